From an optimization exercise on the open Yosys and OpenROAD flow, aimed at small area, a short achievable clock period and few clock cycles per item; shortcuts taken in it are not production practice. At most, simulation tests tie the RTL to the original design; equivalence was not proved. The runs stand in the order in which they began. Some may have run side by side, so a run need not build on the results above it, and the first need not be the original design. Some runs may be left out. An edit can pass the tests and still lose a function that they never use. For runs 2, 3, 5 to 11, 15, 20, 23, 24 and 28, only the layout was checked, not whether the RTL still works.

$ cat run.sh
#!/bin/bash
# synth_recipe.tcl (not shown) runs the flow's synth.tcl, then flattens the netlist and writes it again
# the make line also repeats each setting of config.mk as NAME=value (left out here)
make -C /OpenROAD-flow-scripts/flow DESIGN_CONFIG=/design/flow/config.mk WORK_HOME=/design/flow/orfs CLKGATE_MAP_FILE= SYNTH_SCRIPT=/design/flow/synth_recipe.tcl finish
$ cat config.mk
export PLATFORM = sky130hd
export DESIGN_NAME = GCD_full
export DESIGN_NICKNAME = GCD_full
export VERILOG_FILES = /design/flow/design.v
export SDC_FILE = /design/flow/constraint.sdc
export NUM_CORES = 4
export LEC_CHECK = 0
export CAP_MARGIN = 20
export CORE_MARGIN = 2
export CORE_UTILIZATION = 40
export SLEW_MARGIN = 20
$ cat constraint.sdc
create_clock -name core_clock -period 3.6 [get_ports {clk}]
set_input_delay 0.7200 -clock core_clock [delete_from_list [all_inputs] [get_ports {clk}]]
set_output_delay 0.7200 -clock core_clock [all_outputs]
set_load 0.01 [all_outputs]
$ cat design.v
module GCD_FSM(
   input x_eq_y, x_gt_y, x_lt_y, calculate_new,
   input clk,rstn, 
   output reg x_sel, y_sel, x_ld, y_ld, data_en
   );
   reg [2:0]   state;    
   reg [2:0]   nextstate;
   parameter [2:0] X_Y_LOAD=3'b000;  
   parameter [2:0] COMPARE=3'b001;  
   parameter [2:0] Y_MINUS_X=3'b010;  
   parameter [2:0] X_MINUS_Y=3'b011;  
   parameter [2:0] DATA_READY=3'b100;  
   always @(posedge clk or negedge rstn)
     begin
       if (!rstn)  
         state=X_Y_LOAD;
       else
         state=nextstate;
     end
   always @(state,x_eq_y, x_gt_y, x_lt_y, calculate_new)
     begin
    case (state)        
            X_Y_LOAD:   begin
                            if (calculate_new==1'b1)			                                                nextstate = COMPARE;                                                                       
                            else							                                                    nextstate = X_Y_LOAD;
            end
			COMPARE: 	begin
                            if (x_gt_y==1'b1&&calculate_new==1'b0)                                              nextstate = X_MINUS_Y;
                            else if (x_lt_y==1'b1&&calculate_new==1'b0)                                         nextstate = Y_MINUS_X;
                            else if (x_eq_y==1'b1&&calculate_new==1'b0)                                         nextstate = DATA_READY;
					        else							                                                    nextstate = COMPARE;
            end
			Y_MINUS_X:	begin
                            nextstate = COMPARE;
            end
			X_MINUS_Y:    begin
                            nextstate = COMPARE;
            end
            DATA_READY:    begin
                            nextstate = X_Y_LOAD;
            end
			default:								                                                            nextstate = X_Y_LOAD;
    endcase  
     end  
   always @(state)
 begin
   case (state)
      X_Y_LOAD: 
      begin 
        x_sel <= 1'b1;
        y_sel <= 1'b1;
        x_ld <= 1'b1;
        y_ld <= 1'b1;
        data_en <= 1'b0;
      end
      COMPARE: 
      begin 
        x_sel <= 1'b0;
        y_sel <= 1'b0;
        x_ld <= 1'b0;
        y_ld <= 1'b0;
        data_en <= 1'b0;
      end
      X_MINUS_Y   : 
      begin 
        x_sel <= 1'b0;
        y_sel <= 1'b0;
        x_ld <= 1'b1;
        y_ld <= 1'b0;
        data_en <= 1'b0;
      end
      Y_MINUS_X   : 
      begin 
        x_sel <= 1'b0;
        y_sel <= 1'b0;
        x_ld <= 1'b0;
        y_ld <= 1'b1;
        data_en <= 1'b0;
      end
      DATA_READY   : 
      begin 
        x_sel <= 1'b0;
        y_sel <= 1'b0;
        x_ld <= 1'b0;
        y_ld <= 1'b0;
        data_en <= 1'b1;
      end
    default: begin 
        x_sel <= 1'b1;
        y_sel <= 1'b1;
        x_ld <= 1'b1;
        y_ld <= 1'b1;
        data_en <= 1'b0;
      end
   endcase  
 end
endmodule
module Comparator(
    input [31:0] x_i,
    input [31:0] y_i,
    output x_eq_y, x_gt_y, x_lt_y,
    output [31:0] x_o
);
    assign x_eq_y = (x_i==y_i) ? 1 : 0;
    assign x_gt_y = (x_i>y_i) ? 1 : 0;
    assign x_lt_y = (x_i<y_i) ? 1 : 0;
    assign x_o = x_i;
endmodule
module GCD_Datapath(
input [31:0] x_i,
input [31:0] y_i,
input x_sel, y_sel, x_ld, y_ld, data_en,
input clk,rstn,
output x_eq_y, x_gt_y, x_lt_y,
output [31:0] data_o
);
reg [31:0] output_reg;
wire [31:0] x_o;
wire [31:0] mux_for_x;
wire [31:0] mux_for_y;
wire [31:0] x_sub;
wire [31:0] y_sub;
reg [31:0] x_reg;
reg [31:0] y_reg;
wire [31:0] x_mid;
wire [31:0] y_mid;
assign x_sub = x_reg - y_reg;
assign y_sub = y_reg - x_reg;
assign mux_for_x = (x_sel) ? x_i : x_sub;
assign mux_for_y = (y_sel) ? y_i : y_sub;
always @ (posedge clk or negedge rstn) begin
    if (!rstn) x_reg <= 32'h0000;
    else if (x_ld) x_reg <= mux_for_x;
end
always @ (posedge clk or negedge rstn) begin
    if (!rstn) y_reg <= 32'h0000;
    else if (y_ld) y_reg <= mux_for_y;
end
assign x_mid = x_reg;
assign y_mid = y_reg;
Comparator c1(x_mid, y_mid, x_eq_y, x_gt_y, x_lt_y, x_o);
always @ (posedge clk or negedge rstn) begin
    if (!rstn) output_reg <= 32'h0000;
    else if(data_en) output_reg <= x_o;
end
assign data_o = output_reg;
endmodule
module GCD_full
(
input [31:0] x_i,
input [31:0] y_i,
input calculate_new,     
input clk,         
input rstn,     
output [31:0] data_o,
output data_ready_reg
);
wire x_sel_w, y_sel_w, x_ld_w, y_ld_w, data_en_w, x_eq_y_w, x_gt_y_w, x_lt_y_w;
GCD_FSM fsm(x_eq_y_w, x_gt_y_w, x_lt_y_w, calculate_new, clk, rstn, x_sel_w, y_sel_w, x_ld_w, y_ld_w, data_en_w);
GCD_Datapath dp(x_i, y_i, x_sel_w, y_sel_w, x_ld_w, y_ld_w, data_en_w, clk, rstn, x_eq_y_w, x_gt_y_w, x_lt_y_w, data_o);
assign data_ready_reg = data_en_w;
endmodule
==> results of run 1 <==
## metrics by stage
step	instances	area [um2]
after floorplan	999	8229
after global placement	1323	9432
after detailed placement	1323	9432
after CTS	1339	9723
after global routing	1339	9723
final	1339	9723
## worst paths after layout
path | slack [ps] | cells after the start | end | from
min in group core_clock | 510 | 1 | dp.output_reg[22] | dp.output_reg[22]
setup reg to reg | 480 | 10 | dp.x_reg[18] | dp.y_reg[0]
hold reg to reg | 510 | 1 | dp.output_reg[22] | dp.output_reg[22]
hold / removal | 370 | 1 | dp.output_reg[4] | rstn
setup / recovery | 480 | 10 | dp.x_reg[18] | dp.y_reg[0]
max in group asynchronous | 2480 | 2 | dp.x_reg[17] | rstn
## routing by layer
metal | vias to the layer above | routed length (um)
met1 | 3625 | 12240
met4 | 0 | 464
met3 | 24 | 1222
li1 | 3709 | -
met5 | - | 0
met2 | 205 | 11500
## cells by family after synthesis
family,Yosys count,synth area share
buf+inv,140,0.06933
mux,44,0.05839
flops,99,0.3010
simple gates,259,0.1510
fa+ha+maj,65,0.1007
xor+xnor,44,0.04683
compound gates,348,0.2728
## layout make-up
type | instances | area, um2 | share of cell area
multi-input cells | 760 | 5195 | 0.5343
flip-flops and latches | 99 | 2477 | 0.2548
well taps | 270 | 337.8 | 0.03474
inverters | 78 | 292.8 | 0.03011
clock inverters | 3 | 21.27 | 0.002188
repair buffers | 116 | 1129 | 0.1161
clock buffers | 13 | 270.3 | 0.02780
## cell usage in the layout (no fill, tap or decap), drive strengths merged, types with 10 or more instances in the layout
cell           synthesis  layout
dfrtp                 99      99
clkdlybuf4s50          0      98
a21oi                 96      96
nand2                 85      85
o21ai                 80      80
inv                   78      78
ha                    63      63
nor2                  60      60
a21o                  33      33
mux2                  32      32
xnor2                 29      29
nor3                  24      24
nand3                 19      19
buf                   25      18
a211oi                17      17
a22oi                 16      16
xor2                  15      15
a31oi                 13      13
clkbuf                37      13
mux2i                 12      12
o21a                  12      12
o22ai                 12      12
a221oi                11      11
and3                  11      11
nor2b                 10      10
==> summary.txt, run 1 <==
* Area Growth Syn to Fin at 18.15%
* Worst slew margin at 0.5093
* DRT Pass-1 Iters at 5
* Final setup viols at 0
* CTS root buffer: clkbuf_16
* Met1 global-route usage at 0.3381
* # hold bufs at CTS at 0
* CP max stage cell: dfrtp_1
* Initial drt markers at 665
* Core footprint at 20230 um2
* Cts repair resizes at 0
* Clock latency (worst-skew pair) at 360 ps
* IO Pins at 100
* Top Usage Layer GRT: met2
* Critical-path cell list: ha_1 -> fa_1 -> and2b_1 -> o31a_1 -> o21ai_0 -> nand2_1 -> a21oi_1 -> o21bai_1 -> xnor2_1 -> a41oi_1
* Clock buffer depth at 2
* Final Hold Vio Count at 0
* DIE HEIGHT at 147.4 um
* Starting Density at 0.4067
* Initial antenna violation count at 0
* Setup crit end kind: flip-flop
* Setup Skew at 11.09 ps
* Syn Area/Cell at 8.237 um2
* Yosys reg bits at 99
* FP Rows at 52
* TritonCTS buffer count at 9
* CP required at 3790 ps
* Status: no timing/DRC/antenna violations
* Final worst setup slack at 480.6 ps
* Synth Instances at 999
* Final min period at 3119 ps
* Nets at 1196
* Yosys cell types at 72
* First-pass GRT wire length at 40280 um
* Die area at 21740 um2
* Die Wd at 147.4 um
* GRT overflow at 0
* CTS tree: yes
* CTS H-Tree Depth at 3
* Number of diodes at 0
* Synthesized net count at 1131
* Vias in the first global route at 7288
* Met3 usage at 0.03272
* RSZ-0062 raised after global routing: false
* Met2 GRT Util at 0.3731
* Largest cells by area after synthesis: dfrtp_1 (30%), ha_1 (9.6%), a21oi_1 (5.8%)
* I/O Buffers at 99
* DR WL/cell at 18.99 um
* Fillers at 1983
* Worst Setup Start Kind: flip-flop
* Setup TNS at 0 ps
* Area leader, netlist: dfrtp_1
* Post-synth top cells: dfrtp_1 (99), a21oi_1 (95), nand2_1 (85), inv_1 (78), o21ai_0 (73)
* Async SR Flop Fraction at 1.000
* Crit-path max FO at 4
* Most frequent cell after synthesis: dfrtp_1
* Tcrit/Tclk final at 0.8665
* CP delay by family, top: compound AO/OA/AOI/OAI gates
* Via count at 7563
* Setup bufs post-CTS at 0
* EDFF count, synth at 0
* Post-Syn Area at 8229 um2
* Share of layout cells above drive strength 1 at 0.07858
* DRC at 0
* Total wire length at 25420 um
* Dpl ws at 560.9 ps
* Number of vias per cell at 5.648
* Clock sinks at 99
* Top achievable clock speed at 320.6 MHz
* Final Max Tran Viols at 0
* Min-Delay Path Class: primary input to asynchronous set/reset pin
* Final Util at 0.4805
* Number of max-cap violations at 0
* Dominant synthesized flop cell: dfrtp_1
* RePlAce Congestion at 0.9078
* Max stage delay on crit path at 470 ps
* Worst slew pin tran at 736.1 ps
* Register area share after synthesis at 0.3010
* Worst hold slack at 366.1 ps
* Pin count of the biggest net entering global routing at 55
* Worst endpoint data arrival time at 3310 ps
* Crit path buffers/inverters at 0
* Global Route Usage Sum at 0.2359
* Worst Setup Path Type: flip-flop to flip-flop
* CTS clk-pin slew, worst paths at 70 ps
* Dpl hpwl at 19100 um
* Top-area cell type share of the netlist area at 0.3010
* Routed Antenna Nets at 0
* Yosys warning count at 2
Testbench counts, summed over its fixed seeds: cycles 284,128, items 960.
Power of run 1 is not shown: the default activity estimate is doubtful for this run.
==> inputs of run 2 (changes only) <==
==> design.v (replaced) <==
module GCD_full
(
input [31:0] x_i,
input [31:0] y_i,
input calculate_new,
input clk,
input rstn,
output [31:0] data_o,
output data_ready_reg
);
localparam N = 31;
reg        busy;      
reg        shl;       
reg [4:0]  k;         
reg [31:0] a, b;
reg [31:0] res;
wire ao = a[0];
wire bo = b[0];
wire m_sub  = ao & bo;
wire m_both = ~ao & ~bo;
wire use_a  = ~ao | bo;
wire use_b  = ao;
wire [N-1:0] A = a[31:1] & {N{use_a}};
wire [N-1:0] B = b[31:1] & {N{use_b}};
wire [N-1:0] p = ~(A ^ B);
wire [N-1:0] g = A & ~B;
wire [N-1:0] Gs [0:5];
wire [N-1:0] Ps [0:5];
assign Gs[0] = g;
assign Ps[0] = p;
genvar i, l;
generate
  for (l = 0; l < 5; l = l + 1) begin : lvl
    for (i = 0; i < N; i = i + 1) begin : bt
      if (i >= (1 << l)) begin : node
        assign Gs[l+1][i] = Gs[l][i] | (Ps[l][i] & Gs[l][i-(1<<l)]);
        assign Ps[l+1][i] = Ps[l][i] & Ps[l][i-(1<<l)];
      end else begin : pass
        assign Gs[l+1][i] = Gs[l][i];
        assign Ps[l+1][i] = Ps[l][i];
      end
    end
  end
endgenerate
wire [N-1:0] G = Gs[5];
wire [N-1:0] P = Ps[5];
wire ge = G[N-1] | P[N-1];           
wire eqv = P[N-1];                    
wire [N-1:0] c0 = {G[N-2:0], 1'b0};
wire [N-1:0] c1 = {G[N-2:0] | P[N-2:0], 1'b1};
wire [N-1:0] R = ge ? (p ^ c1) : ~(p ^ c0);
wire [2:0] dl = A[2:0] - B[2:0];
wire [1:0] t = m_both ? 2'd0 : dl[0] ? 2'd0 : dl[1] ? 2'd1 : dl[2] ? 2'd2 : 2'd3;
wire [N-1:0] Rs = R >> t;
wire kz  = (k == 5'd0);
wire k31 = (k == 5'd31);
wire eq  = (m_sub & eqv) | (m_both & k31);
wire done  = busy & kz & (shl | eq);
wire step  = busy & ~shl & ~eq;
wire a_upd = step & (m_both | (~ao & bo) | (m_sub & ge));
wire b_upd = step & ((ao & ~bo) | (m_sub & ~ge));
wire start = ~busy & calculate_new;
assign data_ready_reg = done;
assign data_o = res;
always @(posedge clk or negedge rstn) begin
    if (!rstn) begin
        busy <= 1'b0;
        shl  <= 1'b0;
    end else begin
        if (start) busy <= 1'b1;
        else if (done) busy <= 1'b0;
        if (done) shl <= 1'b0;
        else if (busy & eq & ~kz) shl <= 1'b1;
    end
end
always @(posedge clk) begin
    if (start) begin
        a <= x_i;
        k <= 5'd0;
    end else if (busy & (shl | eq) & ~kz) begin
        a <= {a[30:0], 1'b0};
        k <= k - 5'd1;
    end else begin
        if (a_upd) a <= {1'b0, Rs};
        if (step & m_both) k <= k + 5'd1;
    end
    if (start) b <= y_i;
    else if (step & m_both) b <= {1'b0, b[31:1]};
    else if (b_upd) b <= {1'b0, Rs};
    if (done) res <= a;
end
endmodule
==> summary.txt, run 2 <==
* Status: finished with violations
* Violated Checks: setup timing
* CP max stage cell: edfxtp_1
* Max stage delay on crit path at 410 ps (-60 ps)
* Final Max Tran Viols at 0 (unchanged)
* Yosys warning count at 1 (-1)
* Number of max-cap violations at 0 (unchanged)
* Setup Skew at 8.188 ps (-2.906 ps)
* Area Growth Syn to Fin at 71.30%
* Most frequent cell after synthesis: nand2_1
* Yosys cell types at 90 (+25%)
* Worst endpoint data arrival time at 4130 ps (+820 ps)
* Initial drt markers at 983 (+48%)
* Largest cells by area after synthesis: edfxtp_1 (33%), a21oi_1 (5.4%), ha_1 (5.0%)
* Via count at 10560 (+40%)
* Final min period at 4014 ps (+894.3 ps)
* I/O Buffers at 99 (unchanged)
* DRC at 0 (unchanged)
* Top-area cell type share of the netlist area at 0.3276 (+0.02650)
* Worst slew pin tran at 658.1 ps (-78.01 ps)
* Synthesized net count at 1120 (-0.97%)
* Post-synth top cells: nand2_1 (105), edfxtp_1 (96), a21oi_1 (95), nor2_1 (82), o21ai_0 (69)
* Yosys reg bits at 103 (+4.0%)
* Pin count of the biggest net entering global routing at 34 (-38%)
* Total wire length at 40190 um (+58%)
* Most frequent cells in the layout: buf_4 (312), clkdlybuf4s50_1 (98), nand2_1 (97)
* Register area share after synthesis at 0.3446 (+0.04356)
* Final Util at 0.6951 (+0.2146)
* TritonCTS buffer count at 9 (unchanged)
* Fillers at 1577 (-20%)
* Syn Area/Cell at 8.645 um2 (+5.0%)
* Global Route Usage Sum at 0.3192 (+0.08329)
* CTS H-Tree Depth at 3 (unchanged)
* Initial antenna violation count at 0 (unchanged)
* Clock sinks at 103 (+4.0%)
* Core footprint at 21690 um2 (+7.2%)
* Final setup viols at 98 (+98)
* EDFF count, synth at 96 (+96)
* CP required at 3710 ps (-80 ps)
* DR WL/cell at 23.40 um (+23%)
* Vias in the first global route at 10488 (+44%)
* Post-Syn Area at 8801 um2 (+6.9%)
* Reg area at 3033 um2 (+22%)
* GRT overflow at 0 (unchanged)
* Number of vias per cell at 6.147 (+8.8%)
* Area leader, netlist: edfxtp_1
* CTS root buffer: clkbuf_16
* Multi-input gate area at 7162 um2 (+38%)
* Die area at 23200 um2 (+6.8%)
* Clock buffer depth at 2 (unchanged)
* Most common cell after layout, fill and taps aside: buf_4
* FP Rows at 54 (+3.8%)
* Dominant synthesized flop cell: edfxtp_1
* Critical-path cell list: buf_6 -> nand2b_4 -> and2_4 -> ha_4 -> nand4_1 -> nor3_4 -> buf_6 -> a41o_4 -> o31ai_4 -> buf_6 -> buf_6 -> a221o_1 -> o21ai_2 -> xor2_2 -> mux2i_1 -> mux2i_1 -> buf_4 -> a21oi_1
* Nets at 1535 (+28%)
* IO Pins at 100 (unchanged)
* First-pass GRT wire length at 58390 um (+45%)
* Number of diodes at 0 (unchanged)
* CTS tree: yes
* Async SR Flop Fraction at 0.01942 (-0.9806)
* Tcrit/Tclk final at 1.115 (+0.2484)
* RePlAce Congestion at 0.9749 (+7.4%)
* Final Hold Vio Count at 0 (unchanged)
* Setup crit end kind: flip-flop
* Top achievable clock speed at 249.1 MHz (-22%)
* Routed Antenna Nets at 0 (unchanged)
* Synth Instances at 1018 (+1.9%)
* Final worst setup slack at -413.8 ps (-894.3 ps)
* Most Frequent Cell on Critical Path: buf_6
* Worst Setup Path Type: flip-flop to flip-flop
* Die Wd at 152.3 um (+3.3%)
* Dpl hpwl at 28230 um (+48%)
* Share of layout cells above drive strength 1 at 0.4618 (+0.3832)
* DRT Pass-1 Iters at 5 (unchanged)
* Worst Setup Start Kind: flip-flop
* Clock latency (worst-skew pair) at 360 ps (about the same)
* Worst slew margin at 0.5597 (+0.05038)
* Starting Density at 0.4058 (-0.0008985)
* Crit-path max FO at 7 (+3)
* Min-Delay Path Class: primary input to asynchronous set/reset pin
* DIE HEIGHT at 152.3 um (+3.3%)
* RSZ-0062 raised after global routing: true
* CTS clk-pin slew, worst paths at 80 ps (about the same)
-- run 2: cell types whose count changed after synthesis, sizes merged, moves of 23 or more --
cell    delta
ha        -28
and2      +30
inv       -62
mux2      -29
o22ai     +23
edfxtp    +96
nor2      +24
dfrtp     -97
-- run 2: layer usage --
layer  routed length [um]  global-route usage  vias to the layer above
li1                     -                   -                     4758
met1                15490              0.3999                     5079
met2                19470              0.5491                      578
met3                 2944             0.04778                      145
met4                 2282              0.1366                        0
met5                    0                   0                        -
-- run 2: cells by family after synthesis --
kind of cell,Yosys count,synth area share
adders and majority gates,35,0.04976
buffers and inverters,93,0.05033
AOI/OAI and AO/OA,386,0.2954
muxes,26,0.03042
DFF,103,0.3446
and+or+nand+nor,340,0.1946
xor gates and xnor gates,35,0.03483
-- run 2: worst max-delay path: cells and delay by family, from the launching register on --
kind	cells	cell delay (ps)
buffers and inverters	5	710
adder cells (fa/ha/maj)	1	280
AO/OA/AOI/OAI	5	780
AND/OR/NAND/NOR	4	980
flip-flops	1	410
multiplexers	2	350
XOR/XNOR	1	260
-- run 2: final timing paths --
| check | start | endpoint | slack (ps) | cells past startpoint |
|---|---|---|---|---|
| max in group asynchronous | rstn | busy | 2970 | 1 |
| min in group core_clock | a[31] | res[31] | 510 | 0 |
| setup reg to reg | b[0] | b[7] | -410 | 18 |
| hold / removal | rstn | shl | 510 | 1 |
| setup / recovery | b[0] | b[7] | -410 | 18 |
| hold reg to reg | a[31] | res[31] | 510 | 0 |
-- run 2: timing repair --
item                                    4_1_cts  5_1_grt
resized for setup                           235      132
pin swaps                                    86       88
hold buffers                                  0        0
buffers inserted                             48       35
endpoints found under the setup margin      130      130
gates cloned                                  6        2
-- run 2: through the flow --
| step | hold slack (ps) | std cells | TNS, ps | setup WS [ps] | cell area (um2) |
|---|---|---|---|---|---|
| 3_5_place_dp | 492.0 | 1619 | -38260 | -578.1 | 12340 |
| 6_report | 511.1 | 1718 | -27160 | -413.8 | 15080 |
| 5_1_grt | 516.2 | 1718 | -43730 | -537.1 | 15080 |
| 4_1_cts | 508.2 | 1684 | -11130 | -237.4 | 14160 |
| 2_1_floorplan | 417.4 | 1018 | -13390 | -409.1 | 9193 |
| 3_3_place_gp | 492.9 | 1619 | -35300 | -576.1 | 12340 |
-- run 2: final cells by class --
| type | count | area share |
|---|---|---|
| Clock buffer | 9 | 0.01494 |
| Clock inverter | 7 | 0.004233 |
| Inverter | 16 | 0.004316 |
| Multi-Input combinational cell | 828 | 0.4751 |
| Sequential cell | 103 | 0.2012 |
| Tap cell | 280 | 0.02324 |
| Timing Repair Buffer | 475 | 0.2770 |
Power of run 2 is left out: the tool's default activity adds up to more than one toggle a clock period on the data nets, which glitch-free logic cannot reach.
==> inputs of run 3 (changes only) <==
--- a/design.v
+++ b/design.v
@@ -32,9 +32,9 @@
 generate
   for (l = 0; l < 5; l = l + 1) begin : lvl
     for (i = 0; i < N; i = i + 1) begin : bt
-      if (i >= (1 << l)) begin : node
-        assign Gs[l+1][i] = Gs[l][i] | (Ps[l][i] & Gs[l][i-(1<<l)]);
-        assign Ps[l+1][i] = Ps[l][i] & Ps[l][i-(1<<l)];
+      if ((i >> l) & 1) begin : node
+        assign Gs[l+1][i] = Gs[l][i] | (Ps[l][i] & Gs[l][((i >> l) << l) - 1]);
+        assign Ps[l+1][i] = Ps[l][i] & Ps[l][((i >> l) << l) - 1];
       end else begin : pass
         assign Gs[l+1][i] = Gs[l][i];
         assign Ps[l+1][i] = Ps[l][i];
==> summary.txt, run 3 <==
* Largest cells by area after synthesis: edfxtp_1 (36%), ha_1 (5.4%), nand2_1 (4.4%)
* Synth Instances at 880 (-14%)
* FP Rows at 51 (-5.6%)
* R2R setup slack at -360 ps (+60 ps)
* DR WL/cell at 21.72 um (-7.2%)
* DIE HEIGHT at 145.9 um (-4.2%)
* Yosys cell types at 74 (-18%)
* Dominant synthesized flop cell: edfxtp_1
* CP delay by family, top: simple AND/OR/NAND/NOR gates
* Dpl ws at -533.0 ps (+45.02 ps)
* CTS root buffer: clkbuf_16
* Final setup viols at 66 (-33%)
* # hold bufs at CTS at 0 (unchanged)
* Syn Area/Cell at 9.154 um2 (+5.9%)
* CTS clk-pin slew, worst paths at 70 ps (about the same)
* Top-area cell type share of the netlist area at 0.3579 (+0.03032)
* Pin count of the biggest net entering global routing at 34 (unchanged)
* CTS tree: yes
* Async SR Flop Fraction at 0.01942 (unchanged)
* Max stage delay on crit path at 400 ps (about the same)
* Post-Syn Area at 8055 um2 (-8.5%)
* Crit path buffers/inverters at 3 (-2)
* Register area share after synthesis at 0.3765 (+0.03190)
* Setup Skew at 10.89 ps (+2.697 ps)
* Final Hold Vio Count at 0 (unchanged)
* Final Max Tran Viols at 0 (unchanged)
* Initial antenna violation count at 0 (unchanged)
* Vias in the first global route at 8846 (-16%)
* RSZ-0062 raised after global routing: true
* Top Usage Layer GRT: met2
* Hold path start: a[31]
* TritonCTS buffer count at 9 (unchanged)
* Final worst setup slack at -355.1 ps (+58.67 ps)
* Top achievable clock speed at 252.8 MHz (+1.5%)
* Fillers at 1579 (+0.13%)
* Starting Density at 0.4112 (+0.005398)
* Final instance area at 12940 um2 (-14%)
* Clock sinks at 103 (unchanged)
* Number of diodes at 0 (unchanged)
* Global Route Usage Sum at 0.2942 (-0.02499)
* IO Pins at 100 (unchanged)
* Number of vias per cell at 5.973 (-2.8%)
* Dpl cell area at 11200 um2 (-9.2%)
* Final min period at 3955 ps (-58.67 ps)
* Worst slew margin at 0.4112 (-0.1485)
* Setup crit end kind: primary output
* Most frequent cell after synthesis: edfxtp_1
* DRT Pass-1 Iters at 5 (unchanged)
* Via count at 8834 (-16%)
* I/O Buffers at 99 (unchanged)
* First-pass GRT wire length at 49010 um (-16%)
* Most common cell after layout, fill and taps aside: buf_4
* Critical-path cell list: nand2b_4 -> buf_4 -> and2_1 -> ha_4 -> nand4_1 -> buf_4 -> or3_4 -> nor2_4 -> nand4_1 -> a21boi_2 -> and2_4 -> clkdlybuf4s15_2
* Post-synth top cells: edfxtp_1 (96), nand2_1 (94), a21oi_1 (69), nor2_1 (54), o21ai_0 (48)
* Cell depth of the worst hold path at 0
* Violated Checks: setup timing
* Area Growth Syn to Fin at 60.62%
* Worst r2r src: b[0]
* Area leader, netlist: edfxtp_1
* Die area at 21290 um2 (-8.3%)
* Number of max-cap violations at 0 (unchanged)
* Initial drt markers at 833 (-15%)
* Share of layout cells above drive strength 1 at 0.3954 (-0.06637)
* Met3 usage at 0.03950 (-0.008283)
* Crit-path max FO at 6 (-1)
* Yosys warning count at 1 (unchanged)
* CP required at 2880 ps (-830 ps)
* Worst Setup Path Type: flip-flop to primary output
* Core footprint at 19590 um2 (-9.7%)
* Nets at 1318 (-14%)
* Most frequent cells in the layout: buf_4 (237), clkdlybuf4s50_1 (98), edfxtp_1 (96)
* Final Util at 0.6605 (-0.03464)
* CP max stage cell: edfxtp_1
* Status: finished with violations
* Met1 global-route usage at 0.4034 (+0.003551)
* Routed Antenna Nets at 0 (unchanged)
* FF-to-FF path depth at 16 (-2)
* RePlAce Congestion at 0.9305 (-4.6%)
* Synthesized net count at 989 (-12%)
* Clock latency (worst-skew pair) at 360 ps (about the same)
* Worst endpoint data arrival time at 3240 ps (-890 ps)
* Total wire length at 32120 um (-20%)
* Tcrit/Tclk final at 1.099 (-0.01630)
* R2R Path End: b[2]
* EDFF count, synth at 96 (unchanged)
* DRC at 0 (unchanged)
* Die Wd at 145.9 um (-4.2%)
* GRT overflow at 0 (unchanged)
* Worst Setup Start Kind: flip-flop
* Worst slew pin tran at 882.3 ps (+224.2 ps)
* Yosys reg bits at 103 (unchanged)
* Dpl hpwl at 23530 um (-17%)
* Min-Delay Path Class: flip-flop to flip-flop
* Met2 GRT Util at 0.4821 (-0.06705)
* Clock buffer depth at 2 (unchanged)
* CTS H-Tree Depth at 3 (unchanged)
* Hold Path End: res[31]
==> run 3: worst max path at each step <==
stage,from,endpoint,slack [ps],cells after the start
after floorplan,b[0],k[4],-170,20
after CTS,b[0],a[6],-340,14
final,b[0],data_ready_reg,-360,12
after detailed placement,a[0],a[6],-530,14
after global routing,b[0],data_ready_reg,-490,12
after global placement,b[0],b[4],-500,17
==> run 3: through the flow <==
step,hold WS (ps),instances,TNS (ps)
after floorplan,417.4,880,-630.0
after global placement,438.2,1429,-22460
after detailed placement,443.5,1429,-25920
after CTS,461.6,1466,-14290
after global routing,474.0,1479,-28210
final,460.3,1479,-16300
==> run 3: what timing repair did <==
action,in CTS,in global routing
endpoints found under the setup margin,109,132
pin swaps,63,58
resized for setup,140,103
setup buffers,22,13
gates cloned,1,1
==> run 3: cells by family after synthesis <==
kind of cell,synth area share
AO/OA/AOI/OAI,0.2799
XOR/XNOR,0.03573
adder cells (fa/ha/maj),0.07176
buffers and inverters,0.04768
flip-flops,0.3765
multiplexers,0.01879
AND/OR/NAND/NOR,0.1696
==> run 3: area by class of cell <==
class / count / area, um2 / area share
clock buffers: 13 / 282.8 / 0.02185
clock inverters: 3 / 22.52 / 0.001741
inverters: 28 / 105.1 / 0.008123
multi-input cells: 688 / 5767 / 0.4457
flip-flops and latches: 103 / 3033 / 0.2344
well taps: 265 / 331.6 / 0.02563
repair buffers: 379 / 3397 / 0.2625
==> run 3: layer usage <==
layer  wire [um]  share of wire
met1       13720           0.43
met2       15540           0.48
met3        2137          0.067
met4         719          0.022
met5           0              0
Power of run 3 is left out for the same reason.
==> inputs of run 4 (changes only) <==
==> design.v (replaced) <==
module GCD_full
(
input [31:0] x_i,
input [31:0] y_i,
input calculate_new,
input clk,
input rstn,
output [31:0] data_o,
output data_ready_reg
);
reg        busy;      
reg        shl;       
reg [4:0]  k;         
reg [31:0] a, b;
reg [31:0] res;
wire eq     = (a == b);
wire sub_en = a[0] & b[0];
wire [32:0] da = {1'b0, a} - {1'b0, b & {32{sub_en}}};
wire [31:0] db = b - (a & {32{sub_en}});
wire a_lt_b = da[32];
wire kz     = (k == 5'd0);
wire done   = busy & kz & (shl | eq);
wire step   = busy & ~shl & ~eq;
wire a_upd  = step & (~a[0] | (sub_en & ~a_lt_b));
wire b_upd  = step & (~b[0] | (sub_en &  a_lt_b));
wire start  = ~busy & calculate_new;
assign data_ready_reg = done;
assign data_o = res;
always @(posedge clk or negedge rstn) begin
    if (!rstn) begin
        busy <= 1'b0;
        shl  <= 1'b0;
    end else begin
        if (start) busy <= 1'b1;
        else if (done) busy <= 1'b0;
        if (done) shl <= 1'b0;
        else if (busy & eq & ~kz) shl <= 1'b1;
    end
end
always @(posedge clk) begin
    if (start) begin
        a <= x_i;
        k <= 5'd0;
    end else if (busy & (shl | eq) & ~kz) begin
        a <= {a[30:0], 1'b0};
        k <= k - 5'd1;
    end else if (a_upd) begin
        a <= da[32:1];
    end
    if (step & ~a[0] & ~b[0]) k <= k + 5'd1;
    if (start) b <= y_i;
    else if (b_upd) b <= db[31:1];
    if (done) res <= a;
end
endmodule
==> summary.txt, run 4 <==
* Status: no timing/DRC/antenna violations
* DRT Pass-1 Iters at 7 (+2)
* TritonCTS buffer count at 9 (unchanged)
* Max stage delay on crit path at 410 ps (about the same)
* Synth Instances at 939 (+6.7%)
* Area leader, netlist: edfxtp_1
* Worst Setup Start Kind: flip-flop
* Cell depth of the worst hold path at 2 (+2)
* Largest cells by area after synthesis: edfxtp_1 (36%), ha_1 (9.5%), nand2_1 (7.5%)
* Area Growth Syn to Fin at 25.57%
* Final min period at 3521 ps (-433.7 ps)
* Die area at 22200 um2 (+4.3%)
* I/O Buffers at 99 (unchanged)
* Core footprint at 20820 um2 (+6.3%)
* Worst slew pin tran at 707.3 ps (-174.9 ps)
* Final Hold Vio Count at 0 (unchanged)
* EDFF count, synth at 101 (+5.2%)
* Post-route insts no fill at 1339 (-9.5%)
* IO Pins at 100 (unchanged)
* First-pass GRT wire length at 38830 um (-21%)
* Setup crit end kind: flip-flop
* Crit-path max FO at 11 (+5)
* Vias in the first global route at 7120 (-20%)
* Yosys cell types at 78 (+5.4%)
* Clock sinks at 103 (unchanged)
* Placed Cells at 1308 (-8.5%)
* Async SR Flop Fraction at 0.01942 (unchanged)
* Most frequent cells in the layout: nand2_1 (166), edfxtp_1 (101), clkdlybuf4s50_1 (99)
* Critical-path cell list: ha_4 -> buf_12 -> nand2_8 -> fa_2 -> a211oi_2 -> o21bai_2 -> o2111ai_2 -> a311oi_2 -> a41o_1 -> a21o_1 -> or2_4 -> a41oi_4 -> buf_12 -> clkbuf_16
* Top-area cell type share of the netlist area at 0.3606 (+0.002732)
* Worst r2r src: a[0]
* Number of vias per cell at 5.645 (-5.5%)
* Most frequent cell after synthesis: nand2_1
* Yosys warning count at 1 (unchanged)
* Worst Setup Path Type: flip-flop to flip-flop
* CTS clk-pin slew, worst paths at 80 ps (about the same)
* Total wire length at 25380 um (-21%)
* Hold Path End: shl
* Via count at 7559 (-14%)
* FP Rows at 53 (+3.9%)
* RSZ-0062 raised after global routing: true
* GRT overflow at 0 (unchanged)
* Die Wd at 149.0 um (+2.1%)
* Clock buffer depth at 2 (unchanged)
* CTS root buffer: clkbuf_16
* Min-Delay Path Class: flip-flop to flip-flop
* Initial antenna violation count at 0 (unchanged)
* R2R Path End: b[31]
* Tcrit/Tclk final at 0.9782 (-0.1205)
* Most Frequent Cell on Critical Path: buf_12
* Dpl hpwl at 19110 um (-19%)
* CTS tree: yes
* DIE HEIGHT at 149.0 um (+2.1%)
* Initial drt markers at 593 (-29%)
* Final worst setup slack at 78.59 ps (+433.7 ps)
* Pin count of the biggest net entering global routing at 59 (+74%)
* Final Util at 0.5072 (-0.1533)
* Nets at 1192 (-9.6%)
* Register area share after synthesis at 0.3666 (-0.009957)
* Routed Antenna Nets at 0 (unchanged)
* Most common cell after layout, fill and taps aside: nand2_1
* Worst endpoint data arrival time at 3600 ps (+360 ps)
* DRC at 0 (unchanged)
* # hold bufs at CTS at 0 (unchanged)
* FF-to-FF path depth at 14 (-2)
* Post-Syn Area at 8411 um2 (+4.4%)
* Dpl cell area at 9980 um2 (-11%)
* Syn Area/Cell at 8.957 um2 (-2.1%)
* Final Max Tran Viols at 0 (unchanged)
* Dominant synthesized flop cell: edfxtp_1
* Share of layout cells above drive strength 1 at 0.1081 (-0.2873)
* Fillers at 2010 (+27%)
* Global Route Usage Sum at 0.2255 (-0.06870)
* Reg area at 3083 um2 (+1.7%)
* Clock latency (worst-skew pair) at 360 ps (about the same)
* Worst slew margin at 0.5284 (+0.1173)
* Number of diodes at 0 (unchanged)
* Hold path start: shl
* RePlAce Congestion at 0.9420 (+1.2%)
* Post-synth top cells: nand2_1 (167), edfxtp_1 (101), a21oi_1 (77), nor2_1 (72), ha_1 (64)
* Multi-input gate area at 5243 um2 (-9.1%)
* CP max stage cell: edfxtp_1
* Dpl ws at 81.62 ps (+614.6 ps)
* CP required at 3680 ps (+800 ps)
* Final instance area at 10560 um2 (-18%)
* Yosys reg bits at 103 (unchanged)
* DR WL/cell at 18.95 um (-13%)
* Synthesized net count at 1072 (+8.4%)
* CTS H-Tree Depth at 3 (unchanged)
* R2R setup slack at 80 ps (+430 ps)
* Starting Density at 0.4039 (-0.007272)
* Top achievable clock speed at 284.0 MHz (+12%)
* Number of max-cap violations at 0 (unchanged)
* Final setup viols at 0 (-100%)
* Setup Skew at 9.598 ps (-1.287 ps)
## run 4: changes by cell type after synthesis, sizes merged, moves of 12 or more
| cell | change |
|---|---|
| nand2 | +71 |
| and2 | -38 |
| xnor2 | +34 |
| ha | +29 |
| o21ai | -26 |
| a21o | +20 |
| a22oi | -19 |
| nor2 | +18 |
| o22ai | -15 |
| xor2 | +15 |
| buf | -12 |
## run 4: worst max path at each step
stage          startpoint              to  slack [ps]  cells after the start
2_1_floorplan        b[0]            b[0]        -180                     13
3_3_place_gp         b[0]            a[0]         180                     13
3_5_place_dp         a[0]            a[2]          80                     13
4_1_cts              a[6]  data_ready_reg          50                      6
5_1_grt              a[0]           b[31]         -40                     14
6_report             a[0]           b[31]          80                     14
## run 4: what timing repair did
item / in CTS / in global routing
buffers inserted: 0 / 10
pin swaps: 0 / 10
gates resized for setup: 3 / 7
gates cloned: 0 / 6
endpoints found under the setup margin: 1 / 70
## run 4: area by class of cell
type / count / area share
multi-input cells: 775 / 0.4964
flip-flops and latches: 103 / 0.2919
repair buffers: 152 / 0.1441
well taps: 275 / 0.03258
clock buffers: 9 / 0.02132
clock inverters: 7 / 0.007345
inverters: 18 / 0.006397
## run 4: cell families after synthesis
| family | synth area share |
|---|---|
| compound gates | 0.2242 |
| mux | 0.007290 |
| fa+ha+maj | 0.09997 |
| buf+inv | 0.02871 |
| simple gates | 0.1889 |
| flops | 0.3666 |
| xor+xnor | 0.08435 |
## run 4: metrics by stage
| step | hold slack (ps) | setup TNS (ps) |
|---|---|---|
| floorplan | 424.4 | -5828 |
| global placement | 519.1 | 0 |
| detailed placement | 521.6 | 0 |
| CTS | 546.9 | 0 |
| global route | 574.9 | -668.8 |
| finish | 550.3 | 0 |
## run 4: routing by layer
layer | global-route usage | share of wire
met3 | 0.03333 | 0.073
met5 | 0 | 0
met4 | 0.06429 | 0.016
met2 | 0.3304 | 0.43
met1 | 0.3437 | 0.48
## run 4: worst max-delay path, delay by kind of cell, from the launching register on
kind / cells / cell delay (ps)
compound gates: 7 / 1500
fa+ha+maj: 2 / 540
buf+inv: 3 / 460
flops: 1 / 410
simple gates: 2 / 310
Testbench counts for the RTL of run 4, summed over its fixed seeds: cycles 39,516, items 960.
Power of run 4 is not shown: the default activity estimate is doubtful for this run.
==> inputs of run 5 (changes only) <==
==> design.v (replaced) <==
module GCD_full
(
input [31:0] x_i,
input [31:0] y_i,
input calculate_new,
input clk,
input rstn,
output [31:0] data_o,
output data_ready_reg
);
localparam N = 31;
reg        busy;      
reg        shl;       
reg [4:0]  k;         
reg [31:0] a, b;
reg [31:0] res;
wire ao = a[0];
wire bo = b[0];
wire m_sub  = ao & bo;
wire m_both = ~ao & ~bo;
wire [N-1:0] A = a[31:1];
wire [N-1:0] B = b[31:1] & {N{ao}};
wire [N-1:0] p = ~(A ^ B);
wire [N-1:0] g = A & ~B;
wire [N-1:0] Gs [0:5];
wire [N-1:0] Ps [0:5];
assign Gs[0] = g;
assign Ps[0] = p;
genvar i, l;
generate
  for (l = 0; l < 5; l = l + 1) begin : lvl
    for (i = 0; i < N; i = i + 1) begin : bt
      if (i >= (1 << l)) begin : node
        assign Gs[l+1][i] = Gs[l][i] | (Ps[l][i] & Gs[l][i-(1<<l)]);
        assign Ps[l+1][i] = Ps[l][i] & Ps[l][i-(1<<l)];
      end else begin : pass
        assign Gs[l+1][i] = Gs[l][i];
        assign Ps[l+1][i] = Ps[l][i];
      end
    end
  end
endgenerate
wire [N-1:0] G = Gs[5];
wire [N-1:0] P = Ps[5];
wire ge = G[N-1] | P[N-1];           
wire eqv = P[N-1];                    
wire [N-1:0] c0 = {G[N-2:0], 1'b0};
wire [N-1:0] c1 = {G[N-2:0] | P[N-2:0], 1'b1};
wire [N-1:0] R = ge ? (p ^ c1) : ~(p ^ c0);
wire [2:0] dl = A[2:0] - B[2:0];
wire [1:0] t = m_both ? 2'd0 : dl[0] ? 2'd0 : dl[1] ? 2'd1 : dl[2] ? 2'd2 : 2'd3;
wire [N-1:0] Rs = R >> t;
wire kz  = (k == 5'd0);
wire k31 = (k == 5'd31);
wire eq  = (m_sub & eqv) | (m_both & k31);
wire done  = busy & kz & (shl | eq);
wire step  = busy & ~shl & ~eq;
wire a_upd = step & ~(ao & ~bo);
wire b_sh  = step & ~bo;
wire b_min = step & m_sub & ~ge;
wire start = ~busy & calculate_new;
assign data_ready_reg = done;
assign data_o = res;
always @(posedge clk or negedge rstn) begin
    if (!rstn) begin
        busy <= 1'b0;
        shl  <= 1'b0;
    end else begin
        if (start) busy <= 1'b1;
        else if (done) busy <= 1'b0;
        if (done) shl <= 1'b0;
        else if (busy & eq & ~kz) shl <= 1'b1;
    end
end
always @(posedge clk) begin
    if (start) begin
        a <= x_i;
        k <= 5'd0;
    end else if (busy & (shl | eq) & ~kz) begin
        a <= {a[30:0], 1'b0};
        k <= k - 5'd1;
    end else begin
        if (a_upd) a <= {1'b0, Rs};
        if (step & m_both) k <= k + 5'd1;
    end
    if (start) b <= y_i;
    else if (b_sh) b <= {1'b0, b[31:1]};
    else if (b_min) b <= a;
    if (done) res <= a;
end
endmodule
==> summary.txt, run 5 <==
* Worst hold slack at 490.5 ps (-59.81 ps)
* Nets at 1334 (+12%)
* RSZ-0062 raised after global routing: true
* Tcrit/Tclk final at 1.012 (+0.03398)
* Multi-input gate area at 5605 um2 (+6.9%)
* Dpl hpwl at 24280 um (+27%)
* # hold bufs at CTS at 0 (unchanged)
* Violated Checks: setup timing
* Async SR Flop Fraction at 0.01942 (unchanged)
* Initial antenna violation count at 0 (unchanged)
* Area leader, netlist: edfxtp_1
* Most common cell after layout, fill and taps aside: buf_4
* Routed Antenna Nets at 0 (unchanged)
* Number of vias per cell at 5.796 (+2.7%)
* Largest cells by area after synthesis: edfxtp_1 (35%), mux2i_1 (7.2%), ha_1 (6.6%)
* Setup Skew at 5.526 ps (-4.072 ps)
* Top-area cell type share of the netlist area at 0.3528 (-0.007828)
* Clock latency (worst-skew pair) at 360 ps (about the same)
* Global Route Usage Sum at 0.2768 (+0.05128)
* Most frequent cells in the layout: buf_4 (226), nand2_1 (123), clkdlybuf4s50_1 (98)
* GRT overflow at 0 (unchanged)
* Setup TNS at -147.2 ps (-147.2 ps)
* Worst Setup Start Kind: flip-flop
* CP delay by family, top: simple AND/OR/NAND/NOR gates
* Crit-path max FO at 8 (-3)
* EDFF count, synth at 96 (-5.0%)
* Number of max-cap violations at 0 (unchanged)
* Post-Syn Area at 8172 um2 (-2.8%)
* Initial drt markers at 966 (+63%)
* Final Hold Vio Count at 0 (unchanged)
* Final setup viols at 7 (+7)
* Critical-path cell list: buf_12 -> buf_12 -> nand2_2 -> ha_4 -> nand4_1 -> nor4_2 -> buf_4 -> buf_4 -> a21boi_4 -> nand2b_4 -> mux2i_1 -> xor2_1 -> nand2_1 -> a222oi_1 -> o21ai_1
* Register area share after synthesis at 0.3712 (+0.004595)
* FP Rows at 52 (-1.9%)
* Final min period at 3644 ps (+122.3 ps)
* CTS clk-pin slew, worst paths at 70 ps (about the same)
* DIE HEIGHT at 146.9 um (-1.4%)
* Final Util at 0.6128 (+0.1056)
* Worst slew margin at 0.4698 (-0.05868)
* Synthesized net count at 1025 (-4.4%)
* IO Pins at 100 (unchanged)
* I/O Buffers at 99 (unchanged)
* Final worst setup slack at -43.74 ps (-122.3 ps)
* Most frequent cell after synthesis: nand2_1
* CP max stage cell: edfxtp_1
* Max stage delay on crit path at 410 ps (about the same)
* Via count at 8676 (+15%)
* Pin count of the biggest net entering global routing at 56 (-5.1%)
* CP required at 3700 ps (+20 ps)
* R2R setup slack at -40 ps (-120 ps)
* Syn Area/Cell at 8.950 um2 (about the same)
* Placed Cells at 1461 (+12%)
* Die Wd at 146.9 um (-1.4%)
* TritonCTS buffer count at 9 (unchanged)
* Clock sinks at 103 (unchanged)
* Worst slew pin tran at 787.0 ps (+79.70 ps)
* Dominant synthesized flop cell: edfxtp_1
* Min-Delay Path Class: flip-flop to flip-flop
* Crit path buffers/inverters at 4 (+1)
* Clock buffer depth at 2 (unchanged)
* Yosys cell types at 76 (-2.6%)
* First-pass GRT wire length at 46170 um (+19%)
* Post-route insts no fill at 1497 (+12%)
* Setup crit end kind: flip-flop
* Yosys warning count at 1 (unchanged)
* Vias in the first global route at 8131 (+14%)
* Area Growth Syn to Fin at 51.26%
* Synth Instances at 913 (-2.8%)
* Number of diodes at 0 (unchanged)
* Die area at 21590 um2 (-2.8%)
* Worst Setup Path Type: flip-flop to flip-flop
* RePlAce Congestion at 0.9662 (+2.6%)
* Status: finished with violations
* Worst endpoint data arrival time at 3740 ps (+140 ps)
* CTS H-Tree Depth at 3 (unchanged)
* CTS tree: yes
* Top achievable clock speed at 274.4 MHz (-3.4%)
* Share of layout cells above drive strength 1 at 0.3366 (+0.2285)
* Total wire length at 31500 um (+24%)
* DRT Pass-1 Iters at 6 (-1)
* Post-synth top cells: nand2_1 (140), edfxtp_1 (96), a21oi_1 (81), nor2_1 (73), o21ai_0 (71)
* CTS root buffer: clkbuf_16
* DRC at 0 (unchanged)
* Core footprint at 20170 um2 (-3.1%)
* Yosys reg bits at 103 (unchanged)
* DR WL/cell at 21.04 um (+11%)
* Starting Density at 0.4051 (+0.001231)
* Final Max Tran Viols at 0 (unchanged)
* Fillers at 1797 (-11%)
* Reg area at 3033 um2 (-1.6%)
run 5: area by class of cell:
cell class	count	area share
Clock inverter	6	0.004454
Multi-Input combinational cell	748	0.4535
Timing Repair Buffer	349	0.2475
Sequential cell	103	0.2454
Inverter	11	0.003340
Clock buffer	10	0.01852
Tap cell	270	0.02733
run 5: per-stage QoR:
stage / setup slack (ps) / instance area (um2)
floorplan: 23.04 / 8240
finish: -43.74 / 12360
CTS: -33.77 / 11490
detailed placement: -138.1 / 11130
global placement: -80.82 / 11130
global route: -183.0 / 12360
run 5: logic make-up (layout without fill, tap and decap cells):
logic type | count (synthesis) | in the layout | synth area share
adders and majority gates | 45 | 45 | 0.07074
AOI/OAI and AO/OA | 296 | 296 | 0.2297
buffers and inverters | 63 | 376 | 0.03721
DFF | 103 | 103 | 0.3712
xor gates and xnor gates | 42 | 42 | 0.04502
muxes | 63 | 63 | 0.07778
and+or+nand+nor | 301 | 302 | 0.1684
run 5: final timing paths:
path                            from  endpoint  cells past startpoint
worst max register to register  a[0]      a[1]                     15
max in group asynchronous       rstn      busy                      1
worst max-delay path            a[0]      a[1]                     15
min in group asynchronous       rstn       shl                      1
worst min-delay path             shl       shl                      1
worst min register to register   shl       shl                      1
run 5: routing by layer:
layer / part of all wire / routed length, um / vias up / global-route usage
li1: - / - / 4056 / -
met1: 0.47 / 14800 / 4184 / 0.4372
met2: 0.43 / 13430 / 408 / 0.3946
met3: 0.090 / 2825 / 28 / 0.04348
met4: 0.014 / 437 / 0 / 0.06346
met5: 0 / 0 / - / 0
run 5: timing repair:
item / CTS / global route
endpoints found under the setup margin: 20 / 33
cloned: 1 / 0
setup buffers: 2 / 20
pin swaps: 4 / 37
resized for setup: 15 / 155
Power of run 5 is not shown: default switching activity piles up to over one toggle a cycle in this logic, so the estimate is an artifact.
==> inputs of run 6 (changes only) <==
--- a/config.mk
+++ b/config.mk
@@ -7,5 +7,5 @@
 export LEC_CHECK = 0
 export CAP_MARGIN = 20
 export CORE_MARGIN = 2
-export CORE_UTILIZATION = 40
+export CORE_UTILIZATION = 65
 export SLEW_MARGIN = 20
==> summary.txt, run 6 <==
* Global Route Usage Sum at 0.7476
* Status: stopped before the end
* Starting Density at 0.6719 (+0.2668)
* GRT overflow at 82
* Worst_ep kind: register data pin
* EDFF count, synth at 96 (unchanged)
* Area leader, netlist: edfxtp_1
* Post-synth top cells: nand2_1 (140), edfxtp_1 (96), a21oi_1 (81), nor2_1 (73), o21ai_0 (71)
* IO Pins at 100 (unchanged)
* DIE HEIGHT at 116.1 um (-21%)
* Yosys warning count at 1 (unchanged)
* Post-Syn Area at 8172 um2 (unchanged)
* Yosys reg bits at 103 (unchanged)
* FP Rows at 40 (-23%)
* Clock buffer depth at 2 (unchanged)
* Err: [ERROR GRT-0232] Routing congestion too high. Check the congestion heatmap in the GUI.
* Worst endpoint after global-route timing repair: a[1]$_DFFE_PP_/D
* Synthesized net count at 1025 (unchanged)
* TritonCTS buffer count at 9 (unchanged)
* Dpl hpwl at 21360 um (-12%)
* Stopped at: global routing
* Clock sinks at 103 (unchanged)
* Pin count of the biggest net entering global routing at 47
* Dpl ws at -90.99 ps (+47.14 ps)
* Async SR Flop Fraction at 0.01942 (unchanged)
* RePlAce Congestion at 1.142 (+18%)
* Yosys cell types at 76 (unchanged)
* Synth Instances at 913 (unchanged)
* Top-area cell type share of the netlist area at 0.3528 (unchanged)
* Dominant synthesized flop cell: edfxtp_1
* Most frequent cell after synthesis: nand2_1
* Die Wd at 116.1 um (-21%)
* CTS root buffer: clkbuf_16
* Register area share after synthesis at 0.3712 (unchanged)
* Syn Area/Cell at 8.950 um2 (unchanged)
* CTS H-Tree Depth at 3 (unchanged)
* I/O Buffers at 99 (unchanged)
* Largest cells by area after synthesis: edfxtp_1 (35%), mux2i_1 (7.2%), ha_1 (6.6%)
[run 6: cell counts after synthesis]
Identical to the previous run, type by type.
[run 6: cell families after synthesis]
family | share of synthesized area
and+or+nand+nor | 0.1684
muxes | 0.07778
xor gates and xnor gates | 0.04502
buffers and inverters | 0.03721
AOI/OAI and AO/OA | 0.2297
adders and majority gates | 0.07074
DFF | 0.3712
[run 6: worst max path at each step]
stage | from | endpoint | slack [ps]
CTS | a[0] | data_ready_reg | -2
floorplan | a[0] | k[4] | 20
detailed placement | a[0] | data_ready_reg | -90
global placement | a[0] | data_ready_reg | 6
[run 6: per-layer routing]
layer  overflow  GRT usage
met5          0    0.07778
met4         33     0.7556
met3          1     0.5812
met2         47     0.9279
met1          1     0.7572
[run 6: through the flow]
stage | setup TNS, ps | utilization | cell area (um2) | instances | hold WS [ps]
after floorplan | 0 | - | 8240 | 913 | 424.4
after global placement | 0 | 0.8377 | 10190 | 1250 | 471.7
after detailed placement | -323.4 | 0.8377 | 10190 | 1250 | 479.0
after CTS | -3.894 | 0.8777 | 10670 | 1276 | 494.0
[run 6: repair_timing]
action / 4_1_cts
hold buffers: 0
endpoints found under the setup margin: 14
cloned: 2
gates resized for setup: 26
pin swaps: 7
buffers inserted: 8
==> inputs of run 7 (changes only) <==
--- a/config.mk
+++ b/config.mk
@@ -8,4 +8,5 @@
 export CAP_MARGIN = 20
 export CORE_MARGIN = 2
 export CORE_UTILIZATION = 65
+export SETUP_SLACK_MARGIN = 0.15
 export SLEW_MARGIN = 20
==> summary.txt, run 7 <==
* Syn Area/Cell at 8.950 um2 (unchanged)
* I/O Buffers at 99 (unchanged)
* Pin count of the biggest net entering global routing at 43
* Clock sinks at 103 (unchanged)
* Yosys warning count at 1 (unchanged)
* DIE HEIGHT at 116.1 um (unchanged)
* Die Wd at 116.1 um (unchanged)
* Dominant synthesized flop cell: edfxtp_1
* EDFF count, synth at 96 (unchanged)
* Register area share after synthesis at 0.3712 (unchanged)
* Area leader, netlist: edfxtp_1
* CTS H-Tree Depth at 3 (unchanged)
* # hold bufs at CTS at 0 (unchanged)
* Synthesized net count at 1025 (unchanged)
* Global Route Usage Sum at 0.6789
* Most frequent cell after synthesis: nand2_1
* Starting Density at 0.6719 (unchanged)
* Synth Instances at 913 (unchanged)
* Post-synth top cells: nand2_1 (140), edfxtp_1 (96), a21oi_1 (81), nor2_1 (73), o21ai_0 (71)
* Top-area cell type share of the netlist area at 0.3528 (unchanged)
* FP Rows at 40 (unchanged)
* Largest cells by area after synthesis: edfxtp_1 (35%), mux2i_1 (7.2%), ha_1 (6.6%)
* First-pass GRT wire length at 67850 um
* Clock buffer depth at 2 (unchanged)
* Status: stopped before the end
* CTS root buffer: clkbuf_16
* Dpl hpwl at 21870 um (+2.4%)
* Yosys cell types at 76 (unchanged)
* Stopped at: global routing
* Err: [ERROR GRT-0116] Global routing finished with congestion. Check the congestion regions in the DRC Viewer.
* GRT overflow at 3
* Vias in the first global route at 11502
* IO Pins at 100 (unchanged)
* Async SR Flop Fraction at 0.01942 (unchanged)
* TritonCTS buffer count at 9 (unchanged)
* RePlAce Congestion at 1.162 (+1.8%)
* Yosys reg bits at 103 (unchanged)
* Post-Syn Area at 8172 um2 (unchanged)
-- run 7: cell counts after synthesis --
Identical to the previous run, type by type.
-- run 7: what timing repair did --
action | 4_1_cts
pin swaps | 57
gates resized for setup | 158
cloned | 3
endpoints found under the setup margin | 37
setup buffers | 40
-- run 7: cells by family after synthesis --
family	Yosys count	synth area share
AOI/OAI and AO/OA	296	0.2297
xor gates and xnor gates	42	0.04502
adders and majority gates	45	0.07074
buffers and inverters	63	0.03721
DFF	103	0.3712
muxes	63	0.07778
and+or+nand+nor	301	0.1684
-- run 7: how the worst max path moves through the flow --
stage,from,endpoint,slack (ps),cells after the start
after floorplan,a[0],a[1],140,16
after global placement,a[0],a[20],20,16
after detailed placement,a[0],k[4],-200,20
after CTS,a[0],a[1],10,16
-- run 7: per-stage QoR --
step	util	cell area (um2)	worst slack, ps	cells
after floorplan	-	8328	137.7	913
after global placement	0.8376	10190	19.61	1246
after detailed placement	0.8376	10190	-200.5	1246
after CTS	0.9474	11520	13.55	1305
-- run 7: metal layers --
metal  GRT usage  GRT overflow
met5      0.2333             0
met1      0.7011             0
met3      0.5117             0
met4      0.5976             1
met2      0.8655             2
==> inputs of run 8 (changes only) <==
==> design.v (replaced) <==
module GCD_full
(
input [31:0] x_i,
input [31:0] y_i,
input calculate_new,
input clk,
input rstn,
output [31:0] data_o,
output data_ready_reg
);
localparam W = 33;
reg        busy;      
reg        fin;       
reg        shl;       
reg [4:0]  k;         
reg [W-1:0] a, b;
reg [31:0] res;
wire ao  = a[0];
wire bo  = b[0];
wire sa  = a[W-1];
wire sb  = b[W-1];
wire run = ~fin & ~shl;
wire m_sub  = run & ao & bo;
wire m_both = run & ~ao & ~bo;
wire use_b = ao | fin;
wire inv   = fin ? sb : ~(sa ^ sb);
wire [W-1:0] bx = (b & {W{use_b}}) ^ {W{inv}};
wire [W:0]   rc = {a, 1'b1} + {bx, inv};
wire [W-1:0] r  = rc[W:1];
wire [1:0] t = m_both ? 2'd0 : r[1] ? 2'd0 : r[2] ? 2'd1 : r[3] ? 2'd2 : 2'd3;
wire [W-1:0] r1 = {r[W-1], r[W-1:1]};
wire [W-1:0] rs = $signed(r1) >>> t;
wire kz   = (k == 5'd0);
wire k31  = (k == 5'd31);
wire rz   = (r == {W{1'b0}});
wire done = busy & ~run & kz;
wire step = busy & run;
wire start = ~busy & calculate_new;
assign data_ready_reg = done;
assign data_o = res;
always @(posedge clk or negedge rstn) begin
    if (!rstn) begin
        busy <= 1'b0;
        fin  <= 1'b0;
        shl  <= 1'b0;
    end else begin
        if (start) busy <= 1'b1;
        else if (done) busy <= 1'b0;
        if (done) begin
            fin <= 1'b0;
            shl <= 1'b0;
        end else if (busy) begin
            if (fin) begin
                fin <= 1'b0;
                shl <= 1'b1;
            end else if ((m_sub & rz) | (m_both & k31)) begin
                fin <= 1'b1;
            end
        end
    end
end
always @(posedge clk) begin
    if (start) begin
        a <= {1'b0, x_i};
        k <= 5'd0;
    end else if (busy & ~run & ~kz) begin
        a <= {r[W-2:0], 1'b0};
        k <= k - 5'd1;
    end else if (step & ~(ao & ~bo)) begin
        a <= rs;
        if (m_both & ~k31) k <= k + 5'd1;
    end
    if (start) b <= {1'b0, y_i};
    else if (step & ~bo) b <= {b[W-1], b[W-1:1]};
    else if ((m_sub & (r[W-1] ^ sa)) | (busy & fin)) b <= a;
    if (done) res <= r[31:0];
end
endmodule
--- a/config.mk
+++ b/config.mk
@@ -7,6 +7,5 @@
 export LEC_CHECK = 0
 export CAP_MARGIN = 20
 export CORE_MARGIN = 2
-export CORE_UTILIZATION = 65
-export SETUP_SLACK_MARGIN = 0.15
+export CORE_UTILIZATION = 40
 export SLEW_MARGIN = 20
==> summary.txt, run 8 <==
* Number of diodes at 0
* Top-area cell type share of the netlist area at 0.3603 (+0.007502)
* Yosys warning count at 1 (unchanged)
* Synth Instances at 904 (-0.99%)
* Post-synth top cells: nand2_1 (128), edfxtp_1 (96), a21oi_1 (87), o21ai_0 (80), nor2_1 (70)
* Yosys reg bits at 106 (+2.9%)
* Async SR Flop Fraction at 0.02830 (+0.008884)
* CP required at 3880 ps
* Worst endpoint data arrival time at 4730 ps
* Starting Density at 0.4098 (-0.2621)
* Clock latency (worst-skew pair) at 370 ps
* Yosys cell types at 66 (-13%)
* Routed Antenna Nets at 0
* Most frequent cells in the layout: buf_4 (232), nand2_1 (118), clkdlybuf4s50_1 (99)
* Area leader, netlist: edfxtp_1
* Clock buffer depth at 2 (unchanged)
* Final setup viols at 67
* Largest cells by area after synthesis: edfxtp_1 (36%), nand2_1 (6.0%), ha_1 (5.8%)
* Pin count of the biggest net entering global routing at 89
* Core footprint at 19530 um2
* Vias in the first global route at 8254
* I/O Buffers at 99 (unchanged)
* Post-route insts no fill at 1513
* Setup TNS at -36520 ps
* Number of vias per cell at 5.533
* Critical-path cell list: buf_6 -> o21ai_4 -> nand2_8 -> buf_12 -> xnor2_1 -> ha_2 -> buf_6 -> buf_6 -> nand2_1 -> o21ai_1 -> o311a_1 -> a211oi_2 -> or4_1 -> or4_1 -> or4b_1 -> o31ai_2
* Die area at 21150 um2
* CTS clk-pin slew, worst paths at 80 ps
* Dpl hpwl at 21510 um (-1.6%)
* Min-Delay Path Class: flip-flop to flip-flop
* Worst slew pin tran at 740.1 ps
* Most common cell after layout, fill and taps aside: buf_4
* Initial antenna violation count at 0
* DRT Pass-1 Iters at 7
* Dominant synthesized flop cell: edfxtp_1
* Max stage delay on crit path at 530 ps
* DIE HEIGHT at 145.4 um (+25%)
* CTS tree: yes
* Register area share after synthesis at 0.3872 (+0.01602)
* Area Growth Syn to Fin at 63.30%
* CTS root buffer: clkbuf_16
* Crit path buffers/inverters at 4
* Final min period at 4445 ps
* Share of layout cells above drive strength 1 at 0.3998
* TritonCTS buffer count at 9 (unchanged)
* Global Route Usage Sum at 0.2759
* Worst Setup Start Kind: flip-flop
* Final Max Tran Viols at 0
* Worst Setup Path Type: flip-flop to flip-flop
* Status: finished with violations
* Syn Area/Cell at 8.851 um2 (-1.1%)
* CP max stage cell: or4_1
* Tcrit/Tclk final at 1.235
* RSZ-0062 raised after global routing: true
* Violated Checks: setup timing
* GRT overflow at 0
* DRC at 0
* FP Rows at 51 (+28%)
* CP startpoint: fin
* CP delay by family, top: simple AND/OR/NAND/NOR gates
* Setup Skew at 10.18 ps
* Total wire length at 30130 um
* RePlAce Congestion at 0.9542 (-18%)
* Nets at 1348
* Placed Cells at 1452 (+17%)
* Final Hold Vio Count at 0
* Dpl ws at -935.5 ps (-735.1 ps)
* Worst r2r src: fin
* Most frequent cell after synthesis: nand2_1
* EDFF count, synth at 96 (unchanged)
* DR WL/cell at 19.92 um
* Hold path start: k[4]
* Top achievable clock speed at 225.0 MHz
* CTS H-Tree Depth at 3 (unchanged)
* Clock sinks at 106 (+2.9%)
* Final worst setup slack at -845.2 ps
* Setup crit end kind: flip-flop
* First-pass GRT wire length at 45590 um
* Synthesized net count at 1009 (-1.6%)
* Initial drt markers at 700
* Most Frequent Cell on Critical Path: buf_6
* Post-Syn Area at 8001 um2 (-2.1%)
* Worst slew margin at 0.5048
* IO Pins at 100 (unchanged)
* Die Wd at 145.4 um (+25%)
* Number of max-cap violations at 0
* Via count at 8371
* Crit-path max FO at 9
-- run 8: final cells by class --
cell class                      instances  area [um2]
Clock inverter                          7       83.83
Timing Repair Buffer                  375        3343
Tap cell                              265       331.6
Multi-Input combinational cell        733        5916
Sequential cell                       106        3099
Fill cell                            1588        6460
Clock buffer                            9       225.2
Inverter                               18       67.56
-- run 8: path summary, 6_finish.rpt --
path	end	slack, ps	depth (start not counted)
setup / recovery	fin	-850	16
max in group asynchronous	busy	2830	1
min in group asynchronous	shl	570	1
hold / removal	k[4]	520	2
hold reg to reg	k[4]	520	2
setup reg to reg	fin	-850	16
-- run 8: through the flow --
stage               hold WS, ps  instance area [um2]  utilization
finish                    518.4                13070       0.6692
global route              541.6                13070       0.6692
CTS                       517.3                12360       0.6328
detailed placement        505.8                11110       0.5690
global placement          496.7                11110       0.5690
floorplan                 424.4                 8155            -
-- run 8: per-layer routing --
metal | vias up | track usage | wire length [um]
met4 | 0 | 0.1088 | 1108
met1 | 3983 | 0.3523 | 12430
li1 | 4025 | - | -
met3 | 61 | 0.03887 | 1582
met2 | 302 | 0.4735 | 15010
met5 | - | 0 | 0
-- run 8: kinds of logic (layout without fill, tap and decap cells) --
family          after synthesis  count (layout)  share of synthesized area
simple gates                298             299                     0.1703
mux                          54              54                    0.06880
fa+ha+maj                    38              38                    0.06036
xor+xnor                     64              64                    0.07006
flops                       106             106                     0.3872
buf+inv                      66             409                    0.03143
compound gates              278             278                     0.2119
-- run 8: what timing repair did --
item	CTS	global route
pin swaps	55	50
endpoints found under the setup margin	76	77
resized for setup	156	126
hold endpoints to repair	0	0
gates cloned	3	0
hold buffers	0	0
buffers inserted	29	20
-- run 8: worst reg2reg max path, stage by stage, from the launching register on --
cell and delay (ps):
dfrtp_1 410, buf_6 130, o21ai_4 290, nand2_8 150, buf_12 180, xnor2_1 130
ha_2 400, buf_6 120, buf_6 100, nand2_1 60, o21ai_1 330, o311a_1 240
a211oi_2 50, or4_1 530, or4_1 510, or4b_1 530, o31ai_2 190
Power of run 8 is left out for the same reason.
==> inputs of run 9 (changes only) <==
==> design.v (replaced) <==
module GCD_full
(
input [31:0] x_i,
input [31:0] y_i,
input calculate_new,
input clk,
input rstn,
output [31:0] data_o,
output data_ready_reg
);
localparam N = 31;
reg        busy;      
reg        shl;       
reg [4:0]  k;         
reg [31:0] a, b;
reg [31:0] res;
wire ao = a[0];
wire bo = b[0];
wire m_sub  = ao & bo;
wire m_both = ~ao & ~bo;
wire [N-1:0] A = a[31:1];
wire [N-1:0] B = b[31:1] & {N{ao}};
wire [N-1:0] p = ~(A ^ B);
wire [N-1:0] g = A & ~B;
wire [N-1:0] Gs [0:5];
wire [N-1:0] Ps [0:5];
assign Gs[0] = g;
assign Ps[0] = p;
genvar i, l;
generate
  for (l = 0; l < 5; l = l + 1) begin : lvl
    for (i = 0; i < N; i = i + 1) begin : bt
      if (i >= (1 << l)) begin : node
        assign Gs[l+1][i] = Gs[l][i] | (Ps[l][i] & Gs[l][i-(1<<l)]);
        assign Ps[l+1][i] = Ps[l][i] & Ps[l][i-(1<<l)];
      end else begin : pass
        assign Gs[l+1][i] = Gs[l][i];
        assign Ps[l+1][i] = Ps[l][i];
      end
    end
  end
endgenerate
wire [N-1:0] G = Gs[5];
wire [N-1:0] P = Ps[5];
wire ge = G[N-1] | P[N-1];           
wire eqv = P[N-1];                    
wire [N-1:0] c0 = {G[N-2:0], 1'b0};
wire [N-1:0] c1 = {G[N-2:0] | P[N-2:0], 1'b1};
wire [N-1:0] R = ge ? (p ^ c1) : ~(p ^ c0);
wire [2:0] dl = A[2:0] - B[2:0];
wire [1:0] t = m_both ? 2'd0 : dl[0] ? 2'd0 : dl[1] ? 2'd1 : dl[2] ? 2'd2 : 2'd3;
wire [N-1:0] Rs = R >> t;
wire kz  = (k == 5'd0);
wire k31 = (k == 5'd31);
wire eq  = (m_sub & eqv) | (m_both & k31);
wire done  = busy & kz & (shl | eq);
wire step  = busy & ~shl & ~eq;
wire a_upd = step & ~(ao & ~bo);
wire b_sh  = step & ~bo;
wire b_min = step & m_sub & ~ge;
wire start = ~busy & calculate_new;
assign data_ready_reg = done;
assign data_o = res;
always @(posedge clk or negedge rstn) begin
    if (!rstn) begin
        busy <= 1'b0;
        shl  <= 1'b0;
    end else begin
        if (start) busy <= 1'b1;
        else if (done) busy <= 1'b0;
        if (done) shl <= 1'b0;
        else if (busy & eq & ~kz) shl <= 1'b1;
    end
end
always @(posedge clk) begin
    if (start) begin
        a <= x_i;
        k <= 5'd0;
    end else if (busy & (shl | eq) & ~kz) begin
        a <= {a[30:0], 1'b0};
        k <= k - 5'd1;
    end else begin
        if (a_upd) a <= {1'b0, Rs};
        if (step & m_both) k <= k + 5'd1;
    end
    if (start) b <= y_i;
    else if (b_sh) b <= {1'b0, b[31:1]};
    else if (b_min) b <= a;
    if (done) res <= a;
end
endmodule
--- a/config.mk
+++ b/config.mk
@@ -8,4 +8,5 @@
 export CAP_MARGIN = 20
 export CORE_MARGIN = 2
 export CORE_UTILIZATION = 40
+export SETUP_SLACK_MARGIN = 0.2
 export SLEW_MARGIN = 20
==> summary.txt, run 9 <==
* Violated Checks: setup timing
* Worst hold slack at 510.0 ps (-8.325 ps)
* Core footprint at 20170 um2 (+3.3%)
* Number of max-cap violations at 0 (unchanged)
* Post-synth top cells: nand2_1 (140), edfxtp_1 (96), a21oi_1 (81), nor2_1 (73), o21ai_0 (71)
* DIE HEIGHT at 146.9 um (+1.0%)
* Worst Setup Start Kind: flip-flop
* Crit-path max FO at 5 (-4)
* CP startpoint: a[0]
* First-pass GRT wire length at 49660 um (+8.9%)
* Via count at 8871 (+6.0%)
* Final worst setup slack at -147.8 ps (+697.4 ps)
* Routed Antenna Nets at 0 (unchanged)
* Die area at 21590 um2 (+2.1%)
* GRT overflow at 0 (unchanged)
* Yosys warning count at 1 (unchanged)
* Final Hold Vio Count at 0 (unchanged)
* Pin count of the biggest net entering global routing at 56 (-37%)
* Tcrit/Tclk final at 1.041 (-0.1937)
* Dominant synthesized flop cell: edfxtp_1
* Top-area cell type share of the netlist area at 0.3528 (-0.007502)
* CTS clk-pin slew, worst paths at 80 ps (about the same)
* Yosys cell types at 76 (+15%)
* Initial drt markers at 959 (+37%)
* RSZ-0062 raised after global routing: true
* Area leader, netlist: edfxtp_1
* Most common cell after layout, fill and taps aside: buf_4
* Placed Cells at 1449 (-0.21%)
* Final setup viols at 16 (-76%)
* Syn Area/Cell at 8.950 um2 (+1.1%)
* CTS root buffer: clkbuf_16
* Setup TNS at -847.6 ps (+35670 ps)
* TritonCTS buffer count at 9 (unchanged)
* Number of diodes at 0 (unchanged)
* Starting Density at 0.4051 (-0.004629)
* FF-to-FF path depth at 21 (+5)
* Register area share after synthesis at 0.3712 (-0.01602)
* # hold bufs at CTS at 0 (unchanged)
* Post-route insts no fill at 1524 (+0.73%)
* Synth Instances at 913 (+1.0%)
* IO Pins at 100 (unchanged)
* Worst Setup Path Type: flip-flop to flip-flop
* Worst slew margin at 0.4230 (-0.08184)
* Min-Delay Path Class: primary input to asynchronous set/reset pin
* CP required at 3710 ps (-170 ps)
* Share of layout cells above drive strength 1 at 0.4011 (+0.001277)
* Global Route Usage Sum at 0.2959 (+0.01996)
* Crit path to: a[23]
* RePlAce Congestion at 0.9704 (+1.7%)
* Vias in the first global route at 8653 (+4.8%)
* Most frequent cell after synthesis: nand2_1
* Worst r2r src: a[0]
* Status: finished with violations
* Worst slew pin tran at 856.5 ps (+116.4 ps)
* Clock latency (worst-skew pair) at 360 ps (about the same)
* Multi-input gate area at 6105 um2 (+3.2%)
* Number of vias per cell at 5.821 (+5.2%)
* Setup crit end kind: flip-flop
* Top achievable clock speed at 266.8 MHz (+19%)
* Dpl hpwl at 24380 um (+13%)
* Setup Skew at 12.53 ps (+2.352 ps)
* Area Growth Syn to Fin at 62.52%
* Worst endpoint data arrival time at 3850 ps (-880 ps)
* Initial antenna violation count at 0 (unchanged)
* Die Wd at 146.9 um (+1.0%)
* CTS tree: yes
* Nets at 1361 (+0.96%)
* DRC at 0 (unchanged)
* Clock buffer depth at 2 (unchanged)
* Final Max Tran Viols at 0 (unchanged)
* Most frequent cells in the layout: buf_4 (235), nand2_1 (108), clkdlybuf4s50_1 (98)
* Yosys reg bits at 103 (-2.8%)
* Final Util at 0.6584 (-0.01073)
* DRT Pass-1 Iters at 5 (-2)
* R2R setup slack at -150 ps (+700 ps)
* R2R Path End: a[23]
* Largest cells by area after synthesis: edfxtp_1 (35%), mux2i_1 (7.2%), ha_1 (6.6%)
* Final min period at 3748 ps (-697.4 ps)
* Clock sinks at 103 (-2.8%)
* I/O Buffers at 99 (unchanged)
* EDFF count, synth at 96 (unchanged)
* Async SR Flop Fraction at 0.01942 (-0.008884)
* Post-Syn Area at 8172 um2 (+2.1%)
* Total wire length at 33280 um (+10%)
* FP Rows at 52 (+2.0%)
* DR WL/cell at 21.84 um (+9.6%)
* Fillers at 1638 (+3.1%)
* Reg area at 3033 um2 (-2.1%)
* Synthesized net count at 1025 (+1.6%)
* CTS H-Tree Depth at 3 (unchanged)
-- run 9: cells by family after synthesis --
logic type | share of synthesized area
buf+inv | 0.03721
mux | 0.07778
compound gates | 0.2297
simple gates | 0.1684
xor+xnor | 0.04502
fa+ha+maj | 0.07074
flops | 0.3712
-- run 9: worst min-delay path by stage --
stage / to / slack [ps] / cells past startpoint
2_1_floorplan: busy / 420 / 0
3_3_place_gp: shl / 480 / 1
3_5_place_dp: shl / 490 / 1
4_1_cts: shl / 500 / 1
5_1_grt: shl / 520 / 1
6_report: shl / 510 / 1
-- run 9: timing repair --
action                                  4_1_cts  5_1_grt
pin swaps                                    62       54
endpoints found under the setup margin       72      144
gates resized for setup                     167       88
setup buffers                                33       17
cloned                                        2        7
-- run 9: metrics by stage --
stage          setup WS [ps]  instance area (um2)
6_report              -147.8                13280
5_1_grt               -235.5                13280
4_1_cts                22.00                12580
3_5_place_dp          -275.1                11190
3_3_place_gp          -322.8                11190
2_1_floorplan          157.7                 8424
-- run 9: critical path: stages, from the launching register on --
cell	delay, ps
edfxtp_1	390
buf_6	140
buf_6	100
buf_16	120
nand2_2	80
ha_4	290
nand4_1	250
buf_4	240
buf_4	120
buf_4	120
buf_4	120
buf_4	120
buf_4	120
buf_4	130
nor2_4	90
a21oi_2	70
xor2_1	170
mux2i_1	150
buf_4	180
buf_4	140
a221oi_2	250
a21oi_1	100
-- run 9: area by class of cell --
class | instances | share of cell area
Inverter | 11 | 0.003486
Timing Repair Buffer | 377 | 0.2607
Sequential cell | 103 | 0.2284
Clock buffer | 10 | 0.01724
Clock inverter | 6 | 0.005088
Tap cell | 270 | 0.02544
Multi-Input combinational cell | 747 | 0.4597
-- run 9: metal layers --
metal	global-route usage	vias up	part of all wire
met4	0.07163	0	0.019
met3	0.04814	53	0.076
li1	-	4089	-
met2	0.4455	396	0.45
met5	0	-	0
met1	0.4452	4333	0.46
Power of run 9 is left out for the same reason.
==> inputs of run 10 (changes only) <==
--- a/config.mk
+++ b/config.mk
@@ -7,6 +7,6 @@
 export LEC_CHECK = 0
 export CAP_MARGIN = 20
 export CORE_MARGIN = 2
-export CORE_UTILIZATION = 40
+export CORE_UTILIZATION = 50
 export SETUP_SLACK_MARGIN = 0.2
 export SLEW_MARGIN = 20
==> summary.txt, run 10 <==
* Status: finished with violations
* Violated Checks: setup timing
* Via count at 9483 (+6.9%)
* CTS root buffer: clkbuf_16
* Number of max-cap violations at 0 (unchanged)
* Pin count of the biggest net entering global routing at 48 (-14%)
* Synthesized net count at 1025 (unchanged)
* Core footprint at 15940 um2 (-21%)
* Share of layout cells above drive strength 1 at 0.3940 (-0.007103)
* Most frequent cell after synthesis: nand2_1
* FP Rows at 46 (-12%)
* GRT overflow at 0 (unchanged)
* Nets at 1343 (-1.3%)
* Yosys cell types at 76 (unchanged)
* RSZ-0062 raised after global routing: true
* Critical-path cell list: buf_6 -> buf_12 -> buf_16 -> nand2_4 -> ha_4 -> nand4_1 -> buf_4 -> nor4_4 -> buf_4 -> buf_12 -> nand4_1 -> buf_4 -> buf_6 -> buf_6 -> buf_6 -> nand3_2 -> or2_4 -> clkbuf_16 -> mux2i_1 -> o21ai_1
* CP required at 3710 ps (about the same)
* Min-Delay Path Class: primary input to asynchronous set/reset pin
* Register area share after synthesis at 0.3712 (unchanged)
* Syn Area/Cell at 8.950 um2 (unchanged)
* CTS H-Tree Depth at 3 (unchanged)
* CTS tree: yes
* Clock buffer depth at 2 (unchanged)
* Largest cells by area after synthesis: edfxtp_1 (35%), mux2i_1 (7.2%), ha_1 (6.6%)
* Placed Cells at 1376 (-5.0%)
* Post-route insts no fill at 1452 (-4.7%)
* DRT Pass-1 Iters at 5 (unchanged)
* Tcrit/Tclk final at 1.068 (+0.02651)
* Worst Setup Start Kind: flip-flop
* Die Wd at 131.8 um (-10%)
* Starting Density at 0.5126 (+0.1074)
* TritonCTS buffer count at 9 (unchanged)
* Worst slew margin at 0.5971 (+0.1741)
* Final Hold Vio Count at 0 (unchanged)
* Die area at 17380 um2 (-19%)
* Final setup viols at 63 (+47)
* Synth Instances at 913 (unchanged)
* Global Route Usage Sum at 0.3867 (+0.09080)
* Worst endpoint data arrival time at 3950 ps (+100 ps)
* Initial antenna violation count at 0 (unchanged)
* Number of diodes at 0 (unchanged)
* R2R setup slack at -240 ps (-100 ps)
* Worst Setup Path Type: flip-flop to flip-flop
* Routed Antenna Nets at 0 (unchanged)
* IO Pins at 100 (unchanged)
* Total wire length at 36790 um (+11%)
* Worst slew pin tran at 602.9 ps (-253.6 ps)
* Most common cell after layout, fill and taps aside: buf_4
* Final Util at 0.8278 (+0.1694)
* Setup crit end kind: flip-flop
* Clock sinks at 103 (unchanged)
* Crit-path max FO at 7 (+2)
* Dpl cell area at 10980 um2 (-1.9%)
* Post-synth top cells: nand2_1 (140), edfxtp_1 (96), a21oi_1 (81), nor2_1 (73), o21ai_0 (71)
* Area Growth Syn to Fin at 61.51%
* CP max stage cell: edfxtp_1
* Dpl hpwl at 25200 um (+3.4%)
* RePlAce Congestion at 0.9962 (+2.7%)
* DR WL/cell at 25.34 um (+16%)
* DRC at 0 (unchanged)
* Final instance area at 13200 um2 (-0.62%)
* CTS clk-pin slew, worst paths at 80 ps (about the same)
* Final min period at 3843 ps (+95.43 ps)
* Post-Syn Area at 8172 um2 (unchanged)
* EDFF count, synth at 96 (unchanged)
* Final Max Tran Viols at 0 (unchanged)
* First-pass GRT wire length at 51820 um (+4.3%)
* R2R Path End: b[1]
* Vias in the first global route at 9013 (+4.2%)
* Async SR Flop Fraction at 0.01942 (unchanged)
* Worst r2r src: a[0]
* Setup Skew at 8.449 ps (-4.082 ps)
* Dominant synthesized flop cell: edfxtp_1
* CP delay by family, top: buffers and inverters
* Crit path buffers/inverters at 11 (-1)
* Yosys reg bits at 103 (unchanged)
* Top-area cell type share of the netlist area at 0.3528 (unchanged)
* Top achievable clock speed at 260.2 MHz (-2.5%)
* Area leader, netlist: edfxtp_1
* Initial drt markers at 1230 (+28%)
* # hold bufs at CTS at 0 (unchanged)
* Final worst setup slack at -243.3 ps (-95.43 ps)
* Clock latency (worst-skew pair) at 360 ps (about the same)
* Most frequent cells in the layout: buf_4 (214), nand2_1 (113), clkdlybuf4s50_1 (98)
* I/O Buffers at 99 (unchanged)
* Most Frequent Cell on Critical Path: buf_6
* DIE HEIGHT at 131.8 um (-10%)
* Yosys warning count at 1 (unchanged)
* Max stage delay on crit path at 370 ps (-20 ps)
* FF-to-FF path depth at 20 (-4.8%)
* Number of vias per cell at 6.531 (+12%)
## run 10: worst max path at each step
stage / start / slack, ps / to / depth (start not counted)
2_1_floorplan: a[0] / 160 / a[1] / 16
3_3_place_gp: a[0] / -550 / a[21] / 15
3_5_place_dp: a[0] / -570 / a[21] / 15
4_1_cts: a[0] / -50 / k[4] / 21
5_1_grt: a[0] / -290 / b[1] / 20
6_report: a[0] / -240 / b[1] / 20
## run 10: cell type report
| cell class | count | area (um2) |
|---|---|---|
| multi-input cells | 747 | 6155 |
| inverters | 11 | 43.79 |
| repair buffers | 359 | 3415 |
| fillers | 915 | 2745 |
| clock buffers | 10 | 239.0 |
| well taps | 216 | 270.3 |
| flip-flops and latches | 103 | 3033 |
| clock inverters | 6 | 42.54 |
## run 10: through the flow
step	setup slack [ps]	setup TNS, ps	hold WS (ps)
after floorplan	157.7	0	424.4
after global placement	-550.5	-4083	475.6
after detailed placement	-566.6	-4830	486.4
after CTS	-54.10	-192.3	501.5
after global routing	-294.1	-14480	526.6
final	-243.3	-7504	518.3
## run 10: cell families (layout without fill, tap and decap cells)
group | Yosys count | count (layout) | share of synthesized area
multiplexers | 63 | 63 | 0.07778
buffers and inverters | 63 | 386 | 0.03721
AND/OR/NAND/NOR | 301 | 301 | 0.1684
flip-flops | 103 | 103 | 0.3712
AO/OA/AOI/OAI | 296 | 296 | 0.2297
XOR/XNOR | 42 | 42 | 0.04502
adder cells (fa/ha/maj) | 45 | 45 | 0.07074
## run 10: repair_timing
action	4_1_cts	5_1_grt
gates resized for setup	127	167
pin swaps	50	68
setup endpoints to repair	98	165
gates cloned	4	9
setup buffers	29	18
## run 10: routing by layer
metal / track usage / up-vias / routed length [um]
li1: - / 4064 / -
met2: 0.6399 / 771 / 17130
met5: 0 / - / 0
met3: 0.06690 / 181 / 3934
met1: 0.5033 / 4467 / 13790
met4: 0.1606 / 0 / 1937
Power of run 10 is left out for the same reason.
==> inputs of run 11 (changes only) <==
==> design.v (replaced) <==
module GCD_full
(
input [31:0] x_i,
input [31:0] y_i,
input calculate_new,
input clk,
input rstn,
output [31:0] data_o,
output data_ready_reg
);
localparam W = 33;
reg         busy;     
reg         fin;      
reg         shl;      
reg  [4:0]  k;        
reg  [W-1:0] a, b;
reg  [31:0] res;
reg         use_b;    
reg         inv;      
wire ao  = a[0];
wire bo  = b[0];
wire run = ~fin & ~shl;
wire m_sub  = run & ao & bo;
wire m_both = run & ~ao & ~bo;
wire [W-1:0] bx = (b & {W{use_b}}) ^ {W{inv}};
wire [W:0]   rc = {a, 1'b1} + {bx, inv};
wire [W-1:0] r  = rc[W:1];
wire rz = &(a[W-1:1] ^ bx[W-1:1]);
wire [1:0] t = m_both ? 2'd0 : r[1] ? 2'd0 : r[2] ? 2'd1 : r[3] ? 2'd2 : 2'd3;
wire [W-1:0] r1 = {r[W-1], r[W-1:1]};
wire [W-1:0] rs = $signed(r1) >>> t;
wire kz    = (k == 5'd0);
wire k31   = (k == 5'd31);
wire done  = busy & ~run & kz;
wire step  = busy & run;
wire start = ~busy & calculate_new;
wire fin_n = step & ((m_sub & rz) | (m_both & k31));
wire shl_n = busy & ~kz & (fin | shl);
reg [W-1:0] a_n, b_n;
always @(*) begin
    if (start)                  a_n = {1'b0, x_i};
    else if (busy & ~run & ~kz) a_n = {r[W-2:0], 1'b0};
    else if (step & ~(ao & ~bo)) a_n = rs;
    else                        a_n = a;
    if (start)                  b_n = {1'b0, y_i};
    else if (step & ~bo)        b_n = {b[W-1], b[W-1:1]};
    else if ((m_sub & (r[W-1] ^ a[W-1])) | (busy & fin)) b_n = a;
    else                        b_n = b;
end
assign data_ready_reg = done;
assign data_o = res;
always @(posedge clk or negedge rstn) begin
    if (!rstn) begin
        busy <= 1'b0;
        fin  <= 1'b0;
        shl  <= 1'b0;
    end else begin
        if (start) busy <= 1'b1;
        else if (done) busy <= 1'b0;
        fin <= fin_n;
        shl <= shl_n;
    end
end
always @(posedge clk) begin
    a <= a_n;
    b <= b_n;
    use_b <= a_n[0] | fin_n;
    inv   <= fin_n ? b_n[W-1] : ~(a_n[W-1] ^ b_n[W-1]);
    if (start) k <= 5'd0;
    else if (busy & ~run & ~kz) k <= k - 5'd1;
    else if (m_both & ~k31 & busy) k <= k + 5'd1;
    if (done) res <= r[31:0];
end
endmodule
--- a/config.mk
+++ b/config.mk
@@ -7,6 +7,5 @@
 export LEC_CHECK = 0
 export CAP_MARGIN = 20
 export CORE_MARGIN = 2
-export CORE_UTILIZATION = 50
-export SETUP_SLACK_MARGIN = 0.2
+export CORE_UTILIZATION = 40
 export SLEW_MARGIN = 20
==> summary.txt, run 11 <==
* Yosys cell types at 76 (unchanged)
* GRT overflow at 0 (unchanged)
* Worst r2r src: use_b
* CP required at 3680 ps (-30 ps)
* Yosys warning count at 1 (unchanged)
* Die area at 21000 um2 (+21%)
* RePlAce Congestion at 0.9628 (-3.4%)
* CTS root buffer: clkbuf_16
* Reg area at 3133 um2 (+3.3%)
* Global Route Usage Sum at 0.2459 (-0.1408)
* Worst Setup Path Type: flip-flop to flip-flop
* Core footprint at 19460 um2 (+22%)
* Most common cell after layout, fill and taps aside: nand2_1
* # hold bufs at CTS at 0 (unchanged)
* Pin count of the biggest net entering global routing at 38 (-21%)
* Crit path to: b[5]
* Syn Area/Cell at 8.896 um2 (-0.61%)
* Critical-path cell list: buf_12 -> nand2_1 -> xnor2_1 -> ha_2 -> nand3_4 -> a211oi_4 -> o211ai_2 -> a2111oi_4 -> o41ai_2 -> xnor3_1 -> o211ai_4 -> or2_4 -> clkbuf_16
* Yosys reg bits at 108 (+4.9%)
* Starting Density at 0.4082 (-0.1044)
* TritonCTS buffer count at 9 (unchanged)
* Post-Syn Area at 7944 um2 (-2.8%)
* Top-area cell type share of the netlist area at 0.3591 (+0.006333)
* Clock sinks at 108 (+4.9%)
* Die Wd at 144.9 um (+9.9%)
* Setup Skew at 8.108 ps (-0.3413 ps)
* Multi-input gate area at 4697 um2 (-24%)
* Top achievable clock speed at 287.4 MHz (+10%)
* Worst Setup Start Kind: flip-flop
* Tcrit/Tclk final at 0.9664 (-0.1011)
* Total wire length at 26470 um (-28%)
* Dpl hpwl at 19200 um (-24%)
* R2R setup slack at 120 ps (+360 ps)
* Synthesized net count at 996 (-2.8%)
* Initial drt markers at 865 (-30%)
* Largest cells by area after synthesis: edfxtp_1 (36%), xnor2_1 (6.4%), a21oi_1 (6.0%)
* Clock latency (worst-skew pair) at 360 ps (about the same)
* RSZ-0062 raised after global routing: true
* Area Growth Syn to Fin at 30.35%
* Clock buffer depth at 2 (unchanged)
* Number of diodes at 0 (unchanged)
* DRT Pass-1 Iters at 5 (unchanged)
* Routed Antenna Nets at 0 (unchanged)
* Max stage delay on crit path at 430 ps (+60 ps)
* Worst hold slack at 543.4 ps (+25.11 ps)
* CP delay by family, top: compound AO/OA/AOI/OAI gates
* Most frequent cells in the layout: nand2_1 (107), clkdlybuf4s50_1 (99), nor2_1 (96)
* Most frequent cell after synthesis: nand2_1
* CP max stage cell: ha_2
* FP Rows at 51 (+11%)
* Dominant synthesized flop cell: edfxtp_1
* CP startpoint: use_b
* Share of layout cells above drive strength 1 at 0.1546 (-0.2394)
* Post-synth top cells: nand2_1 (109), nor2_1 (98), a21oi_1 (96), edfxtp_1 (95), o21ai_0 (72)
* EDFF count, synth at 95 (-1.0%)
* WP depth at 13 (-35%)
* R2R Path End: b[5]
* Nets at 1133 (-16%)
* Worst slew margin at 0.4504 (-0.1467)
* First-pass GRT wire length at 40770 um (-21%)
* Vias in the first global route at 7204 (-20%)
* Register area share after synthesis at 0.3938 (+0.02261)
* CTS clk-pin slew, worst paths at 70 ps (about the same)
* Initial antenna violation count at 0 (unchanged)
* Async SR Flop Fraction at 0.02778 (+0.008360)
* CTS H-Tree Depth at 3 (unchanged)
* Worst endpoint data arrival time at 3550 ps (-400 ps)
* Crit-path max FO at 11 (+4)
* CTS tree: yes
* Worst slew pin tran at 823.5 ps (+220.6 ps)
* FF-to-FF path depth at 13 (-35%)
* Min-Delay Path Class: primary input to asynchronous set/reset pin
* Synth Instances at 893 (-2.2%)
* DIE HEIGHT at 144.9 um (+9.9%)
* Number of max-cap violations at 0 (unchanged)
* I/O Buffers at 99 (unchanged)
* Number of vias per cell at 5.741 (-12%)
* IO Pins at 100 (unchanged)
* Status: no timing/DRC/antenna violations
* Crit path buffers/inverters at 2 (-9)
* Via count at 7463 (-21%)
* Fillers at 1818 (+99%)
* Area leader, netlist: edfxtp_1
* Final Max Tran Viols at 0 (unchanged)
* Setup crit end kind: flip-flop
* DR WL/cell at 20.36 um (-20%)
* Final Hold Vio Count at 0 (unchanged)
* Final setup viols at 0 (-100%)
* Final min period at 3479 ps (-364.0 ps)
* DRC at 0 (unchanged)
## run 11: cell types whose count changed in the layout (fill, tap and decap cells not counted), moves of 10 or more
cell | before | now
mux2i_1 | 41 | 17
inv_1 | 10 | 20
nor2_1 | 61 | 96
xnor2_1 | 18 | 53
buf_4 | 214 | 72
nand2_2 | 19 | 3
o21ai_1 | 43 | 6
ha_1 | 17 | 29
ha_4 | 22 | 1
o21ai_2 | 18 | 3
mux2i_2 | 11 | 1
o21ai_0 | 26 | 67
buf_6 | 19 | 3
a21oi_1 | 58 | 86
## run 11: what timing repair did
item	in CTS	in global routing
cloned	0	4
setup buffers	1	4
setup endpoints to repair	8	89
resized for setup	1	52
pin swaps	1	19
## run 11: final cells by class
cell class	count	share of cell area
Clock buffer	12	0.02380
Clock inverter	4	0.007129
Inverter	21	0.007975
Multi-Input combinational cell	705	0.4536
Sequential cell	108	0.3026
Tap cell	265	0.03202
Timing Repair Buffer	185	0.1729
## run 11: worst min path at each step
stage | endpoint | cells after the start | slack (ps)
after floorplan | busy | 0 | 420
after global placement | k[4] | 2 | 520
after detailed placement | k[4] | 2 | 530
after CTS | busy | 1 | 540
after global routing | busy | 1 | 540
final | busy | 1 | 540
## run 11: layer usage
| layer | routed length [um] | vias to the layer above | track usage |
|---|---|---|---|
| met5 | 0 | - | 0 |
| met4 | 568 | 0 | 0.07673 |
| met2 | 11900 | 329 | 0.3862 |
| li1 | - | 3564 | - |
| met1 | 12210 | 3525 | 0.3462 |
| met3 | 1792 | 45 | 0.04277 |
## run 11: logic make-up (layout without fill, tap and decap cells)
logic type / count (synthesis) / in the layout / synth area share
muxes: 22 / 22 / 0.02835
adders and majority gates: 36 / 36 / 0.05765
and+or+nand+nor: 276 / 276 / 0.1507
xor gates and xnor gates: 71 / 71 / 0.08332
AOI/OAI and AO/OA: 300 / 300 / 0.2440
buffers and inverters: 80 / 222 / 0.04221
DFF: 108 / 108 / 0.3938
## run 11: stage by stage
| step | instance area (um2) | cells | setup TNS, ps | utilization | setup slack [ps] |
|---|---|---|---|---|---|
| finish | 10350 | 1300 | 0 | 0.5320 | 120.8 |
| global route | 10350 | 1300 | -824.3 | 0.5320 | -36.33 |
| CTS | 10010 | 1292 | 0 | 0.5141 | 18.70 |
| detailed placement | 9674 | 1275 | -12.89 | 0.4971 | -12.89 |
| global placement | 9674 | 1275 | 0 | 0.4971 | 108.4 |
| floorplan | 7954 | 893 | 0 | - | 83.87 |
Power of run 11 is left out for the same reason.
==> inputs of run 12 (changes only) <==
--- a/design.v
+++ b/design.v
@@ -28,7 +28,8 @@
 wire rz = &(a[W-1:1] ^ bx[W-1:1]);
 wire [1:0] t = m_both ? 2'd0 : r[1] ? 2'd0 : r[2] ? 2'd1 : r[3] ? 2'd2 : 2'd3;
 wire [W-1:0] r1 = {r[W-1], r[W-1:1]};
-wire [W-1:0] rs = $signed(r1) >>> t;
+wire [W+2:0] rx = {{3{r[W-1]}}, r1} >> t;
+wire [W-1:0] rs = rx[W-1:0];
 wire kz    = (k == 5'd0);
 wire k31   = (k == 5'd31);
 wire done  = busy & ~run & kz;
==> summary.txt, run 12 <==
* CP startpoint: use_b
* Met1 global-route usage at 0.3462 (unchanged)
* Crit-path max FO at 11 (unchanged)
* Core footprint at 19460 um2 (unchanged)
* FF-to-FF path depth at 13 (unchanged)
* CTS clk-pin slew, worst paths at 70 ps (about the same)
* Initial drt markers at 865 (unchanged)
* Most frequent cells in the layout: nand2_1 (107), clkdlybuf4s50_1 (99), nor2_1 (96)
* Clock sinks at 108 (unchanged)
* Min-Delay Path Class: primary input to asynchronous set/reset pin
* Worst slew margin at 0.4504 (unchanged)
* Worst slew pin tran at 823.5 ps (unchanged)
* Dpl cell area at 9674 um2 (unchanged)
* Setup Skew at 8.108 ps (unchanged)
* Placed Cells at 1275 (unchanged)
* Met3 usage at 0.04277 (unchanged)
* Tcrit/Tclk final at 0.9664 (unchanged)
* CTS root buffer: clkbuf_16
* Yosys warning count at 1 (unchanged)
* Starting Density at 0.4082 (unchanged)
* Final Hold Vio Count at 0 (unchanged)
* # hold bufs at CTS at 0 (unchanged)
* Largest cells by area after synthesis: edfxtp_1 (36%), xnor2_1 (6.4%), a21oi_1 (6.0%)
* Top-area cell type share of the netlist area at 0.3591 (unchanged)
* Area leader, netlist: edfxtp_1
* DIE HEIGHT at 144.9 um (unchanged)
* Most common cell after layout, fill and taps aside: nand2_1
* Top achievable clock speed at 287.4 MHz (unchanged)
* Met2 GRT Util at 0.3862 (unchanged)
* Final instance area at 10350 um2 (unchanged)
* Area Growth Syn to Fin at 30.35% (unchanged)
* First-pass GRT wire length at 40770 um (unchanged)
* Vias in the first global route at 7204 (unchanged)
* IO Pins at 100 (unchanged)
* Number of max-cap violations at 0 (unchanged)
* Worst Setup Start Kind: flip-flop
* DR WL/cell at 20.36 um (unchanged)
* Die Wd at 144.9 um (unchanged)
* I/O Buffers at 99 (unchanged)
* Number of vias per cell at 5.741 (unchanged)
* Fillers at 1818 (unchanged)
* EDFF count, synth at 95 (unchanged)
* Synth Instances at 893 (unchanged)
* Most frequent cell after synthesis: nand2_1
* Worst Setup Path Type: flip-flop to flip-flop
* Clock buffer depth at 2 (unchanged)
* Share of layout cells above drive strength 1 at 0.1546 (unchanged)
* GRT overflow at 0 (unchanged)
* Nets at 1133 (unchanged)
* Routed Antenna Nets at 0 (unchanged)
* Setup crit end kind: flip-flop
* FP Rows at 51 (unchanged)
* Status: no timing/DRC/antenna violations
* Via count at 7463 (unchanged)
* Number of diodes at 0 (unchanged)
* Multi-input gate area at 4697 um2 (unchanged)
* Dpl hpwl at 19200 um (unchanged)
* CTS tree: yes
* Clock latency (worst-skew pair) at 360 ps (about the same)
* Total wire length at 26470 um (unchanged)
* Worst endpoint data arrival time at 3550 ps (about the same)
* TritonCTS buffer count at 9 (unchanged)
* Pin count of the biggest net entering global routing at 38 (unchanged)
* CP required at 3680 ps (about the same)
* Final min period at 3479 ps (unchanged)
* Syn Area/Cell at 8.896 um2 (unchanged)
* RePlAce Congestion at 0.9628 (unchanged)
* Die area at 21000 um2 (unchanged)
* Global Route Usage Sum at 0.2459 (unchanged)
* Yosys cell types at 76 (unchanged)
* Yosys reg bits at 108 (unchanged)
* R2R Path End: b[5]
* Register area share after synthesis at 0.3938 (unchanged)
* DRT Pass-1 Iters at 5 (unchanged)
* Post-route insts no fill at 1300 (unchanged)
* Post-Syn Area at 7944 um2 (unchanged)
* Dominant synthesized flop cell: edfxtp_1
* Top Usage Layer GRT: met2
* Async SR Flop Fraction at 0.02778 (unchanged)
* Initial antenna violation count at 0 (unchanged)
* DRC at 0 (unchanged)
* Synthesized net count at 996 (unchanged)
* Crit path to: b[5]
* CTS H-Tree Depth at 3 (unchanged)
* Post-synth top cells: nand2_1 (109), nor2_1 (98), a21oi_1 (96), edfxtp_1 (95), o21ai_0 (72)
* Worst r2r src: use_b
* Final Max Tran Viols at 0 (unchanged)
* Final setup viols at 0 (unchanged)
* R2R setup slack at 120 ps (about the same)
* Reg area at 3133 um2 (unchanged)
* RSZ-0062 raised after global routing: true
==> run 12: cell counts in the layout (fill, tap and decap cells not counted) <==
Identical to the previous run, type by type.
==> run 12: layout make-up <==
class / instances / area share
Inverter: 21 / 0.007975
Clock buffer: 12 / 0.02380
Tap cell: 265 / 0.03202
Timing Repair Buffer: 185 / 0.1729
Clock inverter: 4 / 0.007129
Sequential cell: 108 / 0.3026
Multi-Input combinational cell: 705 / 0.4536
==> run 12: what timing repair did <==
| item | CTS | global route |
|---|---|---|
| hold endpoints to repair | 0 | 0 |
| setup endpoints to repair | 8 | 89 |
| setup buffers | 1 | 4 |
| pin swaps | 1 | 19 |
| gates resized for setup | 1 | 52 |
| gates cloned | 0 | 4 |
==> run 12: worst max-delay path: stages (launching register included) <==
cell       delay, ps
dfxtp_4          400
buf_12           140
nand2_1           60
xnor2_1          120
ha_2             430
nand3_4          110
a211oi_4         320
o211ai_2         170
a2111oi_4        370
o41ai_2          140
xnor3_1          230
o211ai_4         270
or2_4            230
clkbuf_16        190
==> run 12: worst min-delay path by stage <==
stage | from | to | slack (ps) | depth (start not counted)
floorplan | rstn | busy | 420 | 0
global placement | k[4] | k[4] | 520 | 2
detailed placement | k[4] | k[4] | 530 | 2
CTS | rstn | busy | 540 | 1
global route | rstn | busy | 540 | 1
finish | rstn | busy | 540 | 1
==> run 12: metal layers <==
layer / routed length, um / vias up
li1: - / 3564
met2: 11900 / 329
met1: 12210 / 3525
met4: 568 / 0
met3: 1792 / 45
met5: 0 / -
==> run 12: logic make-up (layout without fill, tap and decap cells) <==
family / after synthesis / after routing / share of synthesized area
compound gates: 300 / 300 / 0.2440
simple gates: 276 / 276 / 0.1507
flops: 108 / 108 / 0.3938
buf+inv: 80 / 222 / 0.04221
xor+xnor: 71 / 71 / 0.08332
fa+ha+maj: 36 / 36 / 0.05765
mux: 22 / 22 / 0.02835
==> run 12: through the flow <==
| step | setup slack [ps] | TNS, ps | hold slack (ps) | util |
|---|---|---|---|---|
| after floorplan | 83.87 | 0 | 424.4 | - |
| after global placement | 108.4 | 0 | 518.6 | 0.4971 |
| after detailed placement | -12.89 | -12.89 | 531.5 | 0.4971 |
| after CTS | 18.70 | 0 | 540.1 | 0.5141 |
| after global routing | -36.33 | -824.3 | 544.6 | 0.5320 |
| final | 120.8 | 0 | 543.4 | 0.5320 |
Testbench counts for the RTL of run 12, summed over its fixed seeds: cycles 24,109, items 960.
Power of run 12 is left out for the same reason.
==> inputs of run 13 (changes only) <==
--- a/config.mk
+++ b/config.mk
@@ -8,4 +8,5 @@
 export CAP_MARGIN = 20
 export CORE_MARGIN = 2
 export CORE_UTILIZATION = 40
+export SETUP_SLACK_MARGIN = 0.3
 export SLEW_MARGIN = 20
==> summary.txt, run 13 <==
* FP Rows at 51 (unchanged)
* Routed Antenna Nets at 0 (unchanged)
* Most common cell after layout, fill and taps aside: buf_4
* Most frequent cell after synthesis: nand2_1
* Clock buffer depth at 2 (unchanged)
* Post-synth top cells: nand2_1 (109), nor2_1 (98), a21oi_1 (96), edfxtp_1 (95), o21ai_0 (72)
* IO Pins at 100 (unchanged)
* RSZ-0062 raised after global routing: true
* DRT Pass-1 Iters at 7 (+2)
* Register area share after synthesis at 0.3938 (unchanged)
* Die Wd at 144.9 um (unchanged)
* Synthesized net count at 996 (unchanged)
* Largest cells by area after synthesis: edfxtp_1 (36%), xnor2_1 (6.4%), a21oi_1 (6.0%)
* Nets at 1187 (+4.8%)
* Worst slew pin tran at 833.4 ps (+9.919 ps)
* Final setup viols at 0 (unchanged)
* Top achievable clock speed at 282.5 MHz (-1.7%)
* DRC at 0 (unchanged)
* Number of diodes at 0 (unchanged)
* Initial antenna violation count at 0 (unchanged)
* Clock latency (worst-skew pair) at 370 ps (about the same)
* Yosys warning count at 1 (unchanged)
* DIE HEIGHT at 144.9 um (unchanged)
* Reg area at 3133 um2 (unchanged)
* Area Growth Syn to Fin at 45.17%
* CTS root buffer: clkbuf_16
* Core footprint at 19460 um2 (unchanged)
* Yosys cell types at 76 (unchanged)
* EDFF count, synth at 95 (unchanged)
* Number of vias per cell at 5.772 (+0.54%)
* CP delay by family, top: compound AO/OA/AOI/OAI gates
* Yosys reg bits at 108 (unchanged)
* Async SR Flop Fraction at 0.02778 (unchanged)
* TritonCTS buffer count at 9 (unchanged)
* CP required at 3720 ps (+40 ps)
* Pin count of the biggest net entering global routing at 34 (-11%)
* DR WL/cell at 21.25 um (+4.4%)
* Min-Delay Path Class: primary input to asynchronous set/reset pin
* Number of max-cap violations at 0 (unchanged)
* Global Route Usage Sum at 0.2614 (+0.01552)
* Setup Skew at 9.054 ps (+0.9458 ps)
* Area leader, netlist: edfxtp_1
* Initial drt markers at 696 (-20%)
* CTS tree: yes
* Vias in the first global route at 7485 (+3.9%)
* Final Max Tran Viols at 0 (unchanged)
* Synth Instances at 893 (unchanged)
* Final min period at 3540 ps (+60.45 ps)
* First-pass GRT wire length at 43100 um (+5.7%)
* Crit path buffers/inverters at 4 (+2)
* Setup crit end kind: flip-flop
* Total wire length at 28770 um (+8.7%)
* GRT overflow at 0 (unchanged)
* Starting Density at 0.4082 (unchanged)
* CTS clk-pin slew, worst paths at 80 ps (about the same)
* Share of layout cells above drive strength 1 at 0.2948 (+0.1402)
* Top-area cell type share of the netlist area at 0.3591 (unchanged)
* I/O Buffers at 99 (unchanged)
* Final Hold Vio Count at 0 (unchanged)
* Fillers at 1675 (-7.9%)
* Via count at 7815 (+4.7%)
* Max stage delay on crit path at 410 ps (-20 ps)
* # hold bufs at CTS at 0 (unchanged)
* Dominant synthesized flop cell: edfxtp_1
* Dpl hpwl at 20200 um (+5.2%)
* Status: no timing/DRC/antenna violations
* Post-Syn Area at 7944 um2 (unchanged)
* Worst Setup Path Type: flip-flop to flip-flop
* RePlAce Congestion at 0.9848 (+2.3%)
* Syn Area/Cell at 8.896 um2 (unchanged)
* Worst endpoint data arrival time at 3660 ps (+110 ps)
* Worst slew margin at 0.4438 (-0.006619)
* Most frequent cells in the layout: buf_4 (111), clkdlybuf4s50_1 (99), nand2_1 (96)
* Tcrit/Tclk final at 0.9832 (+0.01679)
* Setup TNS at 0 ps (unchanged)
* Clock sinks at 108 (unchanged)
* Crit-path max FO at 11 (unchanged)
* Multi-input gate area at 5403 um2 (+15%)
* CP max stage cell: a2111oi_4
* CTS H-Tree Depth at 3 (unchanged)
* Worst Setup Start Kind: flip-flop
* Die area at 21000 um2 (unchanged)
* Critical-path cell list: buf_8 -> nand2_1 -> xnor2_1 -> ha_1 -> nand2_2 -> a211oi_4 -> buf_6 -> o211ai_4 -> a2111oi_4 -> o41ai_2 -> xnor3_1 -> o211ai_2 -> buf_4 -> or2_4 -> buf_16
run 13: final cells by class:
type | count | area share
multi-input combinational | 705 | 0.4685
timing repair buffer | 239 | 0.1998
clock inverter | 4 | 0.002929
sequential | 108 | 0.2717
clock buffer | 12 | 0.02137
tap | 265 | 0.02875
inverter | 21 | 0.006944
run 13: worst paths after layout:
path                              to  slack (ps)  cells past startpoint   from
max in group asynchronous        fin        2920                      1   rstn
min in group core_clock         k[4]         540                      2   k[4]
worst max register to register  b[4]          60                     15  use_b
worst min-delay path            busy         540                      1   rstn
worst max-delay path            b[4]          60                     15  use_b
worst min register to register  k[4]         540                      2   k[4]
run 13: timing repair:
item | 4_1_cts | 5_1_grt
gates resized for setup | 64 | 163
buffers inserted | 20 | 28
pin swaps | 37 | 70
gates cloned | 2 | 3
endpoints found under the setup margin | 96 | 96
run 13: per-layer routing:
metal,share of wire,track usage,up-vias
met1,0.46,0.3690,3774
met3,0.060,0.04623,48
met5,0,0,-
li1,-,-,3668
met2,0.46,0.4186,325
met4,0.020,0.06188,0
run 13: logic make-up (layout without fill, tap and decap cells):
kind of cell / Yosys count / in the layout / share of synthesized area
adder cells (fa/ha/maj): 36 / 36 / 0.05765
flip-flops: 108 / 108 / 0.3938
AND/OR/NAND/NOR: 276 / 276 / 0.1507
AO/OA/AOI/OAI: 300 / 300 / 0.2440
XOR/XNOR: 71 / 71 / 0.08332
buffers and inverters: 80 / 276 / 0.04221
multiplexers: 22 / 22 / 0.02835
run 13: through the flow:
step	area [um2]	std cells	hold slack, ps	worst slack (ps)	util
finish	11530	1354	535.7	60.33	0.5925
global route	11530	1354	531.4	-73.53	0.5925
CTS	10530	1323	533.7	207.6	0.5411
detailed placement	9798	1285	532.4	-139.3	0.5034
global placement	9798	1285	518.0	-177.0	0.5034
floorplan	8083	893	424.4	174.9	-
run 13: worst register-to-register path, stage by stage (launching register included):
cell and delay [ps]:
dfxtp_4 390, buf_8 150, nand2_1 70, xnor2_1 120
ha_1 330, nand2_2 100, a211oi_4 310, buf_6 160
o211ai_4 90, a2111oi_4 410, o41ai_2 140, xnor3_1 240
o211ai_2 120, buf_4 170, or2_4 320, buf_16 180
Power of run 13 is left out for the same reason.
==> inputs of run 14 (changes only) <==
==> flow/run.sh (new file) <==
#!/bin/bash
# The standard layout, with the port buffers made from the smallest
# plain buffer instead of the delay buffer buffer_ports picks by default.
set -euo pipefail
bash standard.sh "BUFFER_PORTS_ARGS=-buffer_cell sky130_fd_sc_hd__buf_1" finish > standard_flow.log 2>&1
==> standard.sh (new file) <==
#!/bin/bash
# synth_recipe.tcl (not shown) runs the flow's synth.tcl, then flattens the netlist and writes it again
# the make line also repeats each setting of config.mk as NAME=value (left out here)
make -C /OpenROAD-flow-scripts/flow DESIGN_CONFIG=/design/flow/config.mk WORK_HOME=/design/flow/orfs CLKGATE_MAP_FILE= SYNTH_SCRIPT=/design/flow/synth_recipe.tcl "${@:-finish}"
--- a/config.mk
+++ b/config.mk
@@ -8,5 +8,4 @@
 export CAP_MARGIN = 20
 export CORE_MARGIN = 2
 export CORE_UTILIZATION = 40
-export SETUP_SLACK_MARGIN = 0.3
 export SLEW_MARGIN = 20
removed: run.sh
==> summary.txt, run 14 <==
* Status: finished with violations
* Routed Antenna Nets at 0 (unchanged)
* Share of layout cells above drive strength 1 at 0.1953 (-0.09951)
* Final setup viols at 28 (+28)
* Syn Area/Cell at 8.896 um2 (unchanged)
* Area leader, netlist: edfxtp_1
* Number of diodes at 0 (unchanged)
* Worst Setup Path Type: flip-flop to flip-flop
* Critical-path cell list: clkbuf_16 -> nand2_4 -> xnor2_2 -> ha_1 -> nand3_2 -> a211oi_4 -> o211ai_4 -> a2111oi_4 -> o41ai_2 -> xnor3_1 -> o211ai_4 -> buf_12 -> or2_4 -> buf_12
* Initial antenna violation count at 0 (unchanged)
* Final Max Tran Viols at 0 (unchanged)
* Multiplexer share of the synthesized area at 0.02835 (unchanged)
* Compound-gate portion of the synthesized area at 0.2440 (unchanged)
* Min-Delay Path Class: primary input to asynchronous set/reset pin
* Async SR Flop Fraction at 0.02778 (unchanged)
* EDFF count, synth at 95 (unchanged)
* Dpl hpwl at 18820 um (-6.8%)
* Post-route insts no fill at 1320 (-2.5%)
* Worst Setup Start Kind: flip-flop
* Simple-Gate Fraction of Synth Area at 0.1507 (unchanged)
* Total wire length at 27050 um (-6.0%)
* Tcrit/Tclk final at 1.012 (+0.02852)
* Clock buffer depth at 2 (unchanged)
* TritonCTS buffer count at 9 (unchanged)
* Die Wd at 144.9 um (unchanged)
* Pin count of the biggest net entering global routing at 35 (+2.9%)
* Yosys cell types at 76 (unchanged)
* Most common cell after layout, fill and taps aside: nand2_1
* Register area share after synthesis at 0.3938 (unchanged)
* Top-area cell type share of the netlist area at 0.3591 (unchanged)
* CP required at 3680 ps (-40 ps)
* Yosys warning count at 1 (unchanged)
* DR WL/cell at 20.49 um (-3.6%)
* I/O Buffers at 99 (unchanged)
* Final worst setup slack at -42.33 ps (-102.7 ps)
* Worst endpoint data arrival time at 3720 ps (+60 ps)
* Setup TNS at -917.5 ps (-917.5 ps)
* Setup crit end kind: flip-flop
* Core footprint at 19460 um2 (unchanged)
* CTS clk-pin slew, worst paths at 70 ps (about the same)
* Number of vias per cell at 5.736 (-0.63%)
* Final Hold Vio Count at 0 (unchanged)
* Die area at 21000 um2 (unchanged)
* Largest family of logic cells by synthesized area: compound AO/OA/AOI/OAI gates
* Post-synth top cells: nand2_1 (109), nor2_1 (98), a21oi_1 (96), edfxtp_1 (95), o21ai_0 (72)
* FP Rows at 51 (unchanged)
* Setup Skew at 7.694 ps (-1.360 ps)
* Starting Density at 0.4082 (unchanged)
* Synth Instances at 893 (unchanged)
* Synth Area in Adders at 0.05765 (unchanged)
* Post-Syn Area at 7944 um2 (unchanged)
* Worst slew margin at 0.4449 (+0.001104)
* Dominant synthesized flop cell: edfxtp_1
* Vias in the first global route at 7300 (-2.5%)
* Placed Cells at 1280 (-0.39%)
* Final min period at 3642 ps (+102.7 ps)
* Most frequent cell after synthesis: nand2_1
* DRT Pass-1 Iters at 5 (-2)
* Multi-input gate area at 4902 um2 (-9.3%)
* CP max stage cell: dfxtp_4
* CTS H-Tree Depth at 3 (unchanged)
* DIE HEIGHT at 144.9 um (unchanged)
* Crit-path max FO at 16 (+5)
* GRT overflow at 0 (unchanged)
* Initial drt markers at 733 (+5.3%)
* Global Route Usage Sum at 0.2443 (-0.01716)
* Clock latency (worst-skew pair) at 370 ps (about the same)
* IO Pins at 100 (unchanged)
* Synthesized net count at 996 (unchanged)
* Fillers at 1849 (+10%)
* Final Util at 0.5191 (-0.07342)
* Synth Area in XOR/XNOR at 0.08332 (unchanged)
* Via count at 7571 (-3.1%)
* Violated Checks: setup timing
* CTS tree: yes
* RSZ-0062 raised after global routing: true
* Crit path buffers/inverters at 3 (-1)
* Reg area at 3133 um2 (unchanged)
* Most frequent cells in the layout: nand2_1 (101), buf_1 (99), nor2_1 (96)
* Worst slew pin tran at 825.1 ps (-8.368 ps)
* Clock sinks at 108 (unchanged)
* Largest cells by area after synthesis: edfxtp_1 (36%), xnor2_1 (6.4%), a21oi_1 (6.0%)
* Max stage delay on crit path at 450 ps (+40 ps)
* Nets at 1153 (-2.9%)
* Area Growth Syn to Fin at 27.18%
* Top achievable clock speed at 274.6 MHz (-2.8%)
* DRC at 0 (unchanged)
* Number of max-cap violations at 0 (unchanged)
* Yosys reg bits at 108 (unchanged)
* CP delay by family, top: compound AO/OA/AOI/OAI gates
* RePlAce Congestion at 0.9065 (-8.0%)
* First-pass GRT wire length at 40340 um (-6.4%)
* CTS root buffer: clkbuf_16
## run 14: cell count changes in the layout (fill, tap and decap cells not counted), moves of 18 or more
cell	delta
buf_4	-22
a21oi_2	-18
o21ai_2	-19
buf_1	+99
a21oi_1	+18
o21ai_0	+33
clkdlybuf4s50_1	-99
## run 14: final cells by class
type / count / area share
sequential: 108 / 0.3101
tap: 265 / 0.03282
timing repair buffer: 205 / 0.1355
clock inverter: 3 / 0.003839
clock buffer: 13 / 0.02477
multi-input combinational: 705 / 0.4852
inverter: 21 / 0.007802
## run 14: metrics by stage
step / setup slack [ps] / hold slack (ps) / instance area [um2]
after detailed placement: -172.5 / 544.7 / 9105
final: -42.33 / 152.3 / 10100
after global routing: -129.1 / 162.7 / 10100
after CTS: -20.35 / 153.6 / 9464
after global placement: -47.84 / 519.9 / 9105
after floorplan: 83.87 / 424.4 / 7954
## run 14: final timing paths
path	start	to	slack [ps]	cells after the start
max in group asynchronous	rstn	shl	3280	1
setup reg to reg	use_b	b[5]	-40	14
hold reg to reg	k[1]	k[1]	550	2
min in group core_clock	k[1]	k[1]	550	2
hold / removal	rstn	busy	150	1
setup / recovery	use_b	b[5]	-40	14
## run 14: worst reg2reg max path, cell delays in order (launching register included)
cell	delay, ps
dfxtp_4	450
clkbuf_16	210
nand2_4	60
xnor2_2	130
ha_1	330
nand3_2	110
a211oi_4	370
o211ai_4	150
a2111oi_4	370
o41ai_2	140
xnor3_1	240
o211ai_4	280
buf_12	160
or2_4	170
buf_12	180
## run 14: kinds of logic after synthesis
kind of cell    Yosys count
fa+ha+maj                36
buf+inv                  80
mux                      22
simple gates            276
xor+xnor                 71
flops                   108
compound gates          300
## run 14: repair_timing
action,CTS,global route
setup endpoints to repair,61,90
hold endpoints to repair,0,0
gates cloned,0,7
gates resized for setup,12,82
pin swaps,5,17
hold buffers,0,0
buffers inserted,2,16
## run 14: metal layers
layer,global-route usage,wire (um)
met1,0.3457,11950
met2,0.3838,12410
met3,0.03082,1839
met4,0.09010,854
met5,0,0
Power of run 14 is left out for the same reason.
==> inputs of run 15 (changes only) <==
--- a/design.v
+++ b/design.v
@@ -23,8 +23,27 @@
 wire m_sub  = run & ao & bo;
 wire m_both = run & ~ao & ~bo;
 wire [W-1:0] bx = (b & {W{use_b}}) ^ {W{inv}};
-wire [W:0]   rc = {a, 1'b1} + {bx, inv};
-wire [W-1:0] r  = rc[W:1];
+wire [W-1:0] pg_p = a ^ bx;
+wire [W-1:0] pg_g = a & bx;
+wire [W-1:0] Gs [0:6];
+wire [W-1:0] Ps [0:6];
+assign Gs[0] = {pg_g[W-1:1], pg_g[0] | (pg_p[0] & inv)};
+assign Ps[0] = pg_p;
+genvar i, l;
+generate
+  for (l = 0; l < 6; l = l + 1) begin : lvl
+    for (i = 0; i < W; i = i + 1) begin : bt
+      if ((i >> l) & 1) begin : node
+        assign Gs[l+1][i] = Gs[l][i] | (Ps[l][i] & Gs[l][((i >> l) << l) - 1]);
+        assign Ps[l+1][i] = Ps[l][i] & Ps[l][((i >> l) << l) - 1];
+      end else begin : pass
+        assign Gs[l+1][i] = Gs[l][i];
+        assign Ps[l+1][i] = Ps[l][i];
+      end
+    end
+  end
+endgenerate
+wire [W-1:0] r = pg_p ^ {Gs[6][W-2:0], inv};
 wire rz = &(a[W-1:1] ^ bx[W-1:1]);
 wire [1:0] t = m_both ? 2'd0 : r[1] ? 2'd0 : r[2] ? 2'd1 : r[3] ? 2'd2 : 2'd3;
 wire [W-1:0] r1 = {r[W-1], r[W-1:1]};
==> run.sh (new file) <==
#!/bin/bash
# synth_recipe.tcl (not shown) runs the flow's synth.tcl, then flattens the netlist and writes it again
# the make line also repeats each setting of config.mk as NAME=value (left out here)
make -C /OpenROAD-flow-scripts/flow DESIGN_CONFIG=/design/flow/config.mk WORK_HOME=/design/flow/orfs CLKGATE_MAP_FILE= SYNTH_SCRIPT=/design/flow/synth_recipe.tcl finish
removed: flow/run.sh
removed: standard.sh
==> summary.txt, run 15 <==
* Vias in the first global route at 7133 (-2.3%)
* Worst endpoint data arrival time at 3790 ps (+70 ps)
* Initial drt markers at 757 (+3.3%)
* CP required at 3700 ps (+20 ps)
* IO Pins at 100 (unchanged)
* Nets at 1127 (-2.3%)
* RSZ-0062 raised after global routing: true
* Post-route insts no fill at 1259 (-4.6%)
* Worst Setup Start Kind: flip-flop
* Yosys cell types at 67 (-12%)
* Most frequent cell after synthesis: nand2_1
* Violated Checks: setup timing
* Post-Syn Area at 7676 um2 (-3.4%)
* CP max stage cell: dfxtp_4
* Yosys warning count at 1 (unchanged)
* Dpl ws at -91.42 ps (+81.05 ps)
* Placed Cells at 1217 (-4.9%)
* Routed Antenna Nets at 0 (unchanged)
* Top achievable clock speed at 270.6 MHz (-1.5%)
* I/O Buffers at 99 (unchanged)
* Syn Area/Cell at 9.384 um2 (+5.5%)
* TritonCTS buffer count at 9 (unchanged)
* Core footprint at 18770 um2 (-3.6%)
* EDFF count, synth at 95 (unchanged)
* Initial antenna violation count at 0 (unchanged)
* Dominant synthesized flop cell: edfxtp_1
* Global Route Usage Sum at 0.2529 (+0.008588)
* Async SR Flop Fraction at 0.02778 (unchanged)
* FP Rows at 50 (-2.0%)
* Setup crit end kind: flip-flop
* Synth Instances at 818 (-8.4%)
* Most Frequent Cell on Critical Path: clkbuf_16
* Final setup viols at 36 (+29%)
* Max stage delay on crit path at 420 ps (-30 ps)
* Post-synth top cells: nand2_1 (111), edfxtp_1 (95), nor2_1 (91), a21oi_1 (57), xnor2_1 (52)
* Number of diodes at 0 (unchanged)
* Starting Density at 0.4090 (+0.0008354)
* Area Growth Syn to Fin at 39.35%
* Yosys reg bits at 108 (unchanged)
* # hold bufs at CTS at 0 (unchanged)
* Register area share after synthesis at 0.4075 (+0.01374)
* First-pass GRT wire length at 38960 um (-3.4%)
* Min-Delay Path Class: primary input to asynchronous set/reset pin
* DRC at 0 (unchanged)
* Number of vias per cell at 5.836 (+1.8%)
* Pin count of the biggest net entering global routing at 34 (-2.9%)
* Dpl cell area at 9728 um2 (+6.8%)
* Die area at 20310 um2 (-3.3%)
* Dpl hpwl at 18480 um (-1.8%)
* CTS clk-pin slew, worst paths at 80 ps (about the same)
* Die Wd at 142.5 um (-1.7%)
* CTS H-Tree Depth at 3 (unchanged)
* DR WL/cell at 20.64 um (+0.72%)
* Setup Skew at 12.90 ps (+5.201 ps)
* FF-to-FF path depth at 15 (+1)
* Clock latency (worst-skew pair) at 380 ps (about the same)
* Crit-path max FO at 7 (-9)
* Tcrit/Tclk final at 1.027 (+0.01490)
* Final Hold Vio Count at 0 (unchanged)
* Top-area cell type share of the netlist area at 0.3716 (+0.01253)
* Number of max-cap violations at 0 (unchanged)
* CTS tree: yes
* Total wire length at 25990 um (-3.9%)
* WP depth at 15 (+1)
* Worst slew pin tran at 812.9 ps (-12.17 ps)
* Final min period at 3696 ps (+53.64 ps)
* Area leader, netlist: edfxtp_1
* Largest cells by area after synthesis: edfxtp_1 (37%), xnor2_1 (5.9%), ha_1 (5.5%)
* Critical-path cell list: clkbuf_16 -> nand2_1 -> xnor2_1 -> ha_1 -> a21oi_2 -> o21ai_2 -> a221o_1 -> a21o_1 -> or3b_4 -> a31oi_4 -> xnor3_1 -> o211a_4 -> o21ai_4 -> buf_6 -> clkbuf_16
* CP delay by family, top: compound AO/OA/AOI/OAI gates
* Clock sinks at 108 (unchanged)
* Final worst setup slack at -95.96 ps (-53.64 ps)
* Worst Setup Path Type: flip-flop to flip-flop
* Via count at 7348 (-2.9%)
* Crit path buffers/inverters at 3 (unchanged)
* Most frequent cells in the layout: buf_4 (122), nand2_1 (102), clkdlybuf4s50_1 (99)
* GRT overflow at 0 (unchanged)
* Most common cell after layout, fill and taps aside: buf_4
* CTS root buffer: clkbuf_16
* Synthesized net count at 925 (-7.1%)
* Share of layout cells above drive strength 1 at 0.2566 (+0.06132)
* Worst slew margin at 0.4569 (+0.01204)
* DIE HEIGHT at 142.5 um (-1.7%)
* Final instance area at 10700 um2 (+5.9%)
* Clock buffer depth at 2 (unchanged)
* RePlAce Congestion at 0.9462 (+4.4%)
* Status: finished with violations
* DRT Pass-1 Iters at 5 (unchanged)
* Final Max Tran Viols at 0 (unchanged)
-- run 15: cell count changes in the layout (fill, tap and decap cells not counted), moves of 19 or more --
| cell | before | now |
|---|---|---|
| o2bb2ai_1 | 1 | 30 |
| o21ai_0 | 64 | 22 |
| buf_4 | 89 | 122 |
| a21oi_2 | 9 | 28 |
| a21oi_1 | 84 | 48 |
| buf_1 | 99 | 0 |
| clkdlybuf4s50_1 | 0 | 99 |
-- run 15: timing repair --
action	4_1_cts	5_1_grt
gates cloned	4	2
pin swaps	0	23
buffers inserted	6	15
endpoints found under the setup margin	69	88
resized for setup	17	66
-- run 15: per-layer routing --
metal / part of all wire / routed length (um) / global-route usage / vias up
li1: - / - / - / 3457
met1: 0.43 / 11250 / 0.3313 / 3535
met2: 0.47 / 12280 / 0.4102 / 294
met3: 0.053 / 1365 / 0.03129 / 62
met4: 0.042 / 1092 / 0.1324 / 0
met5: 0 / 0 / 0 / -
-- run 15: cell families (layout without fill, tap and decap cells) --
logic type               Yosys count  count (layout)  synth area share
multiplexers                      20              20           0.02722
AND/OR/NAND/NOR                  276             276            0.1563
XOR/XNOR                          61              61           0.07139
adder cells (fa/ha/maj)           40              40           0.07107
AO/OA/AOI/OAI                    243             243            0.2284
buffers and inverters             70             277           0.03814
flip-flops                       108             108            0.4075
-- run 15: final timing paths --
path | start | end | slack, ps
worst max-delay path | use_b | b[20] | -100
worst min-delay path | rstn | busy | 530
worst max register to register | use_b | b[20] | -100
worst min register to register | k[4] | k[4] | 550
max in group asynchronous | rstn | fin | 2930
min in group core_clock | k[4] | k[4] | 550
-- run 15: cell type report --
cell class	instances	area (um2)
clock buffers	9	225.2
clock inverters	7	80.08
fillers	1692	8071
inverters	23	86.33
multi-input cells	640	4634
flip-flops and latches	108	3133
well taps	234	292.8
repair buffers	238	2245
-- run 15: metrics by stage --
stage          utilization  hold slack, ps  TNS (ps)
2_1_floorplan            -           424.4     -8032
3_3_place_gp        0.5183           519.6    -394.9
3_5_place_dp        0.5183           537.7     -2903
4_1_cts             0.5467           524.2     -1928
5_1_grt             0.5699           524.8     -7936
6_report            0.5699           526.5     -2412
Power of run 15 is left out for the same reason.
==> inputs of run 16 (changes only) <==
--- a/design.v
+++ b/design.v
@@ -23,27 +23,8 @@
 wire m_sub  = run & ao & bo;
 wire m_both = run & ~ao & ~bo;
 wire [W-1:0] bx = (b & {W{use_b}}) ^ {W{inv}};
-wire [W-1:0] pg_p = a ^ bx;
-wire [W-1:0] pg_g = a & bx;
-wire [W-1:0] Gs [0:6];
-wire [W-1:0] Ps [0:6];
-assign Gs[0] = {pg_g[W-1:1], pg_g[0] | (pg_p[0] & inv)};
-assign Ps[0] = pg_p;
-genvar i, l;
-generate
-  for (l = 0; l < 6; l = l + 1) begin : lvl
-    for (i = 0; i < W; i = i + 1) begin : bt
-      if ((i >> l) & 1) begin : node
-        assign Gs[l+1][i] = Gs[l][i] | (Ps[l][i] & Gs[l][((i >> l) << l) - 1]);
-        assign Ps[l+1][i] = Ps[l][i] & Ps[l][((i >> l) << l) - 1];
-      end else begin : pass
-        assign Gs[l+1][i] = Gs[l][i];
-        assign Ps[l+1][i] = Ps[l][i];
-      end
-    end
-  end
-endgenerate
-wire [W-1:0] r = pg_p ^ {Gs[6][W-2:0], inv};
+wire [W:0]   rc = {a, 1'b1} + {bx, inv};
+wire [W-1:0] r  = rc[W:1];
 wire rz = &(a[W-1:1] ^ bx[W-1:1]);
 wire [1:0] t = m_both ? 2'd0 : r[1] ? 2'd0 : r[2] ? 2'd1 : r[3] ? 2'd2 : 2'd3;
 wire [W-1:0] r1 = {r[W-1], r[W-1:1]};
--- a/config.mk
+++ b/config.mk
@@ -8,4 +8,5 @@
 export CAP_MARGIN = 20
 export CORE_MARGIN = 2
 export CORE_UTILIZATION = 40
+export GPL_TIMING_DRIVEN = 0
 export SLEW_MARGIN = 20
==> summary.txt, run 16 <==
* Status: finished with violations
* Violated Checks: setup timing
* R2R setup slack at -150 ps (-60 ps)
* Metal1 wirelength at 12510 um (+11%)
* Synthesized net count at 996 (+7.7%)
* Number of max-cap violations at 0 (unchanged)
* Core footprint at 19460 um2 (+3.7%)
* Top-area cell type share of the netlist area at 0.3591 (-0.01253)
* Die area at 21000 um2 (+3.4%)
* Yosys warning count at 1 (unchanged)
* Largest cells by area after synthesis: edfxtp_1 (36%), xnor2_1 (6.4%), a21oi_1 (6.0%)
* RSZ-0062 raised after global routing: true
* CTS root buffer: clkbuf_16
* Worst slew pin tran at 1116 ps (+302.9 ps)
* Crit path buffers/inverters at 5 (+2)
* WL met3 at 2532 um (+85%)
* Initial antenna violation count at 0 (unchanged)
* TritonCTS buffer count at 9 (unchanged)
* Final Max Tran Viols at 0 (unchanged)
* FF-to-FF path depth at 16 (+1)
* Final setup viols at 57 (+58%)
* Dpl ws at -1326 ps (-1234 ps)
* Vias in the first global route at 7376 (+3.4%)
* Dominant synthesized flop cell: edfxtp_1
* Top achievable clock speed at 266.5 MHz (-1.5%)
* Most frequent cell after synthesis: nand2_1
* Via count at 7832 (+6.6%)
* WP depth at 16 (+1)
* CP delay by family, top: compound AO/OA/AOI/OAI gates
* Yosys reg bits at 108 (unchanged)
* First-pass GRT wire length at 42610 um (+9.4%)
* Async SR Flop Fraction at 0.02778 (unchanged)
* CP startpoint: use_b
* Critical-path cell list: buf_12 -> clkbuf_16 -> nand2_4 -> xnor2_2 -> ha_1 -> buf_6 -> a21oi_4 -> o221ai_2 -> a21oi_2 -> a2111oi_4 -> o41ai_4 -> xnor3_1 -> o211ai_4 -> buf_6 -> or2_4 -> buf_12
* IO Pins at 100 (unchanged)
* Clock buffer depth at 2 (unchanged)
* CTS tree: yes
* Crit path to: b[15]
* Worst Setup Start Kind: flip-flop
* Pin count of the biggest net entering global routing at 21 (-38%)
* Most frequent cells in the layout: clkdlybuf4s50_1 (99), nand2_1 (98), edfxtp_1 (95)
* Post-Syn Area at 7944 um2 (+3.5%)
* R2R Path End: b[15]
* Worst r2r src: use_b
* Top Metal Used: met4
* # hold bufs at CTS at 0 (unchanged)
* Post-route insts no fill at 1339 (+6.4%)
* Crit-path max FO at 8 (+1)
* RePlAce Congestion at 0.9241 (-2.3%)
* DRT Pass-1 Iters at 6 (+1)
* Max stage delay on crit path at 380 ps (-40 ps)
* Met2 WL at 12500 um (+1.8%)
* Dpl hpwl at 19680 um (+6.5%)
* Total wire length at 28490 um (+9.6%)
* CP required at 3680 ps (-20 ps)
* Worst Setup Path Type: flip-flop to flip-flop
* FP Rows at 51 (+2.0%)
* Routed Antenna Nets at 0 (unchanged)
* DR WL/cell at 21.28 um (+3.1%)
* Yosys cell types at 76 (+13%)
* Tcrit/Tclk final at 1.042 (+0.01584)
* DRC at 0 (unchanged)
* Worst slew margin at 0.2534 (-0.2035)
* Syn Area/Cell at 8.896 um2 (-5.2%)
* Worst endpoint data arrival time at 3830 ps (+40 ps)
* CTS clk-pin slew, worst paths at 80 ps (about the same)
* Initial drt markers at 758 (+0.13%)
* Worst hold slack at 534.6 ps (+8.099 ps)
* EDFF count, synth at 95 (unchanged)
* Register area share after synthesis at 0.3938 (-0.01374)
* Starting Density at 0.4082 (-0.0008354)
* Number of diodes at 0 (unchanged)
* Placed Cells at 1259 (+3.5%)
* Number of vias per cell at 5.849 (+0.22%)
* Clock sinks at 108 (unchanged)
* Final Hold Vio Count at 0 (unchanged)
* Setup Skew at 9.351 ps (-3.544 ps)
* Clock latency (worst-skew pair) at 360 ps (-20 ps)
* GRT overflow at 0 (unchanged)
* Final worst setup slack at -153.0 ps (-57.02 ps)
* Most common cell after layout, fill and taps aside: clkdlybuf4s50_1
* Post-synth top cells: nand2_1 (109), nor2_1 (98), a21oi_1 (96), edfxtp_1 (95), o21ai_0 (72)
* Min-Delay Path Class: primary input to asynchronous set/reset pin
* Share of layout cells above drive strength 1 at 0.2421 (-0.01450)
* Synth Instances at 893 (+9.2%)
* Global Route Usage Sum at 0.2623 (+0.009427)
* CTS H-Tree Depth at 3 (unchanged)
* Area leader, netlist: edfxtp_1
* Area Growth Syn to Fin at 42.13%
* Setup TNS at -4695 ps (-2283 ps)
* Die Wd at 144.9 um (+1.7%)
* Nets at 1172 (+4.0%)
* Fillers at 1685 (-0.41%)
* Setup crit end kind: flip-flop
* CP max stage cell: o41ai_4
* Final min period at 3753 ps (+57.02 ps)
* DIE HEIGHT at 144.9 um (+1.7%)
* I/O Buffers at 99 (unchanged)
==> run 16: changes by cell type in the layout (fill, tap and decap cells not counted), moves of 14 or more <==
cell | previous run | this run
a21oi_1 | 48 | 74
buf_4 | 122 | 58
buf_6 | 4 | 18
clkbuf_1 | 0 | 25
o21ai_0 | 22 | 40
o2bb2ai_1 | 30 | 1
==> run 16: what timing repair did <==
item | 4_1_cts | 5_1_grt
gates resized for setup | 108 | 137
pin swaps | 51 | 57
setup buffers | 40 | 32
setup endpoints to repair | 111 | 128
gates cloned | 5 | 0
==> run 16: how the worst min path moves through the flow <==
stage / cells after the start / endpoint / start / slack (ps)
6_report: 1 / busy / rstn / 530
5_1_grt: 1 / busy / rstn / 540
4_1_cts: 1 / busy / rstn / 540
3_5_place_dp: 2 / k[1] / k[1] / 550
3_3_place_gp: 2 / k[1] / k[1] / 540
2_1_floorplan: 0 / busy / rstn / 420
==> run 16: per-layer routing <==
| metal | GRT usage | vias to the layer above |
|---|---|---|
| met4 | 0.09851 | 0 |
| met3 | 0.05849 | 68 |
| li1 | - | 3639 |
| met5 | 0 | - |
| met2 | 0.3898 | 385 |
| met1 | 0.3730 | 3740 |
==> run 16: worst register-to-register path, stage by stage, from the launching register on <==
cell and delay (ps):
dfxtp_2 340, buf_12 150, clkbuf_16 180, nand2_4 70, xnor2_2 120, ha_1 300, buf_6 140, a21oi_4 170
o221ai_2 110, a21oi_2 240, a2111oi_4 150, o41ai_4 380, xnor3_1 310, o211ai_4 250, buf_6 160, or2_4 210
buf_12 160
==> run 16: final cells by class <==
cell class | instances | area, um2 | share of cell area
tap | 265 | 331.6 | 0.02937
multi-input combinational | 706 | 5309 | 0.4702
clock buffer | 11 | 232.7 | 0.02061
sequential | 108 | 3129 | 0.2772
clock inverter | 5 | 125.1 | 0.01108
buffer | 48 | 346.6 | 0.03070
inverter | 21 | 87.58 | 0.007757
timing repair buffer | 175 | 1729 | 0.1531
==> run 16: logic make-up (layout without fill, tap and decap cells) <==
group / Yosys count / count (layout) / share of synthesized area
XOR/XNOR: 71 / 71 / 0.08332
AO/OA/AOI/OAI: 300 / 300 / 0.2440
flip-flops: 108 / 108 / 0.3938
adder cells (fa/ha/maj): 36 / 36 / 0.05765
AND/OR/NAND/NOR: 276 / 277 / 0.1507
buffers and inverters: 80 / 260 / 0.04221
multiplexers: 22 / 22 / 0.02835
==> run 16: through the flow <==
| stage | instance area [um2] | util |
|---|---|---|
| 3_3_place_gp | 9276 | 0.4766 |
| 6_report | 11290 | 0.5801 |
| 5_1_grt | 11290 | 0.5801 |
| 3_5_place_dp | 9344 | 0.4801 |
| 4_1_cts | 10470 | 0.5380 |
| 2_1_floorplan | 7954 | - |
Testbench counts for the RTL of run 16, summed over its fixed seeds: cycles 24,109, items 960.
Power of run 16 is left out for the same reason.
==> inputs of run 17 (changes only) <==
--- a/config.mk
+++ b/config.mk
@@ -7,6 +7,5 @@
 export LEC_CHECK = 0
 export CAP_MARGIN = 20
 export CORE_MARGIN = 2
-export CORE_UTILIZATION = 40
-export GPL_TIMING_DRIVEN = 0
+export CORE_UTILIZATION = 50
 export SLEW_MARGIN = 20
==> summary.txt, run 17 <==
* Die area at 16910 um2 (-19%)
* Post-Syn Area at 7944 um2 (unchanged)
* Nets at 1148 (-2.0%)
* Routed Antenna Nets at 0 (unchanged)
* CP delay by family, top: compound AO/OA/AOI/OAI gates
* Critical-path cell list: buf_12 -> nand2_1 -> xnor2_1 -> ha_2 -> nand3_1 -> o21ba_4 -> nor2_1 -> o41ai_4 -> buf_4 -> a31oi_2 -> mux2_4 -> mux2i_2 -> or2_1 -> a41oi_2
* CTS root buffer: clkbuf_16
* DRC at 0 (unchanged)
* I/O Buffers at 99 (unchanged)
* Setup crit end kind: flip-flop
* Worst endpoint data arrival time at 3510 ps (-320 ps)
* DIE HEIGHT at 130.0 um (-10%)
* RePlAce Congestion at 0.9300 (+0.64%)
* Crit path buffers/inverters at 2 (-3)
* Final Util at 0.6566 (+0.07642)
* CTS tree: yes
* Placed Cells at 1235 (-1.9%)
* DR WL/cell at 20.84 um (-2.0%)
* Clock latency (worst-skew pair) at 360 ps (about the same)
* Async SR Flop Fraction at 0.02778 (unchanged)
* DRT Pass-1 Iters at 5 (-1)
* Min-Delay Path Class: primary input to asynchronous set/reset pin
* IO Pins at 100 (unchanged)
* CTS H-Tree Depth at 3 (unchanged)
* Core footprint at 15710 um2 (-19%)
* Worst hold slack at 537.7 ps (+3.143 ps)
* R2R Path End: a[26]
* Clock buffer depth at 2 (unchanged)
* Register area share after synthesis at 0.3938 (unchanged)
* Final setup viols at 0 (-100%)
* Crit-path max FO at 18 (+10)
* Setup Skew at 7.056 ps (-2.295 ps)
* First-pass GRT wire length at 40340 um (-5.3%)
* Synthesized net count at 996 (unchanged)
* Area leader, netlist: edfxtp_1
* Most frequent cell after synthesis: nand2_1
* Final Max Tran Viols at 0 (unchanged)
* FP Rows at 46 (-9.8%)
* Dominant synthesized flop cell: edfxtp_1
* Yosys cell types at 76 (unchanged)
* Status: no timing/DRC/antenna violations
* Synth Instances at 893 (unchanged)
* Share of layout cells above drive strength 1 at 0.1686 (-0.07351)
* Yosys warning count at 1 (unchanged)
* Number of vias per cell at 6.036 (+3.2%)
* Post-route insts no fill at 1266 (-5.5%)
* Worst r2r src: use_b
* Worst slew margin at 0.3251 (+0.07174)
* Dpl ws at -229.1 ps (+1097 ps)
* Initial drt markers at 780 (+2.9%)
* RSZ-0062 raised after global routing: true
* Most frequent cells in the layout: nand2_1 (109), clkdlybuf4s50_1 (99), nor2_1 (96)
* CP max stage cell: ha_2
* GRT overflow at 0 (unchanged)
* Most common cell after layout, fill and taps aside: nand2_1
* CP required at 3680 ps (about the same)
* Via count at 7641 (-2.4%)
* CTS clk-pin slew, worst paths at 80 ps (about the same)
* Worst slew pin tran at 1011 ps (-104.6 ps)
* Pin count of the biggest net entering global routing at 34 (+62%)
* Number of diodes at 0 (unchanged)
* Max stage delay on crit path at 400 ps (+20 ps)
* Die Wd at 130.0 um (-10%)
* Number of max-cap violations at 0 (unchanged)
* Dpl hpwl at 19580 um (-0.50%)
* Worst Setup Start Kind: flip-flop
* Total wire length at 26390 um (-7.4%)
* Worst Setup Path Type: flip-flop to flip-flop
* Area Growth Syn to Fin at 29.86%
* TritonCTS buffer count at 9 (unchanged)
* EDFF count, synth at 95 (unchanged)
* Vias in the first global route at 7305 (-0.96%)
* Top achievable clock speed at 291.2 MHz (+9.3%)
* Top-area cell type share of the netlist area at 0.3591 (unchanged)
* Starting Density at 0.5056 (+0.09741)
* Syn Area/Cell at 8.896 um2 (unchanged)
* Yosys reg bits at 108 (unchanged)
* Tcrit/Tclk final at 0.9539 (-0.08858)
* Final Hold Vio Count at 0 (unchanged)
* Final worst setup slack at 165.9 ps (+318.9 ps)
* R2R setup slack at 170 ps (+320 ps)
* Post-synth top cells: nand2_1 (109), nor2_1 (98), a21oi_1 (96), edfxtp_1 (95), o21ai_0 (72)
* Largest cells by area after synthesis: edfxtp_1 (36%), xnor2_1 (6.4%), a21oi_1 (6.0%)
* FF-to-FF path depth at 14 (-2)
* Initial antenna violation count at 0 (unchanged)
* Final min period at 3434 ps (-318.9 ps)
* Clock sinks at 108 (unchanged)
* Global Route Usage Sum at 0.3132 (+0.05087)
## run 17: cell types whose count changed in the layout (fill, tap and decap cells not counted), moves of 12 or more
| cell | change |
|---|---|
| buf_4 | +33 |
| o21ai_0 | +25 |
| clkbuf_1 | -24 |
| a21oi_1 | +14 |
| buf_6 | -14 |
| xnor2_1 | +14 |
| o21ai_2 | -13 |
| xnor2_2 | -12 |
## run 17: metrics by stage
step                      TNS, ps  area (um2)
after floorplan                 0        7954
after global routing       -9.818       10320
after global placement     -680.6        9681
final                           0       10320
after CTS                       0       10050
after detailed placement    -5421        9681
## run 17: logic make-up (layout without fill, tap and decap cells)
family,after synthesis,in the layout,synth area share
flip-flops,108,108,0.3938
AO/OA/AOI/OAI,300,300,0.2440
multiplexers,22,22,0.02835
adder cells (fa/ha/maj),36,36,0.05765
buffers and inverters,80,237,0.04221
AND/OR/NAND/NOR,276,276,0.1507
XOR/XNOR,71,71,0.08332
## run 17: repair_timing
action                     4_1_cts  5_1_grt
resized for setup               14       44
pin swaps                        4       17
hold endpoints to repair         0        0
setup endpoints to repair       73       93
setup buffers                    1       14
hold buffers                     0        0
## run 17: worst register-to-register path, delay by kind of cell (launching register included)
family	cells	cell delay, ps
xor gates and xnor gates	1	130
muxes	2	580
DFF	1	360
buffers and inverters	2	340
AOI/OAI and AO/OA	4	900
and+or+nand+nor	4	450
adders and majority gates	1	400
## run 17: area by class of cell
cell class / instances / area (um2)
Inverter: 21 / 82.58
Clock buffer: 11 / 242.7
Clock inverter: 5 / 37.54
Sequential cell: 108 / 3131
Multi-Input combinational cell: 705 / 4718
Tap cell: 216 / 270.3
Timing Repair Buffer: 200 / 1834
Fill cell: 1314 / 5396
## run 17: routing by layer
layer  global-route usage  wire length, um
met2               0.5026            12190
met5                    0                0
met1               0.4393            11780
met4              0.09551              686
met3              0.04756             1737
## run 17: worst max-delay path by stage
stage,start,end,slack [ps],depth (start not counted)
after floorplan,use_b,b[0],80,15
after global placement,use_b,a[27],-210,13
after detailed placement,use_b,a[27],-230,13
after CTS,use_b,a[28],0.8,14
after global routing,use_b,b[12],-7,14
final,use_b,a[26],170,14
Power of run 17 is left out for the same reason.
==> inputs of run 18 (changes only) <==
==> flow/run.sh (new file) <==
#!/bin/bash
# The standard layout, with the port buffers made from the smallest
# plain buffer instead of the delay buffer buffer_ports picks by default.
set -euo pipefail
bash standard.sh "BUFFER_PORTS_ARGS=-buffer_cell sky130_fd_sc_hd__buf_1" finish > standard_flow.log 2>&1
==> standard.sh (new file) <==
#!/bin/bash
# synth_recipe.tcl (not shown) runs the flow's synth.tcl, then flattens the netlist and writes it again
# the make line also repeats each setting of config.mk as NAME=value (left out here)
make -C /OpenROAD-flow-scripts/flow DESIGN_CONFIG=/design/flow/config.mk WORK_HOME=/design/flow/orfs CLKGATE_MAP_FILE= SYNTH_SCRIPT=/design/flow/synth_recipe.tcl "${@:-finish}"
--- a/config.mk
+++ b/config.mk
@@ -7,5 +7,5 @@
 export LEC_CHECK = 0
 export CAP_MARGIN = 20
 export CORE_MARGIN = 2
-export CORE_UTILIZATION = 50
+export CORE_UTILIZATION = 45
 export SLEW_MARGIN = 20
removed: run.sh
==> summary.txt, run 18 <==
* Worst endpoint data arrival time at 3720 ps (+210 ps)
* Clock buffer depth at 2 (unchanged)
* Setup crit end kind: flip-flop
* Worst slew pin tran at 880.7 ps (-130.6 ps)
* Multi-input gate area at 4768 um2 (+1.1%)
* Final worst setup slack at -34.67 ps (-200.6 ps)
* Initial drt markers at 733 (-6.0%)
* Routed Antenna Nets at 0 (unchanged)
* Nets at 1149 (+0.087%)
* Worst r2r src: use_b
* Status: finished with violations
* Post-synth top cells: nand2_1 (109), nor2_1 (98), a21oi_1 (96), edfxtp_1 (95), o21ai_0 (72)
* Number of vias per cell at 5.867 (-2.8%)
* RSZ-0062 raised after global routing: true
* Compound-gate portion of the synthesized area at 0.2440 (unchanged)
* Most frequent cells in the layout: nand2_1 (105), buf_1 (99), nor2_1 (96)
* Final setup viols at 20 (+20)
* Most frequent cell after synthesis: nand2_1
* CTS H-Tree Depth at 3 (unchanged)
* DRT Pass-1 Iters at 5 (unchanged)
* Top achievable clock speed at 275.1 MHz (-5.5%)
* GRT overflow at 0 (unchanged)
* Die area at 18730 um2 (+11%)
* Fillers at 1609 (+22%)
* Multiplexer share of the synthesized area at 0.02835 (unchanged)
* Die Wd at 136.9 um (+5.2%)
* Post-Syn Area at 7944 um2 (unchanged)
* DIE HEIGHT at 136.9 um (+5.2%)
* IO Pins at 100 (unchanged)
* Setup Skew at 14.95 ps (+7.898 ps)
* Worst slew margin at 0.4075 (+0.08235)
* Top-area cell type share of the netlist area at 0.3591 (unchanged)
* CP required at 3680 ps (about the same)
* CTS tree: yes
* FF-to-FF path depth at 13 (-1)
* Simple-Gate Fraction of Synth Area at 0.1507 (unchanged)
* DR WL/cell at 20.97 um (+0.61%)
* Crit-path max FO at 6 (-12)
* Reg area at 3133 um2 (about the same)
* EDFF count, synth at 95 (unchanged)
* Vias in the first global route at 7114 (-2.6%)
* Register area share after synthesis at 0.3938 (unchanged)
* Min-Delay Path Class: primary input to asynchronous set/reset pin
* Area leader, netlist: edfxtp_1
* Async SR Flop Fraction at 0.02778 (unchanged)
* R2R setup slack at -30 ps (-200 ps)
* Starting Density at 0.4593 (-0.04630)
* TritonCTS buffer count at 9 (unchanged)
* Violated Checks: setup timing
* Pin count of the biggest net entering global routing at 37 (+8.8%)
* Tcrit/Tclk final at 1.010 (+0.05571)
* Share of layout cells above drive strength 1 at 0.1714 (+0.002857)
* Number of max-cap violations at 0 (unchanged)
* R2R Path End: b[11]
* Most common cell after layout, fill and taps aside: nand2_1
* Initial antenna violation count at 0 (unchanged)
* Area Growth Syn to Fin at 23.89%
* Crit path to: b[11]
* Core footprint at 17300 um2 (+10%)
* Final Hold Vio Count at 0 (unchanged)
* Final Util at 0.5690 (-0.08754)
* CTS clk-pin slew, worst paths at 80 ps (about the same)
* Synth Area in XOR/XNOR at 0.08332 (unchanged)
* Synth Area in Adders at 0.05765 (unchanged)
* I/O Buffers at 99 (unchanged)
* Number of diodes at 0 (unchanged)
* Largest family of logic cells by synthesized area: compound AO/OA/AOI/OAI gates
* RePlAce Congestion at 0.9372 (+0.77%)
* Largest cells by area after synthesis: edfxtp_1 (36%), xnor2_1 (6.4%), a21oi_1 (6.0%)
* Syn Area/Cell at 8.896 um2 (unchanged)
* Synthesized net count at 996 (unchanged)
* Dominant synthesized flop cell: edfxtp_1
* # hold bufs at CTS at 0 (unchanged)
* First-pass GRT wire length at 39720 um (-1.6%)
* Worst Setup Path Type: flip-flop to flip-flop
* Yosys reg bits at 108 (unchanged)
* Global Route Usage Sum at 0.2792 (-0.03398)
* Clock latency (worst-skew pair) at 360 ps (about the same)
* Synth Instances at 893 (unchanged)
* Yosys cell types at 76 (unchanged)
* Yosys warning count at 1 (unchanged)
* CTS root buffer: clkbuf_16
* Dpl hpwl at 18850 um (-3.7%)
* Clock sinks at 108 (unchanged)
* Final Max Tran Viols at 0 (unchanged)
* Final min period at 3635 ps (+200.6 ps)
* CP startpoint: use_b
* FP Rows at 48 (+4.3%)
* Worst Setup Start Kind: flip-flop
* Total wire length at 26740 um (+1.3%)
* DRC at 0 (unchanged)
* Via count at 7481 (-2.1%)
run 18: cell types whose count changed in the layout (fill, tap and decap cells not counted), moves of 3 or more:
cell	change
buf_1	+99
a21oi_1	-3
buf_4	-6
nand2_1	-4
o21ai_1	-3
ha_2	-3
nand2_2	+3
ha_4	+3
clkdlybuf4s50_1	-99
clkbuf_16	+4
run 18: through the flow:
| stage | worst slack, ps | TNS (ps) | std cells | cell area (um2) | hold WS (ps) |
|---|---|---|---|---|---|
| 3_5_place_dp | -43.74 | -109.6 | 1241 | 9062 | 533.4 |
| 3_3_place_gp | 73.65 | 0 | 1241 | 9062 | 518.9 |
| 2_1_floorplan | 83.87 | 0 | 893 | 7954 | 424.4 |
| 6_report | -34.67 | -401.5 | 1275 | 9842 | 167.6 |
| 5_1_grt | -210.9 | -8612 | 1275 | 9842 | 166.0 |
| 4_1_cts | -0.6408 | -0.6408 | 1256 | 9329 | 168.9 |
run 18: cells by family after synthesis:
group / Yosys count
compound gates: 300
simple gates: 276
flops: 108
buf+inv: 80
xor+xnor: 71
fa+ha+maj: 36
mux: 22
run 18: routing by layer:
metal  part of all wire  vias to the layer above  GRT usage
met5                  0                        -          0
met4              0.016                        0    0.06586
met3              0.066                       31    0.03926
met2               0.47                      318     0.4511
met1               0.45                     3547     0.3969
li1                   -                     3585          -
run 18: cell type report:
class                      instances  share of cell area
multi-input combinational        705              0.4845
timing repair buffer             201              0.1342
tap                              225             0.02860
inverter                          21            0.008009
clock inverter                     5            0.003051
sequential                       108              0.3183
clock buffer                      10             0.02326
run 18: worst min path at each step:
stage / startpoint / to / slack, ps
final: rstn / busy / 170
after global routing: rstn / busy / 170
after CTS: rstn / busy / 170
after detailed placement: k[4] / k[4] / 530
after global placement: k[4] / k[4] / 520
after floorplan: rstn / busy / 420
run 18: critical path: stages (launching register included):
cell and delay [ps]:
dfxtp_4 430, clkbuf_16 170, nand2_1 60, xnor2_1 120, ha_1 320, nand2_1 160, o21ai_4 250, o211ai_2 170
a2111oi_4 490, o41ai_4 140, xnor3_1 230, o211ai_4 300, or2_4 300, clkbuf_16 200
run 18: timing repair:
item                       in CTS  in global routing
gates cloned                    0                  5
setup endpoints to repair      32                 93
pin swaps                       0                 28
resized for setup               2                 66
buffers inserted                0                 14
Power of run 18 is left out for the same reason.
==> inputs of run 19 (changes only) <==
--- a/config.mk
+++ b/config.mk
@@ -7,5 +7,6 @@
 export LEC_CHECK = 0
 export CAP_MARGIN = 20
 export CORE_MARGIN = 2
-export CORE_UTILIZATION = 45
+export CORE_UTILIZATION = 50
+export SETUP_SLACK_MARGIN = 0.15
 export SLEW_MARGIN = 20
==> summary.txt, run 19 <==
* CTS H-Tree Depth at 3 (unchanged)
* Crit-path max FO at 8 (+2)
* Starting Density at 0.5056 (+0.04630)
* Min-Delay Path Class: primary input to asynchronous set/reset pin
* CTS root buffer: clkbuf_16
* CTS clk-pin slew, worst paths at 80 ps (about the same)
* DRC at 0 (unchanged)
* DIE HEIGHT at 130.0 um (-5.0%)
* GRT overflow at 0 (unchanged)
* Vias in the first global route at 7347 (+3.3%)
* Yosys warning count at 1 (unchanged)
* FP Rows at 46 (-4.2%)
* Top-area cell type share of the netlist area at 0.3591 (unchanged)
* Final setup viols at 32 (+60%)
* DR WL/cell at 22.17 um (+5.7%)
* Final min period at 3658 ps (+23.06 ps)
* Critical-path cell list: clkbuf_16 -> nand2_1 -> xnor2_2 -> ha_4 -> nand3_4 -> a211oi_4 -> o211ai_2 -> a2111oi_4 -> o41ai_4 -> xnor3_1 -> o211ai_4 -> or2_4 -> buf_12 -> clkbuf_16
* Pin count of the biggest net entering global routing at 34 (-8.1%)
* Post-Syn Area at 7944 um2 (unchanged)
* IO Pins at 100 (unchanged)
* Worst Setup Path Type: flip-flop to flip-flop
* CP required at 3680 ps (about the same)
* First-pass GRT wire length at 41140 um (+3.6%)
* Register area share after synthesis at 0.3938 (unchanged)
* CTS tree: yes
* Die area at 16910 um2 (-9.7%)
* TritonCTS buffer count at 9 (unchanged)
* Core footprint at 15710 um2 (-9.2%)
* Violated Checks: setup timing
* Most Frequent Cell on Critical Path: clkbuf_16
* Multiplexer share of the synthesized area at 0.02835 (unchanged)
* Clock buffer depth at 2 (unchanged)
* Worst slew margin at 0.3800 (-0.02743)
* Area Growth Syn to Fin at 32.05%
* Max stage delay on crit path at 520 ps (+30 ps)
* Largest family of logic cells by synthesized area: compound AO/OA/AOI/OAI gates
* RSZ-0062 raised after global routing: true
* # hold bufs at CTS at 0 (unchanged)
* Largest cells by area after synthesis: edfxtp_1 (36%), xnor2_1 (6.4%), a21oi_1 (6.0%)
* Clock latency (worst-skew pair) at 360 ps (about the same)
* Most frequent cell after synthesis: nand2_1
* Clock sinks at 108 (unchanged)
* Post-synth top cells: nand2_1 (109), nor2_1 (98), a21oi_1 (96), edfxtp_1 (95), o21ai_0 (72)
* Yosys cell types at 76 (unchanged)
* Synth Area in Adders at 0.05765 (unchanged)
* EDFF count, synth at 95 (unchanged)
* Compound-gate portion of the synthesized area at 0.2440 (unchanged)
* R2R Path End: b[9]
* Yosys reg bits at 108 (unchanged)
* Global Route Usage Sum at 0.3191 (+0.03995)
* Worst r2r src: use_b
* FF-to-FF path depth at 14 (+1)
* Dpl ws at -96.01 ps (-52.27 ps)
* Synthesized net count at 996 (unchanged)
* Syn Area/Cell at 8.896 um2 (unchanged)
* Status: finished with violations
* Initial antenna violation count at 0 (unchanged)
* Area leader, netlist: edfxtp_1
* Number of vias per cell at 6.194 (+5.6%)
* Total wire length at 28670 um (+7.2%)
* DRT Pass-1 Iters at 7 (+2)
* Number of max-cap violations at 0 (unchanged)
* Setup Skew at 11.66 ps (-3.290 ps)
* Final Max Tran Viols at 0 (unchanged)
* Nets at 1175 (+2.3%)
* RePlAce Congestion at 0.9768 (+4.2%)
* Setup crit end kind: flip-flop
* Final Hold Vio Count at 0 (unchanged)
* Die Wd at 130.0 um (-5.0%)
* Synth Area in XOR/XNOR at 0.08332 (unchanged)
* CP max stage cell: a2111oi_4
* Number of diodes at 0 (unchanged)
* Worst endpoint data arrival time at 3740 ps (+20 ps)
* R2R setup slack at -60 ps (-20 ps)
* Async SR Flop Fraction at 0.02778 (unchanged)
* Final worst setup slack at -57.73 ps (-23.06 ps)
* Tcrit/Tclk final at 1.016 (+0.006406)
* Initial drt markers at 837 (+14%)
* Dpl hpwl at 19430 um (+3.1%)
* Share of layout cells above drive strength 1 at 0.2386 (+0.06720)
* Synth Instances at 893 (unchanged)
* Routed Antenna Nets at 0 (unchanged)
* Final Util at 0.6676 (+0.09861)
* Worst Setup Start Kind: flip-flop
* Top achievable clock speed at 273.4 MHz (-0.63%)
* Worst slew pin tran at 928.9 ps (+48.27 ps)
* I/O Buffers at 99 (unchanged)
* Dominant synthesized flop cell: edfxtp_1
* Most frequent cells in the layout: nand2_1 (102), buf_4 (101), buf_1 (99)
* Via count at 8009 (+7.1%)
* Simple-Gate Fraction of Synth Area at 0.1507 (unchanged)
* Most common cell after layout, fill and taps aside: nand2_1
run 19: cell counts after synthesis:
No cell type changed its count.
run 19: area by class of cell:
type | instances | area [um2]
multi-input cells | 705 | 5114
well taps | 216 | 270.3
inverters | 21 | 80.08
clock inverters | 5 | 40.04
repair buffers | 227 | 1595
clock buffers | 11 | 257.7
fillers | 1323 | 5223
flip-flops and latches | 108 | 3133
run 19: routing by layer:
metal | global-route usage | routed length, um | share of wire | vias up
met2 | 0.5242 | 13420 | 0.47 | 472
met5 | 0 | 0 | 0 | -
met4 | 0.08349 | 888 | 0.031 | 0
li1 | - | - | - | 3633
met1 | 0.4470 | 12060 | 0.42 | 3813
met3 | 0.04264 | 2310 | 0.081 | 91
run 19: timing repair:
item / in CTS / in global routing
gates cloned: 2 / 5
setup endpoints to repair: 73 / 93
pin swaps: 16 / 47
buffers inserted: 14 / 27
gates resized for setup: 22 / 109
run 19: cell families (layout without fill, tap and decap cells):
family | count (synthesis) | count (layout)
flops | 108 | 108
fa+ha+maj | 36 | 36
xor+xnor | 71 | 71
buf+inv | 80 | 264
mux | 22 | 22
compound gates | 300 | 300
simple gates | 276 | 276
run 19: worst max-delay path by stage:
stage                 end  start
floorplan            b[0]  use_b
global placement    b[12]  use_b
detailed placement   b[5]  use_b
CTS                  b[7]  use_b
global route         b[7]  use_b
finish               b[9]  use_b
run 19: through the flow:
stage	setup TNS (ps)	instance area (um2)	hold WS, ps	cells
2_1_floorplan	0	8049	424.4	893
3_3_place_gp	-136.9	9082	517.4	1229
3_5_place_dp	-1324	9082	533.5	1229
4_1_cts	0	9635	144.1	1261
5_1_grt	-7602	10490	145.7	1293
6_report	-1038	10490	141.0	1293
run 19: worst max-delay path, delay by kind of cell (launching register included):
| kind | cells | cell delay (ps) |
|---|---|---|
| AO/OA/AOI/OAI | 5 | 1340 |
| buffers and inverters | 3 | 490 |
| flip-flops | 1 | 430 |
| adder cells (fa/ha/maj) | 1 | 310 |
| XOR/XNOR | 2 | 410 |
| AND/OR/NAND/NOR | 3 | 370 |
Power of run 19 is left out for the same reason.
==> inputs of run 20 (changes only) <==
--- a/design.v
+++ b/design.v
@@ -22,13 +22,14 @@
 wire run = ~fin & ~shl;
 wire m_sub  = run & ao & bo;
 wire m_both = run & ~ao & ~bo;
-wire [W-1:0] bx = (b & {W{use_b}}) ^ {W{inv}};
+wire [W-1:0] bx = b ^ {W{inv}};
 wire [W:0]   rc = {a, 1'b1} + {bx, inv};
 wire [W-1:0] r  = rc[W:1];
 wire rz = &(a[W-1:1] ^ bx[W-1:1]);
-wire [1:0] t = m_both ? 2'd0 : r[1] ? 2'd0 : r[2] ? 2'd1 : r[3] ? 2'd2 : 2'd3;
-wire [W-1:0] r1 = {r[W-1], r[W-1:1]};
-wire [W+2:0] rx = {{3{r[W-1]}}, r1} >> t;
+wire [W-1:0] q  = use_b ? r : a;
+wire [1:0] t = m_both ? 2'd0 : q[1] ? 2'd0 : q[2] ? 2'd1 : q[3] ? 2'd2 : 2'd3;
+wire [W-1:0] r1 = {q[W-1], q[W-1:1]};
+wire [W+2:0] rx = {{3{q[W-1]}}, r1} >> t;
 wire [W-1:0] rs = rx[W-1:0];
 wire kz    = (k == 5'd0);
 wire k31   = (k == 5'd31);
==> run.sh (new file) <==
#!/bin/bash
# synth_recipe.tcl (not shown) runs the flow's synth.tcl, then flattens the netlist and writes it again
# the make line also repeats each setting of config.mk as NAME=value (left out here)
make -C /OpenROAD-flow-scripts/flow DESIGN_CONFIG=/design/flow/config.mk WORK_HOME=/design/flow/orfs CLKGATE_MAP_FILE= SYNTH_SCRIPT=/design/flow/synth_recipe.tcl finish
--- a/config.mk
+++ b/config.mk
@@ -7,6 +7,5 @@
 export LEC_CHECK = 0
 export CAP_MARGIN = 20
 export CORE_MARGIN = 2
-export CORE_UTILIZATION = 50
-export SETUP_SLACK_MARGIN = 0.15
+export CORE_UTILIZATION = 40
 export SLEW_MARGIN = 20
removed: flow/run.sh
removed: standard.sh
==> summary.txt, run 20 <==
* Yosys reg bits at 108 (unchanged)
* Worst slew pin tran at 720.0 ps (-208.9 ps)
* Placed Cells at 1442 (+17%)
* Multi-input gate area at 5777 um2 (+13%)
* Post-Syn Area at 8388 um2 (+5.6%)
* Dominant synthesized flop cell: edfxtp_1
* Setup crit end kind: flip-flop
* Yosys cell types at 72 (-5.3%)
* Most common cell after layout, fill and taps aside: buf_4
* Violated Checks: setup timing
* Fillers at 1750 (+32%)
* DRC at 0 (unchanged)
* Post-synth top cells: nor2_1 (141), edfxtp_1 (95), nand2_1 (85), a21oi_1 (63), clkbuf_1 (56)
* Syn Area/Cell at 9.058 um2 (+1.8%)
* Number of diodes at 0 (unchanged)
* Register area share after synthesis at 0.3729 (-0.02085)
* Critical-path cell list: buf_12 -> xor2_1 -> ha_1 -> buf_6 -> a41o_1 -> o211ai_2 -> a2111oi_4 -> or4b_4 -> and3_4 -> or2_4 -> mux4_2 -> a211o_1
* DR WL/cell at 20.84 um (-6.0%)
* CTS clk-pin slew, worst paths at 80 ps (about the same)
* Worst slew margin at 0.5195 (+0.1394)
* CP delay by family, top: simple AND/OR/NAND/NOR gates
* IO Pins at 100 (unchanged)
* Worst r2r src: inv
* Final worst setup slack at -161.5 ps (-103.8 ps)
* WP depth at 12 (-2)
* Die Wd at 148.8 um (+14%)
* Clock latency (worst-skew pair) at 370 ps (about the same)
* Synth Instances at 926 (+3.7%)
* Tcrit/Tclk final at 1.045 (+0.02882)
* R2R Path End: a[28]
* Dpl ws at -251.7 ps (-155.7 ps)
* Crit path to: a[28]
* Final min period at 3761 ps (+103.8 ps)
* Total wire length at 31070 um (+8.4%)
* Status: finished with violations
* Crit-path max FO at 14 (+6)
* Synthesized net count at 1029 (+3.3%)
* DIE HEIGHT at 148.8 um (+14%)
* CP required at 3720 ps (+40 ps)
* FP Rows at 52 (+13%)
* RSZ-0062 raised after global routing: true
* Async SR Flop Fraction at 0.02778 (unchanged)
* GRT overflow at 0 (unchanged)
* Setup TNS at -4416 ps (-3377 ps)
* Number of vias per cell at 5.846 (-5.6%)
* Worst hold slack at 521.0 ps (+380.0 ps)
* Largest cells by area after synthesis: edfxtp_1 (34%), nor2_1 (6.3%), ha_1 (5.2%)
* Yosys warning count at 1 (unchanged)
* Nets at 1319 (+12%)
* Worst Setup Path Type: flip-flop to flip-flop
* Vias in the first global route at 8480 (+15%)
* Most frequent cell after synthesis: nor2_1
* CTS root buffer: clkbuf_16
* I/O Buffers at 99 (unchanged)
* CTS H-Tree Depth at 3 (unchanged)
* Top achievable clock speed at 265.9 MHz (-2.8%)
* Pin count of the biggest net entering global routing at 36 (+5.9%)
* Most frequent cells in the layout: buf_4 (218), nor2_1 (136), clkdlybuf4s50_1 (99)
* FF-to-FF path depth at 12 (-2)
* Crit path buffers/inverters at 2 (-1)
* Post-route insts no fill at 1491 (+15%)
* Final setup viols at 70 (+120%)
* Initial antenna violation count at 0 (unchanged)
* First-pass GRT wire length at 47000 um (+14%)
* Setup Skew at 7.239 ps (-4.425 ps)
* CP max stage cell: or4b_4
* Worst Setup Start Kind: flip-flop
* TritonCTS buffer count at 9 (unchanged)
* Clock buffer depth at 2 (unchanged)
* CTS tree: yes
* Final Max Tran Viols at 0 (unchanged)
* Area leader, netlist: edfxtp_1
* Die area at 22140 um2 (+31%)
* Starting Density at 0.4106 (-0.09499)
* Area Growth Syn to Fin at 51.48%
* Routed Antenna Nets at 0 (unchanged)
* Via count at 8716 (+8.8%)
* EDFF count, synth at 95 (unchanged)
* DRT Pass-1 Iters at 5 (-2)
* Final Hold Vio Count at 0 (unchanged)
* Min-Delay Path Class: primary input to asynchronous set/reset pin
* Worst endpoint data arrival time at 3880 ps (+140 ps)
* Share of layout cells above drive strength 1 at 0.3342 (+0.09553)
* Number of max-cap violations at 0 (unchanged)
* Initial drt markers at 778 (-7.0%)
* Top-area cell type share of the netlist area at 0.3401 (-0.01902)
* Core footprint at 20430 um2 (+30%)
* Dpl hpwl at 22560 um (+16%)
* CP startpoint: inv
* RePlAce Congestion at 0.9598 (-1.7%)
* Reg area at 3132 um2 (about the same)
* Max stage delay on crit path at 540 ps (+20 ps)
* Clock sinks at 108 (unchanged)
* Global Route Usage Sum at 0.2742 (-0.04499)
* R2R setup slack at -160 ps (-100 ps)
[run 20: cell count changes after synthesis, moves of 15 or more]
cell,before,now
xnor2_1,58,16
a221oi_1,4,46
a21oi_1,96,63
o21ai_0,72,34
nand3_1,11,26
nand2_1,109,85
mux4_2,0,16
xor2_1,10,48
nor2_1,98,141
clkbuf_1,40,56
[run 20: routing by layer]
layer / vias up / wire length (um) / global-route usage
met5: - / 0 / 0
met4: 0 / 675 / 0.1014
met3: 45 / 2130 / 0.03731
met2: 336 / 14670 / 0.4424
met1: 4224 / 13600 / 0.3775
li1: 4111 / - / -
[run 20: cells by family (layout without fill, tap and decap cells)]
logic type               after synthesis  in the layout  share of synthesized area
AO/OA/AOI/OAI                        267            267                     0.2246
buffers and inverters                 86            381                    0.04027
AND/OR/NAND/NOR                      335            335                     0.1803
multiplexers                          30             30                    0.06041
XOR/XNOR                              64             64                    0.06682
flip-flops                           108            108                     0.3729
adder cells (fa/ha/maj)               36             36                    0.05459
[run 20: worst min path at each step]
stage / cells after the start / slack, ps / to
finish: 1 / 520 / fin
global route: 1 / 530 / fin
CTS: 1 / 510 / fin
detailed placement: 2 / 530 / k[4]
global placement: 2 / 520 / k[4]
floorplan: 0 / 420 / busy
[run 20: repair_timing]
action,in CTS,in global routing
buffers inserted,10,18
hold buffers,0,0
hold endpoints to repair,0,0
pin swaps,17,42
resized for setup,57,111
cloned,2,3
setup endpoints to repair,83,97
[run 20: layout make-up]
class	instances	share of cell area
sequential	108	0.2465
clock inverter	4	0.002265
clock buffer	12	0.02137
tap	270	0.02659
multi-input combinational	732	0.4547
inverter	19	0.005613
timing repair buffer	346	0.2430
[run 20: per-stage QoR]
| stage | utilization | instance area, um2 |
|---|---|---|
| after detailed placement | 0.5469 | 11170 |
| after global placement | 0.5469 | 11170 |
| final | 0.6219 | 12710 |
| after floorplan | - | 8443 |
| after CTS | 0.5813 | 11880 |
| after global routing | 0.6219 | 12710 |
Power of run 20 is left out for the same reason.
==> inputs of run 21 (changes only) <==
--- a/design.v
+++ b/design.v
@@ -22,14 +22,13 @@
 wire run = ~fin & ~shl;
 wire m_sub  = run & ao & bo;
 wire m_both = run & ~ao & ~bo;
-wire [W-1:0] bx = b ^ {W{inv}};
+wire [W-1:0] bx = (b & {W{use_b}}) ^ {W{inv}};
 wire [W:0]   rc = {a, 1'b1} + {bx, inv};
 wire [W-1:0] r  = rc[W:1];
 wire rz = &(a[W-1:1] ^ bx[W-1:1]);
-wire [W-1:0] q  = use_b ? r : a;
-wire [1:0] t = m_both ? 2'd0 : q[1] ? 2'd0 : q[2] ? 2'd1 : q[3] ? 2'd2 : 2'd3;
-wire [W-1:0] r1 = {q[W-1], q[W-1:1]};
-wire [W+2:0] rx = {{3{q[W-1]}}, r1} >> t;
+wire [1:0] t = m_both ? 2'd0 : r[1] ? 2'd0 : r[2] ? 2'd1 : r[3] ? 2'd2 : 2'd3;
+wire [W-1:0] r1 = {r[W-1], r[W-1:1]};
+wire [W+2:0] rx = {{3{r[W-1]}}, r1} >> t;
 wire [W-1:0] rs = rx[W-1:0];
 wire kz    = (k == 5'd0);
 wire k31   = (k == 5'd31);
==> flow/run.sh (new file) <==
#!/bin/bash
# The standard layout, with the port buffers made from the smallest
# plain buffer instead of the delay buffer buffer_ports picks by default.
set -euo pipefail
bash standard.sh "BUFFER_PORTS_ARGS=-buffer_cell sky130_fd_sc_hd__buf_1" finish > standard_flow.log 2>&1
==> standard.sh (new file) <==
#!/bin/bash
# synth_recipe.tcl (not shown) runs the flow's synth.tcl, then flattens the netlist and writes it again
# the make line also repeats each setting of config.mk as NAME=value (left out here)
make -C /OpenROAD-flow-scripts/flow DESIGN_CONFIG=/design/flow/config.mk WORK_HOME=/design/flow/orfs CLKGATE_MAP_FILE= SYNTH_SCRIPT=/design/flow/synth_recipe.tcl "${@:-finish}"
--- a/config.mk
+++ b/config.mk
@@ -7,5 +7,6 @@
 export LEC_CHECK = 0
 export CAP_MARGIN = 20
 export CORE_MARGIN = 2
-export CORE_UTILIZATION = 40
+export CORE_UTILIZATION = 45
+export SETUP_SLACK_MARGIN = 0.2
 export SLEW_MARGIN = 20
removed: run.sh
==> summary.txt, run 21 <==
* First-pass GRT wire length at 39230 um (-17%)
* RePlAce Congestion at 0.9124 (-4.9%)
* Final Max Tran Viols at 0 (unchanged)
* Worst Setup Path Type: flip-flop to flip-flop
* Largest cells by area after synthesis: edfxtp_1 (36%), xnor2_1 (6.4%), a21oi_1 (6.0%)
* Most common cell after layout, fill and taps aside: nand2_1
* Die Wd at 136.9 um (-8.0%)
* DR WL/cell at 20.35 um (-2.3%)
* TritonCTS buffer count at 9 (unchanged)
* Pin count of the biggest net entering global routing at 41 (+14%)
* DIE HEIGHT at 136.9 um (-8.0%)
* Largest family of logic cells by synthesized area: compound AO/OA/AOI/OAI gates
* Initial antenna violation count at 0 (unchanged)
* Final instance area at 9973 um2 (-22%)
* Clock sinks at 108 (unchanged)
* IO Pins at 100 (unchanged)
* Top-area cell type share of the netlist area at 0.3591 (+0.01902)
* Dpl cell area at 9004 um2 (-19%)
* Share of layout cells above drive strength 1 at 0.2013 (-0.1328)
* Starting Density at 0.4593 (+0.04869)
* Synth Area in Adders at 0.05765 (+0.003053)
* Most frequent cell after synthesis: nand2_1
* DRC at 0 (unchanged)
* Worst Setup Start Kind: flip-flop
* I/O Buffers at 99 (unchanged)
* CTS H-Tree Depth at 3 (unchanged)
* Register area share after synthesis at 0.3938 (+0.02085)
* Min-Delay Path Class: primary input to asynchronous set/reset pin
* CTS clk-pin slew, worst paths at 70 ps (about the same)
* Max stage delay on crit path at 380 ps (-160 ps)
* Syn Area/Cell at 8.896 um2 (-1.8%)
* Final Hold Vio Count at 0 (unchanged)
* Fillers at 1620 (-7.4%)
* EDFF count, synth at 95 (unchanged)
* Yosys warning count at 1 (unchanged)
* Yosys reg bits at 108 (unchanged)
* Most Frequent Cell on Critical Path: a21oi_2
* Vias in the first global route at 7147 (-16%)
* Via count at 7608 (-13%)
* Setup Skew at 12.99 ps (+5.749 ps)
* FP Rows at 48 (-7.7%)
* # hold bufs at CTS at 0 (unchanged)
* Final min period at 3446 ps (-315.6 ps)
* Synth Instances at 893 (-3.6%)
* CP required at 3810 ps (+90 ps)
* Simple-Gate Fraction of Synth Area at 0.1507 (-0.02961)
* Critical-path cell list: buf_12 -> nand2_1 -> xnor2_1 -> ha_1 -> a21oi_2 -> o221ai_1 -> a21oi_2 -> a2111oi_4 -> o41ai_2 -> xnor3_1 -> o211ai_2 -> buf_6 -> clkbuf_16 -> o21ai_0 -> a21oi_1
* Total wire length at 26110 um (-16%)
* Routed Antenna Nets at 0 (unchanged)
* CP max stage cell: dfxtp_4
* Multiplexer share of the synthesized area at 0.02835 (-0.03206)
* Crit-path max FO at 17 (+3)
* Post-synth top cells: nand2_1 (109), nor2_1 (98), a21oi_1 (96), edfxtp_1 (95), o21ai_0 (72)
* Top achievable clock speed at 290.2 MHz (+9.2%)
* Setup TNS at 0 ps (+4416 ps)
* Worst endpoint data arrival time at 3660 ps (-220 ps)
* GRT overflow at 0 (unchanged)
* Core footprint at 17300 um2 (-15%)
* Dpl hpwl at 18540 um (-18%)
* Yosys cell types at 76 (+5.6%)
* Post-Syn Area at 7944 um2 (-5.3%)
* Synthesized net count at 996 (-3.2%)
* DRT Pass-1 Iters at 5 (unchanged)
* Final setup viols at 0 (-100%)
* Dominant synthesized flop cell: edfxtp_1
* Setup crit end kind: flip-flop
* Async SR Flop Fraction at 0.02778 (unchanged)
* Placed Cells at 1226 (-15%)
* Number of max-cap violations at 0 (unchanged)
* CTS tree: yes
* Die area at 18730 um2 (-15%)
* Most frequent cells in the layout: nand2_1 (105), buf_1 (99), buf_4 (96)
* Clock buffer depth at 2 (unchanged)
* Number of vias per cell at 5.930 (+1.4%)
* Worst slew pin tran at 838.8 ps (+118.7 ps)
* Post-route insts no fill at 1283 (-14%)
* Area leader, netlist: edfxtp_1
* Nets at 1156 (-12%)
* CTS root buffer: clkbuf_16
* Global Route Usage Sum at 0.2768 (+0.002667)
* Compound-gate portion of the synthesized area at 0.2440 (+0.01933)
* Initial drt markers at 745 (-4.2%)
* Worst slew margin at 0.4402 (-0.07923)
* RSZ-0062 raised after global routing: true
* Area Growth Syn to Fin at 25.55%
* Synth Area in XOR/XNOR at 0.08332 (+0.01649)
* Number of diodes at 0 (unchanged)
* Clock latency (worst-skew pair) at 370 ps (about the same)
* Status: no timing/DRC/antenna violations
* Tcrit/Tclk final at 0.9572 (-0.08767)
## run 21: cell count changes in the layout (fill, tap and decap cells not counted), moves of 16 or more
| cell | before | now |
|---|---|---|
| buf_4 | 218 | 96 |
| buf_1 | 0 | 99 |
| clkdlybuf4s50_1 | 99 | 0 |
| nor2_1 | 136 | 94 |
| o21ai_0 | 25 | 62 |
| a221oi_2 | 36 | 1 |
| xor2_1 | 43 | 8 |
| xnor2_1 | 15 | 48 |
| a21oi_1 | 58 | 84 |
| nand2_1 | 79 | 105 |
| mux4_2 | 16 | 0 |
| nand3_1 | 25 | 9 |
## run 21: kinds of logic after synthesis
logic type                 Yosys count
adders and majority gates           36
xor gates and xnor gates            71
and+or+nand+nor                    276
DFF                                108
muxes                               22
AOI/OAI and AO/OA                  300
buffers and inverters               80
## run 21: layer usage
| metal | GRT usage | vias up | wire length (um) |
|---|---|---|---|
| li1 | - | 3597 | - |
| met1 | 0.3922 | 3622 | 11740 |
| met2 | 0.4336 | 340 | 11840 |
| met3 | 0.04667 | 49 | 1890 |
| met4 | 0.08477 | 0 | 636 |
| met5 | 0 | - | 0 |
## run 21: cell type report
| cell class | count | area [um2] | area share |
|---|---|---|---|
| clock inverter | 7 | 51.30 | 0.005144 |
| multi-input combinational | 705 | 4858 | 0.4871 |
| inverter | 21 | 80.08 | 0.008029 |
| tap | 225 | 281.5 | 0.02823 |
| clock buffer | 9 | 225.2 | 0.02258 |
| sequential | 108 | 3133 | 0.3141 |
| timing repair buffer | 208 | 1344 | 0.1347 |
## run 21: final timing paths
kind                            startpoint    end  slack [ps]  cells after the start
worst max-delay path                 use_b  b[26]         150                     15
max in group asynchronous             rstn    shl        3290                      1
worst min-delay path                  rstn   busy         150                      1
worst max register to register       use_b  b[26]         150                     15
min in group core_clock               k[4]   k[4]         540                      2
worst min register to register        k[4]   k[4]         540                      2
## run 21: repair_timing
| item | in CTS | in global routing |
|---|---|---|
| buffers inserted | 17 | 22 |
| cloned | 1 | 1 |
| gates resized for setup | 16 | 56 |
| endpoints found under the setup margin | 79 | 94 |
| pin swaps | 16 | 37 |
## run 21: stage by stage
step / util / hold slack (ps) / setup WS, ps
final: 0.5766 / 153.8 / 154.1
after global routing: 0.5766 / 152.4 / 47.20
after CTS: 0.5513 / 150.1 / 191.4
after detailed placement: 0.5205 / 520.2 / -18.78
after global placement: 0.5205 / 518.7 / 55.67
after floorplan: - / 424.4 / 174.9
## run 21: worst max-delay path, delay by kind of cell (launching register included)
family / cells / cell delay, ps
buffers and inverters: 3 / 480
AO/OA/AOI/OAI: 8 / 1560
XOR/XNOR: 2 / 420
adder cells (fa/ha/maj): 1 / 360
flip-flops: 1 / 380
AND/OR/NAND/NOR: 1 / 80
Testbench counts for the RTL of run 21, summed over its fixed seeds: cycles 24,109, items 960.
Power of run 21 is left out for the same reason.
==> inputs of run 22 (changes only) <==
==> flow/run.sh (replaced) <==
#!/bin/bash
# The standard layout, with the port buffers made from the smallest
# plain buffer instead of the delay buffer buffer_ports picks by default,
# and ORFS's power recovery (downsizing gates off the critical paths) on.
set -euo pipefail
bash standard.sh "BUFFER_PORTS_ARGS=-buffer_cell sky130_fd_sc_hd__buf_1" RECOVER_POWER=100 finish > standard_flow.log 2>&1
==> config.mk (replaced) <==
export PLATFORM = sky130hd
export DESIGN_NAME = GCD_full
export DESIGN_NICKNAME = GCD_full
export VERILOG_FILES = /design/flow/design.v
export SDC_FILE = /design/flow/constraint.sdc
export NUM_CORES = 4
export LEC_CHECK = 0
export CAP_MARGIN = 10
export CORE_MARGIN = 2
export CORE_UTILIZATION = 45
export SETUP_SLACK_MARGIN = 0.15
export SLEW_MARGIN = 10
==> summary.txt, run 22 <==
* Final setup viols at 0 (unchanged)
* Worst slew margin at -0.4178 (-0.8581)
* Total wire length at 26690 um (+2.2%)
* Yosys cell types at 76 (unchanged)
* Routed Antenna Nets at 0 (unchanged)
* Multiplexer share of the synthesized area at 0.02835 (unchanged)
* Dpl hpwl at 18870 um (+1.8%)
* DR WL/cell at 20.92 um (+2.8%)
* CTS H-Tree Depth at 3 (unchanged)
* Crit-path max FO at 9 (-8)
* Top-area cell type share of the netlist area at 0.3591 (unchanged)
* Worst endpoint data arrival time at 3630 ps (-30 ps)
* Clock buffer depth at 2 (unchanged)
* Die Wd at 136.9 um (unchanged)
* Core footprint at 17300 um2 (unchanged)
* Die area at 18730 um2 (unchanged)
* Syn Area/Cell at 8.896 um2 (unchanged)
* IO Pins at 100 (unchanged)
* Initial drt markers at 884 (+19%)
* I/O Buffers at 99 (unchanged)
* Worst Setup Start Kind: flip-flop
* Most frequent cell after synthesis: nand2_1
* EDFF count, synth at 95 (unchanged)
* FP Rows at 48 (unchanged)
* Top achievable clock speed at 290.3 MHz (about the same)
* First-pass GRT wire length at 40080 um (+2.1%)
* Setup TNS at 0 ps (unchanged)
* Simple-Gate Fraction of Synth Area at 0.1507 (unchanged)
* Fillers at 1611 (-0.56%)
* Dpl cell area at 9071 um2 (+0.75%)
* Number of max-cap violations at 1 (+1)
* CTS root buffer: clkbuf_16
* Final Max Tran Viols at 34 (+34)
* Synth Area in XOR/XNOR at 0.08332 (unchanged)
* Worst Setup Path Type: flip-flop to flip-flop
* Clock sinks at 108 (unchanged)
* CTS tree: yes
* Largest cells by area after synthesis: edfxtp_1 (36%), xnor2_1 (6.4%), a21oi_1 (6.0%)
* Number of vias per cell at 6.014 (+1.4%)
* Status: finished with violations
* Clock latency (worst-skew pair) at 370 ps (about the same)
* DRC at 0 (unchanged)
* Synthesized net count at 996 (unchanged)
* Worst hold slack at 177.5 ps (+23.68 ps)
* Pin count of the biggest net entering global routing at 34 (-17%)
* # hold bufs at CTS at 0 (unchanged)
* Async SR Flop Fraction at 0.02778 (unchanged)
* Most common cell after layout, fill and taps aside: nand2_1
* Most frequent cells in the layout: nand2_1 (106), buf_1 (99), edfxtp_1 (95)
* Violated Checks: capacitance limit, slew limit
* Area Growth Syn to Fin at 25.23%
* Final instance area at 9948 um2 (-0.25%)
* RSZ-0062 raised after global routing: true
* Synth Area in Adders at 0.05765 (unchanged)
* FF-to-FF path depth at 13 (-2)
* Worst slew pin tran at 2127 ps (+1288 ps)
* Global Route Usage Sum at 0.2825 (+0.005695)
* Starting Density at 0.4593 (unchanged)
* Multi-input gate area at 4883 um2 (+0.51%)
* Final worst setup slack at 155.4 ps (+1.329 ps)
* Number of diodes at 0 (unchanged)
* Yosys reg bits at 108 (unchanged)
* Nets at 1149 (-0.61%)
* Reg area at 3133 um2 (unchanged)
* Post-synth top cells: nand2_1 (109), nor2_1 (98), a21oi_1 (96), edfxtp_1 (95), o21ai_0 (72)
* Dpl ws at -25.02 ps (-6.232 ps)
* Setup crit end kind: flip-flop
* Setup Skew at 7.290 ps (-5.698 ps)
* Via count at 7674 (+0.87%)
* CP required at 3790 ps (-20 ps)
* DRT Pass-1 Iters at 6 (+1)
* Area leader, netlist: edfxtp_1
* Largest family of logic cells by synthesized area: compound AO/OA/AOI/OAI gates
* Final Hold Vio Count at 0 (unchanged)
* Initial antenna violation count at 1 (+1)
* Compound-gate portion of the synthesized area at 0.2440 (unchanged)
* TritonCTS buffer count at 9 (unchanged)
* Dominant synthesized flop cell: edfxtp_1
* Vias in the first global route at 7231 (+1.2%)
* Min-Delay Path Class: primary input to asynchronous set/reset pin
* Tcrit/Tclk final at 0.9568 (about the same)
* Register area share after synthesis at 0.3938 (unchanged)
* Post-Syn Area at 7944 um2 (unchanged)
* Synth Instances at 893 (unchanged)
* DIE HEIGHT at 136.9 um (unchanged)
* Share of layout cells above drive strength 1 at 0.1827 (-0.01864)
* RePlAce Congestion at 0.9543 (+4.6%)
* CTS clk-pin slew, worst paths at 70 ps (about the same)
* Final min period at 3445 ps (-1.329 ps)
* GRT overflow at 0 (unchanged)
* Yosys warning count at 1 (unchanged)
[run 22: cell types whose count changed in the layout (fill, tap and decap cells not counted), sizes merged]
cell    previous run  this run
clkinv             6         2
buf              206       195
clkbuf            10        18
[run 22: per-stage QoR]
step | std cells | utilization
after floorplan | 893 | -
after global placement | 1240 | 0.5245
after detailed placement | 1240 | 0.5245
after CTS | 1262 | 0.5482
after global routing | 1276 | 0.5752
final | 1276 | 0.5752
[run 22: worst paths after layout]
path	from	end	slack [ps]
setup reg to reg	use_b	a[6]	160
max in group asynchronous	rstn	busy	3230
min in group core_clock	k[4]	k[4]	550
setup / recovery	use_b	a[6]	160
hold reg to reg	k[4]	k[4]	550
hold / removal	rstn	shl	180
[run 22: cells by family after synthesis]
group | Yosys count
AOI/OAI and AO/OA | 300
xor gates and xnor gates | 71
adders and majority gates | 36
buffers and inverters | 80
DFF | 108
muxes | 22
and+or+nand+nor | 276
[run 22: layer usage]
layer,global-route usage,routed length [um]
met3,0.04889,1911
met5,0,0
met2,0.4517,12120
met4,0.06873,743
met1,0.3990,11910
[run 22: timing repair]
item	in CTS	in global routing
gates cloned	2	1
resized for setup	16	76
setup buffers	4	13
hold endpoints to repair	0	0
setup endpoints to repair	78	94
pin swaps	7	52
[run 22: final cells by class]
cell class / count / area share
clock buffer: 13 / 0.02629
clock inverter: 3 / 0.002138
inverter: 21 / 0.008175
multi-input combinational: 705 / 0.4909
sequential: 108 / 0.3149
tap: 225 / 0.02830
timing repair buffer: 201 / 0.1293
[run 22: worst max-delay path, cell delays in order, from the launching register on]
cell	delay, ps
dfxtp_4	400
clkbuf_16	170
nand2_1	60
xnor2_1	170
ha_2	330
a21oi_1	170
o21ai_0	150
o31ai_1	390
o21ai_0	180
xor2_1	490
mux2_2	320
nor2_1	50
o22a_1	190
o21ai_0	180
Power of run 22 is left out for the same reason.
==> inputs of run 23 (changes only) <==
--- a/design.v
+++ b/design.v
@@ -23,8 +23,9 @@
 wire m_sub  = run & ao & bo;
 wire m_both = run & ~ao & ~bo;
 wire [W-1:0] bx = (b & {W{use_b}}) ^ {W{inv}};
-wire [W:0]   rc = {a, 1'b1} + {bx, inv};
-wire [W-1:0] r  = rc[W:1];
+wire [W:0]   lo  = {1'b0, a[W-2:0], 1'b1} + {1'b0, bx[W-2:0], inv};
+wire         c32 = lo[W];             
+wire [W-1:0] r   = {a[W-1] ^ bx[W-1] ^ c32, lo[W-1:1]};
 wire rz = &(a[W-1:1] ^ bx[W-1:1]);
 wire [1:0] t = m_both ? 2'd0 : r[1] ? 2'd0 : r[2] ? 2'd1 : r[3] ? 2'd2 : 2'd3;
 wire [W-1:0] r1 = {r[W-1], r[W-1:1]};
@@ -45,7 +46,7 @@
     else                        a_n = a;
     if (start)                  b_n = {1'b0, y_i};
     else if (step & ~bo)        b_n = {b[W-1], b[W-1:1]};
-    else if ((m_sub & (r[W-1] ^ a[W-1])) | (busy & fin)) b_n = a;
+    else if ((m_sub & (bx[W-1] ^ c32)) | (busy & fin)) b_n = a;
     else                        b_n = b;
 end
 assign data_ready_reg = done;
==> run.sh (new file) <==
#!/bin/bash
# synth_recipe.tcl (not shown) runs the flow's synth.tcl, then flattens the netlist and writes it again
# the make line also repeats each setting of config.mk as NAME=value (left out here)
make -C /OpenROAD-flow-scripts/flow DESIGN_CONFIG=/design/flow/config.mk WORK_HOME=/design/flow/orfs CLKGATE_MAP_FILE= SYNTH_SCRIPT=/design/flow/synth_recipe.tcl finish
==> config.mk (replaced) <==
export PLATFORM = sky130hd
export DESIGN_NAME = GCD_full
export DESIGN_NICKNAME = GCD_full
export VERILOG_FILES = /design/flow/design.v
export SDC_FILE = /design/flow/constraint.sdc
export NUM_CORES = 4
export LEC_CHECK = 0
export CAP_MARGIN = 20
export CORE_MARGIN = 2
export CORE_UTILIZATION = 40
export SLEW_MARGIN = 20
removed: flow/run.sh
removed: standard.sh
==> summary.txt, run 23 <==
* Largest cells by area after synthesis: edfxtp_1 (35%), nor2_1 (5.9%), a221oi_2 (5.8%)
* Setup crit end kind: flip-flop
* R2R Path End: a[23]
* Worst Setup Path Type: flip-flop to flip-flop
* Setup TNS at 0 ps (unchanged)
* Number of max-cap violations at 0 (-1)
* Tcrit/Tclk final at 0.9644 (+0.007575)
* Critical-path cell list: buf_12 -> nand2_1 -> xnor2_1 -> ha_2 -> nand2_1 -> o21ai_0 -> a21oi_2 -> and4bb_4 -> nor2_2 -> o21ai_1 -> xnor2_2 -> inv_1 -> a22o_1 -> o22a_1
* Number of diodes at 0 (unchanged)
* Clock latency (worst-skew pair) at 370 ps (about the same)
* Synthesized net count at 970 (-2.6%)
* Clock sinks at 108 (unchanged)
* Area leader, netlist: edfxtp_1
* EDFF count, synth at 95 (unchanged)
* Top-area cell type share of the netlist area at 0.3532 (-0.005897)
* First-pass GRT wire length at 40540 um (+1.2%)
* Die area at 21340 um2 (+14%)
* Most common cell after layout, fill and taps aside: nor2_1
* Total wire length at 26420 um (-1.0%)
* Setup Skew at 9.186 ps (+1.896 ps)
* Post-Syn Area at 8076 um2 (+1.7%)
* IO Pins at 100 (unchanged)
* Pin count of the biggest net entering global routing at 34 (unchanged)
* RePlAce Congestion at 0.9515 (-0.29%)
* RSZ-0062 raised after global routing: false
* Starting Density at 0.4109 (-0.04834)
* Placed Cells at 1260 (+1.6%)
* Most frequent cells in the layout: nor2_1 (124), clkdlybuf4s50_1 (99), edfxtp_1 (95)
* Most Frequent Cell on Critical Path: nand2_1
* Most frequent cell after synthesis: nor2_1
* Max stage delay on crit path at 430 ps (-60 ps)
* DR WL/cell at 20.69 um (-1.1%)
* Worst Setup Start Kind: flip-flop
* Clock buffer depth at 2 (unchanged)
* FF-to-FF path depth at 14 (+1)
* Number of vias per cell at 5.739 (-4.6%)
* Dpl hpwl at 19700 um (+4.4%)
* Final Hold Vio Count at 0 (unchanged)
* Status: no timing/DRC/antenna violations
* Crit-path max FO at 18 (+9)
* Worst slew margin at 0.5609 (+0.9787)
* Die Wd at 146.1 um (+6.7%)
* Global Route Usage Sum at 0.2443 (-0.03817)
* Yosys warning count at 1 (unchanged)
* CTS clk-pin slew, worst paths at 70 ps (about the same)
* Core footprint at 19650 um2 (+14%)
* Async SR Flop Fraction at 0.02778 (unchanged)
* Post-route insts no fill at 1277 (+0.078%)
* CTS tree: yes
* Register area share after synthesis at 0.3873 (-0.006466)
* Top achievable clock speed at 288.0 MHz (-0.79%)
* Worst endpoint data arrival time at 3590 ps (-40 ps)
* Worst r2r src: use_b
* Synth Instances at 867 (-2.9%)
* Dominant synthesized flop cell: edfxtp_1
* CTS H-Tree Depth at 3 (unchanged)
* Min-Delay Path Class: primary input to asynchronous set/reset pin
* Vias in the first global route at 7099 (-1.8%)
* Yosys reg bits at 108 (unchanged)
* CP required at 3720 ps (-70 ps)
* Final Max Tran Viols at 0 (-100%)
* Syn Area/Cell at 9.315 um2 (+4.7%)
* CP max stage cell: o21ai_0
* TritonCTS buffer count at 9 (unchanged)
* FP Rows at 51 (+6.3%)
* Initial drt markers at 666 (-25%)
* Routed Antenna Nets at 0 (unchanged)
* Final setup viols at 0 (unchanged)
* Initial antenna violation count at 0 (-1)
* R2R setup slack at 130 ps (-30 ps)
* GRT overflow at 0 (unchanged)
* Worst slew pin tran at 658.0 ps (-1469 ps)
* Share of layout cells above drive strength 1 at 0.1848 (+0.002099)
* Final min period at 3472 ps (+27.27 ps)
* Worst hold slack at 533.3 ps (+355.9 ps)
* I/O Buffers at 99 (unchanged)
* Yosys cell types at 79 (+3.9%)
* DIE HEIGHT at 146.1 um (+6.7%)
* DRT Pass-1 Iters at 5 (-1)
* Via count at 7329 (-4.5%)
* # hold bufs at CTS at 0 (unchanged)
* Nets at 1110 (-3.4%)
* CP startpoint: use_b
* Crit path to: a[23]
* Area Growth Syn to Fin at 27.53%
* Post-synth top cells: nor2_1 (127), edfxtp_1 (95), nand2_1 (91), a21oi_1 (68), xnor2_1 (51)
* CTS root buffer: clkbuf_16
* DRC at 0 (unchanged)
-- run 23: logic make-up after synthesis --
family                     synth area share
AOI/OAI and AO/OA                    0.2468
muxes                               0.02370
xor gates and xnor gates            0.07560
buffers and inverters               0.04028
DFF                                  0.3873
adders and majority gates           0.05670
and+or+nand+nor                      0.1696
-- run 23: worst min path at each step --
stage	to	slack, ps	cells past startpoint
floorplan	busy	420	0
global placement	b[32]	520	2
detailed placement	b[32]	530	2
CTS	shl	530	1
global route	shl	540	1
finish	shl	530	1
-- run 23: area by class of cell --
type                    instances  area [um2]
fillers                      1896        9354
multi-input cells             684        4806
flip-flops and latches        108        3131
repair buffers                182        1675
well taps                     265       331.6
clock buffers                   9       225.2
inverters                      22       82.58
clock inverters                 7       48.80
-- run 23: through the flow --
| step | cell area (um2) | setup slack [ps] | util |
|---|---|---|---|
| 3_3_place_gp | 9857 | 24.91 | 0.5015 |
| 6_report | 10300 | 128.2 | 0.5241 |
| 5_1_grt | 10300 | 3.109 | 0.5241 |
| 4_1_cts | 10130 | 6.556 | 0.5155 |
| 3_5_place_dp | 9857 | 25.51 | 0.5015 |
| 2_1_floorplan | 8083 | 2.770 | - |
-- run 23: repair_timing --
item,4_1_cts,5_1_grt
buffers inserted,0,1
endpoints found under the setup margin,0,78
resized for setup,0,35
-- run 23: critical path: cells and delay by family (launching register included) --
kind / cells / cell delay, ps
XOR/XNOR: 2 / 310
AO/OA/AOI/OAI: 5 / 1140
buffers and inverters: 2 / 270
adder cells (fa/ha/maj): 1 / 400
AND/OR/NAND/NOR: 4 / 720
flip-flops: 1 / 370
-- run 23: routing by layer --
metal	track usage	share of wire	up-vias
li1	-	-	3509
met2	0.3948	0.47	262
met5	0	0	-
met1	0.3368	0.46	3517
met4	0.08544	0.026	0
met3	0.03438	0.052	41
Power of run 23 is left out for the same reason.
==> inputs of run 24 (changes only) <==
==> flow/run.sh (new file) <==
#!/bin/bash
# The standard layout, with the port buffers made from the smallest
# plain buffer instead of the delay buffer buffer_ports picks by default,
# and ORFS's power recovery (downsizing gates off the critical paths) on.
set -euo pipefail
bash standard.sh "BUFFER_PORTS_ARGS=-buffer_cell sky130_fd_sc_hd__buf_1" RECOVER_POWER=100 finish > standard_flow.log 2>&1
==> standard.sh (new file) <==
#!/bin/bash
# synth_recipe.tcl (not shown) runs the flow's synth.tcl, then flattens the netlist and writes it again
# the make line also repeats each setting of config.mk as NAME=value (left out here)
make -C /OpenROAD-flow-scripts/flow DESIGN_CONFIG=/design/flow/config.mk WORK_HOME=/design/flow/orfs CLKGATE_MAP_FILE= SYNTH_SCRIPT=/design/flow/synth_recipe.tcl "${@:-finish}"
--- a/config.mk
+++ b/config.mk
@@ -7,5 +7,6 @@
 export LEC_CHECK = 0
 export CAP_MARGIN = 20
 export CORE_MARGIN = 2
-export CORE_UTILIZATION = 40
+export CORE_UTILIZATION = 45
+export SETUP_SLACK_MARGIN = 0.2
 export SLEW_MARGIN = 20
removed: run.sh
==> summary.txt, run 24 <==
* Area Growth Syn to Fin at 26.46%
* Syn Area/Cell at 9.315 um2 (unchanged)
* Die area at 19040 um2 (-11%)
* Number of vias per cell at 5.989 (+4.4%)
* Number of max-cap violations at 0 (unchanged)
* DRC at 0 (unchanged)
* Yosys reg bits at 108 (unchanged)
* IO Pins at 100 (unchanged)
* Clock buffer depth at 2 (unchanged)
* RePlAce Congestion at 0.9423 (-0.97%)
* Dominant synthesized flop cell: edfxtp_1
* Final Hold Vio Count at 0 (unchanged)
* Total wire length at 26790 um (+1.4%)
* First-pass GRT wire length at 40790 um (+0.61%)
* Synthesized net count at 970 (unchanged)
* CP required at 3710 ps (about the same)
* Crit-path max FO at 8 (-10)
* Worst hold slack at 142.2 ps (-391.2 ps)
* Largest cells by area after synthesis: edfxtp_1 (35%), nor2_1 (5.9%), a221oi_2 (5.8%)
* FP Rows at 48 (-5.9%)
* Dpl hpwl at 19390 um (-1.6%)
* Core footprint at 17420 um2 (-11%)
* Nets at 1141 (+2.8%)
* Vias in the first global route at 7219 (+1.7%)
* Clock sinks at 108 (unchanged)
* I/O Buffers at 99 (unchanged)
* CTS H-Tree Depth at 3 (unchanged)
* Share of layout cells above drive strength 1 at 0.2339 (+0.04916)
* Top-area cell type share of the netlist area at 0.3532 (unchanged)
* Register area share after synthesis at 0.3873 (unchanged)
* DIE HEIGHT at 138.0 um (-5.6%)
* Final setup viols at 0 (unchanged)
* Number of diodes at 0 (unchanged)
* Yosys warning count at 1 (unchanged)
* Setup crit end kind: flip-flop
* Setup Skew at 10.99 ps (+1.804 ps)
* Worst slew pin tran at 1392 ps (+734.2 ps)
* CP startpoint: use_b
* Tcrit/Tclk final at 0.9648 (about the same)
* DR WL/cell at 21.12 um (+2.1%)
* Most frequent cell after synthesis: nor2_1
* Worst Setup Start Kind: flip-flop
* Top achievable clock speed at 287.9 MHz (about the same)
* Fillers at 1605 (-15%)
* CTS root buffer: clkbuf_16
* Worst r2r src: use_b
* TritonCTS buffer count at 9 (unchanged)
* Post-synth top cells: nor2_1 (127), edfxtp_1 (95), nand2_1 (91), a21oi_1 (68), xnor2_1 (51)
* Worst endpoint data arrival time at 3580 ps (about the same)
* Worst slew margin at 0.07184 (-0.4890)
* EDFF count, synth at 95 (unchanged)
* Clock latency (worst-skew pair) at 370 ps (about the same)
* Initial drt markers at 727 (+9.2%)
* CTS clk-pin slew, worst paths at 80 ps (about the same)
* Area leader, netlist: edfxtp_1
* Placed Cells at 1219 (-3.3%)
* Multi-input gate area at 5032 um2 (+4.7%)
* Pin count of the biggest net entering global routing at 38 (+12%)
* Die Wd at 138.0 um (-5.6%)
* Reg area at 3133 um2 (about the same)
* Most common cell after layout, fill and taps aside: nor2_1
* Async SR Flop Fraction at 0.02778 (unchanged)
* Via count at 7594 (+3.6%)
* CTS tree: yes
* GRT overflow at 0 (unchanged)
* Synth Instances at 867 (unchanged)
* Status: no timing/DRC/antenna violations
* Global Route Usage Sum at 0.2849 (+0.04056)
* Worst Setup Path Type: flip-flop to flip-flop
* # hold bufs at CTS at 0 (unchanged)
* Most frequent cells in the layout: nor2_1 (124), buf_1 (99), edfxtp_1 (95)
* Min-Delay Path Class: primary input to asynchronous set/reset pin
* DRT Pass-1 Iters at 6 (+1)
* RSZ-0062 raised after global routing: true
* Final min period at 3473 ps (+1.532 ps)
* Routed Antenna Nets at 0 (unchanged)
* Starting Density at 0.4637 (+0.05278)
* Yosys cell types at 79 (unchanged)
* Post-route insts no fill at 1268 (-0.70%)
* Post-Syn Area at 8076 um2 (unchanged)
* Final Max Tran Viols at 0 (unchanged)
* Initial antenna violation count at 0 (unchanged)
==> run 24: cell counts after synthesis <==
No cell type changed its count.
==> run 24: layout make-up <==
class	count	area share
timing repair buffer	213	0.1359
clock inverter	4	0.002940
clock buffer	12	0.02609
sequential	108	0.3068
tap	225	0.02756
inverter	22	0.008085
multi-input combinational	684	0.4927
==> run 24: per-layer routing <==
metal / vias up / routed length, um / track usage
met2: 333 / 12330 / 0.4527
met5: - / 0 / 0
met1: 3626 / 12060 / 0.3971
met3: 56 / 1694 / 0.04788
li1: 3579 / - / -
met4: 0 / 703 / 0.08957
==> run 24: per-stage QoR <==
| stage | setup WS [ps] | cell area, um2 | utilization | TNS (ps) |
|---|---|---|---|---|
| after global routing | -3.860 | 10210 | 0.5864 | -7.088 |
| after global placement | -59.92 | 9218 | 0.5292 | -59.92 |
| after CTS | 119.4 | 9837 | 0.5648 | 0 |
| after detailed placement | -60.65 | 9218 | 0.5292 | -319.1 |
| after floorplan | 234.7 | 8093 | - | 0 |
| final | 126.6 | 10210 | 0.5864 | 0 |
==> run 24: logic make-up (layout without fill, tap and decap cells) <==
kind of cell             after synthesis  in the layout  synth area share
buffers and inverters                 75            251           0.04028
XOR/XNOR                              68             68           0.07560
flip-flops                           108            108            0.3873
multiplexers                          19             19           0.02370
AO/OA/AOI/OAI                        260            260            0.2468
AND/OR/NAND/NOR                      301            301            0.1696
adder cells (fa/ha/maj)               36             36           0.05670
==> run 24: worst paths after layout <==
kind                        end  depth (start not counted)  slack [ps]
min reg2reg                k[4]                          2         550
min in group core_clock    k[4]                          2         550
min                        busy                          1         140
max in group asynchronous   fin                          1        3300
max reg2reg                a[7]                         16         130
max                        a[7]                         16         130
==> run 24: worst max-delay path, stage by stage (launching register included) <==
cell and delay, ps:
dfxtp_4 400, buf_12 110, buf_16 120, nand2_2 50, xnor2_1 120, ha_1 310, buf_6 130, a21o_1 180
a21oi_2 120, xor2_1 350, inv_2 150, o21ai_4 270, buf_12 190, mux2i_2 290, nand2_1 80, a32oi_1 220
a21oi_1 110
==> run 24: timing repair <==
action	in CTS	in global routing
setup buffers	11	20
resized for setup	46	57
cloned	1	1
pin swaps	20	23
endpoints found under the setup margin	89	95
Power of run 24 is left out for the same reason.
==> inputs of run 25 (changes only) <==
--- a/design.v
+++ b/design.v
@@ -23,9 +23,8 @@
 wire m_sub  = run & ao & bo;
 wire m_both = run & ~ao & ~bo;
 wire [W-1:0] bx = (b & {W{use_b}}) ^ {W{inv}};
-wire [W:0]   lo  = {1'b0, a[W-2:0], 1'b1} + {1'b0, bx[W-2:0], inv};
-wire         c32 = lo[W];             
-wire [W-1:0] r   = {a[W-1] ^ bx[W-1] ^ c32, lo[W-1:1]};
+wire [W:0]   rc = {a, 1'b1} + {bx, inv};
+wire [W-1:0] r  = rc[W:1];
 wire rz = &(a[W-1:1] ^ bx[W-1:1]);
 wire [1:0] t = m_both ? 2'd0 : r[1] ? 2'd0 : r[2] ? 2'd1 : r[3] ? 2'd2 : 2'd3;
 wire [W-1:0] r1 = {r[W-1], r[W-1:1]};
@@ -46,7 +45,7 @@
     else                        a_n = a;
     if (start)                  b_n = {1'b0, y_i};
     else if (step & ~bo)        b_n = {b[W-1], b[W-1:1]};
-    else if ((m_sub & (bx[W-1] ^ c32)) | (busy & fin)) b_n = a;
+    else if ((m_sub & (r[W-1] ^ a[W-1])) | (busy & fin)) b_n = a;
     else                        b_n = b;
 end
 assign data_ready_reg = done;
==> summary.txt, run 25 <==
* Worst Setup Path Type: flip-flop to flip-flop
* Pin count of the biggest net entering global routing at 41 (+7.9%)
* Top achievable clock speed at 290.4 MHz (+0.86%)
* Worst slew margin at 0.04623 (-0.02561)
* RSZ-0062 raised after global routing: true
* Largest cells by area after synthesis: edfxtp_1 (36%), xnor2_1 (6.4%), a21oi_1 (6.0%)
* DIE HEIGHT at 136.9 um (-0.80%)
* CTS root buffer: clkbuf_16
* TritonCTS buffer count at 9 (unchanged)
* Via count at 7599 (+0.066%)
* CP required at 3810 ps (+100 ps)
* Setup TNS at 0 ps (unchanged)
* GRT overflow at 0 (unchanged)
* Setup crit end kind: flip-flop
* CTS clk-pin slew, worst paths at 70 ps (about the same)
* Nets at 1156 (+1.3%)
* Die area at 18730 um2 (-1.6%)
* Setup Skew at 12.23 ps (+1.244 ps)
* Dpl cell area at 9004 um2 (-2.3%)
* Yosys cell types at 76 (-3.8%)
* Most frequent cells in the layout: nand2_1 (105), buf_1 (99), edfxtp_1 (95)
* Worst slew pin tran at 1431 ps (+38.41 ps)
* Min-Delay Path Class: primary input to asynchronous set/reset pin
* Syn Area/Cell at 8.896 um2 (-4.5%)
* Yosys warning count at 1 (unchanged)
* Area leader, netlist: edfxtp_1
* Initial antenna violation count at 0 (unchanged)
* Core footprint at 17300 um2 (-0.69%)
* DRT Pass-1 Iters at 5 (-1)
* Global Route Usage Sum at 0.2768 (-0.008084)
* Final Hold Vio Count at 0 (unchanged)
* CTS H-Tree Depth at 3 (unchanged)
* Worst Setup Start Kind: flip-flop
* Number of vias per cell at 5.923 (-1.1%)
* Tcrit/Tclk final at 0.9566 (-0.008203)
* FP Rows at 48 (unchanged)
* Synthesized net count at 996 (+2.7%)
* EDFF count, synth at 95 (unchanged)
* Post-Syn Area at 7944 um2 (-1.6%)
* Clock sinks at 108 (unchanged)
* Area Growth Syn to Fin at 24.78%
* Starting Density at 0.4593 (-0.004448)
* Crit-path max FO at 17 (+9)
* Yosys reg bits at 108 (unchanged)
* Final Util at 0.5731 (-0.01336)
* Die Wd at 136.9 um (-0.80%)
* Routed Antenna Nets at 0 (unchanged)
* Dpl hpwl at 18540 um (-4.4%)
* IO Pins at 100 (unchanged)
* CTS tree: yes
* RePlAce Congestion at 0.9124 (-3.2%)
* R2R setup slack at 160 ps (+30 ps)
* Synth Instances at 893 (+3.0%)
* I/O Buffers at 99 (unchanged)
* Clock buffer depth at 2 (unchanged)
* Share of layout cells above drive strength 1 at 0.1881 (-0.04585)
* Post-route insts no fill at 1283 (+1.2%)
* Worst endpoint data arrival time at 3660 ps (+80 ps)
* DR WL/cell at 20.38 um (-3.5%)
* Final min period at 3444 ps (-29.53 ps)
* Dominant synthesized flop cell: edfxtp_1
* Status: no timing/DRC/antenna violations
* Number of diodes at 0 (unchanged)
* Most frequent cell after synthesis: nand2_1
* Placed Cells at 1226 (+0.57%)
* Top-area cell type share of the netlist area at 0.3591 (+0.005897)
* Number of max-cap violations at 0 (unchanged)
* Async SR Flop Fraction at 0.02778 (unchanged)
* First-pass GRT wire length at 39230 um (-3.8%)
* Final setup viols at 0 (unchanged)
* DRC at 0 (unchanged)
* Initial drt markers at 719 (-1.1%)
* Post-synth top cells: nand2_1 (109), nor2_1 (98), a21oi_1 (96), edfxtp_1 (95), o21ai_0 (72)
* Fillers at 1635 (+1.9%)
* Clock latency (worst-skew pair) at 370 ps (about the same)
* Most common cell after layout, fill and taps aside: nand2_1
* Register area share after synthesis at 0.3938 (+0.006466)
* # hold bufs at CTS at 0 (unchanged)
* Final Max Tran Viols at 0 (unchanged)
* Vias in the first global route at 7147 (-1.0%)
* Total wire length at 26150 um (-2.4%)
* Final instance area at 9912 um2 (-3.0%)
[run 25: cell count changes in the layout (fill, tap and decap cells not counted), moves of 9 or more]
cell,change
a21oi_1,+25
nand2_1,+20
a221oi_2,-32
a31oi_1,+10
o21ai_0,+39
nor2_1,-30
o21ai_1,-9
[run 25: area by class of cell]
type	count	area, um2	area share
clock buffer	9	225.2	0.02272
clock inverter	7	51.30	0.005175
inverter	21	80.08	0.008079
multi-input combinational	705	4833	0.4876
sequential	108	3133	0.3161
tap	225	281.5	0.02840
timing repair buffer	208	1308	0.1319
[run 25: layer usage]
metal | wire length, um | GRT usage | vias up | part of all wire
li1 | - | - | 3599 | -
met1 | 11600 | 0.3922 | 3620 | 0.44
met2 | 11840 | 0.4336 | 320 | 0.45
met3 | 1954 | 0.04667 | 60 | 0.075
met4 | 756 | 0.08477 | 0 | 0.029
met5 | 0 | 0 | - | 0
[run 25: cell families (layout without fill, tap and decap cells)]
group                      after synthesis  in the layout  synth area share
DFF                                    108            108            0.3938
and+or+nand+nor                        276            276            0.1507
xor gates and xnor gates                71             71           0.08332
muxes                                   22             22           0.02835
buffers and inverters                   80            245           0.04221
adders and majority gates               36             36           0.05765
AOI/OAI and AO/OA                      300            300            0.2440
[run 25: worst paths after layout]
check                      start  endpoint  depth (start not counted)
setup / recovery           use_b     b[26]                         15
hold / removal              rstn      busy                          1
setup reg to reg           use_b     b[26]                         15
hold reg to reg             k[4]      k[4]                          2
max in group asynchronous   rstn       shl                          1
min in group core_clock     k[4]      k[4]                          2
[run 25: stage by stage]
| stage | hold WS (ps) | worst slack (ps) |
|---|---|---|
| final | 153.5 | 156.2 |
| after global routing | 152.4 | -25.23 |
| after CTS | 150.1 | 191.4 |
| after detailed placement | 520.2 | -18.78 |
| after global placement | 518.7 | 55.67 |
| after floorplan | 424.4 | 174.9 |
[run 25: critical path: stages, from the launching register on]
cell and delay [ps]:
dfxtp_4 380, buf_12 150, nand2_1 80, xnor2_1 130, ha_1 360, a21oi_2 190, o221ai_1 140, a21oi_2 270
a2111oi_4 130, o41ai_2 370, xnor3_1 290, o211ai_2 190, buf_6 150, clkbuf_16 180, o21ai_0 100, a21oi_1 170
[run 25: what timing repair did]
action | CTS | global route
buffers inserted | 17 | 22
gates cloned | 1 | 1
resized for setup | 16 | 56
pin swaps | 16 | 37
endpoints found under the setup margin | 79 | 94
Testbench counts for the RTL of run 25, summed over its fixed seeds: cycles 24,109, items 960.
Power of run 25 is left out for the same reason.
==> inputs of run 26 (changes only) <==
--- a/config.mk
+++ b/config.mk
@@ -8,5 +8,5 @@
 export CAP_MARGIN = 20
 export CORE_MARGIN = 2
 export CORE_UTILIZATION = 45
-export SETUP_SLACK_MARGIN = 0.2
+export SETUP_SLACK_MARGIN = 0.25
 export SLEW_MARGIN = 20
==> summary.txt, run 26 <==
* Die Wd at 136.9 um (unchanged)
* Crit-path max FO at 8 (-9)
* Multiplexer share of the synthesized area at 0.02835 (unchanged)
* Tcrit/Tclk final at 0.9699 (+0.01329)
* Dpl hpwl at 19170 um (+3.4%)
* Min-Delay Path Class: primary input to asynchronous set/reset pin
* Met2 GRT Util at 0.4422 (+0.008611)
* Total wire length at 26840 um (+2.7%)
* Vias in the first global route at 7389 (+3.4%)
* Share of layout cells above drive strength 1 at 0.1980 (+0.009865)
* GRT overflow at 0 (unchanged)
* DIE HEIGHT at 136.9 um (unchanged)
* CP max stage cell: dfxtp_4
* Fillers at 1600 (-2.1%)
* Register area share after synthesis at 0.3938 (unchanged)
* Initial antenna violation count at 0 (unchanged)
* Final Max Tran Viols at 0 (unchanged)
* Post-synth top cells: nand2_1 (109), nor2_1 (98), a21oi_1 (96), edfxtp_1 (95), o21ai_0 (72)
* Area Growth Syn to Fin at 26.60%
* Top Usage Layer GRT: met2
* Top achievable clock speed at 286.4 MHz (-1.4%)
* Worst slew margin at 0.3026 (+0.2563)
* EDFF count, synth at 95 (unchanged)
* DRT Pass-1 Iters at 5 (unchanged)
* Worst Setup Path Type: flip-flop to flip-flop
* Final setup viols at 0 (unchanged)
* Final Hold Vio Count at 0 (unchanged)
* CP required at 3720 ps (-90 ps)
* Yosys reg bits at 108 (unchanged)
* Number of vias per cell at 5.951 (+0.47%)
* Clock sinks at 108 (unchanged)
* Nets at 1174 (+1.6%)
* Final min period at 3492 ps (+47.85 ps)
* Starting Density at 0.4593 (unchanged)
* Synth Area in Adders at 0.05765 (unchanged)
* Dominant synthesized flop cell: edfxtp_1
* CTS H-Tree Depth at 3 (unchanged)
* Worst Setup Start Kind: flip-flop
* Clock buffer depth at 2 (unchanged)
* Initial drt markers at 737 (+2.5%)
* Setup Skew at 12.89 ps (+0.6524 ps)
* Yosys cell types at 76 (unchanged)
* DRC at 0 (unchanged)
* FP Rows at 48 (unchanged)
* Number of diodes at 0 (unchanged)
* CTS root buffer: clkbuf_16
* Compound-gate portion of the synthesized area at 0.2440 (unchanged)
* Most Frequent Cell on Critical Path: a211oi_1
* Synth Instances at 893 (unchanged)
* IO Pins at 100 (unchanged)
* Max stage delay on crit path at 400 ps (+20 ps)
* Number of max-cap violations at 0 (unchanged)
* Largest cells by area after synthesis: edfxtp_1 (36%), xnor2_1 (6.4%), a21oi_1 (6.0%)
* Global Route Usage Sum at 0.2877 (+0.01087)
* Status: no timing/DRC/antenna violations
* Final Util at 0.5815 (+0.008392)
* Area leader, netlist: edfxtp_1
* Clock latency (worst-skew pair) at 370 ps (about the same)
* Top-area cell type share of the netlist area at 0.3591 (unchanged)
* Pin count of the biggest net entering global routing at 34 (-17%)
* TritonCTS buffer count at 9 (unchanged)
* First-pass GRT wire length at 40830 um (+4.1%)
* Worst endpoint data arrival time at 3610 ps (-50 ps)
* Most common cell after layout, fill and taps aside: nand2_1
* RePlAce Congestion at 0.9529 (+4.4%)
* Core footprint at 17300 um2 (unchanged)
* Syn Area/Cell at 8.896 um2 (unchanged)
* RSZ-0062 raised after global routing: true
* Die area at 18730 um2 (unchanged)
* Setup TNS at 0 ps (unchanged)
* Via count at 7742 (+1.9%)
* Worst slew pin tran at 1046 ps (-384.5 ps)
* Post-Syn Area at 7944 um2 (unchanged)
* DR WL/cell at 20.63 um (+1.2%)
* I/O Buffers at 99 (unchanged)
* CTS tree: yes
* Most frequent cell after synthesis: nand2_1
* Synthesized net count at 996 (unchanged)
* Critical-path cell list: buf_12 -> nand2_1 -> xnor2_1 -> ha_1 -> nor2b_1 -> a221oi_1 -> o311a_1 -> inv_1 -> a21boi_2 -> clkbuf_2 -> nor2_1 -> a211oi_1 -> a211oi_1 -> a221o_1
* Met3 usage at 0.04259 (-0.004074)
* Async SR Flop Fraction at 0.02778 (unchanged)
* Most frequent cells in the layout: nand2_1 (104), buf_4 (103), buf_1 (99)
* Met1 global-route usage at 0.4111 (+0.01890)
* Routed Antenna Nets at 0 (unchanged)
* Yosys warning count at 1 (unchanged)
* Largest family of logic cells by synthesized area: compound AO/OA/AOI/OAI gates
* Simple-Gate Fraction of Synth Area at 0.1507 (unchanged)
* CTS clk-pin slew, worst paths at 80 ps (about the same)
* Synth Area in XOR/XNOR at 0.08332 (unchanged)
* Setup crit end kind: flip-flop
-- run 26: layout make-up --
| type | instances | area, um2 | share of cell area |
|---|---|---|---|
| repair buffers | 226 | 1475 | 0.1467 |
| inverters | 21 | 81.33 | 0.008087 |
| well taps | 225 | 281.5 | 0.02799 |
| clock inverters | 6 | 41.29 | 0.004106 |
| clock buffers | 10 | 229.0 | 0.02277 |
| flip-flops and latches | 108 | 3133 | 0.3115 |
| multi-input cells | 705 | 4816 | 0.4789 |
-- run 26: kinds of logic after synthesis --
kind of cell / Yosys count
buf+inv: 80
fa+ha+maj: 36
compound gates: 300
simple gates: 276
xor+xnor: 71
flops: 108
mux: 22
-- run 26: per-layer routing --
layer	vias up	part of all wire
li1	3644	-
met1	3688	0.45
met2	355	0.44
met3	55	0.076
met4	0	0.031
met5	-	0
-- run 26: final timing paths --
check	start	endpoint	slack, ps	cells past startpoint
max	use_b	a[4]	110	14
min	rstn	busy	160	1
max reg2reg	use_b	a[4]	110	14
min reg2reg	k[4]	k[4]	550	2
max in group asynchronous	rstn	fin	3280	1
min in group core_clock	k[4]	k[4]	550	2
-- run 26: what timing repair did --
| item | in CTS | in global routing |
|---|---|---|
| hold buffers | 0 | 0 |
| buffers inserted | 17 | 17 |
| resized for setup | 23 | 67 |
| setup endpoints to repair | 90 | 98 |
| gates cloned | 2 | 1 |
| pin swaps | 16 | 35 |
-- run 26: stage by stage --
step / cells / setup slack (ps) / instance area (um2) / hold WS [ps]
after global placement: 1248 / -1.144 / 9151 / 521.6
after CTS: 1283 / 164.5 / 9682 / 156.0
after floorplan: 893 / 174.9 / 8079 / 424.4
after global routing: 1301 / 0.4499 / 10060 / 177.1
final: 1301 / 108.3 / 10060 / 155.3
after detailed placement: 1248 / -60.64 / 9151 / 534.2
-- run 26: worst max-delay path, delay by kind of cell, from the launching register on --
kind / cells / cell delay, ps
AO/OA/AOI/OAI: 6 / 1510
XOR/XNOR: 1 / 120
adder cells (fa/ha/maj): 1 / 370
buffers and inverters: 3 / 520
flip-flops: 1 / 400
AND/OR/NAND/NOR: 3 / 310
Power of run 26 is left out for the same reason.
==> inputs of run 27 (changes only) <==
--- a/config.mk
+++ b/config.mk
@@ -7,6 +7,6 @@
 export LEC_CHECK = 0
 export CAP_MARGIN = 20
 export CORE_MARGIN = 2
-export CORE_UTILIZATION = 45
-export SETUP_SLACK_MARGIN = 0.25
+export CORE_UTILIZATION = 50
+export SETUP_SLACK_MARGIN = 0.2
 export SLEW_MARGIN = 20
==> summary.txt, run 27 <==
* Status: finished with violations
* Violated Checks: setup timing
* Number of diodes at 0 (unchanged)
* CTS clk-pin slew, worst paths at 70 ps (about the same)
* Tcrit/Tclk final at 1.002 (+0.03253)
* Multi-input gate area at 5019 um2 (+4.2%)
* Fillers at 1312 (-18%)
* RePlAce Congestion at 0.9886 (+3.7%)
* Worst hold slack at 143.0 ps (-12.34 ps)
* Initial drt markers at 705 (-4.3%)
* Worst slew margin at 0.3733 (+0.07077)
* First-pass GRT wire length at 40990 um (+0.39%)
* # hold bufs at CTS at 0 (unchanged)
* I/O Buffers at 99 (unchanged)
* Worst slew pin tran at 938.0 ps (-108.1 ps)
* Yosys warning count at 1 (unchanged)
* Final instance area at 10370 um2 (+3.1%)
* Setup TNS at -25.54 ps (-25.54 ps)
* GRT overflow at 0 (unchanged)
* Most frequent cell after synthesis: nand2_1
* CTS H-Tree Depth at 3 (unchanged)
* EDFF count, synth at 95 (unchanged)
* FF-to-FF path depth at 15 (+1)
* R2R setup slack at -9 ps (-120 ps)
* CTS root buffer: clkbuf_16
* Number of vias per cell at 6.040 (+1.5%)
* Synth Instances at 893 (unchanged)
* Starting Density at 0.5056 (+0.04630)
* Post-synth top cells: nand2_1 (109), nor2_1 (98), a21oi_1 (96), edfxtp_1 (95), o21ai_0 (72)
* DRC at 0 (unchanged)
* Worst Setup Path Type: flip-flop to flip-flop
* Final Hold Vio Count at 0 (unchanged)
* Setup crit end kind: flip-flop
* Vias in the first global route at 7493 (+1.4%)
* CP required at 3810 ps (+90 ps)
* Final Max Tran Viols at 0 (unchanged)
* Worst Setup Start Kind: flip-flop
* Crit path to: b[16]
* Crit-path max FO at 7 (-1)
* R2R Path End: b[16]
* Dpl ws at -228.9 ps (-168.2 ps)
* Core footprint at 15710 um2 (-9.2%)
* Synthesized net count at 996 (unchanged)
* Setup Skew at 12.04 ps (-0.8513 ps)
* Area Growth Syn to Fin at 30.49%
* Largest cells by area after synthesis: edfxtp_1 (36%), xnor2_1 (6.4%), a21oi_1 (6.0%)
* DR WL/cell at 21.42 um (+3.8%)
* Die area at 16910 um2 (-9.7%)
* Post-Syn Area at 7944 um2 (unchanged)
* Share of layout cells above drive strength 1 at 0.2322 (+0.03424)
* Register area share after synthesis at 0.3938 (unchanged)
* Top achievable clock speed at 277.1 MHz (-3.2%)
* Dpl cell area at 9040 um2 (-1.2%)
* Min-Delay Path Class: primary input to asynchronous set/reset pin
* Dpl hpwl at 18990 um (-0.95%)
* Clock latency (worst-skew pair) at 370 ps (about the same)
* Final setup viols at 4 (+4)
* Global Route Usage Sum at 0.3187 (+0.03103)
* Syn Area/Cell at 8.896 um2 (unchanged)
* Yosys cell types at 76 (unchanged)
* TritonCTS buffer count at 9 (unchanged)
* Dominant synthesized flop cell: edfxtp_1
* Total wire length at 27790 um (+3.5%)
* FP Rows at 46 (-4.2%)
* Reg area at 3136 um2 (about the same)
* Most common cell after layout, fill and taps aside: buf_4
* Die Wd at 130.0 um (-5.0%)
* Final worst setup slack at -8.799 ps (-117.1 ps)
* Nets at 1179 (+0.43%)
* CTS tree: yes
* Final min period at 3609 ps (+117.1 ps)
* IO Pins at 100 (unchanged)
* RSZ-0062 raised after global routing: true
* Area leader, netlist: edfxtp_1
* Async SR Flop Fraction at 0.02778 (unchanged)
* Yosys reg bits at 108 (unchanged)
* CP startpoint: use_b
* Clock sinks at 108 (unchanged)
* Routed Antenna Nets at 0 (unchanged)
* Clock buffer depth at 2 (unchanged)
* Pin count of the biggest net entering global routing at 36 (+5.9%)
* Number of max-cap violations at 0 (unchanged)
* Top-area cell type share of the netlist area at 0.3591 (unchanged)
* Initial antenna violation count at 0 (unchanged)
* DIE HEIGHT at 130.0 um (-5.0%)
* Worst endpoint data arrival time at 3820 ps (+210 ps)
* DRT Pass-1 Iters at 5 (unchanged)
* Via count at 7834 (+1.2%)
* Most frequent cells in the layout: buf_4 (108), buf_1 (99), nand2_1 (97)
* Worst r2r src: use_b
==> run 27: cell type report <==
cell class	instances	area share
multi-input cells	705	0.4841
flip-flops and latches	108	0.3025
repair buffers	231	0.1532
well taps	216	0.02607
clock buffers	12	0.02378
inverters	21	0.007725
clock inverters	4	0.002655
==> run 27: critical path, cell delays in order (launching register included) <==
cell       delay (ps)
dfxtp_4           450
buf_6             140
nand2_2            60
xnor2_2           140
ha_1              340
nand3_2           130
a211oi_4          300
o211ai_2          190
a2111oi_4         470
o41ai_2           170
xnor3_1           240
o211ai_4          240
buf_12            190
buf_8             140
o21ai_0            80
a21oi_1           170
==> run 27: worst min path at each step <==
stage	cells past startpoint	slack, ps	endpoint	startpoint
3_3_place_gp	2	520	k[4]	k[4]
5_1_grt	1	160	fin	rstn
2_1_floorplan	0	420	busy	rstn
6_report	1	140	fin	rstn
3_5_place_dp	1	530	fin	rstn
4_1_cts	1	140	fin	rstn
==> run 27: cells by family (layout without fill, tap and decap cells) <==
logic type | Yosys count | after routing | synth area share
AOI/OAI and AO/OA | 300 | 300 | 0.2440
adders and majority gates | 36 | 36 | 0.05765
DFF | 108 | 108 | 0.3938
buffers and inverters | 80 | 268 | 0.04221
and+or+nand+nor | 276 | 276 | 0.1507
xor gates and xnor gates | 71 | 71 | 0.08332
muxes | 22 | 22 | 0.02835
==> run 27: layer usage <==
| layer | GRT usage | up-vias | routed length (um) |
|---|---|---|---|
| li1 | - | 3651 | - |
| met1 | 0.4380 | 3734 | 12010 |
| met2 | 0.5137 | 397 | 13060 |
| met3 | 0.04551 | 52 | 2081 |
| met4 | 0.1202 | 0 | 635 |
| met5 | 0 | - | 0 |
==> run 27: through the flow <==
stage,instances,util
final,1297,0.6597
after global routing,1297,0.6597
after CTS,1275,0.6250
after detailed placement,1225,0.5753
after global placement,1225,0.5753
after floorplan,893,-
==> run 27: what timing repair did <==
action                     CTS  global route
gates resized for setup     50            74
hold endpoints to repair     0             0
setup buffers               31            20
pin swaps                   40            56
gates cloned                 3             2
setup endpoints to repair   90            93
Power of run 27 is left out for the same reason.
==> inputs of run 28 (changes only) <==
--- a/design.v
+++ b/design.v
@@ -45,7 +45,7 @@
     else                        a_n = a;
     if (start)                  b_n = {1'b0, y_i};
     else if (step & ~bo)        b_n = {b[W-1], b[W-1:1]};
-    else if ((m_sub & (r[W-1] ^ a[W-1])) | (busy & fin)) b_n = a;
+    else if (m_sub & (r[W-1] ^ a[W-1])) b_n = a;
     else                        b_n = b;
 end
 assign data_ready_reg = done;
--- a/config.mk
+++ b/config.mk
@@ -7,6 +7,6 @@
 export LEC_CHECK = 0
 export CAP_MARGIN = 20
 export CORE_MARGIN = 2
-export CORE_UTILIZATION = 50
+export CORE_UTILIZATION = 45
 export SETUP_SLACK_MARGIN = 0.2
 export SLEW_MARGIN = 20
==> summary.txt, run 28 <==
* Status: no timing/DRC/antenna violations
* DIE HEIGHT at 137.3 um (+5.6%)
* DR WL/cell at 21.74 um (+1.5%)
* Crit path buffers/inverters at 3 (unchanged)
* TritonCTS buffer count at 9 (unchanged)
* RSZ-0062 raised after global routing: true
* CTS tree: yes
* RePlAce Congestion at 0.9320 (-5.7%)
* Tcrit/Tclk final at 0.9785 (-0.02394)
* Number of max-cap violations at 0 (unchanged)
* Min-Delay Path Class: primary input to asynchronous set/reset pin
* Clock buffer depth at 2 (unchanged)
* Die Wd at 137.3 um (+5.6%)
* Worst endpoint data arrival time at 3640 ps (-180 ps)
* Final setup viols at 0 (-4)
* Synthesized net count at 958 (-3.8%)
* Top achievable clock speed at 283.9 MHz (+2.4%)
* Syn Area/Cell at 9.357 um2 (+5.2%)
* Multi-input gate area at 5221 um2 (+4.0%)
* Critical-path cell list: buf_12 -> nand2_2 -> xnor2_1 -> ha_1 -> buf_6 -> nand4_1 -> a2111oi_4 -> nor3_4 -> buf_4 -> nand2_4 -> a31oi_2 -> o311a_4 -> mux4_2 -> nand2_1 -> nand2_1
* Core footprint at 17360 um2 (+10%)
* CTS H-Tree Depth at 3 (unchanged)
* Post-synth top cells: edfxtp_1 (95), nand2_1 (92), nor2_1 (74), a21oi_1 (59), xnor2_1 (47)
* Yosys reg bits at 108 (unchanged)
* Most common cell after layout, fill and taps aside: buf_4
* Synth Instances at 855 (-4.3%)
* Yosys cell types at 93 (+22%)
* CP delay by family, top: compound AO/OA/AOI/OAI gates
* FF-to-FF path depth at 15 (unchanged)
* Register area share after synthesis at 0.3910 (-0.002771)
* Vias in the first global route at 7165 (-4.4%)
* Worst slew pin tran at 1015 ps (+76.95 ps)
* Initial antenna violation count at 0 (unchanged)
* WP depth at 15 (unchanged)
* Yosys warning count at 1 (unchanged)
* Most frequent cells in the layout: buf_4 (106), buf_1 (99), edfxtp_1 (95)
* DRT Pass-1 Iters at 7 (+2)
* Share of layout cells above drive strength 1 at 0.2932 (+0.06098)
* Most Frequent Cell on Critical Path: nand2_1
* Final instance area at 10750 um2 (+3.7%)
* Dominant synthesized flop cell: edfxtp_1
* GRT overflow at 0 (unchanged)
* Number of vias per cell at 6.025 (-0.25%)
* Pin count of the biggest net entering global routing at 34 (-5.6%)
* Fillers at 1475 (+12%)
* Area leader, netlist: edfxtp_1
* I/O Buffers at 99 (unchanged)
* DRC at 0 (unchanged)
* Largest cells by area after synthesis: edfxtp_1 (36%), ha_1 (5.5%), xnor2_1 (5.1%)
* Die area at 18860 um2 (+12%)
* CTS clk-pin slew, worst paths at 70 ps (about the same)
* Reg area at 3133 um2 (about the same)
* CP required at 3710 ps (-100 ps)
* Crit-path max FO at 6 (-1)
* Nets at 1154 (-2.1%)
* FP Rows at 48 (+4.3%)
* Starting Density at 0.4609 (-0.04465)
* Worst Setup Start Kind: flip-flop
* Number of diodes at 0 (unchanged)
* R2R setup slack at 80 ps (+90 ps)
* Clock latency (worst-skew pair) at 360 ps (about the same)
* Area Growth Syn to Fin at 34.38%
* Async SR Flop Fraction at 0.02778 (unchanged)
* CP max stage cell: mux4_2
* Clock sinks at 108 (unchanged)
* First-pass GRT wire length at 40070 um (-2.3%)
* Post-Syn Area at 8000 um2 (+0.71%)
* CTS root buffer: clkbuf_16
* Final Max Tran Viols at 0 (unchanged)
* Final Hold Vio Count at 0 (unchanged)
* Dpl cell area at 9178 um2 (+1.5%)
* Max stage delay on crit path at 470 ps (about the same)
* Setup Skew at 4.943 ps (-7.092 ps)
* Routed Antenna Nets at 0 (unchanged)
* IO Pins at 100 (unchanged)
* Final min period at 3523 ps (-86.19 ps)
* Dpl hpwl at 18600 um (-2.1%)
* Worst slew margin at 0.3208 (-0.05248)
* EDFF count, synth at 95 (unchanged)
* Top-area cell type share of the netlist area at 0.3566 (-0.002527)
* Most frequent cell after synthesis: edfxtp_1
* Total wire length at 27800 um (about the same)
* Initial drt markers at 748 (+6.1%)
* Global Route Usage Sum at 0.2829 (-0.03581)
* Worst Setup Path Type: flip-flop to flip-flop
* Setup crit end kind: flip-flop
* Via count at 7706 (-1.6%)
==> run 28: cell types whose count changed after synthesis, sizes merged, moves of 5 or more <==
cell and change:
o21ai -18, and3 +5, a21oi -32, nor3 +5
nand2 -17, xnor2 -9, nand4 -6, inv +25
buf +5, a22oi +29, clkbuf -17, nor2 -23
==> run 28: logic make-up (layout without fill, tap and decap cells) <==
family / after synthesis / in the layout / synth area share
AOI/OAI and AO/OA: 281 / 281 / 0.2493
and+or+nand+nor: 252 / 254 / 0.1472
adders and majority gates: 36 / 36 / 0.05724
buffers and inverters: 92 / 289 / 0.04958
muxes: 22 / 22 / 0.03097
xor gates and xnor gates: 64 / 64 / 0.07476
DFF: 108 / 108 / 0.3910
==> run 28: cell type report <==
class | instances | share of cell area
Tap cell | 225 | 0.02619
Inverter | 45 | 0.01595
Timing Repair Buffer | 230 | 0.1503
Multi-Input combinational cell | 657 | 0.4857
Clock inverter | 5 | 0.009544
Clock buffer | 9 | 0.02095
Sequential cell | 108 | 0.2914
==> run 28: routing by layer <==
layer  up-vias  track usage  share of wire
met1      3743       0.3922           0.44
met3        47      0.03974          0.070
met4         0      0.09737          0.025
met5         -            0              0
li1       3586            -              -
met2       330       0.4533           0.47
==> run 28: repair_timing <==
action	4_1_cts	5_1_grt
hold endpoints to repair	0	0
hold buffers	0	0
gates cloned	3	6
setup endpoints to repair	83	95
buffers inserted	9	30
pin swaps	14	47
resized for setup	32	134
==> run 28: metrics by stage <==
stage                     setup slack, ps  cells  setup TNS [ps]  hold WS (ps)  utilization
after floorplan                     205.3    855               0         424.4            -
after global placement              24.79   1217               0         522.7       0.5288
after detailed placement           -29.89   1217          -29.89         540.1       0.5288
after CTS                           154.6   1243               0         157.1       0.5639
after global routing               -69.18   1279          -496.8         169.6       0.6194
final                               77.39   1279               0         160.3       0.6194
==> run 28: worst paths after layout <==
kind	startpoint	end
max	use_b	a[10]
min	rstn	busy
max reg2reg	use_b	a[10]
min reg2reg	k[3]	k[3]
max in group asynchronous	rstn	fin
min in group core_clock	k[3]	k[3]
Power of run 28 is left out for the same reason.
==> inputs of run 29 (changes only) <==
--- a/design.v
+++ b/design.v
@@ -45,7 +45,7 @@
     else                        a_n = a;
     if (start)                  b_n = {1'b0, y_i};
     else if (step & ~bo)        b_n = {b[W-1], b[W-1:1]};
-    else if (m_sub & (r[W-1] ^ a[W-1])) b_n = a;
+    else if ((m_sub & (r[W-1] ^ a[W-1])) | (busy & fin)) b_n = a;
     else                        b_n = b;
 end
 assign data_ready_reg = done;
--- a/config.mk
+++ b/config.mk
@@ -8,5 +8,6 @@
 export CAP_MARGIN = 20
 export CORE_MARGIN = 2
 export CORE_UTILIZATION = 45
+export GPL_ROUTABILITY_DRIVEN = 0
 export SETUP_SLACK_MARGIN = 0.2
 export SLEW_MARGIN = 20
==> summary.txt, run 29 <==
* Status: finished with violations
* Violated Checks: capacitance limit, slew limit, setup timing
* RSZ-0062 raised after global routing: true
* Pin count of the biggest net entering global routing at 36 (+5.9%)
* Dpl hpwl at 18710 um (+0.58%)
* Number of max-cap violations at 1 (+1)
* Worst Setup Path Type: flip-flop to flip-flop
* Worst slew pin tran at 2035 ps (+1020 ps)
* TritonCTS buffer count at 9 (unchanged)
* Synthesized net count at 996 (+4.0%)
* Post-Syn Area at 7944 um2 (-0.70%)
* Final Hold Vio Count at 0 (unchanged)
* Setup crit end kind: flip-flop
* Die area at 18730 um2 (-0.68%)
* EDFF count, synth at 95 (unchanged)
* DIE HEIGHT at 136.9 um (-0.34%)
* Syn Area/Cell at 8.896 um2 (-4.9%)
* DRC at 0 (unchanged)
* DRT Pass-1 Iters at 5 (-2)
* Top achievable clock speed at 274.7 MHz (-3.2%)
* Worst Setup Start Kind: flip-flop
* First-pass GRT wire length at 40700 um (+1.6%)
* Final Util at 0.6121 (-0.007253)
* Post-synth top cells: nand2_1 (109), nor2_1 (98), a21oi_1 (96), edfxtp_1 (95), o21ai_0 (72)
* Die Wd at 136.9 um (-0.34%)
* Most common cell after layout, fill and taps aside: nand2_1
* I/O Buffers at 99 (unchanged)
* Clock latency (worst-skew pair) at 370 ps (about the same)
* Total wire length at 27410 um (-1.4%)
* Final setup viols at 25 (+25)
* Yosys reg bits at 108 (unchanged)
* CTS clk-pin slew, worst paths at 70 ps (about the same)
* Core footprint at 17300 um2 (-0.35%)
* Dominant synthesized flop cell: edfxtp_1
* Most frequent cell after synthesis: nand2_1
* Starting Density at 0.4593 (-0.001655)
* Final Max Tran Viols at 34 (+34)
* Worst hold slack at 145.1 ps (-15.21 ps)
* Synth Instances at 893 (+4.4%)
* Largest cells by area after synthesis: edfxtp_1 (36%), xnor2_1 (6.4%), a21oi_1 (6.0%)
* # hold bufs at CTS at 0 (unchanged)
* CTS H-Tree Depth at 3 (unchanged)
* Worst endpoint data arrival time at 3710 ps (+70 ps)
* Area leader, netlist: edfxtp_1
* Yosys cell types at 76 (-18%)
* Post-route insts no fill at 1296 (+1.3%)
* Routed Antenna Nets at 0 (unchanged)
* Most frequent cells in the layout: nand2_1 (100), buf_1 (99), nor2_1 (95), edfxtp_1 (95), buf_4 (92)
* Final instance area at 10590 um2 (-1.5%)
* Area Growth Syn to Fin at 33.28%
* Number of vias per cell at 5.969 (-0.93%)
* FP Rows at 48 (unchanged)
* Final worst setup slack at -40.34 ps (-117.7 ps)
* Min-Delay Path Class: primary input to asynchronous set/reset pin
* Dpl cell area at 9024 um2 (-1.7%)
* Clock buffer depth at 2 (unchanged)
* Setup Skew at 13.69 ps (+8.751 ps)
* CTS root buffer: clkbuf_16
* Number of diodes at 0 (unchanged)
* Register area share after synthesis at 0.3938 (+0.002771)
* Share of layout cells above drive strength 1 at 0.2530 (-0.04013)
* Initial drt markers at 784 (+4.8%)
* Tcrit/Tclk final at 1.011 (+0.03270)
* Fillers at 1524 (+3.3%)
* Worst slew margin at -0.3569 (-0.6777)
* DR WL/cell at 21.15 um (-2.7%)
* Nets at 1169 (+1.3%)
* IO Pins at 100 (unchanged)
* Top-area cell type share of the netlist area at 0.3591 (+0.002527)
* Clock sinks at 108 (unchanged)
* Initial antenna violation count at 0 (unchanged)
* Crit-path max FO at 13 (+7)
* Vias in the first global route at 7404 (+3.3%)
* Placed Cells at 1227 (+0.82%)
* Yosys warning count at 1 (unchanged)
* Async SR Flop Fraction at 0.02778 (unchanged)
* CP required at 3670 ps (-40 ps)
* Final min period at 3640 ps (+117.7 ps)
* Via count at 7736 (+0.39%)
* Global Route Usage Sum at 0.2852 (+0.002318)
* GRT overflow at 0 (unchanged)
* CTS tree: yes
## run 29: changes by cell type in the layout (fill, tap and decap cells not counted), moves of 23 or more
cell / change
a22oi_1: -30
nor2_1: +27
nand2_1: +24
o21ai_0: +30
a21oi_1: +29
inv_1: -23
o21ai_2: -24
## run 29: area by class of cell
class,count,area [um2],share of cell area
multi-input cells,705,5280,0.4987
repair buffers,221,1526,0.1442
clock buffers,10,239.0,0.02257
well taps,225,281.5,0.02659
flip-flops and latches,108,3133,0.2959
inverters,21,80.08,0.007563
clock inverters,6,47.55,0.004491
## run 29: logic make-up (layout without fill, tap and decap cells)
family                     after synthesis  after routing  share of synthesized area
AOI/OAI and AO/OA                      300            300                     0.2440
DFF                                    108            108                     0.3938
buffers and inverters                   80            258                    0.04221
adders and majority gates               36             36                    0.05765
and+or+nand+nor                        276            276                     0.1507
xor gates and xnor gates                71             71                    0.08332
muxes                                   22             22                    0.02835
## run 29: final timing paths
kind	start	endpoint	slack [ps]	cells after the start
min in group core_clock	k[4]	k[4]	550	2
max	use_b	b[19]	-40	14
min	rstn	busy	150	1
max reg2reg	use_b	b[19]	-40	14
max in group asynchronous	rstn	fin	3310	1
min reg2reg	k[4]	k[4]	550	2
## run 29: metrics by stage
step,worst slack (ps),TNS (ps)
after floorplan,174.9,0
after global placement,31.23,0
after detailed placement,-57.35,-106.0
after CTS,158.7,0
after global routing,-151.4,-6977
final,-40.34,-489.6
## run 29: metal layers
layer | vias to the layer above | share of wire | GRT usage
met5 | - | 0 | 0
met4 | 0 | 0.024 | 0.08820
met3 | 46 | 0.077 | 0.05593
met2 | 367 | 0.47 | 0.4600
met1 | 3691 | 0.43 | 0.3877
li1 | 3632 | - | -
## run 29: critical path, stage by stage, from the launching register on
cell	delay (ps)
dfxtp_4	430
clkbuf_16	170
nand2_1	70
xnor2_1	180
ha_1	310
buf_4	170
nand2_1	80
o21ai_1	160
a21oi_2	270
a2111oi_4	120
o41ai_2	370
xnor3_1	320
o211ai_4	240
or2_4	260
buf_12	180
## run 29: timing repair
item,CTS,global route
setup endpoints to repair,83,94
pin swaps,26,77
cloned,4,2
gates resized for setup,32,147
setup buffers,22,25
Testbench counts for the RTL of run 29, summed over its fixed seeds: cycles 24,109, items 960.
Power of run 29 is left out for the same reason.
==> inputs of run 30 (changes only) <==
--- a/config.mk
+++ b/config.mk
@@ -8,6 +8,6 @@
 export CAP_MARGIN = 20
 export CORE_MARGIN = 2
 export CORE_UTILIZATION = 45
-export GPL_ROUTABILITY_DRIVEN = 0
+export PLACE_DENSITY_LB_ADDON = 0.2
 export SETUP_SLACK_MARGIN = 0.2
 export SLEW_MARGIN = 20
==> summary.txt, run 30 <==
* Status: no timing/DRC/antenna violations
* CTS tree: yes
* Worst Setup Start Kind: flip-flop
* RePlAce Congestion at 0.9218
* Core footprint at 17300 um2 (unchanged)
* GRT overflow at 0 (unchanged)
* I/O Buffers at 99 (unchanged)
* EDFF count, synth at 95 (unchanged)
* Clock buffer depth at 2 (unchanged)
* Nets at 1176 (+0.60%)
* Setup Skew at 11.19 ps (-2.505 ps)
* Die Wd at 136.9 um (unchanged)
* Yosys cell types at 76 (unchanged)
* Final Max Tran Viols at 0 (-100%)
* Routed Antenna Nets at 0 (unchanged)
* Dpl hpwl at 18570 um (-0.71%)
* IO Pins at 100 (unchanged)
* Most frequent cell after synthesis: nand2_1
* Number of vias per cell at 6.009 (+0.67%)
* Yosys reg bits at 108 (unchanged)
* Largest cells by area after synthesis: edfxtp_1 (36%), xnor2_1 (6.4%), a21oi_1 (6.0%)
* Clock latency (worst-skew pair) at 370 ps (about the same)
* Dominant synthesized flop cell: edfxtp_1
* Worst Setup Path Type: flip-flop to flip-flop
* Post-synth top cells: nand2_1 (109), nor2_1 (98), a21oi_1 (96), edfxtp_1 (95), o21ai_0 (72)
* Initial antenna violation count at 0 (unchanged)
* First-pass GRT wire length at 39810 um (-2.2%)
* CP required at 3780 ps (+110 ps)
* Final Hold Vio Count at 0 (unchanged)
* CTS clk-pin slew, worst paths at 80 ps (about the same)
* Setup TNS at 0 ps (+489.6 ps)
* DRC at 0 (unchanged)
* Post-Syn Area at 7944 um2 (unchanged)
* Global Route Usage Sum at 0.2819 (-0.003309)
* Clock sinks at 108 (unchanged)
* Async SR Flop Fraction at 0.02778 (unchanged)
* Worst slew pin tran at 1239 ps (-796.8 ps)
* Most common cell after layout, fill and taps aside: nand2_1
* Most frequent cells in the layout: nand2_1 (103), buf_1 (99), edfxtp_1 (95)
* R2R setup slack at 150 ps (+200 ps)
* Vias in the first global route at 7298 (-1.4%)
* Final min period at 3445 ps (-195.0 ps)
* Yosys warning count at 1 (unchanged)
* Area Growth Syn to Fin at 27.66%
* Worst endpoint data arrival time at 3620 ps (-90 ps)
* DR WL/cell at 20.50 um (-3.1%)
* Starting Density at 0.4593 (unchanged)
* TritonCTS buffer count at 9 (unchanged)
* Top achievable clock speed at 290.2 MHz (+5.7%)
* Initial drt markers at 809 (+3.2%)
* Register area share after synthesis at 0.3938 (unchanged)
* FP Rows at 48 (unchanged)
* Top-area cell type share of the netlist area at 0.3591 (unchanged)
* Worst slew margin at 0.1743 (+0.5312)
* Tcrit/Tclk final at 0.9570 (-0.05417)
* Via count at 7830 (+1.2%)
* CTS root buffer: clkbuf_16
* RSZ-0062 raised after global routing: true
* CTS H-Tree Depth at 3 (unchanged)
* Pin count of the biggest net entering global routing at 34 (-5.6%)
* Area leader, netlist: edfxtp_1
* Min-Delay Path Class: primary input to asynchronous set/reset pin
* Die area at 18730 um2 (unchanged)
* Number of diodes at 0 (unchanged)
* Number of max-cap violations at 0 (-1)
* Setup crit end kind: flip-flop
* Syn Area/Cell at 8.896 um2 (unchanged)
* Synth Instances at 893 (unchanged)
* Total wire length at 26710 um (-2.6%)
* Crit-path max FO at 17 (+4)
* Synthesized net count at 996 (unchanged)
* Final setup viols at 0 (-100%)
* Final Util at 0.5863 (-0.02582)
* Share of layout cells above drive strength 1 at 0.2115 (-0.04153)
* DIE HEIGHT at 136.9 um (unchanged)
* DRT Pass-1 Iters at 8 (+3)
==> run 30: cell counts after synthesis <==
Identical to the previous run, type by type.
==> run 30: worst paths after layout <==
path | start | endpoint | cells after the start
hold / removal | rstn | busy | 1
max in group asynchronous | rstn | fin | 1
hold reg to reg | k[4] | k[4] | 2
setup / recovery | use_b | a[10] | 15
setup reg to reg | use_b | a[10] | 15
min in group core_clock | k[4] | k[4] | 2
==> run 30: layout make-up <==
cell class,instances,area (um2)
Multi-Input combinational cell,705,4898
Clock buffer,10,229.0
Clock inverter,6,51.30
Tap cell,225,281.5
Timing Repair Buffer,228,1468
Fill cell,1583,7156
Inverter,21,80.08
Sequential cell,108,3133
==> run 30: per-layer routing <==
layer | global-route usage | part of all wire
met1 | 0.3895 | 0.44
met2 | 0.4469 | 0.46
met3 | 0.03815 | 0.065
met4 | 0.1151 | 0.037
met5 | 0 | 0
==> run 30: through the flow <==
| stage | setup slack, ps | area (um2) | instances | hold slack, ps |
|---|---|---|---|---|
| finish | 154.7 | 10140 | 1303 | 156.3 |
| floorplan | 174.9 | 8071 | 893 | 424.4 |
| global route | 42.02 | 10140 | 1303 | 154.4 |
| global placement | 7.958 | 9099 | 1242 | 517.1 |
| CTS | 148.6 | 9667 | 1279 | 150.6 |
| detailed placement | -10.84 | 9099 | 1242 | 535.8 |
==> run 30: cell families (layout without fill, tap and decap cells) <==
group / Yosys count / count (layout) / synth area share
compound gates: 300 / 300 / 0.2440
simple gates: 276 / 276 / 0.1507
flops: 108 / 108 / 0.3938
buf+inv: 80 / 265 / 0.04221
xor+xnor: 71 / 71 / 0.08332
fa+ha+maj: 36 / 36 / 0.05765
mux: 22 / 22 / 0.02835
==> run 30: worst max-delay path: stages (launching register included) <==
cell      delay (ps)
dfxtp_4          380
buf_12           140
nand2_2           60
xnor2_1          150
ha_2             330
a21oi_1          290
a211oi_4         130
buf_6            140
o31ai_1          210
clkbuf_1         180
o221ai_1         150
xnor2_1          190
clkbuf_1         160
o21ai_0          320
nand2_1          150
a21oi_1          280
==> run 30: what timing repair did <==
action	4_1_cts	5_1_grt
setup buffers	19	23
cloned	2	1
resized for setup	37	78
hold buffers	0	0
pin swaps	18	50
setup endpoints to repair	77	97
Power of run 30 is left out for the same reason.

## port drivers added, routing unchanged
How much do the figures lean on ideal ports? The routed layouts below were timed once more, with nothing changed but the port constraints. Step 1 sets driving cells, clkbuf_16 on the clock port and buf_2 on the other inputs (assumed; they add their load-dependent delay and slew). Step 2 also shifts input and output timing later by t, the mid clock arrival at the registers, as if the neighbouring blocks saw the same clock. Slacks: no drivers / after step 1 / after step 2; pairs: no drivers / after step 1.
| run | t (ns) | setup slack, ns | worst setup path after step 2 | worst register clock-pin slew, ns | pins driven straight from the clock port |
|---|---|---|---|---|---|
| run 1 | 0.401 | 0.481 / 0.481 / 0.481 | register to register | 0.07 / 0.07 | 1 |
| run 2 | 0.396 | -0.414 / -0.414 / -0.414 | register to register | 0.08 / 0.08 | 1 |
| run 3 | 0.404 | -0.355 / -0.403 / -0.347 | register to register | 0.08 / 0.08 | 1 |
| run 4 | 0.400 | 0.079 / 0.038 / 0.079 | register to register | 0.08 / 0.08 | 1 |
| run 5 | 0.401 | -0.044 / -0.044 / -0.044 | register to register | 0.08 / 0.08 | 1 |
| run 8 | 0.412 | -0.845 / -0.845 / -0.845 | register to register | 0.08 / 0.08 | 1 |
| run 9 | 0.406 | -0.148 / -0.148 / -0.148 | register to register | 0.08 / 0.08 | 1 |
| run 10 | 0.405 | -0.243 / -0.243 / -0.243 | register to register | 0.08 / 0.08 | 1 |
| run 11 | 0.405 | 0.121 / 0.121 / 0.121 | register to register | 0.08 / 0.08 | 1 |
| run 12 | 0.405 | 0.121 / 0.121 / 0.121 | register to register | 0.08 / 0.08 | 1 |
| run 13 | 0.408 | 0.060 / 0.060 / 0.060 | register to register | 0.08 / 0.08 | 1 |
| run 14 | 0.414 | -0.042 / -0.042 / -0.042 | register to register | 0.07 / 0.07 | 1 |
| run 15 | 0.419 | -0.096 / -0.096 / -0.096 | register to register | 0.08 / 0.08 | 1 |
| run 16 | 0.406 | -0.153 / -0.153 / -0.153 | register to register | 0.08 / 0.08 | 1 |
| run 17 | 0.400 | 0.166 / 0.166 / 0.166 | register to register | 0.08 / 0.08 | 1 |
| run 18 | 0.401 | -0.035 / -0.035 / -0.035 | register to register | 0.08 / 0.08 | 1 |
| run 19 | 0.404 | -0.058 / -0.058 / -0.058 | register to register | 0.08 / 0.08 | 1 |
| run 20 | 0.410 | -0.161 / -0.161 / -0.161 | register to register | 0.08 / 0.08 | 1 |
| run 21 | 0.404 | 0.154 / 0.154 / 0.154 | register to register | 0.08 / 0.08 | 1 |
| run 22 | 0.405 | 0.155 / 0.155 / 0.155 | register to register | 0.08 / 0.08 | 1 |
| run 23 | 0.410 | 0.128 / 0.128 / 0.128 | register to register | 0.08 / 0.08 | 1 |
| run 24 | 0.412 | 0.127 / 0.127 / 0.127 | register to register | 0.08 / 0.08 | 1 |
| run 25 | 0.403 | 0.156 / 0.156 / 0.156 | register to register | 0.08 / 0.08 | 1 |
| run 26 | 0.402 | 0.108 / 0.108 / 0.108 | register to register | 0.08 / 0.08 | 1 |
| run 27 | 0.403 | -0.009 / -0.009 / -0.009 | register to register | 0.08 / 0.08 | 1 |
| run 28 | 0.397 | 0.077 / 0.077 / 0.077 | register to register | 0.07 / 0.07 | 1 |
| run 29 | 0.404 | -0.040 / -0.040 / -0.040 | register to register | 0.08 / 0.08 | 1 |
| run 30 | 0.409 | 0.155 / 0.155 / 0.155 | register to register | 0.08 / 0.08 | 1 |
